From an optimization exercise on the open Yosys and OpenROAD flow, aimed at small area; shortcuts taken in it are not production practice.
RTL that was checked went through simulation tests only; none was proved equivalent to the original.
Order is by start time. A run may have started before the one above it ended, and the first run may already hold edits.
The series may have gaps, and a smaller design here may also do less where the tests do not look.
Only the layout flow was run in runs 2 and 3; the RTL was not checked for function there.
The flow treats the clock pin as an ideal source, which a real chip does not have.
Power is estimated from default activity; no workload was simulated.

===== design.v =====
module fft_wrapper(
    input               clk_i,
    input               rst_i,
    input               opd,
    input [11:0]        idx,
    input [7:0]         xk_re,
    input [7:0]         xk_im,
    output reg[31:0]    amp_o,
    output reg          amp_vaild_o
);
parameter NUMBER_OF_DATA = 4096;
wire [7:0] xk_re_abs;
wire [7:0] xk_im_abs;
assign xk_re_abs = xk_re[7] ? (8'b1111_1111-xk_re)+1'd1 : xk_re;
assign xk_im_abs = xk_im[7] ? (8'b1111_1111-xk_im)+1'd1 : xk_im;
always@(posedge clk_i or posedge rst_i) begin
    if(rst_i) begin
        amp_o <= 32'd0;
    end
    else if(opd && idx <= 12'd10) begin          
        amp_o <= 32'd0;
    end
    else if(opd) begin
        amp_o <= xk_re_abs*xk_re_abs + xk_im_abs*xk_im_abs;
    end
    else begin
        amp_o <= 32'd0;
    end
end
always@(posedge clk_i or posedge rst_i) begin
    if(rst_i) begin
        amp_vaild_o <= 1'd0;
    end
    else if(idx >= 12'd0 && idx < NUMBER_OF_DATA/2 && opd) begin
        amp_vaild_o <= 1'd1;
    end
    else begin
        amp_vaild_o <= 1'd0;
    end
end
endmodule
module fault_detect(
    input           clk_i,
    input           rst_i,
    input [31:0]    amp_i,
    input           amp_vaild_i,
    output reg      fault_detected_o,
    output reg      vaild_o
);
parameter NUMBER_OF_DATA = 4096;
reg [10:0] amp_idx;
always@(posedge clk_i or posedge rst_i) begin
    if(rst_i) begin
        amp_idx <= 11'd0;
    end
    else if(amp_vaild_i && amp_idx == NUMBER_OF_DATA/2 - 1) begin
        amp_idx <= 11'd0;
    end
    else if(amp_vaild_i) begin
        amp_idx <= amp_idx + 11'd1;
    end
    else begin
        amp_idx <= 11'd0;
    end
end
reg [31:0] max_data1;
reg [31:0] max_data2;
reg [31:0] max_data3;
reg [10:0] max_data1_idx;
reg [10:0] max_data2_idx;
reg [10:0] max_data3_idx;
always@(posedge clk_i or posedge rst_i) begin
    if(rst_i) begin
        max_data1 <= 32'd0;
        max_data2 <= 32'd0;
        max_data3 <= 32'd0;
        max_data1_idx <= 11'd0;
        max_data2_idx <= 11'd0;
        max_data3_idx <= 11'd0;
    end
    else if(vaild_o) begin
        max_data1 <= 32'd0;
        max_data2 <= 32'd0;
        max_data3 <= 32'd0;
        max_data1_idx <= 11'd0;
        max_data2_idx <= 11'd0;
        max_data3_idx <= 11'd0;
    end
    else if(amp_vaild_i) begin
        if(amp_i > max_data1) begin
            max_data3 <= max_data2;
            max_data2 <= max_data1;
            max_data1 <= amp_i;
            max_data3_idx <= max_data2_idx;
            max_data2_idx <= max_data1_idx;
            max_data1_idx <= amp_idx;
        end
        else if(amp_i > max_data2) begin
            max_data3 <= max_data2;
            max_data2 <= amp_i;
            max_data1 <= max_data1;
            max_data3_idx <= max_data2_idx;
            max_data2_idx <= amp_idx;
            max_data1_idx <= max_data1_idx;
        end
        else if(amp_i > max_data3) begin
            max_data3 <= amp_i;
            max_data2 <= max_data2;
            max_data1 <= max_data1;
            max_data3_idx <= amp_idx;
            max_data2_idx <= max_data2_idx;
            max_data1_idx <= max_data1_idx;
        end
        else begin
            max_data3 <= max_data3;
            max_data2 <= max_data2;
            max_data1 <= max_data1;
            max_data3_idx <= max_data3_idx;
            max_data2_idx <= max_data2_idx;
            max_data1_idx <= max_data1_idx;
        end
    end
    else begin
        max_data3 <= max_data3;
        max_data2 <= max_data2;
        max_data1 <= max_data1;
        max_data3_idx <= max_data3_idx;
        max_data2_idx <= max_data2_idx;
        max_data1_idx <= max_data1_idx;
    end
end
wire amp_vaild_negedge;
reg amp_vaild_t0;
reg amp_vaild_t1;
always@(posedge clk_i or posedge rst_i) begin
    if(rst_i) begin
        amp_vaild_t0 <= 1'd0;
        amp_vaild_t1 <= 1'd0;
    end
    else begin
        amp_vaild_t0 <= amp_vaild_t1;
        amp_vaild_t1 <= amp_vaild_i;
    end
end
assign amp_vaild_negedge = (amp_vaild_t0==1'd1 && amp_vaild_t1==1'd0) ? 1'd1 : 1'd0;
always@(posedge clk_i or posedge rst_i) begin
    if(rst_i) begin
        vaild_o <= 1'd0;
    end
    else if(amp_vaild_negedge) begin
        vaild_o <= 1'd1;
    end
    else begin
        vaild_o <= 1'd0;
    end
end
wire max_data1_vaild;       
assign max_data1_vaild = (max_data1_idx>1619 && max_data1_idx<1762);
always@(posedge clk_i or posedge rst_i) begin
    if(rst_i) begin
        fault_detected_o <= 1'd0;
    end
    else if(amp_vaild_negedge) begin
        fault_detected_o <= ~max_data1_vaild;
    end
    else begin
        fault_detected_o <= 1'd0;
    end
end
endmodule
module fault_detect_top(
    input clk_i,
    input rst_i,
    input opd,
    input [11:0] idx,
    input [7:0] xk_re,
    input [7:0] xk_im,
    output fault_detected_o,         
    output vaild_o                   
);
wire [31:0] amp;
wire amp_vaild;
fft_wrapper u_fft_wrapper(
    .clk_i(clk_i),
    .rst_i(rst_i),
    .opd(opd),
    .idx(idx),
    .xk_re(xk_re),
    .xk_im(xk_im),
    .amp_o(amp),
    .amp_vaild_o(amp_vaild)
);
fault_detect u_fault_detect(
    .clk_i(clk_i),
    .rst_i(rst_i),
    .amp_i(amp),
    .amp_vaild_i(amp_vaild),
    .fault_detected_o(fault_detected_o),
    .vaild_o(vaild_o)
);
endmodule
module motor_ctrl(
    input       clk_i,
    input       rst_i,
    input       left_i,      
    input       right_i,     
    output reg  pwm_o        
);
parameter DUTY_CENTRAL = 40500;
localparam DUTY_LEFT = DUTY_CENTRAL - 18000;
localparam DUTY_RIGHT = DUTY_CENTRAL + 18000;
wire left_posedge;
wire right_posedge;
reg left_t0;
reg left_t1;
reg right_t0;
reg right_t1;
reg [31:0] pwm_cnt;
reg [31:0] pwm_duty;
reg [31:0] delay_cnt;
always@(posedge clk_i or posedge rst_i)begin
    if(rst_i)begin
        left_t0 <= 1'd0;
        left_t1 <= 1'd0;
    end
    else begin
        left_t0 <= left_t1;
        left_t1 <= left_i;
    end
end
assign left_posedge = (left_t0 == 1'd0 && left_t1 == 1'd1) ? 1'd1 : 1'd0;
always@(posedge clk_i or posedge rst_i)begin
    if(rst_i)begin
        right_t0 <= 1'd0;
        right_t1 <= 1'd0;
    end
    else begin
        right_t0 <= right_t1;
        right_t1 <= right_i;
    end
end
assign right_posedge = (right_t0 == 1'd0 && right_t1 == 1'd1) ? 1'd1 : 1'd0;
always@(posedge clk_i or posedge rst_i)begin
    if(rst_i)begin
        pwm_cnt <= 32'd0;
    end
    else if(pwm_cnt == 32'd540_000)begin
        pwm_cnt <= 32'd1;
    end
    else begin
        pwm_cnt <= pwm_cnt + 32'd1;
    end
end
always@(posedge clk_i or posedge rst_i)begin
    if(rst_i)begin
        pwm_duty <= DUTY_CENTRAL;
    end
    else if(left_posedge)begin
        pwm_duty <= DUTY_LEFT;
    end
    else if(right_posedge)begin
        pwm_duty <= DUTY_RIGHT;
    end
    else if(delay_cnt == 13_000_000)begin            
        pwm_duty <= DUTY_CENTRAL;
    end
    else begin
        pwm_duty <= pwm_duty;
    end
end
always@(posedge clk_i or posedge rst_i)begin
    if(rst_i)begin
        delay_cnt <= 32'd0;
    end
    else if(left_posedge || right_posedge)begin
        delay_cnt <= 32'd1;
    end
    else if(delay_cnt && delay_cnt == 13_000_000)begin       
        delay_cnt <= 32'd0;
    end
    else if(delay_cnt)begin
        delay_cnt <= delay_cnt + 32'd1;
    end
    else begin
        delay_cnt <= 32'd0;
    end
end
always@(posedge clk_i or posedge rst_i)begin
    if(rst_i)begin
        pwm_o <= 1'd0;
    end
    else if(pwm_cnt >= 32'd1 && pwm_cnt <= pwm_duty)begin
        pwm_o <= 1'd1;
    end
    else begin
        pwm_o <= 1'd0;
    end
end
endmodule
module uart_send(
    input	           sys_clk,              
    input              sys_rst_n,            
    input              uart_en,              
    input       [ 7:0] uart_din,             
    output             uart_tx_busy,         
    output  reg        uart_txd              
    );
parameter  CLK_FREQ = 50000000;              
parameter  UART_BPS = 9600;                  
localparam  BPS_CNT  = CLK_FREQ/UART_BPS;    
reg        uart_en_d0; 
reg        uart_en_d1;  
reg [15:0] clk_cnt;              
reg        tx_flag;              
reg [ 7:0] tx_data;              
reg [ 3:0] tx_cnt;               
wire en_flag;
assign uart_tx_busy = tx_flag;
assign en_flag = (~uart_en_d1) & uart_en_d0;
always @(posedge sys_clk or negedge sys_rst_n) begin         
    if (!sys_rst_n) begin
        uart_en_d0 <= 1'b0;                                  
        uart_en_d1 <= 1'b0;
    end                                                      
    else begin                                               
        uart_en_d0 <= uart_en;                               
        uart_en_d1 <= uart_en_d0;                            
    end
end
always @(posedge sys_clk or negedge sys_rst_n) begin         
    if (!sys_rst_n) begin                                  
        tx_flag <= 1'b0;
        tx_data <= 8'd0;
    end 
    else if (en_flag) begin                  
            tx_flag <= 1'b1;                 
            tx_data <= uart_din;             
        end
        else if ((tx_cnt == 4'd9) && (clk_cnt == BPS_CNT - (BPS_CNT/16))) begin                                       
            tx_flag <= 1'b0;                 
            tx_data <= 8'd0;
        end
        else begin
            tx_flag <= tx_flag;
            tx_data <= tx_data;
        end 
end
always @(posedge sys_clk or negedge sys_rst_n) begin         
    if (!sys_rst_n)                             
        clk_cnt <= 16'd0;                                  
    else if (tx_flag) begin                  
        if (clk_cnt < BPS_CNT - 1)
            clk_cnt <= clk_cnt + 1'b1;
        else
            clk_cnt <= 16'd0;                
    end
    else                             
        clk_cnt <= 16'd0; 				         
end
always @(posedge sys_clk or negedge sys_rst_n) begin         
    if (!sys_rst_n)                             
        tx_cnt <= 4'd0;
    else if (tx_flag) begin                
        if (clk_cnt == BPS_CNT - 1)			 
            tx_cnt <= tx_cnt + 1'b1;		 
        else
            tx_cnt <= tx_cnt;       
    end
    else                              
        tx_cnt  <= 4'd0;				     
end
always @(posedge sys_clk or negedge sys_rst_n) begin        
    if (!sys_rst_n)  
        uart_txd <= 1'b1;        
    else if (tx_flag)
        case(tx_cnt)
            4'd0: uart_txd <= 1'b0;          
            4'd1: uart_txd <= tx_data[0];    
            4'd2: uart_txd <= tx_data[1];
            4'd3: uart_txd <= tx_data[2];
            4'd4: uart_txd <= tx_data[3];
            4'd5: uart_txd <= tx_data[4];
            4'd6: uart_txd <= tx_data[5];
            4'd7: uart_txd <= tx_data[6];
            4'd8: uart_txd <= tx_data[7];    
            4'd9: uart_txd <= 1'b1;          
            default: ;
        endcase
    else 
        uart_txd <= 1'b1;                    
end
endmodule	          
module uart_screen_ctrl(
    input       clk_i,
    input       rst_i,
    input       good_i,          
    input       bad_i,           
    output      uart_tx          
);
parameter CLK_FREQ = 27_000_000;
parameter UART_BPS = 9600;
localparam IDLE              = 0;
localparam GOOD_TXT_SEND     = 1;
localparam GOOD_CNT_SEND     = 2;
localparam BAD_TXT_SEND      = 3;
localparam BAD_CNT_SEND      = 4;
localparam TOTAL_TXT_SEND    = 5;
localparam TOTAL_CNT_SEND    = 6;
localparam END_TXT_SEND      = 7;
wire good_posedge;
reg good_t0;
reg good_t1;
wire bad_posedge;
reg bad_t0;
reg bad_t1;
reg [3:0] state;                     
reg [3:0] state_t0;
reg [3:0] state_t1;
wire state_change;                   
wire uart_busy;
wire uart_busy_negedge;
reg uart_busy_t0;
reg uart_busy_t1;
reg cnt_finish;                      
reg [7:0] good_txt [0:28];
reg [7:0] bad_txt [0:28];
reg [7:0] total_txt [0:15];
reg [7:0] end_txt [0:2];
reg [7:0] good_cnt;                  
reg [7:0] bad_cnt;                   
reg [7:0] total_cnt;                 
wire [7:0] good_cnt_one;             
wire [7:0] good_cnt_ten;             
wire [1:0] good_cnt_num;             
wire [7:0] bad_cnt_one;              
wire [7:0] bad_cnt_ten;              
wire [1:0] bad_cnt_num;              
wire [7:0] total_cnt_one;            
wire [7:0] total_cnt_ten;            
wire [1:0] total_cnt_num;            
reg [7:0] cnt;                       
reg [7:0] cnt_t0;
reg [7:0] cnt_t1;
wire cnt_change;                     
reg [7:0] uart_din;
wire uart_en;
always@(posedge clk_i or posedge rst_i)begin
    if(rst_i)begin
        good_t0 <= 1'd0;
        good_t1 <= 1'd0;
    end
    else begin
        good_t0 <= good_t1;
        good_t1 <= good_i;
    end
end
assign good_posedge = (good_t0 == 1'd0 && good_t1 == 1'd1) ? 1'd1 : 1'd0;
always@(posedge clk_i or posedge rst_i)begin
    if(rst_i)begin
        bad_t0 <= 1'd0;
        bad_t1 <= 1'd0;
    end
    else begin
        bad_t0 <= bad_t1;
        bad_t1 <= bad_i;
    end
end
assign bad_posedge = (bad_t0 == 1'd0 && bad_t1 == 1'd1) ? 1'd1 : 1'd0;
always@(posedge clk_i or posedge rst_i)begin
    if(rst_i)begin
        uart_busy_t0 <= 1'd0;
        uart_busy_t1 <= 1'd0;
    end
    else begin
        uart_busy_t0 <= uart_busy_t1;
        uart_busy_t1 <= uart_busy;
    end
end
assign uart_busy_negedge = (uart_busy_t1 == 1'd0 && uart_busy_t0 == 1'd1) ? 1'd1 : 1'd0;
always@(posedge clk_i or posedge rst_i)begin
    if(rst_i)begin
        state_t0 <= 4'd0;
        state_t1 <= 4'd0;
    end
    else begin
        state_t0 <= state_t1;
        state_t1 <= state;
    end
end
assign state_change = (state_t0 == state_t1) ? 1'd0 : 1'd1;
always@(posedge clk_i or posedge rst_i)begin
    if(rst_i)begin
        cnt_t0 <= 8'd0;
        cnt_t1 <= 8'd0;
    end
    else begin
        cnt_t0 <= cnt_t1;
        cnt_t1 <= cnt;
    end
end
assign cnt_change = (cnt_t0 == cnt_t1) ? 1'd0 : 1'd1;
always@(posedge clk_i or posedge rst_i)begin
    if(rst_i)begin
        good_txt[0] <= 8'd0;
        good_txt[1] <= 8'd0;
        good_txt[2] <= 8'd0;
        good_txt[3] <= 8'd0;
        good_txt[4] <= 8'd0;
        good_txt[5] <= 8'd0;
        good_txt[6] <= 8'd0;
        good_txt[7] <= 8'd0;
        good_txt[8] <= 8'd0;
        good_txt[9] <= 8'd0;
        good_txt[10] <= 8'd0;
        good_txt[11] <= 8'd0;
        good_txt[12] <= 8'd0;
        good_txt[13] <= 8'd0;
        good_txt[14] <= 8'd0;
        good_txt[15] <= 8'd0;
        good_txt[16] <= 8'd0;
        good_txt[17] <= 8'd0;
        good_txt[18] <= 8'd0;
        good_txt[19] <= 8'd0;
        good_txt[20] <= 8'd0;
        good_txt[21] <= 8'd0;
        good_txt[22] <= 8'd0;
        good_txt[23] <= 8'd0;
        good_txt[24] <= 8'd0;
        good_txt[25] <= 8'd0;
        good_txt[26] <= 8'd0;
        good_txt[27] <= 8'd0;
        good_txt[28] <= 8'd0;
    end
    else begin
        good_txt[0] <= 8'h74;
        good_txt[1] <= 8'h32;
        good_txt[2] <= 8'h2E;
        good_txt[3] <= 8'h74;
        good_txt[4] <= 8'h78;
        good_txt[5] <= 8'h74;
        good_txt[6] <= 8'h3D;
        good_txt[7] <= 8'h22;
        good_txt[8] <= 8'hC1;
        good_txt[9] <= 8'hBC;
        good_txt[10] <= 8'hC6;
        good_txt[11] <= 8'hB7;
        good_txt[12] <= 8'h22;
        good_txt[13] <= 8'hFF;
        good_txt[14] <= 8'hFF;
        good_txt[15] <= 8'hFF;
        good_txt[16] <= 8'h70;
        good_txt[17] <= 8'h61;
        good_txt[18] <= 8'h67;
        good_txt[19] <= 8'h65;
        good_txt[20] <= 8'h33;
        good_txt[21] <= 8'h2E;
        good_txt[22] <= 8'h6E;
        good_txt[23] <= 8'h37;
        good_txt[24] <= 8'h2E;
        good_txt[25] <= 8'h76;
        good_txt[26] <= 8'h61;
        good_txt[27] <= 8'h6C;
        good_txt[28] <= 8'h3D;
    end
end
always@(posedge clk_i or posedge rst_i)begin
    if(rst_i)begin
        bad_txt[0] <= 8'd0;
        bad_txt[1] <= 8'd0;
        bad_txt[2] <= 8'd0;
        bad_txt[3] <= 8'd0;
        bad_txt[4] <= 8'd0;
        bad_txt[5] <= 8'd0;
        bad_txt[6] <= 8'd0;
        bad_txt[7] <= 8'd0;
        bad_txt[8] <= 8'd0;
        bad_txt[9] <= 8'd0;
        bad_txt[10] <= 8'd0;
        bad_txt[11] <= 8'd0;
        bad_txt[12] <= 8'd0;
        bad_txt[13] <= 8'd0;
        bad_txt[14] <= 8'd0;
        bad_txt[15] <= 8'd0;
        bad_txt[16] <= 8'd0;
        bad_txt[17] <= 8'd0;
        bad_txt[18] <= 8'd0;
        bad_txt[19] <= 8'd0;
        bad_txt[20] <= 8'd0;
        bad_txt[21] <= 8'd0;
        bad_txt[22] <= 8'd0;
        bad_txt[23] <= 8'd0;
        bad_txt[24] <= 8'd0;
        bad_txt[25] <= 8'd0;
        bad_txt[26] <= 8'd0;
        bad_txt[27] <= 8'd0;
        bad_txt[28] <= 8'd0;
    end
    else begin
        bad_txt[0] <= 8'h74;
        bad_txt[1] <= 8'h32;
        bad_txt[2] <= 8'h2E;
        bad_txt[3] <= 8'h74;
        bad_txt[4] <= 8'h78;
        bad_txt[5] <= 8'h74;
        bad_txt[6] <= 8'h3D;
        bad_txt[7] <= 8'h22;
        bad_txt[8] <= 8'hB4;
        bad_txt[9] <= 8'hCE;
        bad_txt[10] <= 8'hC6;
        bad_txt[11] <= 8'hB7;
        bad_txt[12] <= 8'h22;
        bad_txt[13] <= 8'hFF;
        bad_txt[14] <= 8'hFF;
        bad_txt[15] <= 8'hFF;
        bad_txt[16] <= 8'h70;
        bad_txt[17] <= 8'h61;
        bad_txt[18] <= 8'h67;
        bad_txt[19] <= 8'h65;
        bad_txt[20] <= 8'h33;
        bad_txt[21] <= 8'h2E;
        bad_txt[22] <= 8'h6E;
        bad_txt[23] <= 8'h38;
        bad_txt[24] <= 8'h2E;
        bad_txt[25] <= 8'h76;
        bad_txt[26] <= 8'h61;
        bad_txt[27] <= 8'h6C;
        bad_txt[28] <= 8'h3D;
    end
end
always@(posedge clk_i or posedge rst_i)begin
    if(rst_i)begin
        total_txt[0] <= 8'd0;
        total_txt[1] <= 8'd0;
        total_txt[2] <= 8'd0;
        total_txt[3] <= 8'd0;
        total_txt[4] <= 8'd0;
        total_txt[5] <= 8'd0;
        total_txt[6] <= 8'd0;
        total_txt[7] <= 8'd0;
        total_txt[8] <= 8'd0;
        total_txt[9] <= 8'd0;
        total_txt[10] <= 8'd0;
        total_txt[11] <= 8'd0;
        total_txt[12] <= 8'd0;
        total_txt[13] <= 8'd0;
        total_txt[14] <= 8'd0;
        total_txt[15] <= 8'd0;
    end
    else begin
        total_txt[0] <= 8'hFF;
        total_txt[1] <= 8'hFF;
        total_txt[2] <= 8'hFF;
        total_txt[3] <= 8'h70;
        total_txt[4] <= 8'h61;
        total_txt[5] <= 8'h67;
        total_txt[6] <= 8'h65;
        total_txt[7] <= 8'h33;
        total_txt[8] <= 8'h2E;
        total_txt[9] <= 8'h6E;
        total_txt[10] <= 8'h36;
        total_txt[11] <= 8'h2E;
        total_txt[12] <= 8'h76;
        total_txt[13] <= 8'h61;
        total_txt[14] <= 8'h6C;
        total_txt[15] <= 8'h3D;
    end
end
always@(posedge clk_i or posedge rst_i)begin
    if(rst_i)begin
        end_txt[0] <= 8'd0;
        end_txt[1] <= 8'd0;
        end_txt[2] <= 8'd0;
    end
    else begin
        end_txt[0] <= 8'hFF;
        end_txt[1] <= 8'hFF;
        end_txt[2] <= 8'hFF;
    end
end
always@(posedge clk_i or posedge rst_i)begin
    if(rst_i)begin
        good_cnt <= 8'd0;
    end
    else if(good_posedge && good_cnt == 8'd99)begin
        good_cnt <= 8'd0;
    end
    else if(good_posedge)begin
        good_cnt <= good_cnt + 8'd1;
    end
    else begin
        good_cnt <= good_cnt;
    end
end
assign good_cnt_one = good_cnt % 10;
assign good_cnt_ten = good_cnt / 10;
assign good_cnt_num = good_cnt_ten ? 2'd2 : 2'd1;
always@(posedge clk_i or posedge rst_i)begin
    if(rst_i)begin
        bad_cnt <= 8'd0;
    end
    else if(bad_posedge && bad_cnt == 8'd99)begin
        bad_cnt <= 8'd0;
    end
    else if(bad_posedge)begin
        bad_cnt <= bad_cnt + 8'd1;
    end
    else begin
        bad_cnt <= bad_cnt;
    end
end
assign bad_cnt_one = bad_cnt % 10;
assign bad_cnt_ten = bad_cnt / 10;
assign bad_cnt_num = bad_cnt_ten ? 2'd2 : 2'd1;
always@(posedge clk_i or posedge rst_i)begin
    if(rst_i)begin
        total_cnt <= 8'd0;
    end
    else if((bad_posedge || good_posedge) && total_cnt == 8'd99)begin
        total_cnt <= 8'd0;
    end
    else if(bad_posedge || good_posedge)begin
        total_cnt <= total_cnt + 8'd1;
    end
    else begin
        total_cnt <= total_cnt;
    end
end
assign total_cnt_one = total_cnt % 10;
assign total_cnt_ten = total_cnt / 10;
assign total_cnt_num = total_cnt_ten ? 2'd2 : 2'd1;
always@(posedge clk_i or posedge rst_i)begin
    if(rst_i)begin
        state <= 4'd0;
    end
    else begin
        case(state)
            IDLE: begin
                if(good_posedge)begin
                    state <= GOOD_TXT_SEND;
                end
                else if(bad_posedge)begin
                    state <= BAD_TXT_SEND;
                end 
                else begin
                    state <= state;
                end
            end
            GOOD_TXT_SEND: begin
                if(cnt_finish)begin
                    state <= GOOD_CNT_SEND;
                end
                else begin
                    state <= state;
                end
            end
            GOOD_CNT_SEND: begin
                if(cnt_finish)begin
                    state <= TOTAL_TXT_SEND;
                end
                else begin
                    state <= state;
                end
            end
            BAD_TXT_SEND: begin
                if(cnt_finish)begin
                    state <= BAD_CNT_SEND;
                end
                else begin
                    state <= state;
                end
            end
            BAD_CNT_SEND: begin
                if(cnt_finish)begin
                    state <= TOTAL_TXT_SEND;
                end
                else begin
                    state <= state;
                end
            end
            TOTAL_TXT_SEND: begin
                if(cnt_finish)begin
                    state <= TOTAL_CNT_SEND;
                end
                else begin
                    state <= state;
                end
            end
            TOTAL_CNT_SEND: begin
                if(cnt_finish)begin
                    state <= END_TXT_SEND;
                end
                else begin
                    state <= state;
                end
            end
            END_TXT_SEND: begin
                if(cnt_finish)begin
                    state <= IDLE;
                end
                else begin
                    state <= state;
                end
            end
            default: begin
                state <= IDLE;
            end
        endcase
    end
end
always@(posedge clk_i or posedge rst_i)begin
    if(rst_i)begin
        cnt <= 8'd0;
    end
    else begin
        case(state)
            IDLE: begin
                cnt <= 8'd0;
            end
            GOOD_TXT_SEND: begin
                if(state_change)begin
                    cnt <= 8'd1;
                end
                else if(uart_busy_negedge && cnt == 8'd29)begin
                    cnt <= 8'd0;
                end
                else if(uart_busy_negedge)begin
                    cnt <= cnt + 8'd1;
                end
                else begin
                    cnt <= cnt;
                end
            end
            BAD_TXT_SEND: begin
                if(state_change)begin
                    cnt <= 8'd1;
                end
                else if(uart_busy_negedge && cnt == 8'd29)begin
                    cnt <= 8'd0;
                end
                else if(uart_busy_negedge)begin
                    cnt <= cnt + 8'd1;
                end
                else begin
                    cnt <= cnt;
                end
            end
            GOOD_CNT_SEND: begin
                if(state_change)begin
                    cnt <= 8'd1;
                end
                else if(uart_busy_negedge && cnt == good_cnt_num)begin
                    cnt <= 8'd0;
                end
                else if(uart_busy_negedge)begin
                    cnt <= cnt + 8'd1;
                end
                else begin
                    cnt <= cnt;
                end
            end
            BAD_CNT_SEND: begin
                if(state_change)begin
                    cnt <= 8'd1;
                end
                else if(uart_busy_negedge && cnt == bad_cnt_num)begin
                    cnt <= 8'd0;
                end
                else if(uart_busy_negedge)begin
                    cnt <= cnt + 8'd1;
                end
                else begin
                    cnt <= cnt;
                end
            end
            TOTAL_TXT_SEND: begin
                if(state_change)begin
                    cnt <= 8'd1;
                end
                else if(uart_busy_negedge && cnt == 8'd16)begin
                    cnt <= 8'd0;
                end
                else if(uart_busy_negedge)begin
                    cnt <= cnt + 8'd1;
                end
                else begin
                    cnt <= cnt;
                end
            end
            TOTAL_CNT_SEND: begin
                if(state_change)begin
                    cnt <= 8'd1;
                end
                else if(uart_busy_negedge && cnt == total_cnt_num)begin
                    cnt <= 8'd0;
                end
                else if(uart_busy_negedge)begin
                    cnt <= cnt + 8'd1;
                end
                else begin
                    cnt <= cnt;
                end
            end
            END_TXT_SEND: begin
                if(state_change)begin
                    cnt <= 8'd1;
                end
                else if(uart_busy_negedge && cnt == 8'd3)begin
                    cnt <= 8'd0;
                end
                else if(uart_busy_negedge)begin
                    cnt <= cnt + 8'd1;
                end
                else begin
                    cnt <= cnt;
                end
            end
        endcase
    end
end
always@(posedge clk_i or posedge rst_i)begin
    if(rst_i)begin
        uart_din <= 8'd0;
    end
    else begin
        case(state)
            IDLE: begin
                uart_din <= 8'd0;
            end
            GOOD_TXT_SEND: begin
                if(cnt)begin
                    uart_din <= good_txt[cnt - 8'd1];
                end
                else begin
                    uart_din <= 8'd0;
                end
            end
            BAD_TXT_SEND: begin
                if(cnt)begin
                    uart_din <= bad_txt[cnt - 8'd1];
                end
                else begin
                    uart_din <= 8'd0;
                end
            end
            GOOD_CNT_SEND: begin
                if(good_cnt_num == 2'd2)begin
                    if(cnt == 8'd1)begin
                        uart_din <= good_cnt_ten + 8'd48;
                    end
                    else if(cnt == 8'd2)begin
                        uart_din <= good_cnt_one + 8'd48;
                    end
                    else begin
                        uart_din <= 8'd0;
                    end
                end
                else if(good_cnt_num == 2'd1)begin
                    if(cnt == 8'd1)begin
                        uart_din <= good_cnt_one + 8'd48;
                    end
                    else begin
                        uart_din <= 8'd0;
                    end
                end
            end
            BAD_CNT_SEND: begin
                if(bad_cnt_num == 2'd2)begin
                    if(cnt == 8'd1)begin
                        uart_din <= bad_cnt_ten + 8'd48;
                    end
                    else if(cnt == 8'd2)begin
                        uart_din <= bad_cnt_one + 8'd48;
                    end
                    else begin
                        uart_din <= 8'd0;
                    end
                end
                else if(bad_cnt_num == 2'd1)begin
                    if(cnt == 8'd1)begin
                        uart_din <= bad_cnt_one + 8'd48;
                    end
                    else begin
                        uart_din <= 8'd0;
                    end
                end
            end
            TOTAL_TXT_SEND: begin
                if(cnt)begin
                    uart_din <= total_txt[cnt - 8'd1];
                end
                else begin
                    uart_din <= 8'd0;
                end
            end
            TOTAL_CNT_SEND: begin
                if(total_cnt_num == 2'd2)begin
                    if(cnt == 8'd1)begin
                        uart_din <= total_cnt_ten + 8'd48;
                    end
                    else if(cnt == 8'd2)begin
                        uart_din <= total_cnt_one + 8'd48;
                    end
                    else begin
                        uart_din <= 8'd0;
                    end
                end
                else if(total_cnt_num == 2'd1)begin
                    if(cnt == 8'd1)begin
                        uart_din <= total_cnt_one + 8'd48;
                    end
                    else begin
                        uart_din <= 8'd0;
                    end
                end
            end
            END_TXT_SEND: begin
                if(cnt)begin
                    uart_din <= end_txt[cnt - 8'd1];
                end
                else begin
                    uart_din <= 8'd0;
                end
            end
            default: begin  end
        endcase
    end
end
assign uart_en = cnt ? cnt_change : 1'd0;
always@(posedge clk_i or posedge rst_i)begin
    if(rst_i)begin
        cnt_finish <= 1'd0;
    end
    else begin
        case(state)
            IDLE: begin
                cnt_finish <= 1'd0;
            end
            GOOD_TXT_SEND: begin
                if(uart_busy_negedge && cnt == 8'd29)begin
                    cnt_finish <= 1'd1;
                end
                else begin
                    cnt_finish <= 1'd0;
                end
            end
            BAD_TXT_SEND: begin
                if(uart_busy_negedge && cnt == 8'd29)begin
                    cnt_finish <= 1'd1;
                end
                else begin
                    cnt_finish <= 1'd0;
                end
            end
            GOOD_CNT_SEND: begin
                if(good_cnt_num == 2'd2)begin
                    if(uart_busy_negedge && cnt == 8'd2)begin
                        cnt_finish <= 1'd1;
                    end
                    else begin
                        cnt_finish <= 1'd0;
                    end
                end
                else if(good_cnt_num == 2'd1)begin
                    if(uart_busy_negedge && cnt == 8'd1)begin
                        cnt_finish <= 1'd1;
                    end
                    else begin
                        cnt_finish <= 1'd0;
                    end
                end
            end
            BAD_CNT_SEND: begin
                if(bad_cnt_num == 2'd2)begin
                    if(uart_busy_negedge && cnt == 8'd2)begin
                        cnt_finish <= 1'd1;
                    end
                    else begin
                        cnt_finish <= 1'd0;
                    end
                end
                else if(bad_cnt_num == 2'd1)begin
                    if(uart_busy_negedge && cnt == 8'd1)begin
                        cnt_finish <= 1'd1;
                    end
                    else begin
                        cnt_finish <= 1'd0;
                    end
                end
            end
            TOTAL_TXT_SEND: begin
                if(uart_busy_negedge && cnt == 8'd16)begin
                    cnt_finish <= 1'd1;
                end
                else begin
                    cnt_finish <= 1'd0;
                end
            end
            TOTAL_CNT_SEND: begin
                if(total_cnt_num == 2'd2)begin
                    if(uart_busy_negedge && cnt == 8'd2)begin
                        cnt_finish <= 1'd1;
                    end
                    else begin
                        cnt_finish <= 1'd0;
                    end
                end
                else if(total_cnt_num == 2'd1)begin
                    if(uart_busy_negedge && cnt == 8'd1)begin
                        cnt_finish <= 1'd1;
                    end
                    else begin
                        cnt_finish <= 1'd0;
                    end
                end
            end
            END_TXT_SEND: begin
                if(uart_busy_negedge && cnt == 8'd3)begin
                    cnt_finish <= 1'd1;
                end
                else begin
                    cnt_finish <= 1'd0;
                end
            end
            default: begin  end
        endcase
    end
end
uart_send #(
    .CLK_FREQ(CLK_FREQ),
    .UART_BPS(UART_BPS)
)u_uart_send(
    .sys_clk(clk_i),     
    .sys_rst_n(~rst_i),   
    .uart_en(uart_en),     
    .uart_din(uart_din),    
    .uart_tx_busy(uart_busy),
    .uart_txd(uart_tx)     
);
endmodule
module mtd_backend(
    input           clk_i,               
    input           rst_n_i,             
    input           infrared_key,        
    input           fft_opd,             
    input  [11:0]   fft_idx,             
    input  [7:0]    fft_xk_re,           
    input  [7:0]    fft_xk_im,           
    output reg      fault_detect_led,    
    output          motor_pwm,           
    output          uart_tx_o            
);
parameter CLK_FREQ = 27_000_000;
parameter UART_BPS = 9600;
parameter DUTY_CENTRAL = 40500;
wire fault_detect;
wire fault_detect_vaild;
wire infrared_en;
reg good_pulse;
reg bad_pulse;
assign infrared_en = ~infrared_key;
always@(posedge clk_i or negedge rst_n_i)begin
    if(~rst_n_i)begin
        fault_detect_led <= 1'd1;
    end
    else if(infrared_en)begin
        fault_detect_led <= 1'd1;
    end
    else if(fault_detect_vaild)begin
        fault_detect_led <= ~fault_detect;
    end
    else begin
        fault_detect_led <= fault_detect_led;
    end
end
always@(posedge clk_i or negedge rst_n_i)begin
    if(~rst_n_i)begin
        good_pulse <= 1'd0;
        bad_pulse <= 1'd0;
    end
    else if(fault_detect_vaild && fault_detect)begin
        good_pulse <= 1'd0;
        bad_pulse <= 1'd1;
    end
    else if(fault_detect_vaild)begin
        good_pulse <= 1'd1;
        bad_pulse <= 1'd0;
    end
    else begin
        good_pulse <= 1'd0;
        bad_pulse <= 1'd0;
    end
end
fault_detect_top u_fault_detect_top(
    .clk_i(clk_i),
    .rst_i(~rst_n_i),
    .opd(fft_opd),
    .idx(fft_idx),
    .xk_re(fft_xk_re),
    .xk_im(fft_xk_im),
    .fault_detected_o(fault_detect),
    .vaild_o(fault_detect_vaild)
);
motor_ctrl#(
    .DUTY_CENTRAL(DUTY_CENTRAL)
)u_motor_ctrl(
    .clk_i(clk_i),
    .rst_i(~rst_n_i),
    .left_i(good_pulse),
    .right_i(bad_pulse),
    .pwm_o(motor_pwm)
);
uart_screen_ctrl#(
    .CLK_FREQ(CLK_FREQ),
    .UART_BPS(UART_BPS)
)u_uart_screen_ctrl(
    .clk_i(clk_i),
    .rst_i(~rst_n_i),
    .good_i(good_pulse),
    .bad_i(bad_pulse),
    .uart_tx(uart_tx_o)
);
endmodule

===== run.sh =====
#!/bin/bash
# synth_recipe.tcl (not shown) runs the flow's synth.tcl, then flattens the netlist and writes it again
# the make line also repeats each setting of config.mk as NAME=value (left out here)
make -C /OpenROAD-flow-scripts/flow DESIGN_CONFIG=/design/flow/config.mk WORK_HOME=/design/flow/orfs CLKGATE_MAP_FILE= SYNTH_SCRIPT=/design/flow/synth_recipe.tcl finish

===== config.mk =====
export PLATFORM = sky130hd
export DESIGN_NAME = mtd_backend
export DESIGN_NICKNAME = mtd_backend
export VERILOG_FILES = /design/flow/design.v
export SDC_FILE = /design/flow/constraint.sdc
export NUM_CORES = 4
export LEC_CHECK = 0
export CAP_MARGIN = 20
export CORE_MARGIN = 2
export CORE_UTILIZATION = 40
export SLEW_MARGIN = 20

===== constraint.sdc =====
create_clock -name core_clock -period 37.0 [get_ports {clk_i}]
set_input_delay 7.4000 -clock core_clock [delete_from_list [all_inputs] [get_ports {clk_i}]]
set_output_delay 7.4000 -clock core_clock [all_outputs]
set_load 0.01 [all_outputs]

==> summary.txt, run 1 <==
Run status
  • Status: finished clean

Synth
  • Ys flop type: dfrtp_1
  • Most frequent cell after synthesis: nor2_1
  • Yosys cell types: 106
  • Mean Syn Cell Area: 8.79 um^2
  • Top cells by area, synth: dfrtp_1 31%, fa_1 8.0%, ha_1 7.9%
  • Post-synth EDFFs: 0
  • Synth Warn #: 10
  • Async S/R FF share, synth: 100%
  • Seq/Total Area, Yosys: 31.5%
  • Top cells by count, synth: 254 x nor2_1, 234 x dfrtp_1, 182 x nand2_1
  • Post-synth top area share: 30.8%
  • Seq cells post-synth: 239
  • Area leader, netlist: dfrtp_1
  • Synthesized instance count: 2,160
  • Cell Area, Synth: 0.0190 mm^2

Timing
  • Setup Skew: 0.0147 ns
  • Crit path time final: 14.26 ns
  • Final setup vio count: 0
  • Max-slew violation count: 0
  • Hold Vio Cnt, Final: 0
  • Setup TNS: 0 ns
  • Max_slew headroom: 33.2%
  • RSZ-0062 raised after global routing: false
  • F_max: 70.1 MHz
  • Worst Tran Pin Value: 0.994 ns
  • Fin crit share: 38.6%

Worst setup path
  • Req. time, crit path: 37.42 ns
  • CP Launch Type: input port
  • CP dominant cell by count: fa_1
  • Critical Path Max Stage Delay: 0.62 ns
  • Critical Path Sink Type: flop
  • Crit-path max FO: 10
  • Crit path DAT: 14.68 ns
  • Slowest-stage cell, CP: clkdlybuf4s50_1
  • Reg2reg setup slack: 31.52 ns
  • CP Class: in -> reg

Placed design
  • IO Port Bufs: 34
  • HPWL after DPL: 31.8 mm
  • GP Congestion: 0.904

Power
  • Part of the power in combinational logic: 53.0%
  • P_sw: 0.564 mW
  • Total power: 1.37 mW
  • Leak pwr: 9.57 nW
  • Clock power frac: 21.6%
  • Power per cell area: 65.8 mW/mm^2
  • Sequential share of power: 25.4%
  • Max VDD drop: 63.4 uV
  • Int Pwr: 0.806 mW
  • Switching share of power: 41.2%

Clock tree
  • Total setup buffers inserted after CTS: 0
  • Cts hold-fix bufs: 0
  • Worst skew pair latency: 0.56 ns
  • CTS tree: done
  • Number of CTS-inserted buffers: 28
  • Cts repair resizes: 0
  • Longest Clk Path Bufs: 3
  • Root buf cell: clkbuf_16
  • CTS sink cnt: 239
  • Htree depth: 1
  • Worst-path clk slew: 0.07 ns

Routing
  • Total number of vias: 15,122
  • Drt wl/cell: 15.2 um
  • DRC viols: 0
  • Routed Antenna Nets: 0
  • DRT Wirelength: 42.4 mm
  • Pre-antenna DRT Iters: 6
  • 1st-iter DRT viols: 1,224
  • Via density: 5.43

Global route
  • Largest net degree at the start of global routing: 112
  • Grt met2 use: 29.6%
  • Total gr overflow: 0
  • First-pass GRT wire length: 73.6 mm
  • Grt met3 use: 1.75%
  • Met1 Use GR: 23.7%
  • Initial antenna violation count: 0
  • Total track usage: 17.4%
  • Vias in the first global route: 14,910
  • GRT Max-Usage Layer: met2

Die
  • Initial cell density of the core: 40.7%
  • Top-Level Pins: 35
  • Die Area: 0.0492 mm^2
  • Std-Cell Rows: 79
  • Core ar.: 0.0467 mm^2
  • Die height: 222 um
  • Die X: 222 um

Flow run
  • Max-cap violations: 0

Final layout
  • Layout cells sized above 1: 5.79%
  • Area grow syn2layout: 9.69%
  • Diode count: 0
  • Final net count: 2,382
  • Filler Cells Inserted: 4,521
  • Final core occ: 44.6%
  • Seq. cell area: 0.00599 mm^2
  • Multi-input gate area: 0.0120 mm^2

Min path
  • Hold/Removal Path Class: reg -> reg
## metal layers
metal	wire length [um]	share of wire (%)
met1	19900	47
met3	1560	3.7
met5	0	0
met2	20100	47
met4	854	2.0
## power by group through the flow
stage / Combinational, mW / Clock (mW) / Sequential (mW)
floorplan: 0.603 / 0 / 0.325
global placement: 0.718 / 0 / 0.351
detailed placement: 0.731 / 0 / 0.352
CTS: 0.734 / 0.306 / 0.348
global route: 0.842 / 0.316 / 0.354
finish: 0.726 / 0.296 / 0.348
## registers in the layout (all words and copies together) (netlist names), 3 cells and up
signal	flops
u_uart_screen_ctrl.state_t0	3
u_motor_ctrl.pwm_duty	6
u_uart_screen_ctrl.u_uart_send.tx_cnt	4
u_uart_screen_ctrl.cnt	8
u_uart_screen_ctrl.cnt_t0	8
u_fault_detect_top.u_fault_detect.max_data1	17
u_uart_screen_ctrl.u_uart_send.clk_cnt	16
u_fault_detect_top.u_fault_detect.max_data1_idx	10
u_uart_screen_ctrl.uart_din	8
u_motor_ctrl.pwm_cnt	32
u_uart_screen_ctrl.total_cnt	8
u_motor_ctrl.delay_cnt	32
u_fault_detect_top.u_fault_detect.amp_idx	11
u_uart_screen_ctrl.cnt_t1	8
u_uart_screen_ctrl.state	3
u_fault_detect_top.u_fft_wrapper.amp_o	17
u_uart_screen_ctrl.u_uart_send.tx_data	8
u_uart_screen_ctrl.state_t1	3
u_uart_screen_ctrl.good_cnt	8
u_uart_screen_ctrl.bad_cnt	8
## final timing paths
kind,start,end,depth (start not counted)
worst min-delay path,good_pulse,u_uart_screen_ctrl.good_t1,0
worst max-delay path,fft_xk_re[0],u_fault_detect_top.u_fft_wrapper.amp_o[16],28
max in group asynchronous,rst_n_i,u_fault_detect_top.u_fault_detect.max_data1[0],2
worst min register to register,good_pulse,u_uart_screen_ctrl.good_t1,0
min in group asynchronous,rst_n_i,u_uart_screen_ctrl.u_uart_send.clk_cnt[11],1
worst max register to register,u_uart_screen_ctrl.good_cnt[5],u_uart_screen_ctrl.uart_din[5],20
## cell families (layout without fill, tap and decap cells)
kind of cell | Yosys count | in the layout | synth area share, %
AOI/OAI and AO/OA | 401 | 401 | 14.7
xor gates and xnor gates | 163 | 163 | 7.52
adders and majority gates | 202 | 202 | 16.2
buffers and inverters | 264 | 265 | 5.50
DFF | 239 | 239 | 31.5
muxes | 48 | 48 | 2.65
other | 2 | 17 | 0.0396
and+or+nand+nor | 841 | 841 | 21.8
## cell type report
| type | instances | area share [%] |
|---|---|---|
| clock buffer | 38 | 3.93 |
| sequential | 239 | 28.7 |
| timing repair buffer | 41 | 1.93 |
| clock inverter | 14 | 0.877 |
| tap | 607 | 3.65 |
| inverter | 172 | 3.10 |
| multi-input combinational | 1672 | 57.8 |
## worst max-delay path: cells and delay by family
| kind | cells | cell delay (ns) |
|---|---|---|
| compound gates | 8 | 1.79 |
| fa+ha+maj | 8 | 3.52 |
| buf+inv | 6 | 1.05 |
| xor+xnor | 2 | 0.45 |
| simple gates | 4 | 0.45 |
## metrics by stage
| stage | instance area, um^2 | setup WS [ns] | hold WS (ns) | cells |
|---|---|---|---|---|
| after floorplan | 19000 | 23.34 | 0.331 | 2175 |
| after global placement | 19800 | 22.45 | 0.337 | 2731 |
| after detailed placement | 19800 | 22.22 | 0.340 | 2731 |
| after global routing | 20800 | 22.28 | 0.362 | 2783 |
| final | 20800 | 22.74 | 0.349 | 2783 |
| after CTS | 20800 | 22.77 | 0.354 | 2783 |
## placed cells by master, fill, tap and decap left out, drive strengths merged, types with 14 or more instances in the layout
cell and instances:
o21ai 115, mux2i 42, a31oi 15, a221oi 14
ha 120, xor2 81, conb 17, nand3 93
or2 14, a21oi 82, nor2 257, nand4 35
dfrtp 234, nor4 28, a211oi 20, and3 31
o31ai 16, clkdlybuf4s50 33, inv 170, nand2 182
nor3 48, o21a 21, fa 76, nand2b 37
xnor2 82, o211ai 16, and2 36, clkbuf 38
nor2b 27
==> run 2, diff against run 1 <==
==> design.v (replaced) <==
module fft_wrapper(
    input  [11:0] idx,
    input         opd,
    input  [7:0]  xk_re,
    input  [7:0]  xk_im,
    output [15:0] amp_o,         
    output        amp_vaild_o,   
    output        amp_nz_o       
);
amp_sq u_amp_sq(.re(xk_re), .im(xk_im), .a(amp_o));
assign amp_vaild_o = opd & ~idx[11];
assign amp_nz_o    = (|idx[10:4]) | (idx[3] & (idx[2] | (idx[1] & idx[0])));
endmodule
module amp_sq(input [7:0] re, input [7:0] im, output [15:0] a);
wire p1 = re[0];
wire p2 = im[0];
wire p3 = (re[1] & ~re[0]);
wire p4 = (im[1] & ~im[0]);
wire p5 = (re[0] & re[2]);
wire p6 = (re[1] & re[0]);
wire p7 = (im[0] & im[2]);
wire p8 = (im[1] & im[0]);
wire p9 = (re[0] & re[3]);
wire p10 = (re[2] & ~re[1]);
wire p11 = (im[0] & im[3]);
wire p12 = (im[2] & ~im[1]);
wire p13 = (re[0] & re[4]);
wire p14 = (re[1] & re[3]);
wire p15 = (re[2] & re[1]);
wire p16 = (im[0] & im[4]);
wire p17 = (im[1] & im[3]);
wire p18 = (im[2] & im[1]);
wire p19 = (re[0] & re[5]);
wire p20 = (re[1] & re[4]);
wire p21 = (re[3] & ~re[2]);
wire p22 = (im[0] & im[5]);
wire p23 = (im[1] & im[4]);
wire p24 = (im[3] & ~im[2]);
wire p25 = (re[0] & re[6]);
wire p26 = (re[1] & re[5]);
wire p27 = (re[2] & re[4]);
wire p28 = (re[3] & re[2]);
wire p29 = (im[0] & im[6]);
wire p30 = (im[1] & im[5]);
wire p31 = (im[2] & im[4]);
wire p32 = (im[3] & im[2]);
wire p33 = (re[1] & re[6]);
wire p34 = (re[2] & re[5]);
wire p35 = (re[4] & ~re[3]);
wire p36 = (re[7] & ~re[0]);
wire p37 = re[7];
wire p38 = (im[1] & im[6]);
wire p39 = (im[2] & im[5]);
wire p40 = (im[4] & ~im[3]);
wire p41 = (im[7] & ~im[0]);
wire p42 = im[7];
wire p43 = (re[2] & re[6]);
wire p44 = (re[3] & re[5]);
wire p45 = (re[4] & re[3]);
wire p46 = (re[7] & ~re[1]);
wire p47 = (im[2] & im[6]);
wire p48 = (im[3] & im[5]);
wire p49 = (im[4] & im[3]);
wire p50 = (im[7] & ~im[1]);
wire p51 = (re[3] & re[6]);
wire p52 = (re[5] & ~re[4]);
wire p53 = (re[7] & ~re[2]);
wire p54 = (im[3] & im[6]);
wire p55 = (im[5] & ~im[4]);
wire p56 = (im[7] & ~im[2]);
wire p57 = (re[4] & re[6]);
wire p58 = (re[5] & re[4]);
wire p59 = (re[7] & ~re[3]);
wire p60 = (im[4] & im[6]);
wire p61 = (im[5] & im[4]);
wire p62 = (im[7] & ~im[3]);
wire p63 = (re[6] & ~re[5]);
wire p64 = (re[7] & ~re[4]);
wire p65 = (im[6] & ~im[5]);
wire p66 = (im[7] & ~im[4]);
wire p67 = (re[6] & re[5]);
wire p68 = (re[7] & ~re[5]);
wire p69 = (im[6] & im[5]);
wire p70 = (im[7] & ~im[5]);
wire p71 = (re[7] & ~re[6]);
wire p72 = re[7];
wire p73 = (im[7] & ~im[6]);
wire p74 = im[7];
wire p75 = re[7];
wire p76 = im[7];
wire s77 = p33 ^ p34;
wire c78 = p33 & p34;
wire s79 = p25 ^ p26 ^ p27;
wire c80 = (p25 & p26) | (p25 & p27) | (p26 & p27);
wire s81 = p35 ^ p36 ^ p37;
wire c82 = (p35 & p36) | (p35 & p37) | (p36 & p37);
wire s83 = p38 ^ p39 ^ p40;
wire c84 = (p38 & p39) | (p38 & p40) | (p39 & p40);
wire s85 = p43 ^ p44 ^ p45;
wire c86 = (p43 & p44) | (p43 & p45) | (p44 & p45);
wire s87 = p46 ^ p47 ^ p48;
wire c88 = (p46 & p47) | (p46 & p48) | (p47 & p48);
wire s89 = p49 ^ p50;
wire c90 = p49 & p50;
wire s91 = p51 ^ p52 ^ p53;
wire c92 = (p51 & p52) | (p51 & p53) | (p52 & p53);
wire s93 = p54 ^ p55;
wire c94 = p54 & p55;
wire s95 = p57 ^ p58 ^ p59;
wire c96 = (p57 & p58) | (p57 & p59) | (p58 & p59);
wire s97 = p13 ^ p14 ^ p15;
wire c98 = (p13 & p14) | (p13 & p15) | (p14 & p15);
wire s99 = p19 ^ p20 ^ p21;
wire c100 = (p19 & p20) | (p19 & p21) | (p20 & p21);
wire s101 = p22 ^ p23;
wire c102 = p22 & p23;
wire s103 = p28 ^ p29 ^ p30;
wire c104 = (p28 & p29) | (p28 & p30) | (p29 & p30);
wire s105 = p31 ^ p32 ^ s79;
wire c106 = (p31 & p32) | (p31 & s79) | (p32 & s79);
wire s107 = p41 ^ p42 ^ s77;
wire c108 = (p41 & p42) | (p41 & s77) | (p42 & s77);
wire s109 = c80 ^ s81 ^ s83;
wire c110 = (c80 & s81) | (c80 & s83) | (s81 & s83);
wire s111 = c78 ^ c82 ^ c84;
wire c112 = (c78 & c82) | (c78 & c84) | (c82 & c84);
wire s113 = s85 ^ s87 ^ s89;
wire c114 = (s85 & s87) | (s85 & s89) | (s87 & s89);
wire s115 = p56 ^ c86 ^ c88;
wire c116 = (p56 & c86) | (p56 & c88) | (c86 & c88);
wire s117 = c90 ^ s91 ^ s93;
wire c118 = (c90 & s91) | (c90 & s93) | (s91 & s93);
wire s119 = p60 ^ p61 ^ p62;
wire c120 = (p60 & p61) | (p60 & p62) | (p61 & p62);
wire s121 = c92 ^ c94 ^ s95;
wire c122 = (c92 & c94) | (c92 & s95) | (c94 & s95);
wire s123 = p63 ^ p64 ^ p65;
wire c124 = (p63 & p64) | (p63 & p65) | (p64 & p65);
wire s125 = p66 ^ c96;
wire c126 = p66 & c96;
wire s127 = p67 ^ p68 ^ p69;
wire c128 = (p67 & p68) | (p67 & p69) | (p68 & p69);
wire s129 = p71 ^ p72;
wire c130 = p71 & p72;
wire s131 = p5 ^ p6;
wire c132 = p5 & p6;
wire s133 = p9 ^ p10 ^ p11;
wire c134 = (p9 & p10) | (p9 & p11) | (p10 & p11);
wire s135 = p16 ^ p17 ^ p18;
wire c136 = (p16 & p17) | (p16 & p18) | (p17 & p18);
wire s137 = p24 ^ c98 ^ s99;
wire c138 = (p24 & c98) | (p24 & s99) | (c98 & s99);
wire s139 = c100 ^ c102 ^ s103;
wire c140 = (c100 & c102) | (c100 & s103) | (c102 & s103);
wire s141 = c104 ^ c106 ^ s107;
wire c142 = (c104 & c106) | (c104 & s107) | (c106 & s107);
wire s143 = c108 ^ c110 ^ s111;
wire c144 = (c108 & c110) | (c108 & s111) | (c110 & s111);
wire s145 = c112 ^ c114 ^ s115;
wire c146 = (c112 & c114) | (c112 & s115) | (c114 & s115);
wire s147 = c116 ^ c118 ^ s119;
wire c148 = (c116 & c118) | (c116 & s119) | (c118 & s119);
wire s149 = c120 ^ c122 ^ s123;
wire c150 = (c120 & c122) | (c120 & s123) | (c122 & s123);
wire s151 = p70 ^ c124 ^ c126;
wire c152 = (p70 & c124) | (p70 & c126) | (c124 & c126);
wire s153 = p73 ^ p74 ^ c128;
wire c154 = (p73 & p74) | (p73 & c128) | (p74 & c128);
wire s155 = p75 ^ p76;
wire c156 = p75 & p76;
wire s157 = p7 ^ p8;
wire c158 = p7 & p8;
wire s159 = p12 ^ c132 ^ s133;
wire c160 = (p12 & c132) | (p12 & s133) | (c132 & s133);
wire s161 = s97 ^ c134 ^ s135;
wire c162 = (s97 & c134) | (s97 & s135) | (c134 & s135);
wire s163 = s101 ^ c136 ^ s137;
wire c164 = (s101 & c136) | (s101 & s137) | (c136 & s137);
wire s165 = s105 ^ c138 ^ s139;
wire c166 = (s105 & c138) | (s105 & s139) | (c138 & s139);
wire s167 = s109 ^ c140 ^ s141;
wire c168 = (s109 & c140) | (s109 & s141) | (c140 & s141);
wire s169 = s113 ^ c142 ^ s143;
wire c170 = (s113 & c142) | (s113 & s143) | (c142 & s143);
wire s171 = s117 ^ c144 ^ s145;
wire c172 = (s117 & c144) | (s117 & s145) | (c144 & s145);
wire s173 = s121 ^ c146 ^ s147;
wire c174 = (s121 & c146) | (s121 & s147) | (c146 & s147);
wire s175 = s125 ^ c148 ^ s149;
wire c176 = (s125 & c148) | (s125 & s149) | (c148 & s149);
wire s177 = s127 ^ c150 ^ s151;
wire c178 = (s127 & c150) | (s127 & s151) | (c150 & s151);
wire s179 = s129 ^ c152 ^ s153;
wire c180 = (s129 & c152) | (s129 & s153) | (c152 & s153);
wire s181 = c130 ^ c154 ^ s155;
wire c182 = (c130 & c154) | (c130 & s155) | (c154 & s155);
wire s183 = p1 ^ p2;
wire c184 = p1 & p2;
wire s185 = p3 ^ p4;
wire c186 = p3 & p4;
wire s187 = s131 ^ s157 ^ c186;
wire c188 = (s131 & s157) | (s131 & c186) | (s157 & c186);
wire s189 = c158 ^ s159 ^ c188;
wire c190 = (c158 & s159) | (c158 & c188) | (s159 & c188);
wire s191 = c160 ^ s161 ^ c190;
wire c192 = (c160 & s161) | (c160 & c190) | (s161 & c190);
wire s193 = c162 ^ s163 ^ c192;
wire c194 = (c162 & s163) | (c162 & c192) | (s163 & c192);
wire s195 = c164 ^ s165 ^ c194;
wire c196 = (c164 & s165) | (c164 & c194) | (s165 & c194);
wire s197 = c166 ^ s167 ^ c196;
wire c198 = (c166 & s167) | (c166 & c196) | (s167 & c196);
wire s199 = c168 ^ s169 ^ c198;
wire c200 = (c168 & s169) | (c168 & c198) | (s169 & c198);
wire s201 = c170 ^ s171 ^ c200;
wire c202 = (c170 & s171) | (c170 & c200) | (s171 & c200);
wire s203 = c172 ^ s173 ^ c202;
wire c204 = (c172 & s173) | (c172 & c202) | (s173 & c202);
wire s205 = c174 ^ s175 ^ c204;
wire c206 = (c174 & s175) | (c174 & c204) | (s175 & c204);
wire s207 = c176 ^ s177 ^ c206;
wire c208 = (c176 & s177) | (c176 & c206) | (s177 & c206);
wire s209 = c178 ^ s179 ^ c208;
wire c210 = (c178 & s179) | (c178 & c208) | (s179 & c208);
wire s211 = c180 ^ s181 ^ c210;
wire c212 = (c180 & s181) | (c180 & c210) | (s181 & c210);
assign a = {s211, s209, s207, s205, s203, s201, s199, s197, s195, s193, s191, s189, s187, s185, c184, s183};
endmodule
module fault_detect(
    input         clk_i,
    input         rst_n_i,
    input  [15:0] amp_i,
    input         amp_vaild_i,
    input         amp_nz_i,
    output reg    fault_detected_o,
    output reg    vaild_o
);
localparam [10:0] LO = 11'd1620, HI = 11'd1761;
reg [2:0]  vh;        
reg [10:0] pos;       
reg [15:0] max_amp;
reg        max_inb;   
reg gt;
integer i;
always @(*) begin
    gt = 1'b0;
    for (i = 0; i < 16; i = i + 1)
        gt = (amp_i[i] & ~max_amp[i]) | (~(amp_i[i] ^ max_amp[i]) & gt);
end
reg [10:0] pos_inc;
reg        c;
always @(*) begin
    c = 1'b1;
    for (i = 0; i < 11; i = i + 1) begin
        pos_inc[i] = pos[i] ^ c;
        c = c & pos[i];
    end
end
wire dec      = vh[2] & ~vh[1];      
wire dec_next = vh[1] & ~vh[0];      
wire upd      = amp_vaild_i & amp_nz_i & gt;
reg ge_lo, le_hi;
always @(*) begin
    ge_lo = 1'b1;
    le_hi = 1'b1;
    for (i = 0; i < 11; i = i + 1) begin
        ge_lo = (pos[i] & ~LO[i]) | (~(pos[i] ^ LO[i]) & ge_lo);
        le_hi = (~pos[i] & HI[i]) | (~(pos[i] ^ HI[i]) & le_hi);
    end
end
wire inb = ge_lo & le_hi;
always @(posedge clk_i or negedge rst_n_i) begin
    if (!rst_n_i) begin
        vh <= 3'd0;
        pos <= 11'd0;
        max_amp <= 16'd0;
        max_inb <= 1'b0;
        vaild_o <= 1'b0;
        fault_detected_o <= 1'b0;
    end else begin
        vh <= {vh[1:0], amp_vaild_i};
        pos <= amp_vaild_i ? pos_inc : 11'd0;
        if (dec) begin
            max_amp <= 16'd0;
            max_inb <= 1'b0;
        end else if (upd) begin
            max_amp <= amp_i;
            if (!dec_next)
                max_inb <= inb;
        end
        vaild_o <= dec;
        fault_detected_o <= dec & ~max_inb;
    end
end
endmodule
module fault_detect_top(
    input        clk_i,
    input        rst_n_i,
    input        opd,
    input [11:0] idx,
    input [7:0]  xk_re,
    input [7:0]  xk_im,
    output       fault_detected_o,
    output       vaild_o
);
wire [15:0] amp;
wire        amp_vld;
wire        amp_nz;
fft_wrapper u_fft_wrapper(
    .opd(opd),
    .idx(idx),
    .xk_re(xk_re),
    .xk_im(xk_im),
    .amp_o(amp),
    .amp_vaild_o(amp_vld),
    .amp_nz_o(amp_nz)
);
fault_detect u_fault_detect(
    .clk_i(clk_i),
    .rst_n_i(rst_n_i),
    .amp_i(amp),
    .amp_vaild_i(amp_vld),
    .amp_nz_i(amp_nz),
    .fault_detected_o(fault_detected_o),
    .vaild_o(vaild_o)
);
endmodule
module motor_ctrl(
    input       clk_i,
    input       rst_n_i,
    input       left_i,      
    input       right_i,     
    output reg  pwm_o
);
localparam [19:0] P_22500  = 20'h907FB;
localparam [19:0] P_40500  = 20'h2F337;
localparam [19:0] P_58500  = 20'hB7227;
localparam [19:0] P_539999 = 20'hCA6F5;
localparam [23:0] D_END    = 24'h650431;    
reg [19:0] pc;
reg [1:0]  zone;         
reg [1:0]  duty;         
reg [23:0] dc;
wire p_end = (pc == P_539999);
wire d_end = (dc == D_END);
always @(posedge clk_i or negedge rst_n_i) begin
    if (!rst_n_i) begin
        pc <= 20'd0;
        zone <= 2'd3;
        duty <= 2'd0;
        dc <= 24'd0;
        pwm_o <= 1'b0;
    end else begin
        pc <= p_end ? 20'd0 : {pc[18:0], ~(pc[19] ^ pc[16])};
        if (pc == 20'd0)
            zone <= 2'd0;
        else if (pc == P_22500)
            zone <= 2'd1;
        else if (pc == P_40500)
            zone <= 2'd2;
        else if (pc == P_58500)
            zone <= 2'd3;
        if (left_i)
            duty <= 2'd1;
        else if (right_i)
            duty <= 2'd2;
        else if (d_end)
            duty <= 2'd0;
        if (left_i | right_i)
            dc <= 24'd1;
        else if (d_end)
            dc <= 24'd0;
        else
            dc <= {dc[22:0], dc[23] ^ dc[22] ^ dc[21] ^ dc[16]};
        pwm_o <= duty[0] ? (zone == 2'd0) :
                 duty[1] ? (zone != 2'd3) : ~zone[1];
    end
end
endmodule
module uart_send(
    input              sys_clk,
    input              sys_rst_n,
    input              uart_en,        
    input       [7:0]  uart_din,       
    output             uart_tx_busy,
    output reg         uart_txd
);
localparam [11:0] C_2637 = 12'hC30;
localparam [11:0] C_2811 = 12'hCAC;
reg        en_d;
reg        tx_flag;
reg [11:0] clk_cnt;
reg [3:0]  tx_cnt;
assign uart_tx_busy = tx_flag;
always @(posedge sys_clk or negedge sys_rst_n) begin
    if (!sys_rst_n) begin
        en_d <= 1'b0;
        tx_flag <= 1'b0;
        clk_cnt <= 12'd0;
        tx_cnt <= 4'd0;
        uart_txd <= 1'b1;
    end else begin
        en_d <= uart_en;
        if (en_d)
            tx_flag <= 1'b1;
        else if (tx_cnt == 4'd9 && clk_cnt == C_2637)
            tx_flag <= 1'b0;
        if (tx_flag) begin
            clk_cnt <= (clk_cnt == C_2811) ? 12'd0 :
                       {clk_cnt[10:0], ~(clk_cnt[11] ^ clk_cnt[10] ^ clk_cnt[9] ^ clk_cnt[3])};
            if (clk_cnt == C_2811)
                tx_cnt <= {tx_cnt[3:1] ^ {tx_cnt[2] & tx_cnt[1] & tx_cnt[0], tx_cnt[1] & tx_cnt[0], tx_cnt[0]}, ~tx_cnt[0]};
        end else begin
            clk_cnt <= 12'd0;
            tx_cnt <= 4'd0;
        end
        if (tx_flag)
            case (tx_cnt)
                4'd0: uart_txd <= 1'b0;
                4'd1: uart_txd <= uart_din[0];
                4'd2: uart_txd <= uart_din[1];
                4'd3: uart_txd <= uart_din[2];
                4'd4: uart_txd <= uart_din[3];
                4'd5: uart_txd <= uart_din[4];
                4'd6: uart_txd <= uart_din[5];
                4'd7: uart_txd <= uart_din[6];
                4'd8: uart_txd <= uart_din[7];
                default: uart_txd <= 1'b1;
            endcase
        else
            uart_txd <= 1'b1;
    end
end
endmodule
module uart_screen_ctrl(
    input       clk_i,
    input       rst_n_i,
    input       good_i,          
    input       bad_i,           
    output      uart_tx
);
localparam IDLE = 3'd0, GTXT = 3'd1, GCNT = 3'd2, BTXT = 3'd3,
           BCNT = 3'd4, TTXT = 3'd5, TCNT = 3'd6, ENDT = 3'd7;
reg [2:0] state;
reg [7:0] cnt;
reg       st_chg;        
reg       st_chg_d;      
reg       cnt_chg;
reg       cnt_chg_d;
reg       cnt_finish;
reg       busy_t1, busy_t0;
reg [3:0] digit;         
reg [3:0] g_one, g_ten, b_one, b_ten, t_one, t_ten;    
wire uart_busy;
function [3:0] inc4(input [3:0] x);
    inc4 = {x[3] ^ (x[2] & x[1] & x[0]), x[2] ^ (x[1] & x[0]), x[1] ^ x[0], ~x[0]};
endfunction
function [7:0] bcd_inc(input [3:0] ten, input [3:0] one);
    if (one == 4'd9)
        bcd_inc = {(ten == 4'd9) ? 4'd0 : inc4(ten), 4'd0};
    else
        bcd_inc = {ten, inc4(one)};
endfunction
reg [7:0] cnt_inc;
reg       ci;
integer   i;
always @(*) begin
    ci = 1'b1;
    for (i = 0; i < 8; i = i + 1) begin
        cnt_inc[i] = cnt[i] ^ ci;
        ci = ci & cnt[i];
    end
end
always @(posedge clk_i or negedge rst_n_i) begin
    if (!rst_n_i) begin
        {g_ten, g_one} <= 8'd0;
        {b_ten, b_one} <= 8'd0;
        {t_ten, t_one} <= 8'd0;
    end else begin
        if (good_i)
            {g_ten, g_one} <= bcd_inc(g_ten, g_one);
        if (bad_i)
            {b_ten, b_one} <= bcd_inc(b_ten, b_one);
        if (good_i | bad_i)
            {t_ten, t_one} <= bcd_inc(t_ten, t_one);
    end
end
wire is_g = (state == GCNT);
wire is_b = (state == BCNT);
wire [3:0] c_ten = is_g ? g_ten : is_b ? b_ten : t_ten;
wire [3:0] c_one = is_g ? g_one : is_b ? b_one : t_one;
wire       two   = (c_ten != 4'd0);
wire       is_cnt = is_g | is_b | (state == TCNT);
reg [7:0] last_n;
always @(*) begin
    case (state)
        GTXT, BTXT: last_n = 8'd29;
        TTXT:       last_n = 8'd16;
        ENDT:       last_n = 8'd3;
        default:    last_n = two ? 8'd2 : 8'd1;
    endcase
end
wire busy_negedge = busy_t0 & ~busy_t1;
wire last = (cnt == last_n);
reg [2:0] state_nx;
always @(*) begin
    state_nx = state;
    case (state)
        IDLE: if (good_i) state_nx = GTXT; else if (bad_i) state_nx = BTXT;
        GTXT: if (cnt_finish) state_nx = GCNT;
        GCNT: if (cnt_finish) state_nx = TTXT;
        BTXT: if (cnt_finish) state_nx = BCNT;
        BCNT: if (cnt_finish) state_nx = TTXT;
        TTXT: if (cnt_finish) state_nx = TCNT;
        TCNT: if (cnt_finish) state_nx = ENDT;
        ENDT: if (cnt_finish) state_nx = IDLE;
    endcase
end
reg [7:0] cnt_nx;
always @(*) begin
    if (state == IDLE)
        cnt_nx = 8'd0;
    else if (st_chg_d)
        cnt_nx = 8'd1;
    else if (busy_negedge)
        cnt_nx = last ? 8'd0 : cnt_inc;
    else
        cnt_nx = cnt;
end
wire uart_en = (cnt != 8'd0) & cnt_chg_d;
wire [3:0] code = two ? ((cnt == 8'd1) ? c_ten : (cnt == 8'd2) ? c_one : 4'hF)
                      : ((cnt == 8'd1) ? c_one : 4'hF);
always @(posedge clk_i or negedge rst_n_i) begin
    if (!rst_n_i) begin
        state <= IDLE;
        cnt <= 8'd0;
        st_chg <= 1'b0;
        st_chg_d <= 1'b0;
        cnt_chg <= 1'b0;
        cnt_chg_d <= 1'b0;
        cnt_finish <= 1'b0;
        busy_t1 <= 1'b0;
        busy_t0 <= 1'b0;
        digit <= 4'd0;
    end else begin
        state <= state_nx;
        cnt <= cnt_nx;
        st_chg <= (state_nx != state);
        st_chg_d <= st_chg;
        cnt_chg <= (cnt_nx != cnt);
        cnt_chg_d <= cnt_chg;
        cnt_finish <= (state != IDLE) & busy_negedge & last;
        busy_t1 <= uart_busy;
        busy_t0 <= busy_t1;
        if (uart_en)
            digit <= code;
    end
end
reg [7:0] txt;
always @(*) begin
    txt = 8'h00;
    case (state)
        GTXT, BTXT:
            case (cnt)
                8'd1:  txt = 8'h74;
                8'd2:  txt = 8'h32;
                8'd3:  txt = 8'h2E;
                8'd4:  txt = 8'h74;
                8'd5:  txt = 8'h78;
                8'd6:  txt = 8'h74;
                8'd7:  txt = 8'h3D;
                8'd8:  txt = 8'h22;
                8'd9:  txt = (state == GTXT) ? 8'hC1 : 8'hB4;
                8'd10: txt = (state == GTXT) ? 8'hBC : 8'hCE;
                8'd11: txt = 8'hC6;
                8'd12: txt = 8'hB7;
                8'd13: txt = 8'h22;
                8'd14: txt = 8'hFF;
                8'd15: txt = 8'hFF;
                8'd16: txt = 8'hFF;
                8'd17: txt = 8'h70;
                8'd18: txt = 8'h61;
                8'd19: txt = 8'h67;
                8'd20: txt = 8'h65;
                8'd21: txt = 8'h33;
                8'd22: txt = 8'h2E;
                8'd23: txt = 8'h6E;
                8'd24: txt = (state == GTXT) ? 8'h37 : 8'h38;
                8'd25: txt = 8'h2E;
                8'd26: txt = 8'h76;
                8'd27: txt = 8'h61;
                8'd28: txt = 8'h6C;
                8'd29: txt = 8'h3D;
                default: txt = 8'h00;
            endcase
        TTXT:
            case (cnt)
                8'd1:  txt = 8'hFF;
                8'd2:  txt = 8'hFF;
                8'd3:  txt = 8'hFF;
                8'd4:  txt = 8'h70;
                8'd5:  txt = 8'h61;
                8'd6:  txt = 8'h67;
                8'd7:  txt = 8'h65;
                8'd8:  txt = 8'h33;
                8'd9:  txt = 8'h2E;
                8'd10: txt = 8'h6E;
                8'd11: txt = 8'h36;
                8'd12: txt = 8'h2E;
                8'd13: txt = 8'h76;
                8'd14: txt = 8'h61;
                8'd15: txt = 8'h6C;
                8'd16: txt = 8'h3D;
                default: txt = 8'h00;
            endcase
        ENDT:
            txt = 8'hFF;
        default:
            txt = (digit == 4'hF) ? 8'h00 : {4'h3, digit};
    endcase
end
uart_send u_uart_send(
    .sys_clk(clk_i),
    .sys_rst_n(rst_n_i),
    .uart_en(uart_en),
    .uart_din(txt),
    .uart_tx_busy(uart_busy),
    .uart_txd(uart_tx)
);
endmodule
module mtd_backend(
    input           clk_i,
    input           rst_n_i,
    input           infrared_key,
    input           fft_opd,
    input  [11:0]   fft_idx,
    input  [7:0]    fft_xk_re,
    input  [7:0]    fft_xk_im,
    output reg      fault_detect_led,
    output          motor_pwm,
    output          uart_tx_o
);
wire dec_vld;    
wire dec_bad;    
reg  good_pulse, bad_pulse;
reg  good_d, bad_d;
always @(posedge clk_i or negedge rst_n_i) begin
    if (!rst_n_i)
        fault_detect_led <= 1'b1;
    else if (!infrared_key)
        fault_detect_led <= 1'b1;
    else if (dec_vld)
        fault_detect_led <= ~dec_bad;
end
always @(posedge clk_i or negedge rst_n_i) begin
    if (!rst_n_i) begin
        good_pulse <= 1'b0;
        bad_pulse  <= 1'b0;
        good_d     <= 1'b0;
        bad_d      <= 1'b0;
    end else begin
        good_pulse <= dec_vld & ~dec_bad;
        bad_pulse  <= dec_vld & dec_bad;
        good_d     <= good_pulse;
        bad_d      <= bad_pulse;
    end
end
fault_detect_top u_fault_detect_top(
    .clk_i(clk_i),
    .rst_n_i(rst_n_i),
    .opd(fft_opd),
    .idx(fft_idx),
    .xk_re(fft_xk_re),
    .xk_im(fft_xk_im),
    .fault_detected_o(dec_bad),
    .vaild_o(dec_vld)
);
motor_ctrl u_motor_ctrl(
    .clk_i(clk_i),
    .rst_n_i(rst_n_i),
    .left_i(good_d),
    .right_i(bad_d),
    .pwm_o(motor_pwm)
);
uart_screen_ctrl u_uart_screen_ctrl(
    .clk_i(clk_i),
    .rst_n_i(rst_n_i),
    .good_i(good_d),
    .bad_i(bad_d),
    .uart_tx(uart_tx_o)
);
endmodule
==> summary.txt, run 2 <==
Final layout
  • Registers with the most flip-flops: u_motor_ctrl.dc x24, u_motor_ctrl.pc x20, u_fault_detect_top.u_fault_detect.max_amp x16
  • Largest Register: u_motor_ctrl.dc
  • Final net count: 1,184
  • Commonest non-fill, non-tap cells in the layout: 148 x dfrtp_1, 112 x inv_1, 83 x and2_1
  • Seq. cell area: 0.00381 mm^2
  • Diode count: 0
  • Layout cells sized above 1: 5.84%
  • Largest register FFs: 24
  • Area grow syn2layout: 12.1%
  • Final core occ: 45.8%
  • Commonest non-fill, non-tap cell in the layout: dfrtp_1
  • Filler Cells Inserted: 2,379
  • Multi-input gate area: 0.00554 mm^2

Synth
  • Seq/Total Area, Yosys: 38.2%
  • Ys flop type: dfrtp_1
  • Area leader, netlist: dfrtp_1
  • Seq cells post-synth: 152
  • Synth Warn #: 5
  • Synthesized instance count: 1,038
  • Top cells by count, synth: 148 x dfrtp_1, 112 x inv_1, 83 x and2_1
  • Yosys cell types: 69
  • Cell Area, Synth: 0.00997 mm^2
  • Top cells by area, synth: dfrtp_1 37%, fa_1 10%, ha_1 6.7%
  • Async S/R FF share, synth: 100%
  • Mean Syn Cell Area: 9.60 um^2
  • Most frequent cell after synthesis: dfrtp_1
  • Post-synth EDFFs: 0
  • Post-synth top area share: 37.2%

Clock tree
  • Longest Clk Path Bufs: 2
  • Worst-path clk slew: 0.07 ns
  • Root buf cell: clkbuf_16
  • Htree depth: 4
  • Cts repair resizes: 0
  • CTS tree: done
  • CTS sink cnt: 152
  • Worst skew pair latency: 0.43 ns
  • Number of CTS-inserted buffers: 17
  • Total setup buffers inserted after CTS: 0
  • Cts hold-fix bufs: 0

Worst setup path
  • CP Launch Type: input port
  • CP Class: in -> reg
  • Critical Path Sink Type: flop
  • FF-to-FF path depth: 10
  • Crit-path max FO: 20
  • Req. time, crit path: 37.31 ns
  • Crit path DAT: 15.30 ns

Routing
  • DRT Wirelength: 20.5 mm
  • Drt wl/cell: 14.8 um
  • DRC viols: 0
  • Routed Antenna Nets: 0
  • 1st-iter DRT viols: 565
  • Via density: 5.18
  • Total number of vias: 7,173
  • Pre-antenna DRT Iters: 5

Timing
  • Max_slew headroom: 38.7%
  • Fin crit share: 40.5%
  • Hold_ws: 0.352 ns
  • F_max: 66.7 MHz
  • Post-route worst setup slack: 22.01 ns
  • RSZ-0062 raised after global routing: false
  • Final setup vio count: 0
  • Setup Skew: 0.0106 ns
  • Max-slew violation count: 0
  • Hold Vio Cnt, Final: 0
  • Crit path time final: 14.99 ns
  • Worst Tran Pin Value: 0.913 ns
  • Setup TNS: 0 ns

Placed design
  • IO Port Bufs: 34
  • DP Worst Slack: 21.56 ns
  • HPWL after DPL: 14.7 mm
  • GP Congestion: 0.889

Power
  • Leak pwr: 5.07 nW
  • Max VDD drop: 38.9 uV
  • Total power: 0.680 mW
  • Power per cell area: 60.9 mW/mm^2

Flow run
  • Max-cap violations: 0

Die
  • Std-Cell Rows: 57
  • Die Area: 0.0262 mm^2
  • Core ar.: 0.0244 mm^2
  • Die height: 162 um
  • Top-Level Pins: 35
  • Initial cell density of the core: 40.9%
  • Die X: 162 um

Global route
  • Initial antenna violation count: 0
  • Total track usage: 16.9%
  • First-pass GRT wire length: 35.9 mm
  • Largest net degree at the start of global routing: 92
  • Vias in the first global route: 7,268
  • Total gr overflow: 0

Min path
  • Hold/Removal Path Class: reg -> reg
  • Hold Crit Depth: 0

Run status
  • Status: finished clean
run 2: cell count changes after synthesis, moves of 29 or more:
cell | before | now
inv_1 | 168 | 112
nand2_1 | 182 | 81
nand4_1 | 35 | 6
nand3_1 | 92 | 22
ha_1 | 120 | 53
a21oi_1 | 80 | 36
xnor2_1 | 82 | 22
dfrtp_1 | 234 | 148
nor2_1 | 254 | 51
and2_1 | 33 | 83
o21ai_0 | 110 | 34
xor2_1 | 81 | 9
run 2: worst paths after layout:
check                      slack (ns)                                        end                      start
setup / recovery                22.01  u_fault_detect_top.u_fault_detect.max_inb               fft_xk_re[0]
hold / removal                   0.35                                      bad_d                  bad_pulse
min in group asynchronous        7.02                        u_motor_ctrl.dc[23]                    rst_n_i
setup reg to reg                33.70    u_uart_screen_ctrl.u_uart_send.uart_txd  u_uart_screen_ctrl.cnt[0]
hold reg to reg                  0.35                                      bad_d                  bad_pulse
max in group asynchronous       28.64  u_uart_screen_ctrl.u_uart_send.clk_cnt[7]                    rst_n_i
run 2: area by class of cell:
cell class | count | area share, %
Multi-Input combinational cell | 724 | 49.6
Sequential cell | 152 | 34.1
Clock buffer | 17 | 3.81
Inverter | 112 | 3.76
Tap cell | 324 | 3.63
Timing Repair Buffer | 41 | 3.53
Clock inverter | 15 | 1.58
run 2: kinds of logic (layout without fill, tap and decap cells):
family / Yosys count / count (layout) / synth area share (%)
AND/OR/NAND/NOR: 381 / 381 / 20.7
AO/OA/AOI/OAI: 186 / 186 / 12.9
buffers and inverters: 162 / 185 / 6.33
flip-flops: 152 / 152 / 38.2
adder cells (fa/ha/maj): 104 / 104 / 16.9
XOR/XNOR: 31 / 31 / 2.72
multiplexers: 22 / 22 / 2.23
run 2: routing by layer:
metal / routed length [um] / part of all wire [%] / track usage (%) / vias up
met4: 347 / 1.7 / 5.71 / 0
li1: - / - / - / 3529
met3: 652 / 3.2 / 2.63 / 24
met5: 0 / 0 / 0 / -
met2: 9400 / 46 / 27.1 / 144
met1: 10100 / 49 / 23.3 / 3476
run 2: worst max-delay path, stage by stage:
cell and delay (ns):
clkdlybuf4s50_1 0.60, and2_1 0.28, fa_1 0.56, fa_1 0.41, inv_1 0.08, fa_1 0.16
inv_1 0.05, fa_1 0.37, fa_1 0.40, fa_1 0.41, fa_1 0.40, fa_1 0.39
fa_1 0.39, fa_1 0.39, fa_1 0.36, inv_1 0.07, fa_1 0.17, fa_1 0.17
xor2_1 0.17, xnor2_1 0.15, xnor2_1 0.13, ha_1 0.22, or4_1 0.39, a211oi_1 0.38
a2111oi_4 0.16, buf_4 0.26, a211o_1 0.30, o311ai_0 0.08
run 2: metrics by stage:
step,area [um^2],cells
final,11200,1385
after global routing,11200,1385
after CTS,11200,1385
after detailed placement,10600,1353
after global placement,10600,1353
after floorplan,9970,1038
run 2: power breakdown:
part           leakage, nW  switching (mW)  internal, mW  total, mW
combinational         2.84           0.153         0.125      0.279
sequential            1.93          0.0318         0.197      0.228
clock                0.295          0.0818        0.0914      0.173
==> run 3, diff against run 2 <==
--- a/design.v
+++ b/design.v
@@ -446,6 +446,6 @@
 reg       st_chg;        
 reg       st_chg_d;      
-reg       cnt_chg;
-reg       cnt_chg_d;
+reg       cnt_up;        
+reg       uart_en;       
 reg       cnt_finish;
 reg       busy_t1, busy_t0;
@@ -462,14 +462,4 @@
         bcd_inc = {ten, inc4(one)};
 endfunction
-reg [7:0] cnt_inc;
-reg       ci;
-integer   i;
-always @(*) begin
-    ci = 1'b1;
-    for (i = 0; i < 8; i = i + 1) begin
-        cnt_inc[i] = cnt[i] ^ ci;
-        ci = ci & cnt[i];
-    end
-end
 always @(posedge clk_i or negedge rst_n_i) begin
     if (!rst_n_i) begin
@@ -486,21 +476,33 @@
     end
 end
-wire is_g = (state == GCNT);
-wire is_b = (state == BCNT);
+reg [7:0] cnt_inc;
+reg       ci;
+integer   i;
+always @(*) begin
+    ci = 1'b1;
+    for (i = 0; i < 8; i = i + 1) begin
+        cnt_inc[i] = cnt[i] ^ ci;
+        ci = ci & cnt[i];
+    end
+end
+wire is_g   = (state == GCNT);
+wire is_b   = (state == BCNT);
+wire is_cnt = is_g | is_b | (state == TCNT);
 wire [3:0] c_ten = is_g ? g_ten : is_b ? b_ten : t_ten;
 wire [3:0] c_one = is_g ? g_one : is_b ? b_one : t_one;
 wire       two   = (c_ten != 4'd0);
-wire       is_cnt = is_g | is_b | (state == TCNT);
+wire       tail  = (state == TTXT) | (state == ENDT);
 reg [7:0] last_n;
 always @(*) begin
     case (state)
-        GTXT, BTXT: last_n = 8'd29;
-        TTXT:       last_n = 8'd16;
-        ENDT:       last_n = 8'd3;
-        default:    last_n = two ? 8'd2 : 8'd1;
+        GTXT, BTXT, TTXT: last_n = 8'd29;
+        ENDT:             last_n = 8'd16;
+        default:          last_n = two ? 8'd2 : 8'd1;
     endcase
 end
 wire busy_negedge = busy_t0 & ~busy_t1;
-wire last = (cnt == last_n);
+wire last  = (cnt == last_n);
+wire zero  = (cnt == 8'd0);
+wire wrap  = &cnt;
 reg [2:0] state_nx;
 always @(*) begin
@@ -522,5 +524,5 @@
         cnt_nx = 8'd0;
     else if (st_chg_d)
-        cnt_nx = 8'd1;
+        cnt_nx = tail ? 8'd14 : 8'd1;
     else if (busy_negedge)
         cnt_nx = last ? 8'd0 : cnt_inc;
@@ -528,5 +530,5 @@
         cnt_nx = cnt;
 end
-wire uart_en = (cnt != 8'd0) & cnt_chg_d;
+wire cnt_up_nx = (state != IDLE) & (st_chg_d ? zero : busy_negedge & ~last & ~wrap);
 wire [3:0] code = two ? ((cnt == 8'd1) ? c_ten : (cnt == 8'd2) ? c_one : 4'hF)
                       : ((cnt == 8'd1) ? c_one : 4'hF);
@@ -537,6 +539,6 @@
         st_chg <= 1'b0;
         st_chg_d <= 1'b0;
-        cnt_chg <= 1'b0;
-        cnt_chg_d <= 1'b0;
+        cnt_up <= 1'b0;
+        uart_en <= 1'b0;
         cnt_finish <= 1'b0;
         busy_t1 <= 1'b0;
@@ -548,6 +550,6 @@
         st_chg <= (state_nx != state);
         st_chg_d <= st_chg;
-        cnt_chg <= (cnt_nx != cnt);
-        cnt_chg_d <= cnt_chg;
+        cnt_up <= cnt_up_nx;
+        uart_en <= cnt_up;
         cnt_finish <= (state != IDLE) & busy_negedge & last;
         busy_t1 <= uart_busy;
@@ -559,64 +561,38 @@
 reg [7:0] txt;
 always @(*) begin
-    txt = 8'h00;
-    case (state)
-        GTXT, BTXT:
-            case (cnt)
-                8'd1:  txt = 8'h74;
-                8'd2:  txt = 8'h32;
-                8'd3:  txt = 8'h2E;
-                8'd4:  txt = 8'h74;
-                8'd5:  txt = 8'h78;
-                8'd6:  txt = 8'h74;
-                8'd7:  txt = 8'h3D;
-                8'd8:  txt = 8'h22;
-                8'd9:  txt = (state == GTXT) ? 8'hC1 : 8'hB4;
-                8'd10: txt = (state == GTXT) ? 8'hBC : 8'hCE;
-                8'd11: txt = 8'hC6;
-                8'd12: txt = 8'hB7;
-                8'd13: txt = 8'h22;
-                8'd14: txt = 8'hFF;
-                8'd15: txt = 8'hFF;
-                8'd16: txt = 8'hFF;
-                8'd17: txt = 8'h70;
-                8'd18: txt = 8'h61;
-                8'd19: txt = 8'h67;
-                8'd20: txt = 8'h65;
-                8'd21: txt = 8'h33;
-                8'd22: txt = 8'h2E;
-                8'd23: txt = 8'h6E;
-                8'd24: txt = (state == GTXT) ? 8'h37 : 8'h38;
-                8'd25: txt = 8'h2E;
-                8'd26: txt = 8'h76;
-                8'd27: txt = 8'h61;
-                8'd28: txt = 8'h6C;
-                8'd29: txt = 8'h3D;
-                default: txt = 8'h00;
-            endcase
-        TTXT:
-            case (cnt)
-                8'd1:  txt = 8'hFF;
-                8'd2:  txt = 8'hFF;
-                8'd3:  txt = 8'hFF;
-                8'd4:  txt = 8'h70;
-                8'd5:  txt = 8'h61;
-                8'd6:  txt = 8'h67;
-                8'd7:  txt = 8'h65;
-                8'd8:  txt = 8'h33;
-                8'd9:  txt = 8'h2E;
-                8'd10: txt = 8'h6E;
-                8'd11: txt = 8'h36;
-                8'd12: txt = 8'h2E;
-                8'd13: txt = 8'h76;
-                8'd14: txt = 8'h61;
-                8'd15: txt = 8'h6C;
-                8'd16: txt = 8'h3D;
-                default: txt = 8'h00;
-            endcase
-        ENDT:
-            txt = 8'hFF;
-        default:
-            txt = (digit == 4'hF) ? 8'h00 : {4'h3, digit};
+    case (cnt[4:0])
+        5'd1:  txt = 8'h74;
+        5'd2:  txt = 8'h32;
+        5'd3:  txt = 8'h2E;
+        5'd4:  txt = 8'h74;
+        5'd5:  txt = 8'h78;
+        5'd6:  txt = 8'h74;
+        5'd7:  txt = 8'h3D;
+        5'd8:  txt = 8'h22;
+        5'd9:  txt = (state == GTXT) ? 8'hC1 : 8'hB4;
+        5'd10: txt = (state == GTXT) ? 8'hBC : 8'hCE;
+        5'd11: txt = 8'hC6;
+        5'd12: txt = 8'hB7;
+        5'd13: txt = 8'h22;
+        5'd14: txt = 8'hFF;
+        5'd15: txt = 8'hFF;
+        5'd16: txt = 8'hFF;
+        5'd17: txt = 8'h70;
+        5'd18: txt = 8'h61;
+        5'd19: txt = 8'h67;
+        5'd20: txt = 8'h65;
+        5'd21: txt = 8'h33;
+        5'd22: txt = 8'h2E;
+        5'd23: txt = 8'h6E;
+        5'd24: txt = (state == GTXT) ? 8'h37 : (state == BTXT) ? 8'h38 : 8'h36;
+        5'd25: txt = 8'h2E;
+        5'd26: txt = 8'h76;
+        5'd27: txt = 8'h61;
+        5'd28: txt = 8'h6C;
+        5'd29: txt = 8'h3D;
+        default: txt = 8'h00;
     endcase
+    if (is_cnt)
+        txt = (digit == 4'hF) ? 8'h00 : {4'h3, digit};
 end
 uart_send u_uart_send(
==> flow/run.sh (new file) <==
#!/bin/bash
# Standard layout, with smaller port buffers and a clock tree without dummy loads.
cp standard.sh standard.sh.txt 2>/dev/null
export BUFFER_PORTS_ARGS="-buffer_cell sky130_fd_sc_hd__buf_1"
export CTS_ARGS="-sink_clustering_enable -repair_clock_nets -dont_use_dummy_load -buf_list sky130_fd_sc_hd__clkbuf_8"
bash standard.sh > standard.log 2>&1
==> standard.sh (new file) <==
#!/bin/bash
# synth_recipe.tcl (not shown) runs the flow's synth.tcl, then flattens the netlist and writes it again
# the make line also repeats each setting of config.mk as NAME=value (left out here)
make -C /OpenROAD-flow-scripts/flow DESIGN_CONFIG=/design/flow/config.mk WORK_HOME=/design/flow/orfs CLKGATE_MAP_FILE= SYNTH_SCRIPT=/design/flow/synth_recipe.tcl "${@:-finish}"
--- a/config.mk
+++ b/config.mk
@@ -6,4 +6,5 @@
 export NUM_CORES = 4
 export LEC_CHECK = 0
+export ABC_AREA = 1
 export CAP_MARGIN = 20
 export CORE_MARGIN = 2
removed: run.sh
==> summary.txt, run 3 <==
Routing
  • 1st-iter DRT viols: 436
  • Via density: 4.78
  • Routed Antenna Nets: 0
  • Drt wl/cell: 12.2 um
  • DRC viols: 0
  • Pre-antenna DRT Iters: 6
  • DRT Wirelength: 18.5 mm
  • Total number of vias: 7,220

Synth
  • Area leader, netlist: dfrtp_1
  • Synthesized instance count: 1,169
  • Top cells by count, synth: 293 x inv_1, 160 x nand2_1, 158 x nor2_1
  • Post-synth EDFFs: 0
  • Most frequent cell after synthesis: inv_1
  • Seq cells post-synth: 152
  • Ys flop type: dfrtp_1
  • Yosys cell types: 45
  • Seq/Total Area, Yosys: 39.9%
  • Cell Area, Synth: 0.00954 mm^2
  • Async S/R FF share, synth: 100%
  • Synth Warn #: 5
  • Top cells by area, synth: dfrtp_1 39%, inv_1 12%, fa_1 11%
  • Mean Syn Cell Area: 8.16 um^2
  • Post-synth top area share: 38.8%

Final layout
  • Final net count: 1,325
  • Seq. cell area: 0.00381 mm^2
  • Layout cells sized above 1: 3.53%
  • Area grow syn2layout: 6.82%
  • Commonest non-fill, non-tap cells in the layout: 293 x inv_1, 160 x nand2_1, 158 x nor2_1
  • Final core occ: 43.4%
  • Multi-input gate area: 0.00448 mm^2
  • Largest Register: u_motor_ctrl.dc
  • Registers with the most flip-flops: u_motor_ctrl.dc x24, u_motor_ctrl.pc x20, u_fault_detect_top.u_fault_detect.max_amp x16
  • Post-Layout Cell Count: 1,510
  • Largest register FFs: 24
  • Diode count: 0
  • Design area: 0.0102 mm^2
  • Commonest non-fill, non-tap cell in the layout: inv_1
  • Filler Cells Inserted: 2,334

Placed design
  • Placed inst area: 0.00995 mm^2
  • HPWL after DPL: 14.4 mm
  • GP Congestion: 0.885
  • DP Worst Slack: 22.86 ns
  • IO Port Bufs: 34
  • Placed cell count: 1,493

Clock tree
  • Root buf cell: clkbuf_8
  • CTS sink cnt: 152
  • CTS tree: done
  • Longest Clk Path Bufs: 2
  • Cts repair resizes: 0
  • Total setup buffers inserted after CTS: 0
  • Htree depth: 4
  • Worst-path clk slew: 0.06 ns
  • Cts hold-fix bufs: 0
  • Number of CTS-inserted buffers: 17
  • Worst skew pair latency: 0.44 ns

Die
  • Initial cell density of the core: 40.6%
  • Die Area: 0.0251 mm^2
  • Top-Level Pins: 35
  • Core ar.: 0.0235 mm^2
  • Die X: 158 um
  • Std-Cell Rows: 56
  • Die height: 158 um

Worst setup path
  • CP Class: in -> reg
  • Family with the most delay on the worst path: adder cells
  • CP Launch Type: input port
  • Critical path buffers and inverters: 5
  • Req. time, crit path: 37.33 ns
  • CP dominant cell by count: fa_1
  • Critical Path Max Stage Delay: 0.45 ns
  • Crit-path max FO: 18
  • Crit path DAT: 14.00 ns
  • Critical Path Sink Type: flop
  • Slowest-stage cell, CP: fa_1

Flow run
  • Max-cap violations: 0

Global route
  • Vias in the first global route: 7,095
  • Total gr overflow: 0
  • Initial antenna violation count: 0
  • First-pass GRT wire length: 32.8 mm
  • Largest net degree at the start of global routing: 79
  • Total track usage: 16.2%

Power
  • Power per cell area: 55.1 mW/mm^2
  • Int Pwr: 0.334 mW
  • Clock power frac: 16.6%
  • Switching share of power: 40.5%
  • Max VDD drop: 25.8 uV
  • Total power: 0.561 mW
  • P_sw: 0.227 mW
  • Sequential share of power: 38.7%
  • Part of the power in combinational logic: 44.8%
  • Leak pwr: 5.29 nW

Timing
  • Max-slew violation count: 0
  • Hold_ws: 0.358 ns
  • Crit path time final: 13.67 ns
  • Fin crit share: 36.9%
  • Final setup vio count: 0
  • Setup TNS: 0 ns
  • Setup Skew: 0.0276 ns
  • Hold Vio Cnt, Final: 0
  • RSZ-0062 raised after global routing: false
  • Max_slew headroom: 37.3%
  • Post-route worst setup slack: 23.33 ns
  • Worst Tran Pin Value: 0.940 ns
  • F_max: 73.2 MHz

Min path
  • Hold/Removal Path Class: reg -> reg

Run status
  • Status: finished clean
[run 3: cell count changes after synthesis, sizes merged, moves of 15 or more]
cell	delta
nand2b	-23
nor2b	-33
and2	-83
o21ai	+29
nand2	+83
nor2	+108
a21oi	-15
mux2i	-20
inv	+183
[run 3: cell families after synthesis]
logic type | count (synthesis) | share of synthesized area, %
xor gates and xnor gates | 22 | 2.02
adders and majority gates | 100 | 17.1
and+or+nand+nor | 428 | 19.1
DFF | 152 | 39.9
AOI/OAI and AO/OA | 140 | 8.80
buffers and inverters | 327 | 13.0
[run 3: area by class of cell]
class | count | area share, %
inverters | 296 | 10.9
flip-flops and latches | 152 | 37.4
multi-input cells | 690 | 44.0
well taps | 319 | 3.92
clock buffers | 17 | 2.30
repair buffers | 36 | 1.47
[run 3: final timing paths]
check,slack [ns],end,startpoint,cells after the start
worst max-delay path,23.33,u_fault_detect_top.u_fault_detect.max_amp[1],fft_xk_re[2],28
worst min-delay path,0.36,u_uart_screen_ctrl.uart_en,u_uart_screen_ctrl.cnt_up,0
worst max register to register,33.96,u_uart_screen_ctrl.cnt[0],u_uart_screen_ctrl.state[0],13
worst min register to register,0.36,u_uart_screen_ctrl.uart_en,u_uart_screen_ctrl.cnt_up,0
max in group asynchronous,28.47,u_uart_screen_ctrl.b_ten[0],rst_n_i,3
min in group asynchronous,7.09,u_motor_ctrl.pc[12],rst_n_i,2
[run 3: worst register-to-register path, cell delays in order (launching register included)]
cell       delay, ns
dfrtp_1         0.46
inv_2           0.17
nand3_2         0.27
o211ai_1        0.21
o21ai_0         0.18
or4_4           0.61
nand2_1         0.09
xor2_1          0.06
a2111oi_1       0.32
nand2_2         0.19
inv_2           0.15
o21ai_2         0.06
o2111ai_1       0.06
o21ai_1         0.08
[run 3: routing by layer]
| layer | wire length [um] | track usage [%] | vias to the layer above |
|---|---|---|---|
| li1 | - | - | 3637 |
| met1 | 8590 | 21.1 | 3431 |
| met2 | 9030 | 27.2 | 129 |
| met3 | 558 | 3.24 | 23 |
| met4 | 310 | 5.15 | 0 |
| met5 | 0 | 0 | - |
[run 3: power by group through the flow]
stage	registers, mW	logic, mW	clock network [mW]
after detailed placement	0.220	0.254	0
after global routing	0.221	0.299	0.103
after global placement	0.220	0.250	0
after floorplan	0.215	0.196	0
after CTS	0.217	0.255	0.0972
final	0.217	0.251	0.0930
==> run 4, diff against run 3 <==
--- a/design.v
+++ b/design.v
@@ -381,53 +381,51 @@
     input              sys_clk,
     input              sys_rst_n,
-    input              uart_en,        
+    input              start_i,        
+    input              halt_i,         
+    input              load_i,         
     input       [7:0]  uart_din,       
-    output             uart_tx_busy,
+    output reg  [11:0] ph_o,
+    output reg  [3:0]  txc_o,
     output reg         uart_txd
 );
-localparam [11:0] C_2637 = 12'hC30;
-localparam [11:0] C_2811 = 12'hCAC;
-reg        en_d;
-reg        tx_flag;
-reg [11:0] clk_cnt;
-reg [3:0]  tx_cnt;
-assign uart_tx_busy = tx_flag;
+localparam [11:0] C_2637 = 12'hC30;    
+localparam [11:0] C_2811 = 12'hCAC;    
+wire stop    = (txc_o == 4'd15);
+wire bit_end = (ph_o == C_2811) & ~stop;
+wire tx_end  = (txc_o == 4'd9) & (ph_o == C_2637);
+wire clr     = start_i | halt_i | bit_end | tx_end | stop;
+always @(posedge sys_clk) begin
+    if (load_i)
+        ph_o <= 12'h007;
+    else if (clr)
+        ph_o <= 12'd0;
+    else
+        ph_o <= {ph_o[10:0], ~(ph_o[11] ^ ph_o[10] ^ ph_o[9] ^ ph_o[3])};
+end
 always @(posedge sys_clk or negedge sys_rst_n) begin
     if (!sys_rst_n) begin
-        en_d <= 1'b0;
-        tx_flag <= 1'b0;
-        clk_cnt <= 12'd0;
-        tx_cnt <= 4'd0;
+        txc_o <= 4'd15;
         uart_txd <= 1'b1;
     end else begin
-        en_d <= uart_en;
-        if (en_d)
-            tx_flag <= 1'b1;
-        else if (tx_cnt == 4'd9 && clk_cnt == C_2637)
-            tx_flag <= 1'b0;
-        if (tx_flag) begin
-            clk_cnt <= (clk_cnt == C_2811) ? 12'd0 :
-                       {clk_cnt[10:0], ~(clk_cnt[11] ^ clk_cnt[10] ^ clk_cnt[9] ^ clk_cnt[3])};
-            if (clk_cnt == C_2811)
-                tx_cnt <= {tx_cnt[3:1] ^ {tx_cnt[2] & tx_cnt[1] & tx_cnt[0], tx_cnt[1] & tx_cnt[0], tx_cnt[0]}, ~tx_cnt[0]};
-        end else begin
-            clk_cnt <= 12'd0;
-            tx_cnt <= 4'd0;
-        end
-        if (tx_flag)
-            case (tx_cnt)
-                4'd0: uart_txd <= 1'b0;
-                4'd1: uart_txd <= uart_din[0];
-                4'd2: uart_txd <= uart_din[1];
-                4'd3: uart_txd <= uart_din[2];
-                4'd4: uart_txd <= uart_din[3];
-                4'd5: uart_txd <= uart_din[4];
-                4'd6: uart_txd <= uart_din[5];
-                4'd7: uart_txd <= uart_din[6];
-                4'd8: uart_txd <= uart_din[7];
-                default: uart_txd <= 1'b1;
-            endcase
-        else
-            uart_txd <= 1'b1;
+        if (start_i)
+            txc_o <= 4'd0;
+        else if (halt_i)
+            txc_o <= 4'd15;
+        else if (load_i | tx_end)
+            txc_o <= 4'd14;
+        else if (bit_end)
+            txc_o <= {txc_o[3:1] ^ {txc_o[2] & txc_o[1] & txc_o[0], txc_o[1] & txc_o[0], txc_o[0]}, ~txc_o[0]};
+        case (txc_o)
+            4'd0: uart_txd <= 1'b0;
+            4'd1: uart_txd <= uart_din[0];
+            4'd2: uart_txd <= uart_din[1];
+            4'd3: uart_txd <= uart_din[2];
+            4'd4: uart_txd <= uart_din[3];
+            4'd5: uart_txd <= uart_din[4];
+            4'd6: uart_txd <= uart_din[5];
+            4'd7: uart_txd <= uart_din[6];
+            4'd8: uart_txd <= uart_din[7];
+            default: uart_txd <= 1'b1;
+        endcase
     end
 end
@@ -444,13 +442,17 @@
 reg [2:0] state;
 reg [7:0] cnt;
-reg       st_chg;        
-reg       st_chg_d;      
-reg       cnt_up;        
-reg       uart_en;       
-reg       cnt_finish;
-reg       busy_t1, busy_t0;
+reg       fin;           
 reg [3:0] digit;         
 reg [3:0] g_one, g_ten, b_one, b_ten, t_one, t_ten;    
-wire uart_busy;
+wire [11:0] ph;          
+wire [3:0]  txc;         
+wire        gap  = (txc == 4'd14);
+wire        stop = (txc == 4'd15);
+wire s1 = gap & ph[0] & ~ph[1];
+wire s2 = gap & ph[1] & ~ph[2];
+wire s3 = gap & ph[2] & ~ph[3];
+wire s4 = gap & ph[3] & ~ph[4];
+wire s6 = gap & ph[5] & ~ph[6];
+wire s7 = gap & ph[6] & ~ph[7];
 function [3:0] inc4(input [3:0] x);
     inc4 = {x[3] ^ (x[2] & x[1] & x[0]), x[2] ^ (x[1] & x[0]), x[1] ^ x[0], ~x[0]};
@@ -492,5 +494,4 @@
 wire [3:0] c_one = is_g ? g_one : is_b ? b_one : t_one;
 wire       two   = (c_ten != 4'd0);
-wire       tail  = (state == TTXT) | (state == ENDT);
 reg [7:0] last_n;
 always @(*) begin
@@ -501,34 +502,23 @@
     endcase
 end
-wire busy_negedge = busy_t0 & ~busy_t1;
-wire last  = (cnt == last_n);
-wire zero  = (cnt == 8'd0);
-wire wrap  = &cnt;
+wire last = (cnt == last_n);
 reg [2:0] state_nx;
 always @(*) begin
-    state_nx = state;
     case (state)
-        IDLE: if (good_i) state_nx = GTXT; else if (bad_i) state_nx = BTXT;
-        GTXT: if (cnt_finish) state_nx = GCNT;
-        GCNT: if (cnt_finish) state_nx = TTXT;
-        BTXT: if (cnt_finish) state_nx = BCNT;
-        BCNT: if (cnt_finish) state_nx = TTXT;
-        TTXT: if (cnt_finish) state_nx = TCNT;
-        TCNT: if (cnt_finish) state_nx = ENDT;
-        ENDT: if (cnt_finish) state_nx = IDLE;
+        GTXT:    state_nx = GCNT;
+        GCNT:    state_nx = TTXT;
+        BTXT:    state_nx = BCNT;
+        BCNT:    state_nx = TTXT;
+        TTXT:    state_nx = TCNT;
+        TCNT:    state_nx = ENDT;
+        default: state_nx = IDLE;
     endcase
 end
-reg [7:0] cnt_nx;
-always @(*) begin
-    if (state == IDLE)
-        cnt_nx = 8'd0;
-    else if (st_chg_d)
-        cnt_nx = tail ? 8'd14 : 8'd1;
-    else if (busy_negedge)
-        cnt_nx = last ? 8'd0 : cnt_inc;
-    else
-        cnt_nx = cnt;
-end
-wire cnt_up_nx = (state != IDLE) & (st_chg_d ? zero : busy_negedge & ~last & ~wrap);
+wire idle    = (state == IDLE);
+wire restart = idle & (good_i | bad_i) & (stop | s3);    
+wire wrap    = s1 & ~last & (&cnt);                      
+wire halt    = wrap | (s3 & fin & idle & ~restart);
+wire start   = fin ? s7 : s4;
+wire latch   = fin ? s6 : s3;
 wire [3:0] code = two ? ((cnt == 8'd1) ? c_ten : (cnt == 8'd2) ? c_one : 4'hF)
                       : ((cnt == 8'd1) ? c_one : 4'hF);
@@ -537,26 +527,25 @@
         state <= IDLE;
         cnt <= 8'd0;
-        st_chg <= 1'b0;
-        st_chg_d <= 1'b0;
-        cnt_up <= 1'b0;
-        uart_en <= 1'b0;
-        cnt_finish <= 1'b0;
-        busy_t1 <= 1'b0;
-        busy_t0 <= 1'b0;
-        digit <= 4'd0;
+        fin <= 1'b0;
     end else begin
-        state <= state_nx;
-        cnt <= cnt_nx;
-        st_chg <= (state_nx != state);
-        st_chg_d <= st_chg;
-        cnt_up <= cnt_up_nx;
-        uart_en <= cnt_up;
-        cnt_finish <= (state != IDLE) & busy_negedge & last;
-        busy_t1 <= uart_busy;
-        busy_t0 <= busy_t1;
-        if (uart_en)
-            digit <= code;
+        if (restart) begin
+            state <= good_i ? GTXT : BTXT;
+            cnt <= 8'd1;
+        end else if (s2 & fin) begin
+            state <= state_nx;
+            cnt <= (state_nx == TTXT || state_nx == ENDT) ? 8'd14 : 8'd1;
+        end else if (s1) begin
+            cnt <= last ? cnt : cnt_inc;
+        end
+        if (restart & stop)
+            fin <= 1'b1;
+        else if (s1)
+            fin <= last;
     end
 end
+always @(posedge clk_i) begin
+    if (latch)
+        digit <= code;
+end
 reg [7:0] txt;
 always @(*) begin
@@ -599,7 +588,10 @@
     .sys_clk(clk_i),
     .sys_rst_n(rst_n_i),
-    .uart_en(uart_en),
+    .start_i(start),
+    .halt_i(halt),
+    .load_i(restart & stop),
     .uart_din(txt),
-    .uart_tx_busy(uart_busy),
+    .ph_o(ph),
+    .txc_o(txc),
     .uart_txd(uart_tx)
 );
==> run.sh (new file) <==
#!/bin/bash
# synth_recipe.tcl (not shown) runs the flow's synth.tcl, then flattens the netlist and writes it again
# the make line also repeats each setting of config.mk as NAME=value (left out here)
make -C /OpenROAD-flow-scripts/flow DESIGN_CONFIG=/design/flow/config.mk WORK_HOME=/design/flow/orfs CLKGATE_MAP_FILE= SYNTH_SCRIPT=/design/flow/synth_recipe.tcl finish
removed: flow/run.sh
removed: standard.sh
==> summary.txt, run 4 <==
Routing
  • Routed Antenna Nets: 0
  • 1st-iter DRT viols: 467
  • DRT Wirelength: 18.1 mm
  • DRC viols: 0
  • Drt wl/cell: 11.7 um
  • Pre-antenna DRT Iters: 5
  • Total number of vias: 7,324
  • Via density: 4.75

Run status
  • Status: finished clean

Final layout
  • Registers with the most flip-flops: u_motor_ctrl.dc x24, u_motor_ctrl.pc x20, u_fault_detect_top.u_fault_detect.max_amp x16
  • Commonest non-fill, non-tap cells in the layout: 306 x inv_1, 168 x nor2_1, 158 x nand2_1
  • Area grow syn2layout: 13.4%
  • Largest register FFs: 24
  • Largest Register: u_motor_ctrl.dc
  • Filler Cells Inserted: 2,320
  • Layout cells sized above 1: 5.39%
  • Diode count: 0
  • Commonest non-fill, non-tap cell in the layout: inv_1
  • Design area: 0.0107 mm^2
  • Final net count: 1,343

Synth
  • Top cells by count, synth: 306 x inv_1, 169 x nor2_1, 158 x nand2_1
  • Top cells by area, synth: dfrtp_1 32%, inv_1 12%, fa_1 11%
  • Post-synth EDFFs: 4
  • Ys flop type: dfrtp_1
  • Synth Warn #: 5
  • Async S/R FF share, synth: 88.9%
  • Synthesized instance count: 1,187
  • Seq cells post-synth: 144
  • Seq/Total Area, Yosys: 37.8%
  • Most frequent cell after synthesis: inv_1
  • Area leader, netlist: dfrtp_1
  • Mean Syn Cell Area: 7.97 um^2
  • Post-synth top area share: 31.7%
  • Cell Area, Synth: 0.00946 mm^2
  • Yosys cell types: 51

Die
  • Die Area: 0.0249 mm^2
  • Initial cell density of the core: 40.6%
  • Top-Level Pins: 35
  • Die X: 158 um
  • Std-Cell Rows: 56
  • Core ar.: 0.0233 mm^2
  • Die height: 158 um

Placed design
  • IO Port Bufs: 34
  • HPWL after DPL: 13.9 mm
  • Placed inst area: 0.0101 mm^2
  • GP Congestion: 0.905

Global route
  • Total gr overflow: 0
  • Total track usage: 15.9%
  • Largest net degree at the start of global routing: 73
  • Grt met3 use: 2.57%
  • Grt met2 use: 26.8%
  • Vias in the first global route: 7,237
  • First-pass GRT wire length: 32.2 mm
  • Met1 Use GR: 20.4%
  • Initial antenna violation count: 0
  • GRT Max-Usage Layer: met2

Worst setup path
  • CP dominant cell by count: fa_1
  • CP Launch Type: input port
  • FF-to-FF Start: u_fault_detect_top.u_fault_detect.max_amp[1]
  • Critical Path Max Stage Delay: 0.67 ns
  • Crit path from: fft_xk_re[2]
  • Req. time, crit path: 37.33 ns
  • Crit path DAT: 14.54 ns
  • Crit-path max FO: 16
  • CP Class: in -> reg
  • Critical Path Sink Type: flop
  • Family with the most delay on the worst path: adder cells
  • Critical path buffers and inverters: 5
  • Slowest-stage cell, CP: clkdlybuf4s50_1

Clock tree
  • Cts repair resizes: 0
  • Longest Clk Path Bufs: 2
  • Worst-path clk slew: 0.06 ns
  • Number of CTS-inserted buffers: 17
  • Cts hold-fix bufs: 0
  • Htree depth: 4
  • CTS sink cnt: 144
  • Root buf cell: clkbuf_16
  • CTS tree: done
  • Worst skew pair latency: 0.43 ns
  • Total setup buffers inserted after CTS: 0

Timing
  • Worst Tran Pin Value: 0.861 ns
  • Setup Skew: 0.0116 ns
  • F_max: 70.4 MHz
  • RSZ-0062 raised after global routing: false
  • Fin crit share: 38.4%
  • Crit path time final: 14.21 ns
  • Hold Vio Cnt, Final: 0
  • Max_slew headroom: 42.1%
  • Setup TNS: 0 ns
  • Final setup vio count: 0
  • Max-slew violation count: 0

Min path
  • Hold/Removal Path Class: reg -> reg
  • Worst hold path startpoint: bad_pulse

Power
  • Power per cell area: 49.2 mW/mm^2
  • Leak pwr: 5.48 nW
  • Max VDD drop: 31.1 uV

Flow run
  • Max-cap violations: 0
## run 4: area by class of cell
class | instances | area (um^2) | area share (%)
well taps | 319 | 399 | 3.72
clock buffers | 17 | 425 | 3.96
clock inverters | 15 | 218 | 2.03
multi-input cells | 704 | 4600 | 42.9
inverters | 308 | 1160 | 10.8
repair buffers | 36 | 357 | 3.32
flip-flops and latches | 144 | 3570 | 33.3
## run 4: cells by family after synthesis
family / share of synthesized area [%]
buf+inv: 13.7
fa+ha+maj: 17.3
xor+xnor: 2.02
simple gates: 21.0
flops: 37.8
compound gates: 8.22
## run 4: where the power goes
| group | switching [mW] | total [mW] | internal [mW] |
|---|---|---|---|
| clock network | 0.0771 | 0.187 | 0.110 |
| registers | 0.00887 | 0.182 | 0.173 |
| logic | 0.0939 | 0.159 | 0.0654 |
| total | 0.180 | 0.528 | 0.348 |
## run 4: stage by stage
stage	util, %	power [mW]	hold slack (ns)	cells	worst slack [ns]
floorplan	-	0.308	0.331	1187	23.17
global placement	43.2	0.343	0.335	1511	22.13
detailed placement	43.2	0.348	0.335	1511	21.95
CTS	46.0	0.537	0.350	1543	22.36
global route	46.0	0.572	0.355	1543	22.33
finish	46.0	0.528	0.346	1543	22.79
## run 4: worst paths after layout
check / to / slack (ns) / cells past startpoint
worst min register to register: bad_d / 0.35 / 0
worst max register to register: u_fault_detect_top.u_fault_detect.max_amp[4] / 33.94 / 36
worst max-delay path: u_fault_detect_top.u_fault_detect.max_amp[4] / 22.79 / 29
min in group asynchronous: u_uart_screen_ctrl.cnt[2] / 6.99 / 1
worst min-delay path: bad_d / 0.35 / 0
max in group asynchronous: u_fault_detect_top.u_fault_detect.pos[3] / 28.83 / 2
## run 4: routing by layer
metal	wire length, um	up-vias
met5	0	-
met3	504	30
met1	8500	3461
met2	8700	122
met4	396	0
li1	-	3711
## run 4: worst reg2reg max path, delay by kind of cell (launching register included)
family	cells	cell delay (ns)
AOI/OAI and AO/OA	1	0.10
adders and majority gates	1	0.27
buffers and inverters	1	0.05
DFF	1	0.32
and+or+nand+nor	33	2.22
==> run 5, diff against run 4 <==
==> flow/run.sh (new file) <==
#!/bin/bash
# Layout flow: the standard flow (standard.sh) with three changes:
#  1. after the standard synthesis, the logic between the registers is
#     re-mapped by ABC for area (flow/post.tcl); registers, adder cells and tie
#     cells are kept. The new netlist is used only if Yosys proves it
#     equivalent to the standard one (flow/eq.tcl);
#  2. ports are buffered with buf_1 instead of clkdlybuf4s50_1;
#  3. the clock tree uses clkbuf_8 and no dummy loads.
# Each tool's output goes to its own log file in this folder.
set -uo pipefail
R=$PWD/orfs/results/sky130hd/mtd_backend/base
YOSYS=$(command -v yosys || echo /OpenROAD-flow-scripts/tools/install/yosys/bin/yosys)
export BUFFER_PORTS_ARGS="-buffer_cell sky130_fd_sc_hd__buf_1"
export CTS_ARGS="-sink_clustering_enable -repair_clock_nets -dont_use_dummy_load -buf_list sky130_fd_sc_hd__clkbuf_8"

bash standard.sh "$R/1_2_yosys.v" > std_synth.log 2>&1 || exit 1
cp "$R/1_2_yosys.v" std_1_2_yosys.v

export POST_LIB=$FLOW_HOME/platforms/sky130hd/lib/sky130_fd_sc_hd__tt_025C_1v80.lib
export POST_DONT_USE=$PWD/flow/dont_use.txt
export POST_ABC=$PWD/flow/post.abc
export POST_IN=$PWD/std_1_2_yosys.v
export POST_OUT=$PWD/post_1_2_yosys.v
if "$YOSYS" -c flow/post.tcl > post.log 2>&1 && "$YOSYS" -c flow/eq.tcl > eq.log 2>&1; then
    cp post_1_2_yosys.v "$R/1_2_yosys.v"
    touch "$R/1_2_yosys.v"
    echo "re-mapped netlist used" > post_status.txt
else
    echo "re-mapped netlist not used" > post_status.txt
fi

bash standard.sh > std_flow.log 2>&1
==> flow/dont_use.txt (new file) <==
sky130_fd_sc_hd__lpflow_bleeder_1
sky130_fd_sc_hd__lpflow_clkbufkapwr_1
sky130_fd_sc_hd__lpflow_clkbufkapwr_16
sky130_fd_sc_hd__lpflow_clkbufkapwr_2
sky130_fd_sc_hd__lpflow_clkbufkapwr_4
sky130_fd_sc_hd__lpflow_clkbufkapwr_8
sky130_fd_sc_hd__lpflow_clkinvkapwr_1
sky130_fd_sc_hd__lpflow_clkinvkapwr_16
sky130_fd_sc_hd__lpflow_clkinvkapwr_2
sky130_fd_sc_hd__lpflow_clkinvkapwr_4
sky130_fd_sc_hd__lpflow_clkinvkapwr_8
sky130_fd_sc_hd__lpflow_decapkapwr_12
sky130_fd_sc_hd__lpflow_decapkapwr_3
sky130_fd_sc_hd__lpflow_decapkapwr_4
sky130_fd_sc_hd__lpflow_decapkapwr_6
sky130_fd_sc_hd__lpflow_decapkapwr_8
sky130_fd_sc_hd__lpflow_inputiso0n_1
sky130_fd_sc_hd__lpflow_inputiso0p_1
sky130_fd_sc_hd__lpflow_inputiso1n_1
sky130_fd_sc_hd__lpflow_inputiso1p_1
sky130_fd_sc_hd__lpflow_inputisolatch_1
sky130_fd_sc_hd__lpflow_isobufsrc_1
sky130_fd_sc_hd__lpflow_isobufsrc_16
sky130_fd_sc_hd__lpflow_isobufsrc_2
sky130_fd_sc_hd__lpflow_isobufsrc_4
sky130_fd_sc_hd__lpflow_isobufsrc_8
sky130_fd_sc_hd__lpflow_isobufsrckapwr_16
sky130_fd_sc_hd__lpflow_lsbuf_lh_hl_isowell_tap_1
sky130_fd_sc_hd__lpflow_lsbuf_lh_hl_isowell_tap_2
sky130_fd_sc_hd__lpflow_lsbuf_lh_hl_isowell_tap_4
sky130_fd_sc_hd__lpflow_lsbuf_lh_isowell_4
sky130_fd_sc_hd__lpflow_lsbuf_lh_isowell_tap_1
sky130_fd_sc_hd__lpflow_lsbuf_lh_isowell_tap_2
sky130_fd_sc_hd__lpflow_lsbuf_lh_isowell_tap_4
sky130_fd_sc_hd__probe_p_8
sky130_fd_sc_hd__probec_p_8
==> flow/eq.tcl (new file) <==
# Prove the re-mapped netlist equivalent to the standard one (same registers).
yosys read_liberty -ignore_miss_func -ignore_miss_dir $::env(POST_LIB)
yosys read_verilog $::env(POST_IN)
yosys rename $::env(FLOW_TOP) gold
yosys read_verilog $::env(POST_OUT)
yosys rename $::env(FLOW_TOP) gate
yosys hierarchy -check
yosys flatten
yosys opt_clean
yosys async2sync
yosys equiv_make gold gate equiv
yosys hierarchy -top equiv
yosys equiv_simple -seq 1
yosys equiv_induct -seq 1
yosys equiv_status -assert
==> flow/post.abc (new file) <==
strash
&get -n
&deepsyn -T 60
&put
dch -f
&get -n
&nf -a -R 1000
&put
topo
==> flow/post.tcl (new file) <==
# Re-map the combinational logic of the standard synthesis netlist for area.
# Registers, full/half adder cells and tie cells are kept as they are.
yosys read_liberty -ignore_miss_func -ignore_miss_dir $::env(POST_LIB)
yosys read_verilog $::env(POST_IN)
yosys hierarchy -top $::env(FLOW_TOP)
yosys setattr -mod -set keep_hierarchy 1 sky130_fd_sc_hd__df* sky130_fd_sc_hd__edf* sky130_fd_sc_hd__fa_* sky130_fd_sc_hd__ha_* sky130_fd_sc_hd__conb_*
yosys flatten
yosys opt -purge
set du {}
foreach c [split [string trim [read [open $::env(POST_DONT_USE)]]] "\n"] { lappend du -dont_use $c }
yosys abc -liberty $::env(POST_LIB) {*}$du -script $::env(POST_ABC)
yosys opt_clean -purge
yosys stat -liberty $::env(POST_LIB)
yosys select $::env(FLOW_TOP)
yosys write_verilog -noattr -selected $::env(POST_OUT)
==> standard.sh (new file) <==
#!/bin/bash
# synth_recipe.tcl (not shown) runs the flow's synth.tcl, then flattens the netlist and writes it again
# the make line also repeats each setting of config.mk as NAME=value (left out here)
make -C /OpenROAD-flow-scripts/flow DESIGN_CONFIG=/design/flow/config.mk WORK_HOME=/design/flow/orfs CLKGATE_MAP_FILE= SYNTH_SCRIPT=/design/flow/synth_recipe.tcl "${@:-finish}"
removed: run.sh
==> summary.txt, run 5 <==
Worst setup path
  • Critical Path Sink Type: flop
  • Setup crit end: u_fault_detect_top.u_fault_detect.max_amp[3]
  • Reg2reg setup slack: 32.92 ns
  • FF-to-FF path depth: 26
  • CP Class: in -> reg
  • Crit path from: fft_xk_re[0]
  • CP Launch Type: input port
  • Worst reg2reg endpoint: u_fault_detect_top.u_fault_detect.max_inb
  • Crit-path max FO: 13
  • Crit path DAT: 14.93 ns
  • FF-to-FF Start: u_fault_detect_top.u_fault_detect.max_amp[1]
  • Req. time, crit path: 37.34 ns

Routing
  • Via density: 5.11
  • Drt wl/cell: 14.3 um
  • 1st-iter DRT viols: 292
  • Total number of vias: 6,014
  • DRT Wirelength: 16.8 mm
  • DRC viols: 0
  • Routed Antenna Nets: 0
  • Pre-antenna DRT Iters: 7

Clock tree
  • CTS tree: done
  • CTS sink cnt: 144
  • Htree depth: 4
  • Root buf cell: clkbuf_8
  • Cts repair resizes: 0
  • Worst-path clk slew: 0.07 ns
  • Worst skew pair latency: 0.44 ns
  • Cts hold-fix bufs: 0
  • Longest Clk Path Bufs: 2
  • Number of CTS-inserted buffers: 17
  • Total setup buffers inserted after CTS: 0

Global route
  • Total track usage: 16.3%
  • Vias in the first global route: 6,060
  • Met1 Use GR: 22.4%
  • Largest net degree at the start of global routing: 77
  • Initial antenna violation count: 0
  • Grt met2 use: 26.2%
  • Grt met3 use: 2.94%
  • Total gr overflow: 0
  • GRT Max-Usage Layer: met2
  • First-pass GRT wire length: 29.4 mm

Timing
  • RSZ-0062 raised after global routing: false
  • Worst Tran Pin Value: 0.907 ns
  • Setup Skew: 0.0322 ns
  • Max-slew violation count: 0
  • F_max: 68.6 MHz
  • Fin crit share: 39.4%
  • Post-route worst setup slack: 22.41 ns
  • Hold Vio Cnt, Final: 0
  • Crit path time final: 14.59 ns
  • Max_slew headroom: 39.5%
  • Setup TNS: 0 ns
  • Final setup vio count: 0
  • Hold_ws: 0.358 ns

Die
  • Std-Cell Rows: 53
  • Top-Level Pins: 35
  • Die Area: 0.0227 mm^2
  • Core ar.: 0.0211 mm^2
  • Die X: 151 um
  • Die height: 151 um
  • Initial cell density of the core: 40.8%

Final layout
  • Registers with the most flip-flops: u_motor_ctrl.dc x24, u_motor_ctrl.pc x20, u_fault_detect_top.u_fault_detect.max_amp x16
  • Design area: 0.00934 mm^2
  • Filler Cells Inserted: 2,047
  • Area grow syn2layout: 8.52%
  • Largest register FFs: 24
  • Commonest non-fill, non-tap cell in the layout: dfrtp_1
  • Commonest non-fill, non-tap cells in the layout: 120 x dfrtp_1, 96 x clkinv_1, 68 x and2_0
  • Post-Layout Cell Count: 1,176
  • Final net count: 1,035
  • Diode count: 0
  • Final core occ: 44.3%
  • Largest Register: u_motor_ctrl.dc
  • Layout cells sized above 1: 3.33%

Power
  • Max VDD drop: 20.1 uV
  • Leak pwr: 3.98 nW
  • Total power: 0.422 mW
  • Power per cell area: 45.2 mW/mm^2

Run status
  • Status: finished clean

Min path
  • Hold/Removal Path Class: reg -> reg

Synth
  • Cell Area, Synth: 0.00861 mm^2
  • Mean Syn Cell Area: 10.2 um^2
  • Synth Warn #: 5
  • Synthesized instance count: 848

Placed design
  • GP Congestion: 0.836
  • HPWL after DPL: 12.7 mm
  • IO Port Bufs: 34
  • Placed cell count: 1,159
  • DP Worst Slack: 22.02 ns
  • Placed inst area: 0.00910 mm^2

Flow run
  • Max-cap violations: 0
==> run 5: changes by cell type in the layout (fill, tap and decap cells not counted), moves of 25 or more <==
cell	previous run	this run
nand2b_1	1	26
nand2_1	158	62
nor2_1	168	52
clkdlybuf4s50_1	33	0
buf_1	0	33
and2_0	0	68
clkinv_1	1	96
inv_1	306	0
nor2b_1	0	40
==> run 5: area by class of cell <==
| type | instances | area [um^2] | area share, % |
|---|---|---|---|
| clock buffers | 17 | 234 | 2.50 |
| inverters | 96 | 360 | 3.86 |
| multi-input cells | 608 | 4680 | 50.1 |
| flip-flops and latches | 144 | 3570 | 38.3 |
| well taps | 275 | 344 | 3.68 |
| repair buffers | 36 | 146 | 1.57 |
==> run 5: worst min path at each step <==
stage	start	cells past startpoint	slack, ns	endpoint
after global routing	bad_pulse	0	0.36	bad_d
after detailed placement	bad_pulse	0	0.35	bad_d
after global placement	good_pulse	0	0.35	good_d
after floorplan	bad_pulse	0	0.33	bad_d
after CTS	good_pulse	0	0.36	good_d
final	bad_pulse	0	0.36	bad_d
==> run 5: layer usage <==
layer  part of all wire (%)  vias up
met3                    2.7       20
met5                      0        -
met2                     47      108
met1                     48     2901
li1                       -     2985
met4                    1.8        0
==> run 5: where the power goes <==
| group | internal [mW] | leakage (nW) | switching (mW) | total [mW] |
|---|---|---|---|---|
| sequential | 0.174 | 1.78 | 0.0142 | 0.189 |
| clock | 0.0404 | 0.122 | 0.0495 | 0.0900 |
| combinational | 0.0666 | 2.08 | 0.0771 | 0.144 |
==> run 5: critical path, cell delays in order <==
cell and delay, ns:
buf_1 0.18, and2_0 0.23, fa_1 0.58, fa_1 0.42, clkinv_1 0.07, fa_1 0.16, clkinv_1 0.08, fa_1 0.38
fa_1 0.40, fa_1 0.39, fa_1 0.39, fa_1 0.39, fa_1 0.39, fa_1 0.38, fa_1 0.37, clkinv_1 0.06
fa_1 0.17, fa_1 0.18, xor2_1 0.17, xnor2_1 0.15, xnor2_1 0.10, ha_1 0.28, a21oi_1 0.06, a311oi_1 0.37
and2_0 0.65, clkinv_1 0.26, o21ai_0 0.21
==> run 6, diff against run 5 <==
--- a/design.v
+++ b/design.v
@@ -524,23 +524,22 @@
                       : ((cnt == 8'd1) ? c_one : 4'hF);
 always @(posedge clk_i or negedge rst_n_i) begin
-    if (!rst_n_i) begin
+    if (!rst_n_i)
         state <= IDLE;
-        cnt <= 8'd0;
-        fin <= 1'b0;
-    end else begin
-        if (restart) begin
-            state <= good_i ? GTXT : BTXT;
-            cnt <= 8'd1;
-        end else if (s2 & fin) begin
-            state <= state_nx;
-            cnt <= (state_nx == TTXT || state_nx == ENDT) ? 8'd14 : 8'd1;
-        end else if (s1) begin
-            cnt <= last ? cnt : cnt_inc;
-        end
-        if (restart & stop)
-            fin <= 1'b1;
-        else if (s1)
-            fin <= last;
-    end
+    else if (restart)
+        state <= good_i ? GTXT : BTXT;
+    else if (s2 & fin)
+        state <= state_nx;
+end
+always @(posedge clk_i) begin
+    if (restart)
+        cnt <= 8'd1;
+    else if (s2 & fin)
+        cnt <= (state_nx == TTXT || state_nx == ENDT) ? 8'd14 : 8'd1;
+    else if (s1 & ~last)
+        cnt <= cnt_inc;
+    if (restart & stop)
+        fin <= 1'b1;
+    else if (s1)
+        fin <= last;
 end
 always @(posedge clk_i) begin
==> summary.txt, run 6 <==
Run status
  • Status: finished clean

Timing
  • F_max: 67.6 MHz
  • Hold Vio Cnt, Final: 0
  • Fin crit share: 40.0%
  • Setup Skew: 0.0301 ns
  • Max-slew violation count: 0
  • Hold_ws: 0.344 ns
  • RSZ-0062 raised after global routing: false
  • Setup TNS: 0 ns
  • Final setup vio count: 0
  • Worst Tran Pin Value: 1.02 ns
  • Crit path time final: 14.80 ns
  • Max_slew headroom: 31.9%

Final layout
  • Diode count: 0
  • Largest register FFs: 24
  • Largest Register: u_motor_ctrl.dc
  • Area grow syn2layout: 8.47%
  • Registers with the most flip-flops: u_motor_ctrl.dc x24, u_motor_ctrl.pc x20, u_fault_detect_top.u_fault_detect.max_amp x16
  • Layout cells sized above 1: 3.16%
  • Commonest non-fill, non-tap cell in the layout: dfrtp_1
  • Final net count: 1,052
  • Filler Cells Inserted: 2,021
  • Post-Layout Cell Count: 1,193
  • Commonest non-fill, non-tap cells in the layout: 111 x dfrtp_1, 95 x clkinv_1, 86 x and2_0
  • Design area: 0.00931 mm^2

Routing
  • Total number of vias: 6,070
  • 1st-iter DRT viols: 232
  • DRT Wirelength: 16.8 mm
  • Pre-antenna DRT Iters: 4
  • DRC viols: 0
  • Via density: 5.09
  • Drt wl/cell: 14.1 um
  • Routed Antenna Nets: 0

Clock tree
  • Worst-path clk slew: 0.08 ns
  • Cts repair resizes: 0
  • CTS tree: done
  • Cts hold-fix bufs: 0
  • Number of CTS-inserted buffers: 17
  • Htree depth: 4
  • CTS sink cnt: 144
  • Root buf cell: clkbuf_8
  • Longest Clk Path Bufs: 2
  • Total setup buffers inserted after CTS: 0
  • Worst skew pair latency: 0.44 ns

Worst setup path
  • CP Class: in -> reg
  • FF-to-FF Start: u_uart_screen_ctrl.state[1]
  • CP dominant cell by count: fa_1
  • Critical Path Sink Type: flop
  • CP Launch Type: input port
  • Crit path from: fft_xk_re[0]
  • Crit-path max FO: 13
  • Worst reg2reg endpoint: u_uart_screen_ctrl.u_uart_send.ph_o[6]
  • Reg2reg setup slack: 32.73 ns
  • Crit path DAT: 15.16 ns
  • Req. time, crit path: 37.36 ns
  • Slowest-stage cell, CP: nor2b_1
  • Critical Path Max Stage Delay: 0.86 ns
  • FF-to-FF path depth: 13

Power
  • Int Pwr: 0.284 mW
  • Switching share of power: 33.7%
  • Total power: 0.428 mW
  • Clock power frac: 21.2%
  • Max VDD drop: 21.2 uV
  • Power per cell area: 46.0 mW/mm^2
  • Part of the power in combinational logic: 35.0%
  • Sequential share of power: 43.8%
  • P_sw: 0.144 mW
  • Leak pwr: 3.96 nW

Die
  • Die Area: 0.0226 mm^2
  • Std-Cell Rows: 53
  • Initial cell density of the core: 40.8%
  • Die X: 150 um
  • Core ar.: 0.0210 mm^2
  • Die height: 150 um
  • Top-Level Pins: 35

Min path
  • End of the worst hold path: good_d
  • Hold Crit Depth: 0
  • Hold/Removal Path Class: reg -> reg
  • Worst hold path startpoint: good_pulse

Global route
  • Initial antenna violation count: 0
  • Total track usage: 16.0%
  • Total gr overflow: 0
  • Largest net degree at the start of global routing: 63
  • First-pass GRT wire length: 29.0 mm
  • Vias in the first global route: 5,999

Placed design
  • GP Congestion: 0.826
  • IO Port Bufs: 34
  • Placed cell count: 1,176
  • HPWL after DPL: 12.6 mm
  • Placed inst area: 0.00907 mm^2

Synth
  • Cell Area, Synth: 0.00858 mm^2
  • Synthesized instance count: 865
  • Mean Syn Cell Area: 9.92 um^2
  • Synth Warn #: 5

Flow run
  • Max-cap violations: 0
run 6: cell count changes in the layout (fill, tap and decap cells not counted), sizes merged, moves of 11 or more:
cell	before	now
and2	68	86
nand2	62	73
nor2	53	67
o22ai	3	14
run 6: power by group through the flow:
stage / Sequential [mW] / Combinational (mW) / Clock, mW
floorplan: 0.186 / 0.112 / 0
finish: 0.187 / 0.150 / 0.0908
detailed placement: 0.190 / 0.154 / 0
global placement: 0.190 / 0.149 / 0
global route: 0.190 / 0.178 / 0.100
CTS: 0.187 / 0.154 / 0.0941
run 6: stage by stage:
stage | util [%] | setup slack [ns]
floorplan | - | 22.82
global placement | 43.1 | 22.03
detailed placement | 43.2 | 21.71
CTS | 44.3 | 22.19
global route | 44.3 | 21.71
finish | 44.3 | 22.20
run 6: worst max-delay path by stage:
stage	endpoint	slack, ns	cells past startpoint
final	u_fault_detect_top.u_fault_detect.max_amp[4]	22.20	26
after global routing	u_fault_detect_top.u_fault_detect.max_amp[14]	21.71	27
after CTS	u_fault_detect_top.u_fault_detect.max_amp[4]	22.19	26
after detailed placement	u_fault_detect_top.u_fault_detect.max_amp[13]	21.71	26
after global placement	u_fault_detect_top.u_fault_detect.max_amp[14]	22.03	26
after floorplan	u_fault_detect_top.u_fault_detect.max_amp[13]	22.82	25
run 6: worst max-delay path: cells and delay by family:
family / cells / cell delay [ns]
AOI/OAI and AO/OA: 3 / 0.62
xor gates and xnor gates: 3 / 0.43
adders and majority gates: 13 / 4.92
buffers and inverters: 5 / 0.71
and+or+nand+nor: 2 / 1.09
run 6: per-layer routing:
| layer | routed length (um) | GRT usage (%) | vias up | part of all wire, % |
|---|---|---|---|---|
| li1 | - | - | 3022 | - |
| met2 | 7850 | 25.9 | 103 | 47 |
| met1 | 8180 | 22.1 | 2933 | 49 |
| met4 | 195 | 4.58 | 0 | 1.2 |
| met3 | 535 | 2.97 | 12 | 3.2 |
| met5 | 0 | 0 | - | 0 |
run 6: final cells by class:
| class | count | area (um^2) | area share, % |
|---|---|---|---|
| inverter | 95 | 357 | 3.83 |
| timing repair buffer | 36 | 146 | 1.57 |
| clock buffer | 17 | 234 | 2.51 |
| multi-input combinational | 626 | 4700 | 50.5 |
| tap | 275 | 344 | 3.70 |
| sequential | 144 | 3530 | 37.9 |
==> run 7, diff against run 6 <==
--- a/flow/run.sh
+++ b/flow/run.sh
@@ -12,5 +12,5 @@
 YOSYS=$(command -v yosys || echo /OpenROAD-flow-scripts/tools/install/yosys/bin/yosys)
 export BUFFER_PORTS_ARGS="-buffer_cell sky130_fd_sc_hd__buf_1"
-export CTS_ARGS="-sink_clustering_enable -repair_clock_nets -dont_use_dummy_load -buf_list sky130_fd_sc_hd__clkbuf_8"
+export CTS_ARGS="-repair_clock_nets -dont_use_dummy_load -buf_list sky130_fd_sc_hd__clkbuf_8"
 
 bash standard.sh "$R/1_2_yosys.v" > std_synth.log 2>&1 || exit 1
==> flow/post.abc (replaced) <==
strash
&get -n
&deepsyn -T 10
&put
dch -f
&get -n
&nf -a -R 1000
&put
topo
==> summary.txt, run 7 <==
Run status
  • Status: finished clean

Placed design
  • IO Port Bufs: 34
  • HPWL after DPL: 13.1 mm
  • DP Worst Slack: 21.79 ns
  • GP Congestion: 0.886
  • Placed cell count: 1,190

Die
  • Die height: 151 um
  • Initial cell density of the core: 41.0%
  • Top-Level Pins: 35
  • Core ar.: 0.0212 mm^2
  • Die Area: 0.0229 mm^2
  • Std-Cell Rows: 53
  • Die X: 151 um

Global route
  • Initial antenna violation count: 0
  • Total gr overflow: 0
  • First-pass GRT wire length: 30.5 mm
  • Vias in the first global route: 6,277
  • Total track usage: 16.8%
  • Largest net degree at the start of global routing: 77

Worst setup path
  • Worst reg2reg endpoint: u_uart_screen_ctrl.u_uart_send.ph_o[3]
  • Critical Path Sink Type: flop
  • Crit-path max FO: 13
  • CP Launch Type: input port
  • CP Class: in -> reg
  • Crit path DAT: 15.01 ns
  • FF-to-FF path depth: 15
  • FF-to-FF Start: u_uart_screen_ctrl.state[1]
  • Setup crit end: u_fault_detect_top.u_fault_detect.max_amp[4]
  • Crit path from: fft_xk_re[0]
  • Req. time, crit path: 37.34 ns
  • Reg2reg setup slack: 32.62 ns

Timing
  • F_max: 68.2 MHz
  • RSZ-0062 raised after global routing: false
  • Hold_ws: 0.348 ns
  • Hold Vio Cnt, Final: 0
  • Max_slew headroom: 35.6%
  • Max-slew violation count: 0
  • Worst Tran Pin Value: 0.966 ns
  • Final setup vio count: 0
  • Fin crit share: 39.6%
  • Setup Skew: 0.0290 ns
  • Post-route worst setup slack: 22.33 ns
  • Crit path time final: 14.67 ns
  • Setup TNS: 0 ns

Clock tree
  • CTS sink cnt: 144
  • Worst skew pair latency: 0.45 ns
  • Total setup buffers inserted after CTS: 0
  • Root buf cell: clkbuf_8
  • Number of CTS-inserted buffers: 17
  • Longest Clk Path Bufs: 2
  • Htree depth: 4
  • CTS tree: done
  • Cts hold-fix bufs: 0
  • Worst-path clk slew: 0.07 ns
  • Cts repair resizes: 0

Routing
  • Drt wl/cell: 14.3 um
  • 1st-iter DRT viols: 294
  • DRT Wirelength: 17.3 mm
  • Total number of vias: 6,214
  • Via density: 5.15
  • Pre-antenna DRT Iters: 4
  • Routed Antenna Nets: 0
  • DRC viols: 0

Synth
  • Cell Area, Synth: 0.00867 mm^2
  • Synthesized instance count: 877
  • Mean Syn Cell Area: 9.89 um^2
  • Synth Warn #: 5

Final layout
  • Post-Layout Cell Count: 1,207
  • Diode count: 0
  • Registers with the most flip-flops: u_motor_ctrl.dc x24, u_motor_ctrl.pc x20, u_fault_detect_top.u_fault_detect.max_amp x16
  • Layout cells sized above 1: 3.33%
  • Final net count: 1,066
  • Area grow syn2layout: 8.58%
  • Seq. cell area: 0.00353 mm^2
  • Commonest non-fill, non-tap cell in the layout: dfrtp_1
  • Multi-input gate area: 0.00480 mm^2
  • Filler Cells Inserted: 2,044
  • Largest register FFs: 24
  • Commonest non-fill, non-tap cells in the layout: 111 x dfrtp_1, 92 x clkinv_1, 81 x nand2_1
  • Largest Register: u_motor_ctrl.dc

Power
  • Power per cell area: 45.5 mW/mm^2
  • Total power: 0.428 mW
  • Max VDD drop: 18.5 uV
  • Leak pwr: 3.96 nW

Min path
  • Worst hold path startpoint: bad_pulse
  • Hold/Removal Path Class: reg -> reg

Flow run
  • Max-cap violations: 0
-- run 7: area by class of cell --
cell class	count	share of cell area [%]
well taps	275	3.65
repair buffers	38	1.71
multi-input cells	641	51.0
flip-flops and latches	144	37.5
inverters	92	3.67
clock buffers	17	2.48
-- run 7: worst min-delay path by stage --
stage	end	slack [ns]	cells after the start
after detailed placement	bad_d	0.34	0
after CTS	bad_d	0.35	0
after global routing	bad_d	0.36	0
final	bad_d	0.35	0
after global placement	good_d	0.34	0
after floorplan	bad_d	0.33	0
-- run 7: routing by layer --
| metal | routed length (um) | global-route usage, % | vias up |
|---|---|---|---|
| met2 | 7940 | 26.1 | 97 |
| met4 | 211 | 5.14 | 0 |
| met1 | 8570 | 23.6 | 3016 |
| met3 | 555 | 3.40 | 17 |
| li1 | - | - | 3084 |
| met5 | 0 | 0 | - |
-- run 7: critical path: stages --
cell and delay, ns:
buf_1 0.17, and2_0 0.23, fa_1 0.58, fa_1 0.42
clkinv_1 0.07, fa_1 0.16, clkinv_1 0.07, fa_1 0.40
fa_1 0.41, fa_1 0.39, fa_1 0.39, fa_1 0.39
fa_1 0.40, fa_1 0.40, fa_1 0.37, clkinv_1 0.06
fa_1 0.17, fa_1 0.18, xor2_1 0.18, xnor2_1 0.15
xnor2_1 0.11, ha_1 0.28, a21oi_1 0.06, a311oi_1 0.29
nor2b_1 0.79, clkinv_1 0.29, o21ai_0 0.22
-- run 7: power by group --
group / switching (mW) / internal, mW
registers: 0.0146 / 0.174
logic: 0.0809 / 0.0683
clock network: 0.0499 / 0.0404
-- run 7: stage by stage --
stage / utilization, % / instance area (um^2)
final: 44.5 / 9420
after global routing: 44.5 / 9420
after CTS: 44.5 / 9410
after detailed placement: 43.4 / 9180
after global placement: 43.3 / 9160
after floorplan: - / 8670
==> run 8, diff against run 7 <==
--- a/flow/run.sh
+++ b/flow/run.sh
@@ -12,5 +12,5 @@
 YOSYS=$(command -v yosys || echo /OpenROAD-flow-scripts/tools/install/yosys/bin/yosys)
 export BUFFER_PORTS_ARGS="-buffer_cell sky130_fd_sc_hd__buf_1"
-export CTS_ARGS="-repair_clock_nets -dont_use_dummy_load -buf_list sky130_fd_sc_hd__clkbuf_8"
+export CTS_ARGS="-sink_clustering_enable -sink_clustering_size 36 -sink_clustering_max_diameter 150 -sink_clustering_levels 1 -repair_clock_nets -dont_use_dummy_load -buf_list sky130_fd_sc_hd__clkbuf_16"
 
 bash standard.sh "$R/1_2_yosys.v" > std_synth.log 2>&1 || exit 1
==> summary.txt, run 8 <==
Clock tree
  • Longest Clk Path Bufs: 2
  • CTS sink cnt: 144
  • CTS tree: done
  • Worst-path clk slew: 0.05 ns
  • Cts repair resizes: 0
  • Cts hold-fix bufs: 0
  • Total setup buffers inserted after CTS: 0
  • Htree depth: 4
  • Number of CTS-inserted buffers: 17
  • Root buf cell: clkbuf_16
  • Worst skew pair latency: 0.42 ns

Timing
  • Final setup vio count: 0
  • Worst Tran Pin Value: 0.963 ns
  • RSZ-0062 raised after global routing: false
  • Max-slew violation count: 0
  • Crit path time final: 14.69 ns
  • Setup Skew: 0.0203 ns
  • Post-route worst setup slack: 22.31 ns
  • F_max: 68.1 MHz
  • Hold Vio Cnt, Final: 0
  • Max_slew headroom: 35.8%
  • Fin crit share: 39.7%
  • Setup TNS: 0 ns

Worst setup path
  • CP Class: in -> reg
  • CP Launch Type: input port
  • Req. time, crit path: 37.32 ns
  • Critical Path Sink Type: flop
  • Crit path DAT: 15.01 ns
  • Crit-path max FO: 13
  • Critical Path Max Stage Delay: 0.79 ns
  • CP dominant cell by count: fa_1
  • Slowest-stage cell, CP: nor2b_1

Global route
  • Total track usage: 16.7%
  • First-pass GRT wire length: 30.6 mm
  • Largest net degree at the start of global routing: 77
  • Total gr overflow: 0
  • Initial antenna violation count: 0
  • Vias in the first global route: 6,271

Flow run
  • Max-cap violations: 0

Min path
  • Hold/Removal Path Class: reg -> reg

Power
  • Leak pwr: 4.05 nW
  • Power per cell area: 49.2 mW/mm^2
  • Max VDD drop: 21.5 uV

Final layout
  • Final core occ: 45.4%
  • Commonest non-fill, non-tap cell in the layout: dfrtp_1
  • Layout cells sized above 1: 3.33%
  • Registers with the most flip-flops: u_motor_ctrl.dc x24, u_motor_ctrl.pc x20, u_fault_detect_top.u_fault_detect.max_amp x16
  • Diode count: 0
  • Largest register FFs: 24
  • Largest Register: u_motor_ctrl.dc
  • Area grow syn2layout: 10.8%
  • Final net count: 1,066
  • Post-Layout Cell Count: 1,207
  • Commonest non-fill, non-tap cells in the layout: 111 x dfrtp_1, 92 x clkinv_1, 81 x nand2_1

Synth
  • Synthesized instance count: 877
  • Mean Syn Cell Area: 9.89 um^2
  • Synth Warn #: 5
  • Cell Area, Synth: 0.00867 mm^2

Die
  • Die Area: 0.0229 mm^2
  • Die height: 151 um
  • Die X: 151 um
  • Core ar.: 0.0212 mm^2
  • Std-Cell Rows: 53
  • Initial cell density of the core: 41.0%
  • Top-Level Pins: 35

Routing
  • Pre-antenna DRT Iters: 4
  • DRT Wirelength: 17.2 mm
  • DRC viols: 0
  • Routed Antenna Nets: 0
  • 1st-iter DRT viols: 314
  • Via density: 5.17
  • Drt wl/cell: 14.2 um
  • Total number of vias: 6,236

Placed design
  • Placed cell count: 1,190
  • IO Port Bufs: 34
  • HPWL after DPL: 13.1 mm
  • GP Congestion: 0.886
  • DP Worst Slack: 21.79 ns

Run status
  • Status: finished clean
## run 8: per-layer routing
metal / up-vias / GRT usage, % / part of all wire (%)
met4: 0 / 4.86 / 1.3
met5: - / 0 / 0
met1: 3035 / 23.6 / 50
met3: 15 / 3.40 / 2.8
li1: 3089 / - / -
met2: 97 / 26.2 / 46
## run 8: power breakdown
| group | total [mW] | internal [mW] | switching (mW) | leakage, nW |
|---|---|---|---|---|
| Combinational | 0.149 | 0.0680 | 0.0806 | 2.14 |
| Sequential | 0.189 | 0.175 | 0.0146 | 1.70 |
| Clock | 0.135 | 0.0794 | 0.0552 | 0.209 |
| Total | 0.472 | 0.322 | 0.150 | 4.05 |
## run 8: path summary, 6_finish.rpt
| path | slack (ns) | cells past startpoint | start | to |
|---|---|---|---|---|
| worst min register to register | 0.35 | 0 | bad_pulse | bad_d |
| max in group asynchronous | 28.59 | 2 | rst_n_i | u_uart_screen_ctrl.state[0] |
| worst min-delay path | 0.35 | 0 | bad_pulse | bad_d |
| worst max-delay path | 22.31 | 27 | fft_xk_re[0] | u_fault_detect_top.u_fault_detect.max_amp[4] |
| min in group asynchronous | 7.02 | 1 | rst_n_i | u_motor_ctrl.pc[10] |
| worst max register to register | 32.65 | 15 | u_uart_screen_ctrl.state[1] | u_uart_screen_ctrl.u_uart_send.ph_o[5] |
## run 8: critical path: cells and delay by family
family,cells,cell delay [ns]
xor+xnor,3,0.44
fa+ha+maj,14,4.93
compound gates,3,0.57
buf+inv,5,0.67
simple gates,2,1.02
## run 8: layout make-up
| cell class | instances | area (um^2) |
|---|---|---|
| Sequential cell | 144 | 3530 |
| Timing Repair Buffer | 38 | 161 |
| Tap cell | 275 | 344 |
| Inverter | 92 | 345 |
| Clock buffer | 17 | 425 |
| Fill cell | 2031 | 11500 |
| Multi-Input combinational cell | 641 | 4800 |
## run 8: per-stage QoR
stage / instance area (um^2) / hold WS [ns] / power (mW)
after floorplan: 8670 / 0.331 / 0.298
after global placement: 9160 / 0.336 / 0.336
after detailed placement: 9180 / 0.336 / 0.343
after CTS: 9600 / 0.349 / 0.480
after global routing: 9610 / 0.352 / 0.513
final: 9610 / 0.350 / 0.472
==> run 9, diff against run 8 <==
==> flow/run.sh (replaced) <==
#!/bin/bash
# Layout flow: the standard flow (standard.sh) with three changes:
#  1. after the standard synthesis, the full adder cells' polarities are chosen
#     to need fewer inverters (flow/fapol.py), then the logic between the
#     registers is re-mapped by ABC for area (flow/post.tcl); registers, adder
#     cells and tie cells are kept. The new netlist is used only if Yosys proves
#     it equivalent to the standard one (flow/eq.tcl);
#  2. ports are buffered with buf_1 instead of clkdlybuf4s50_1;
#  3. the clock tree uses clkbuf_8 and no dummy loads.
# Each tool's output goes to its own log file in this folder.
set -uo pipefail
R=$PWD/orfs/results/sky130hd/mtd_backend/base
YOSYS=$(command -v yosys || echo /OpenROAD-flow-scripts/tools/install/yosys/bin/yosys)
export BUFFER_PORTS_ARGS="-buffer_cell sky130_fd_sc_hd__buf_1"
export CTS_ARGS="-sink_clustering_enable -repair_clock_nets -dont_use_dummy_load -buf_list sky130_fd_sc_hd__clkbuf_8"

bash standard.sh "$R/1_2_yosys.v" > std_synth.log 2>&1 || exit 1
cp "$R/1_2_yosys.v" std_1_2_yosys.v

export POST_LIB=$FLOW_HOME/platforms/sky130hd/lib/sky130_fd_sc_hd__tt_025C_1v80.lib
export POST_DONT_USE=$PWD/flow/dont_use.txt
export POST_ABC=$PWD/flow/post.abc
export POST_OUT=$PWD/post_1_2_yosys.v
if python3 flow/fapol.py std_1_2_yosys.v fapol_1_2_yosys.v > fapol.log 2>&1; then
    export POST_IN=$PWD/fapol_1_2_yosys.v
else
    export POST_IN=$PWD/std_1_2_yosys.v
fi
if "$YOSYS" -c flow/post.tcl > post.log 2>&1 && POST_IN=$PWD/std_1_2_yosys.v "$YOSYS" -c flow/eq.tcl > eq.log 2>&1; then
    cp post_1_2_yosys.v "$R/1_2_yosys.v"
    touch "$R/1_2_yosys.v"
    echo "re-mapped netlist used" > post_status.txt
else
    echo "re-mapped netlist not used" > post_status.txt
fi

bash standard.sh > std_flow.log 2>&1
==> flow/fapol.py (new file) <==
#!/usr/bin/env python3
"""Choose the output polarity of each full-adder cell (a full adder with all
inputs and outputs inverted is still a full adder) so that as few inverters as
possible sit between adder cells, registers and other fixed cells. Inverters
feeding the remaining gates are left for ABC to absorb.
usage: fapol.py in.v out.v"""
import re, sys, random

src = open(sys.argv[1]).read()
m = re.search(r'module\s+(\w+)\s*\((.*?)\);(.*)endmodule', src, re.S)
top, body = m.group(1), m.group(3)
inst_re = re.compile(r'^\s*(sky130_fd_sc_hd__\w+)\s+(\S+)\s*\((.*?)\);\s*$', re.S | re.M)
pin_re = re.compile(r'\.(\w+)\(\s*(.*?)\s*\)\s*(?:,|$)', re.S)
OUTP = {'X', 'Y', 'Q', 'Q_N', 'SUM', 'COUT', 'HI', 'LO'}

insts = []
for mm in inst_re.finditer(body):
    t, n, p = mm.group(1), mm.group(2), mm.group(3)
    pins = [(a, b.strip()) for a, b in pin_re.findall(p)]
    insts.append([t, n, pins])
rest = inst_re.sub('', body)

def kind(t):
    if re.search(r'__(clk)?inv_\d+$', t): return 'inv'
    if '__fa_' in t: return 'fa'
    if re.search(r'__(ha_|df|edf|sdf|dl|conb)', t): return 'fixed'
    return 'gate'

drv = {}
for i, (t, n, pins) in enumerate(insts):
    for a, b in pins:
        if a in OUTP: drv[b] = (i, a)

# logical signal of a net: (base net, polarity), looking through inverters
memo = {}
def logical(net):
    if net in memo: return memo[net]
    d = drv.get(net)
    if d and kind(insts[d[0]][0]) == 'inv':
        b, q = logical(dict(insts[d[0]][2])['A'])
        r = (b, q ^ 1)
    else:
        r = (net, 0)
    memo[net] = r
    return r

# outputs of the module that are driven through inverters: keep them as they are
ports_out = set(re.findall(r'output\s+(?:\[[^\]]*\]\s*)?(\w+)', body))
fa_of = {}        # base net -> fa index
for i, (t, n, pins) in enumerate(insts):
    if kind(t) == 'fa':
        for a, b in pins:
            if a in ('SUM', 'COUT'): fa_of[b] = i

# consumers: (inst, pin, base, pol, fixed?)
cons = []
for i, (t, n, pins) in enumerate(insts):
    k = kind(t)
    if k == 'inv': continue
    for a, b in pins:
        if a in OUTP: continue
        if b.startswith("1'") or b == '': continue
        base, q = logical(b)
        cons.append((i, a, base, q, k in ('fa', 'fixed')))
need = {}
for i, a, base, q, fixed in cons:
    need.setdefault(base, []).append((i, q, fixed))
port_nets = {}
for pn in ports_out:
    port_nets[pn] = logical(pn)

fas = [i for i, x in enumerate(insts) if kind(x[0]) == 'fa']
def cost(flip):
    c = 0
    for base, lst in need.items():
        f = fa_of.get(base)
        phys = flip.get(f, 0) if f is not None else None
        pols = set()
        for i, q, fixed in lst:
            if kind(insts[i][0]) == 'fa' and flip.get(i, 0): q ^= 1
            if fixed: pols.add(q)
        if phys is None:
            d = drv.get(base)
            if d is None or kind(insts[d[0]][0]) != 'gate':
                phys = 0
        if phys is None:
            c += 1 if len(pols) == 2 else 0
        else:
            c += 1 if (phys ^ 1) in pols else 0
    return c

best = {i: 0 for i in fas}
bc = cost(best)
base_cost = bc
random.seed(1)
for rnd in range(20):
    cur = dict(best) if rnd == 0 else {i: random.randint(0, 1) for i in fas}
    cc = cost(cur)
    improved = True
    while improved:
        improved = False
        for i in fas:
            cur[i] ^= 1
            c2 = cost(cur)
            if c2 < cc:
                cc = c2; improved = True
            else:
                cur[i] ^= 1
    if cc < bc:
        bc, best = cc, dict(cur)
print(f"fapol: fixed-cell inverters {base_cost} -> {bc}, flipped {sum(best.values())} of {len(fas)} adders", file=sys.stderr)

# rebuild the netlist
phys_pol = {}
for base in need:
    f = fa_of.get(base)
    phys_pol[base] = best.get(f, 0) if f is not None else 0
new_insts = []
inv_net = {}
extra_wires = []
phys_name = {}
for base, p in phys_pol.items():
    if p:
        phys_name[base] = f"_fapol_f{len(phys_name)}_"
        extra_wires.append(phys_name[base])
def get_net(base, q):
    p = phys_pol.get(base, 0)
    if q == p: return phys_name.get(base, base)
    if base not in inv_net:
        nn = f"_fapol_n{len(inv_net)}_"
        inv_net[base] = nn
        extra_wires.append(nn)
        new_insts.append(['sky130_fd_sc_hd__inv_1', f"_fapol_i{len(inv_net)}_", [('A', phys_name.get(base, base)), ('Y', nn)]])
    return inv_net[base]
for i, (t, n, pins) in enumerate(insts):
    k = kind(t)
    if k == 'inv': continue
    newpins = []
    for a, b in pins:
        if a in OUTP:
            newpins.append((a, phys_name.get(b, b) if k == 'fa' else b)); continue
        if b.startswith("1'") or b == '':
            newpins.append((a, b)); continue
        base, q = logical(b)
        if k == 'fa' and best.get(i, 0): q ^= 1
        newpins.append((a, get_net(base, q)))
    if k != 'fixed':
        n = f"_fapol_c{i}_"     # new names: pins of re-wired cells must not pair with the old ones
    new_insts.append([t, n, newpins])
# module output ports driven through inverters
for pn, (base, q) in port_nets.items():
    if base != pn or q != 0:
        src_net = get_net(base, q) if not (base == pn) else None
        new_insts.append(['sky130_fd_sc_hd__buf_1', f"_fapol_o_{pn}_", [('A', src_net), ('X', pn)]])
# a flipped adder drives its output net with the inverted value: nets keep names,
# their logical meaning is recorded by phys_pol, all consumers were re-resolved above.
out = [f"module {top}({m.group(2)});", rest.rstrip()]
for w in extra_wires:
    out.append(f"  wire {w};")
for t, n, pins in new_insts:
    out.append(f"  {t} {n} (" + ", ".join(f".{a}({b} )" for a, b in pins) + ");")
out.append("endmodule")
open(sys.argv[2], 'w').write("\n".join(out) + "\n")
==> flow/post.abc (replaced) <==
strash
&get -n
&deepsyn -T 60
&put
dch -f
&get -n
&nf -a -R 1000
&put
topo
==> summary.txt, run 9 <==
Power
  • Max VDD drop: 20.6 uV
  • Leak pwr: 3.99 nW
  • Power per cell area: 45.5 mW/mm^2

Routing
  • Wire length on met1: 7.92 mm
  • Met2 wire length: 7.44 mm
  • 1st-iter DRT viols: 273
  • DRC viols: 0
  • Routed Antenna Nets: 0
  • Met3 WL: 394 um
  • Uppermost layer routed: met4
  • Total number of vias: 5,887
  • DRT Wirelength: 16.0 mm
  • Via density: 5.21
  • Pre-antenna DRT Iters: 4
  • Drt wl/cell: 14.1 um

Final layout
  • Area grow syn2layout: 8.95%
  • Filler Cells Inserted: 1,990
  • Final net count: 995
  • Commonest non-fill, non-tap cells in the layout: 111 x dfrtp_1, 87 x and2_0, 75 x nor2_1
  • Multi-input gate area: 0.00474 mm^2
  • Seq. cell area: 0.00353 mm^2
  • Registers with the most flip-flops: u_motor_ctrl.dc x24, u_motor_ctrl.pc x20, u_fault_detect_top.u_fault_detect.max_amp x16
  • Largest Register: u_motor_ctrl.dc
  • Final core occ: 44.7%
  • Largest register FFs: 24
  • Commonest non-fill, non-tap cell in the layout: dfrtp_1
  • Diode count: 0
  • Post-Layout Cell Count: 1,131
  • Layout cells sized above 1: 3.83%

Global route
  • First-pass GRT wire length: 27.8 mm
  • Initial antenna violation count: 0
  • Total gr overflow: 0
  • Total track usage: 15.6%
  • Largest net degree at the start of global routing: 76
  • Vias in the first global route: 5,936

Min path
  • Hold/Removal Path Class: reg -> reg

Die
  • Std-Cell Rows: 52
  • Die Area: 0.0221 mm^2
  • Top-Level Pins: 35
  • Die X: 149 um
  • Die height: 149 um
  • Core ar.: 0.0204 mm^2
  • Initial cell density of the core: 41.1%

Run status
  • Status: finished clean

Clock tree
  • Htree depth: 4
  • CTS sink cnt: 144
  • Cts repair resizes: 0
  • Worst skew pair latency: 0.46 ns
  • Number of CTS-inserted buffers: 17
  • Root buf cell: clkbuf_8
  • Longest Clk Path Bufs: 2
  • Total setup buffers inserted after CTS: 0
  • CTS tree: done
  • Worst-path clk slew: 0.06 ns
  • Cts hold-fix bufs: 0

Timing
  • Setup TNS: 0 ns
  • Max-slew violation count: 0
  • Setup Skew: 0.0329 ns
  • Final setup vio count: 0
  • Crit path time final: 14.87 ns
  • Fin crit share: 40.2%
  • Max_slew headroom: 35.5%
  • Hold Vio Cnt, Final: 0
  • Worst Tran Pin Value: 0.967 ns
  • F_max: 67.3 MHz
  • RSZ-0062 raised after global routing: false

Worst setup path
  • Slowest-stage cell, CP: and2_0
  • CP dominant cell by count: fa_1
  • CP Launch Type: input port
  • CP Class: in -> reg
  • Critical Path Max Stage Delay: 0.75 ns
  • Critical Path Sink Type: flop
  • Family with the most delay on the worst path: adder cells
  • Req. time, crit path: 37.36 ns
  • Reg2reg setup slack: 32.55 ns
  • Crit-path max FO: 16
  • Crit path DAT: 15.23 ns
  • Worst-path cell chain: buf_1 > and2_0 > fa_1 > fa_1 > fa_1 > fa_1 > fa_1 > fa_1 > fa_1 > fa_1 > fa_1 > fa_1 > fa_1 > fa_1 > fa_1 > xnor2_1 > xnor2_1 > xnor2_1 > ha_1 > a21oi_1 > a311oi_1 > and2_0 > a22o_1
  • Critical path buffers and inverters: 1

Synth
  • Cell Area, Synth: 0.00839 mm^2
  • Synth Warn #: 5
  • Mean Syn Cell Area: 10.4 um^2
  • Synthesized instance count: 804

Flow run
  • Max-cap violations: 0

Placed design
  • HPWL after DPL: 11.9 mm
  • IO Port Bufs: 34
  • GP Congestion: 0.828
  • Placed cell count: 1,114
==> run 9: worst paths after layout <==
check | startpoint | endpoint | cells past startpoint
setup / recovery | fft_xk_im[0] | u_fault_detect_top.u_fault_detect.max_amp[1] | 23
hold / removal | good_pulse | good_d | 0
setup reg to reg | u_uart_screen_ctrl.state[0] | u_uart_screen_ctrl.u_uart_send.ph_o[3] | 18
hold reg to reg | good_pulse | good_d | 0
max in group asynchronous | rst_n_i | u_motor_ctrl.zone[0] | 3
min in group asynchronous | rst_n_i | u_fault_detect_top.u_fault_detect.max_amp[15] | 2
==> run 9: layer usage <==
layer	GRT usage, %	vias to the layer above
li1	-	2920
met1	21.9	2880
met2	24.7	67
met3	3.33	20
met4	4.24	0
met5	0	-
==> run 9: layout make-up <==
type	count	area share, %
Sequential cell	144	38.6
Timing Repair Buffer	40	1.93
Clock buffer	17	2.56
Inverter	32	1.31
Multi-Input combinational cell	628	51.9
Tap cell	270	3.70
==> run 9: worst reg2reg max path, cell delays in order, from the launching register on <==
cell and delay (ns):
dfrtp_1 0.46, clkinv_1 0.13, o21ai_0 0.15, nor2_1 0.51
nand2_1 0.31, nor2_1 0.17, nor2_1 0.07, or4_1 0.60
nand2_1 0.12, a21oi_1 0.05, a211oi_1 0.38, nor4b_1 0.09
buf_4 0.17, clkinv_1 0.05, nor3_1 0.06, a41oi_1 0.36
nand2_1 0.12, nor2_1 0.42, and2_0 0.20
==> run 9: report_power, final <==
| part | switching [mW] | internal [mW] | total, mW |
|---|---|---|---|
| clock network | 0.0499 | 0.0404 | 0.0904 |
| registers | 0.0134 | 0.174 | 0.188 |
| logic | 0.0703 | 0.0678 | 0.138 |
==> run 9: through the flow <==
step	power, mW	hold slack [ns]	area (um^2)	worst slack, ns
after floorplan	0.295	0.331	8390	22.37
after global placement	0.330	0.332	8900	21.56
after detailed placement	0.332	0.341	8900	21.53
after CTS	0.424	0.356	9140	21.99
after global routing	0.457	0.357	9140	21.61
final	0.416	0.352	9140	22.13
==> run 10, diff against run 9 <==
--- a/flow/run.sh
+++ b/flow/run.sh
@@ -13,5 +13,5 @@
 YOSYS=$(command -v yosys || echo /OpenROAD-flow-scripts/tools/install/yosys/bin/yosys)
 export BUFFER_PORTS_ARGS="-buffer_cell sky130_fd_sc_hd__buf_1"
-export CTS_ARGS="-sink_clustering_enable -repair_clock_nets -dont_use_dummy_load -buf_list sky130_fd_sc_hd__clkbuf_8"
+export CTS_ARGS="-repair_clock_nets -dont_use_dummy_load -root_buf sky130_fd_sc_hd__clkbuf_16 -buf_list {sky130_fd_sc_hd__clkbuf_4 sky130_fd_sc_hd__clkbuf_8}"
 
 bash standard.sh "$R/1_2_yosys.v" > std_synth.log 2>&1 || exit 1
==> flow/post.abc (replaced) <==
strash
&get -n
&deepsyn -T 10
&put
dch -f
&get -n
&nf -a -R 1000
&put
topo
==> summary.txt, run 10 <==
Worst setup path
  • Critical Path Max Stage Delay: 0.59 ns
  • Worst reg2reg endpoint: u_fault_detect_top.u_fault_detect.max_inb
  • Critical Path Sink Type: flop
  • FF-to-FF Start: u_fault_detect_top.u_fault_detect.max_amp[1]
  • Crit path DAT: 15.19 ns
  • Worst-path cell chain: buf_1 > nor2b_1 > fa_1 > fa_1 > fa_1 > fa_1 > fa_1 > fa_1 > fa_1 > fa_1 > fa_1 > fa_1 > fa_1 > fa_1 > fa_1 > xor2_1 > xnor2_1 > xor2_1 > ha_1 > a21oi_1 > a311oi_1 > nor2_2 > a21oi_1 > mux2_1
  • Critical path buffers and inverters: 1
  • Crit-path max FO: 17
  • Slowest-stage cell, CP: nor2_2
  • Reg2reg setup slack: 32.71 ns
  • Req. time, crit path: 37.24 ns
  • FF-to-FF path depth: 26
  • CP Launch Type: input port
  • Crit path from: fft_xk_re[2]
  • CP Class: in -> reg
  • Family with the most delay on the worst path: adder cells
  • CP dominant cell by count: fa_1

Min path
  • Hold Crit Depth: 0
  • Worst hold path startpoint: good_pulse
  • End of the worst hold path: good_d
  • Hold/Removal Path Class: reg -> reg

Routing
  • Total number of vias: 5,912
  • Routed Antenna Nets: 0
  • DRC viols: 0
  • Pre-antenna DRT Iters: 6
  • 1st-iter DRT viols: 352
  • DRT Wirelength: 16.2 mm
  • Via density: 5.28
  • Drt wl/cell: 14.5 um

Synth
  • Cell Area, Synth: 0.00838 mm^2
  • Mean Syn Cell Area: 10.5 um^2
  • Synth Warn #: 5
  • Synthesized instance count: 797

Placed design
  • Placed inst area: 0.00886 mm^2
  • Placed cell count: 1,103
  • HPWL after DPL: 12.1 mm
  • GP Congestion: 0.855
  • IO Port Bufs: 34

Clock tree
  • Cts repair resizes: 0
  • Worst skew pair latency: 0.36 ns
  • CTS tree: done
  • Longest Clk Path Bufs: 2
  • Root buf cell: clkbuf_16
  • Number of CTS-inserted buffers: 17
  • Worst-path clk slew: 0.07 ns
  • Htree depth: 4
  • Cts hold-fix bufs: 0
  • Total setup buffers inserted after CTS: 0
  • CTS sink cnt: 144

Die
  • Core ar.: 0.0204 mm^2
  • Top-Level Pins: 35
  • Die X: 149 um
  • Die Area: 0.0221 mm^2
  • Std-Cell Rows: 52
  • Die height: 149 um
  • Initial cell density of the core: 41.1%

Global route
  • Vias in the first global route: 6,007
  • Total gr overflow: 0
  • First-pass GRT wire length: 28.9 mm
  • Largest net degree at the start of global routing: 80
  • Initial antenna violation count: 0
  • Total track usage: 16.1%

Timing
  • Worst Tran Pin Value: 0.949 ns
  • Hold Vio Cnt, Final: 0
  • Fin crit share: 40.4%
  • Crit path time final: 14.95 ns
  • Final setup vio count: 0
  • Setup TNS: 0 ns
  • Max_slew headroom: 36.2%
  • Max-slew violation count: 0
  • RSZ-0062 raised after global routing: false
  • F_max: 66.9 MHz
  • Setup Skew: 0.0151 ns

Final layout
  • Filler Cells Inserted: 1,984
  • Largest Register: u_motor_ctrl.dc
  • Largest register FFs: 24
  • Area grow syn2layout: 8.84%
  • Post-Layout Cell Count: 1,120
  • Commonest non-fill, non-tap cell in the layout: dfrtp_1
  • Commonest non-fill, non-tap cells in the layout: 111 x dfrtp_1, 84 x and2_0, 61 x nor2_1
  • Diode count: 0
  • Multi-input gate area: 0.00475 mm^2
  • Registers with the most flip-flops: u_motor_ctrl.dc x24, u_motor_ctrl.pc x20, u_fault_detect_top.u_fault_detect.max_amp x16
  • Final net count: 984
  • Design area: 0.00912 mm^2
  • Layout cells sized above 1: 3.65%
  • Seq. cell area: 0.00353 mm^2
  • Final core occ: 44.8%

Power
  • Power per cell area: 45.7 mW/mm^2
  • Leak pwr: 3.96 nW
  • Max VDD drop: 47.0 uV
  • Total power: 0.417 mW

Flow run
  • Max-cap violations: 0

Run status
  • Status: finished clean
[run 10: worst max-delay path by stage]
| stage | endpoint | cells past startpoint |
|---|---|---|
| CTS | u_fault_detect_top.u_fault_detect.max_inb | 24 |
| finish | u_fault_detect_top.u_fault_detect.max_inb | 24 |
| detailed placement | u_fault_detect_top.u_fault_detect.max_inb | 24 |
| floorplan | u_fault_detect_top.u_fault_detect.max_inb | 23 |
| global placement | u_fault_detect_top.u_fault_detect.max_inb | 24 |
| global route | u_fault_detect_top.u_fault_detect.max_inb | 24 |
[run 10: metrics by stage]
step | hold WS (ns) | setup WS, ns
floorplan | 0.331 | 22.19
global placement | 0.332 | 21.48
detailed placement | 0.336 | 21.28
CTS | 0.348 | 21.67
global route | 0.354 | 21.63
finish | 0.346 | 22.05
[run 10: per-layer routing]
metal / part of all wire (%) / vias to the layer above / track usage [%]
met2: 48 / 89 / 25.7
met3: 2.8 / 14 / 3.00
li1: - / 2917 / -
met1: 48 / 2892 / 22.5
met5: 0 / - / 0
met4: 1.3 / 0 / 5.00
[run 10: power by group]
part           switching [mW]  leakage (nW)  internal (mW)
Sequential             0.0137          1.73          0.174
Clock                  0.0498         0.127         0.0433
Combinational          0.0698          2.10         0.0668
Total                   0.133          3.96          0.284
[run 10: layout make-up]
class	count	share of cell area [%]
Sequential cell	144	38.7
Tap cell	270	3.70
Clock buffer	17	2.69
Multi-Input combinational cell	623	52.0
Timing Repair Buffer	36	1.65
Inverter	30	1.23
==> run 11, diff against run 10 <==
--- a/flow/run.sh
+++ b/flow/run.sh
@@ -7,5 +7,7 @@
 #     it equivalent to the standard one (flow/eq.tcl);
 #  2. ports are buffered with buf_1 instead of clkdlybuf4s50_1;
-#  3. the clock tree uses clkbuf_8 and no dummy loads.
+#  3. the clock tree uses clkbuf_8 and no dummy loads; after CTS, clock buffers
+#     are downsized while every register's clock pin slew stays under 100 ps
+#     (flow/ctsdown.tcl, run by ORFS as its POST_CTS_TCL hook).
 # Each tool's output goes to its own log file in this folder.
 set -uo pipefail
@@ -13,5 +15,6 @@
 YOSYS=$(command -v yosys || echo /OpenROAD-flow-scripts/tools/install/yosys/bin/yosys)
 export BUFFER_PORTS_ARGS="-buffer_cell sky130_fd_sc_hd__buf_1"
-export CTS_ARGS="-repair_clock_nets -dont_use_dummy_load -root_buf sky130_fd_sc_hd__clkbuf_16 -buf_list {sky130_fd_sc_hd__clkbuf_4 sky130_fd_sc_hd__clkbuf_8}"
+export CTS_ARGS="-sink_clustering_enable -repair_clock_nets -dont_use_dummy_load -buf_list sky130_fd_sc_hd__clkbuf_8"
+export POST_CTS_TCL=$PWD/flow/ctsdown.tcl
 
 bash standard.sh "$R/1_2_yosys.v" > std_synth.log 2>&1 || exit 1
==> flow/ctsdown.tcl (new file) <==
proc ctsdown_worst_slew {} {
  set w 0
  foreach p [get_pins -hierarchical */CLK] {
    set s [get_property $p slew_max]
    if {$s > $w} { set w $s }
  }
  return $w
}
proc ctsdown { limit } {
  set sizes {sky130_fd_sc_hd__clkbuf_2 sky130_fd_sc_hd__clkbuf_4 sky130_fd_sc_hd__clkbuf_8 sky130_fd_sc_hd__clkbuf_16}
  estimate_parasitics -placement
  set before [ctsdown_worst_slew]
  set leaves {}
  set roots {}
  foreach inst [get_cells clkbuf_*_clk_i] {
    if {[string match "clkbuf_0_*" [get_property $inst full_name]]} { lappend roots $inst } else { lappend leaves $inst }
  }
  set n 0
  foreach inst [concat $leaves $roots] {
    set idx [lsearch $sizes [get_property $inst ref_name]]
    while {$idx > 1} {
      replace_cell $inst [lindex $sizes [expr {$idx - 1}]]
      estimate_parasitics -placement
      if {[ctsdown_worst_slew] > $limit} {
        replace_cell $inst [lindex $sizes $idx]
        estimate_parasitics -placement
        break
      }
      incr n
      incr idx -1
    }
  }
  puts "ctsdown: $n clock buffers downsized, worst clock pin slew $before -> [ctsdown_worst_slew] ns"
}
ctsdown 0.100
==> flow/post.abc (replaced) <==
strash
&get -n
&deepsyn -T 60
&put
dch -f
&get -n
&nf -a -R 1000
&put
topo
==> summary.txt, run 11 <==
Power
  • Max VDD drop: 19.5 uV
  • Int Pwr: 0.272 mW
  • Part of the power in combinational logic: 34.2%
  • Clock power frac: 19.4%
  • Switching share of power: 32.7%
  • Leak pwr: 3.97 nW
  • Sequential share of power: 46.4%
  • P_sw: 0.132 mW
  • Power per cell area: 44.5 mW/mm^2

Final layout
  • Commonest non-fill, non-tap cells in the layout: 111 x dfrtp_1, 87 x and2_0, 75 x nor2_1
  • Final net count: 995
  • Filler Cells Inserted: 2,000
  • Registers with the most flip-flops: u_motor_ctrl.dc x24, u_motor_ctrl.pc x20, u_fault_detect_top.u_fault_detect.max_amp x16
  • Commonest non-fill, non-tap cell in the layout: dfrtp_1
  • Multi-input gate area: 0.00474 mm^2
  • Layout cells sized above 1: 3.83%
  • Area grow syn2layout: 8.31%
  • Post-Layout Cell Count: 1,132
  • Largest register FFs: 24
  • Largest Register: u_motor_ctrl.dc
  • Seq. cell area: 0.00353 mm^2

Routing
  • Routed Antenna Nets: 0
  • Via density: 5.19
  • Drt wl/cell: 14.1 um
  • Pre-antenna DRT Iters: 4
  • DRC viols: 0
  • DRT Wirelength: 16.0 mm
  • Total number of vias: 5,876
  • 1st-iter DRT viols: 305

Synth
  • Synthesized instance count: 804
  • Mean Syn Cell Area: 10.4 um^2
  • Cell Area, Synth: 0.00839 mm^2
  • Synth Warn #: 5

Clock tree
  • Worst skew pair latency: 0.57 ns
  • Worst-path clk slew: 0.09 ns
  • CTS sink cnt: 144
  • CTS tree: done

Placed design
  • GP Congestion: 0.828
  • IO Port Bufs: 34
  • Placed cell count: 1,114
  • HPWL after DPL: 11.9 mm

Global route
  • Vias in the first global route: 5,928
  • First-pass GRT wire length: 27.8 mm
  • Initial antenna violation count: 1
  • Grt met2 use: 24.7%
  • Largest net degree at the start of global routing: 76
  • Total track usage: 15.6%
  • Grt met3 use: 3.49%
  • GRT Max-Usage Layer: met2
  • Total gr overflow: 0
  • Met1 Use GR: 21.9%

Timing
  • Max-slew violation count: 0
  • Max_slew headroom: 35.3%
  • Setup TNS: 0 ns
  • F_max: 67.8 MHz
  • Crit path time final: 14.75 ns
  • Worst Tran Pin Value: 0.971 ns
  • RSZ-0062 raised after global routing: false
  • Final setup vio count: 0
  • Fin crit share: 39.9%
  • Hold Vio Cnt, Final: 0
  • Setup Skew: 0.0349 ns

Worst setup path
  • FF-to-FF Start: u_uart_screen_ctrl.state[0]
  • CP Launch Type: input port
  • Crit-path max FO: 16
  • FF-to-FF path depth: 18
  • Crit path from: fft_xk_im[0]
  • Req. time, crit path: 37.47 ns
  • CP Class: in -> reg
  • Worst reg2reg endpoint: u_uart_screen_ctrl.u_uart_send.ph_o[3]
  • Crit path DAT: 15.23 ns
  • Reg2reg setup slack: 32.51 ns
  • Critical Path Sink Type: flop

Min path
  • Hold/Removal Path Class: reg -> reg
  • End of the worst hold path: good_d
  • Worst hold path startpoint: good_pulse
  • Hold Crit Depth: 0

Die
  • Die height: 149 um
  • Initial cell density of the core: 41.1%
  • Std-Cell Rows: 52
  • Core ar.: 0.0204 mm^2
  • Top-Level Pins: 35
  • Die X: 149 um
  • Die Area: 0.0221 mm^2

Flow run
  • Max-cap violations: 0

Run status
  • Status: finished clean
==> run 11: cell count changes in the layout (fill, tap and decap cells not counted), moves of 4 or more <==
cell      delta
nor2_1      +14
clkbuf_4     +9
clkbuf_8     -8
nand2_1      -7
a22oi_1      -5
buf_4        +5
o22a_1       +5
a222oi_1     -4
nand2b_1     +4
nand3_1      -4
nand4_1      -4
o22ai_1      +4
o32a_1       -4
==> run 11: area by class of cell <==
| type | count | share of cell area, % |
|---|---|---|
| multi-input cells | 628 | 52.2 |
| flip-flops and latches | 144 | 38.8 |
| well taps | 270 | 3.72 |
| clock buffers | 17 | 1.96 |
| repair buffers | 40 | 1.94 |
| inverters | 32 | 1.32 |
| diodes | 1 | 0.0275 |
==> run 11: how the worst max path moves through the flow <==
stage,cells after the start,endpoint,slack [ns]
floorplan,23,u_fault_detect_top.u_fault_detect.max_inb,22.37
global placement,24,u_fault_detect_top.u_fault_detect.max_inb,21.56
detailed placement,23,u_fault_detect_top.u_fault_detect.max_amp[15],21.53
global route,23,u_fault_detect_top.u_fault_detect.max_amp[6],21.76
finish,23,u_fault_detect_top.u_fault_detect.max_amp[6],22.25
==> run 11: through the flow <==
| step | cell area, um^2 | hold slack [ns] | worst slack (ns) | power [mW] | util (%) |
|---|---|---|---|---|---|
| 2_1_floorplan | 8390 | 0.331 | 22.37 | 0.295 | - |
| 3_3_place_gp | 8900 | 0.332 | 21.56 | 0.330 | 43.6 |
| 6_report | 9080 | 0.359 | 22.25 | 0.404 | 44.5 |
| 3_5_place_dp | 8900 | 0.341 | 21.53 | 0.332 | 43.6 |
| 5_1_grt | 9080 | 0.366 | 21.76 | 0.445 | 44.5 |
==> run 11: power groups by stage <==
stage	Combinational [mW]	Sequential, mW	Clock, mW
2_1_floorplan	0.109	0.187	0
3_3_place_gp	0.140	0.190	0
3_5_place_dp	0.142	0.190	0
5_1_grt	0.166	0.190	0.0897
6_report	0.138	0.187	0.0784
==> run 11: worst max-delay path, cell delays in order <==
cell      delay [ns]
buf_1           0.29
and2_0          0.21
fa_1            0.44
fa_1            0.47
fa_1            0.42
fa_1            0.39
fa_1            0.39
fa_1            0.39
fa_1            0.38
fa_1            0.38
fa_1            0.38
fa_1            0.38
fa_1            0.38
fa_1            0.38
fa_1            0.39
xnor2_1         0.19
xnor2_1         0.15
xnor2_1         0.11
ha_1            0.28
a21oi_1         0.06
a311oi_1        0.34
and2_0          0.75
a22o_1          0.26
==> run 11: layer usage <==
| layer | vias up | routed length [um] |
|---|---|---|
| li1 | 2925 | - |
| met1 | 2875 | 7950 |
| met2 | 55 | 7450 |
| met3 | 21 | 335 |
| met4 | 0 | 231 |
| met5 | - | 0 |

## what the ideal ports hide
How much do the figures lean on ideal ports? The routed layouts below were timed once more, with nothing changed but the port constraints.
Step 1: set_driving_cell puts a clkbuf_16 on clk_i and a buf_2 on each other input, an assumption about the parent block.
Step 2 moves the port delays by t, midway between the first and last clock arrival at a register: inputs arrive t later, outputs are due t later. That takes back most of the time a late clock gives input paths.
Three values: no drivers, after step 1, after step 2; two values: the first two.
run	shift t [ns]	setup WS [ns]	worst setup path after step 2	pins driven straight from the clock port
run 1	0.603	22.735 / 22.758 / 22.155	input to register	1
run 2	0.472	22.011 / 22.033 / 21.561	input to register	1
run 3	0.468	23.334 / 23.356 / 22.888	input to register	1
run 4	0.466	22.790 / 22.804 / 22.338	input to register	1
run 5	0.468	22.415 / 22.435 / 21.967	input to register	1
run 6	0.471	22.197 / 22.218 / 21.748	input to register	1
run 7	0.474	22.334 / 22.349 / 21.875	input to register	1
run 8	0.451	22.308 / 22.329 / 21.878	input to register	1
run 9	0.470	22.131 / 22.139 / 21.669	input to register	1
run 10	0.399	22.045 / 22.067 / 21.667	input to register	1
run 11	0.582	22.246 / 22.254 / 21.672	input to register	1
After both steps every run listed still meets setup and hold. For run 1, which loses most, drivers alone change the setup slack by +0.023 ns; drivers and shift together by -0.580 ns.
